Context: an optimization exercise on an open-source flow, tuned for small area. The choices shown serve that exercise and are no tape-out recipe.
At most, simulation tests tie the RTL to the original design; equivalence was not proved.
Order is by start time. A run may have started before the one above it ended, and the first run may already hold edits.
The series may have gaps, and a smaller design here may also do less where the tests do not look.
Function not checked in run 1: the RTL went through the layout flow alone.
No activity file was given, so power comes from the tool's default toggle rates.

===== run.sh =====
#!/bin/bash
# synth_recipe.tcl (not shown) runs the flow's synth.tcl, then flattens the netlist and writes it again
# the make line also repeats each setting of config.mk as NAME=value (left out here)
make -C /OpenROAD-flow-scripts/flow DESIGN_CONFIG=/design/flow/config.mk WORK_HOME=/design/flow/orfs CLKGATE_MAP_FILE= SYNTH_SCRIPT=/design/flow/synth_recipe.tcl finish

===== config.mk =====
export PLATFORM = sky130hd
export DESIGN_NAME = Brick_Escape
export DESIGN_NICKNAME = Brick_Escape
export VERILOG_FILES = /design/flow/design.v
export SDC_FILE = /design/flow/constraint.sdc
export NUM_CORES = 4
export LEC_CHECK = 0
export CAP_MARGIN = 40
export CORE_MARGIN = 2
export CORE_UTILIZATION = 40
export SLEW_MARGIN = 20

===== constraint.sdc =====
create_clock -name core_clock -period 10.0 [get_ports {CLOCK_50}]
set_input_delay 2.0000 -clock core_clock [delete_from_list [all_inputs] [get_ports {CLOCK_50}]]
set_output_delay 2.0000 -clock core_clock [all_outputs]
set_load 0.01 [all_outputs]

===== design.v =====
module Brick_Escape
	(
		CLOCK_50,						 
		rst,							 
        KEY,
        SW,
		  HEX0,
		  HEX1,
		  HEX2,
		  HEX3,
		  HEX4,
		  HEX5,
		  HEX6,
		  HEX7,
		fb_x,
		fb_y,
		fb_colour
	);
	input			CLOCK_50;				 
	input			rst;
	input   [9:0]   SW;
	input   [3:0]   KEY;
	output  [7:0]   HEX0;
	output  [7:0]   HEX1;
	output  [7:0]   HEX2;
	output  [7:0]   HEX3;
	output  [7:0]   HEX4;
	output  [7:0]   HEX5;
	output  [7:0]   HEX6;
	output  [7:0]   HEX7;
	output  [6:0]   fb_x;
	output  [6:0]   fb_y;
	output  [2:0]   fb_colour;
	wire resetn;
	assign resetn = ~SW[0];
	wire [2:0] colour;
	wire [6:0] x;
	wire [6:0] y;
	assign fb_x = x;
	assign fb_y = y;
	assign fb_colour = colour;
	 wire wonGame;
	 wire go_next, clear_screen, print_path, update_player, update_enemy, wait_screen;	 
	 wire update;		 
	 rateDivider ratedivider(CLOCK_50, rst, update);
	 wire [6:0] playerx;		 
	 wire [6:0] playery;		 
	 wire collided;
	 Player player(CLOCK_50, rst, update, resetn, playerx, playery, KEY, wonGame, collided);
	 wire [6:0] enemyx;
	 wire [6:0] enemyy;
	 wire [6:0] collisionx;
	 wire [6:0] collisiony;
	 wire [6:0] enemyIterator;
	 wire [6:0] collisionIterator;
	 EnemyController enemies(CLOCK_50, rst, update, resetn, enemyx, enemyy, collisionx, collisiony, enemyIterator, collisionIterator);
	 Collision collision(CLOCK_50, rst, clear_screen, playerx, playery, collisionx, collisiony, collided, collisionIterator, wonGame);
	 Controller controller(CLOCK_50, rst, resetn, go_next, print_path, update_player, update_enemy, wait_screen);
	 Datapath datapath(CLOCK_50, rst, resetn, clear_screen, go_next, print_path, update_player, update_enemy, wait_screen, playerx, playery, enemyx, enemyy, enemyIterator, x, y, colour);
	 Score score(CLOCK_50, rst, resetn, playerx, playery, collided, wonGame, HEX0, HEX1, HEX2, HEX3, HEX4, HEX5, HEX6, HEX7);
endmodule
module Collision(clk, rst, clear_screen, playerx, playery, enemyx, enemyy, collided, collisionIterator, wonGame);
	input clk;
	input rst;
	input [6:0] playerx;
	input [6:0] playery;
	input [6:0] enemyx;
	input [6:0] enemyy;
	output reg collided;
	output reg [6:0] collisionIterator;  
	output reg wonGame;
	output reg clear_screen;
		reg [6:0] collisionIterator_nx;
	reg collided_nx;
	reg wonGame_nx;
	reg clear_screen_nx;
	always @(*)
	begin
		collisionIterator_nx = collisionIterator;
		collided_nx = collided;
		wonGame_nx = wonGame;
		clear_screen_nx = clear_screen;
		if(rst)
	begin
		collisionIterator_nx = 7'd0;
		collided_nx = 1'd0;
		wonGame_nx = 1'd0;
		clear_screen_nx = 1'd0;
	end
	else
	begin
		collisionIterator_nx = collisionIterator_nx + 1'd1;
		if(collisionIterator_nx > 7'd66)  
		begin
			collisionIterator_nx = 1'd0;
		end
		else
		begin
			if((playerx == enemyx) && (playery == enemyy))
			begin
				collided_nx = 1'd1;
			end
			else if(((7'd11 <= playerx && playerx <= 7'd21) && (7'd0 <= playery && playery <= 7'd40)) ||
			((7'd11 <= playerx && playerx <= 7'd36) && (7'd40 <= playery && playery <= 7'd42)) ||
			((7'd26 <= playerx && playerx <= 7'd36) && (7'd10 <= playery && playery <= 7'd42)) ||
			((7'd36 <= playerx && playerx <= 7'd43) && (7'd10 <= playery && playery <= 7'd30)) ||
			((7'd43 <= playerx && playerx <= 7'd51) && (7'd10 <= playery && playery <= 7'd60)) ||
			((7'd11 <= playerx && playerx <= 7'd51) && (7'd60 <= playery && playery <= 7'd70)) ||
			((7'd11 <= playerx && playerx <= 7'd21) && (7'd70 <= playery && playery <= 7'd75)) ||
			((7'd11 <= playerx && playerx <= 7'd51) && (7'd75 <= playery && playery <= 7'd83)) ||
			((7'd41 <= playerx && playerx <= 7'd51) && (7'd83 <= playery && playery <= 7'd88)) ||
			((7'd11 <= playerx && playerx <= 7'd51) && (7'd88 <= playery && playery <= 7'd94)) ||
			((7'd11 <= playerx && playerx <= 7'd15) && (7'd95 <= playery && playery <= 7'd99)) ||
			((7'd11 <= playerx && playerx <= 7'd66) && (7'd96 <= playery && playery <= 7'd99)) ||
			((7'd56 <= playerx && playerx <= 7'd66) && (7'd10 <= playery && playery <= 7'd96)) ||
			((7'd66 <= playerx && playerx <= 7'd86) && (7'd10 <= playery && playery <= 7'd40)) ||
			((7'd76 <= playerx && playerx <= 7'd77) && (7'd40 <= playery && playery <= 7'd100)) ||
			((7'd11 <= playerx && playerx <= 7'd77) && (7'd101 <= playery && playery <= 7'd110)) ||
			((7'd11 <= playerx && playerx <= 7'd31) && (7'd110 <= playery && playery <= 7'd115)) ||
			((7'd11 <= playerx && playerx <= 7'd96) && (7'd115 <= playery && playery <= 7'd120)) ||
			((7'd86 <= playerx && playerx <= 7'd96) && (7'd50 <= playery && playery <= 7'd115)) ||
			((7'd96 <= playerx && playerx <= 7'd127) && (7'd50 <= playery && playery <= 7'd54)))
			begin
				collided_nx = 1'd0;
				clear_screen_nx = 1'd0;
			end
			else  
			begin
				clear_screen_nx = 1'd1;
				collided_nx = 1'd1;
			end
		end
		if((playerx > 7'd124 && playerx < 7'd126) && (playery > 7'd50 && playery < 7'd55))
			begin
				wonGame_nx = 1'd1;
			end
		else
			begin
				wonGame_nx = 1'd0;
			end
	end
	end
	always @(posedge clk)
	begin
		collisionIterator <= collisionIterator_nx;
		collided <= collided_nx;
		wonGame <= wonGame_nx;
		clear_screen <= clear_screen_nx;
	end
endmodule
module Datapath(clk, rst, resetn, clear_screen, go_next, print_path, update_player, update_enemy, wait_screen, playerx, playery, enemyx, enemyy, enemyIterator, x, y, colour);
	input clk;
	input rst;
	input resetn;
	input print_path;
	input update_player;
	input update_enemy;
	input wait_screen;
	input [6:0] playerx;
	input [6:0] playery;
	input [6:0] enemyx;
	input [6:0] enemyy;
	reg [6:0] clear_screen_x;
	reg [6:0] clear_screen_y;
	parameter NUMOFENEMIES = 66;
	reg [6:0] pathx;
	reg [6:0] pathy;
	output reg [6:0] enemyIterator;
	output reg go_next;
	output reg [6:0] x;
	output reg [6:0] y;
	output reg [2:0] colour;
	input clear_screen;
	reg cleared;
	reg path1;
	reg path2;
	reg path3;
	reg path4;
	reg path5;
	reg path6;
	reg path7;
	reg path8;
	reg path9;
	reg path10;
	reg path11;
	reg path12;
	reg path13;
	reg path14;
	reg path15;
	reg path16;
	reg path17;
	reg path18;
	reg path19;
	reg path20;
	reg finishLine;
	reg get_new_path;
	reg [6:0] pathx_beg;
	reg [6:0] pathy_beg;
	reg [6:0] pathx_end;
	reg [6:0] pathy_end;
		reg [6:0] clear_screen_x_nx;
	reg [6:0] clear_screen_y_nx;
	reg [6:0] pathx_nx;
	reg [6:0] pathy_nx;
	reg [6:0] enemyIterator_nx;
	reg go_next_nx;
	reg [6:0] x_nx;
	reg [6:0] y_nx;
	reg [2:0] colour_nx;
	reg cleared_nx;
	reg path1_nx;
	reg path2_nx;
	reg path3_nx;
	reg path4_nx;
	reg path5_nx;
	reg path6_nx;
	reg path7_nx;
	reg path8_nx;
	reg path9_nx;
	reg path10_nx;
	reg path11_nx;
	reg path12_nx;
	reg path13_nx;
	reg path14_nx;
	reg path15_nx;
	reg path16_nx;
	reg path17_nx;
	reg path18_nx;
	reg path19_nx;
	reg path20_nx;
	reg finishLine_nx;
	reg get_new_path_nx;
	reg [6:0] pathx_beg_nx;
	reg [6:0] pathy_beg_nx;
	reg [6:0] pathx_end_nx;
	reg [6:0] pathy_end_nx;
	always @(*)
	begin
		clear_screen_x_nx = clear_screen_x;
		clear_screen_y_nx = clear_screen_y;
		pathx_nx = pathx;
		pathy_nx = pathy;
		enemyIterator_nx = enemyIterator;
		go_next_nx = go_next;
		x_nx = x;
		y_nx = y;
		colour_nx = colour;
		cleared_nx = cleared;
		path1_nx = path1;
		path2_nx = path2;
		path3_nx = path3;
		path4_nx = path4;
		path5_nx = path5;
		path6_nx = path6;
		path7_nx = path7;
		path8_nx = path8;
		path9_nx = path9;
		path10_nx = path10;
		path11_nx = path11;
		path12_nx = path12;
		path13_nx = path13;
		path14_nx = path14;
		path15_nx = path15;
		path16_nx = path16;
		path17_nx = path17;
		path18_nx = path18;
		path19_nx = path19;
		path20_nx = path20;
		finishLine_nx = finishLine;
		get_new_path_nx = get_new_path;
		pathx_beg_nx = pathx_beg;
		pathy_beg_nx = pathy_beg;
		pathx_end_nx = pathx_end;
		pathy_end_nx = pathy_end;
			begin
			if(rst)		 
				begin
					get_new_path_nx = 1'd1;
					go_next_nx = 1'd0;
					x_nx = 7'd15;
					y_nx = 7'd2;
					colour_nx = 3'b011;
					clear_screen_x_nx = 7'd0;
					clear_screen_y_nx = 7'd0;
					cleared_nx = 1'b0;
					pathx_nx = 7'd0;
					pathy_nx = 7'd0;
					pathx_beg_nx = 7'd0;
					pathy_beg_nx = 7'd0;
					pathx_end_nx = 7'd0;
					pathy_end_nx = 7'd0;
					enemyIterator_nx = 7'd0;
					finishLine_nx = 1'd0;
					path1_nx = 1'd0;
					path2_nx = 1'd0;
					path3_nx = 1'd0;
					path4_nx = 1'd0;
					path5_nx = 1'd0;
					path6_nx = 1'd0;
					path7_nx = 1'd0;
					path8_nx = 1'd0;
					path9_nx = 1'd0;
					path10_nx = 1'd0;
					path11_nx = 1'd0;
					path12_nx = 1'd0;
					path13_nx = 1'd0;
					path14_nx = 1'd0;
					path15_nx = 1'd0;
					path16_nx = 1'd0;
					path17_nx = 1'd0;
					path18_nx = 1'd0;
					path19_nx = 1'd0;
					path20_nx = 1'd0;
				end
			else if(~resetn)		 
				begin
					go_next_nx = 1'd0;
					x_nx = 7'd15;
					y_nx = 7'd2;
					colour_nx = 3'b011;
				end
			else
				begin
					if(print_path)
					begin
						go_next_nx = 1'd0;
						if(clear_screen)
						begin
							cleared_nx = 1'b0;
						end
						if(!cleared_nx)
						begin
							x_nx = clear_screen_x_nx;
							y_nx = clear_screen_y_nx;
							colour_nx = 3'b000;
							clear_screen_x_nx = clear_screen_x_nx + 1'd1;	 
							if(clear_screen_x_nx > 7'd126)	 
							begin
								clear_screen_x_nx = 1'd0;	 
								clear_screen_y_nx = clear_screen_y_nx + 1'd1;	 
							end
							else if(clear_screen_x_nx == 7'd126 && clear_screen_y_nx == 7'd126)	 
							begin
								clear_screen_x_nx = 1'd0;	 
								clear_screen_y_nx = 1'd0;
								cleared_nx = 1'b1;	 
							end
						end
						else
						begin
							if(!path20_nx)
							begin
								colour_nx = 3'b111;
							end
							else
							begin
								colour_nx = 3'b011;
							end
							if(!path1_nx && get_new_path_nx == 1'd1)
							begin
								pathx_beg_nx = 7'd10;
								pathy_beg_nx = 7'd0;
								pathx_nx = 7'd10;
								pathy_nx = 7'd0;
								pathx_end_nx = 7'd20;
								pathy_end_nx = 7'd40;
								get_new_path_nx = 1'd0;
							end
							if(!path2_nx && get_new_path_nx == 1'd1)
							begin
								pathx_beg_nx = 7'd10;
								pathy_beg_nx = 7'd40;
								pathx_nx = 7'd10;
								pathy_nx = 7'd40;
								pathx_end_nx = 7'd35;
								pathy_end_nx = 7'd42;
								get_new_path_nx = 1'd0;
							end
							if(!path3_nx && get_new_path_nx == 1'd1)
							begin
								pathx_beg_nx = 7'd25;
								pathy_beg_nx = 7'd10;
								pathx_nx = 7'd25;
								pathy_nx = 7'd10;
								pathx_end_nx = 7'd35;
								pathy_end_nx = 7'd42;
								get_new_path_nx = 1'd0;
							end
							if(!path4_nx && get_new_path_nx == 1'd1)
							begin
								pathx_beg_nx = 7'd35;
								pathy_beg_nx = 7'd10;
								pathx_nx = 7'd35;
								pathy_nx = 7'd10;
								pathx_end_nx = 7'd42;
								pathy_end_nx = 7'd30;
								get_new_path_nx = 1'd0;
							end
							if(!path5_nx && get_new_path_nx == 1'd1)
							begin
								pathx_beg_nx = 7'd42;
								pathy_beg_nx = 7'd10;
								pathx_nx = 7'd42;
								pathy_nx = 7'd10;
								pathx_end_nx = 7'd50;
								pathy_end_nx = 7'd60;
								get_new_path_nx = 1'd0;
							end
							if(!path6_nx && get_new_path_nx == 1'd1)
							begin
								pathx_beg_nx = 7'd10;
								pathy_beg_nx = 7'd60;
								pathx_nx = 7'd10;
								pathy_nx = 7'd60;
								pathx_end_nx = 7'd50;
								pathy_end_nx = 7'd70;
								get_new_path_nx = 1'd0;
							end
							if(!path7_nx && get_new_path_nx == 1'd1)
							begin
								pathx_beg_nx = 7'd10;
								pathy_beg_nx = 7'd70;
								pathx_nx = 7'd10;
								pathy_nx = 7'd70;
								pathx_end_nx = 7'd20;
								pathy_end_nx = 7'd75;
								get_new_path_nx = 1'd0;
							end
							if(!path8_nx && get_new_path_nx == 1'd1)
							begin
								pathx_beg_nx = 7'd10;
								pathy_beg_nx = 7'd75;
								pathx_nx = 7'd10;
								pathy_nx = 7'd75;
								pathx_end_nx = 7'd50;
								pathy_end_nx = 7'd83;
								get_new_path_nx = 1'd0;
							end
							if(!path9_nx && get_new_path_nx == 1'd1)
							begin
								pathx_beg_nx = 7'd40;
								pathy_beg_nx = 7'd83;
								pathx_nx = 7'd40;
								pathy_nx = 7'd83;
								pathx_end_nx = 7'd50;
								pathy_end_nx = 7'd88;
								get_new_path_nx = 1'd0;
							end
							if(!path10_nx && get_new_path_nx == 1'd1)
							begin
								pathx_beg_nx = 7'd10;
								pathy_beg_nx = 7'd88;
								pathx_nx = 7'd10;
								pathy_nx = 7'd88;
								pathx_end_nx = 7'd50;
								pathy_end_nx = 7'd94;
								get_new_path_nx = 1'd0;
							end
							if(!path11_nx && get_new_path_nx == 1'd1)
							begin
								pathx_beg_nx = 7'd10;
								pathy_beg_nx = 7'd95;
								pathx_nx = 7'd10;
								pathy_nx = 7'd95;
								pathx_end_nx = 7'd14;
								pathy_end_nx = 7'd99;
								get_new_path_nx = 1'd0;
							end
							if(!path12_nx && get_new_path_nx == 1'd1)
							begin
								pathx_beg_nx = 7'd10;
								pathy_beg_nx = 7'd96;
								pathx_nx = 7'd10;
								pathy_nx = 7'd96;
								pathx_end_nx = 7'd65;
								pathy_end_nx = 7'd99;
								get_new_path_nx = 1'd0;
							end
							if(!path13_nx && get_new_path_nx == 1'd1)
							begin
								pathx_beg_nx = 7'd55;
								pathy_beg_nx = 7'd10;
								pathx_nx = 7'd55;
								pathy_nx = 7'd10;
								pathx_end_nx = 7'd65;
								pathy_end_nx = 7'd96;
								get_new_path_nx = 1'd0;
							end
							if(!path14_nx && get_new_path_nx == 1'd1)
							begin
								pathx_beg_nx = 7'd65;
								pathy_beg_nx = 7'd10;
								pathx_nx = 7'd65;
								pathy_nx = 7'd10;
								pathx_end_nx = 7'd85;
								pathy_end_nx = 7'd40;
								get_new_path_nx = 1'd0;
							end
							if(!path15_nx && get_new_path_nx == 1'd1)
							begin
								pathx_beg_nx = 7'd75;
								pathy_beg_nx = 7'd40;
								pathx_nx = 7'd75;
								pathy_nx = 7'd40;
								pathx_end_nx = 7'd76;
								pathy_end_nx = 7'd100;
								get_new_path_nx = 1'd0;
							end
							if(!path16_nx && get_new_path_nx == 1'd1)
							begin
								pathx_beg_nx = 7'd10;
								pathy_beg_nx = 7'd101;
								pathx_nx = 7'd10;
								pathy_nx = 7'd101;
								pathx_end_nx = 7'd76;
								pathy_end_nx = 7'd110;
								get_new_path_nx = 1'd0;
							end
							if(!path17_nx && get_new_path_nx == 1'd1)
							begin
								pathx_beg_nx = 7'd10;
								pathy_beg_nx = 7'd110;
								pathx_nx = 7'd10;
								pathy_nx = 7'd110;
								pathx_end_nx = 7'd30;
								pathy_end_nx = 7'd115;
								get_new_path_nx = 1'd0;
							end
							if(!path18_nx && get_new_path_nx == 1'd1)
							begin
								pathx_beg_nx = 7'd10;
								pathy_beg_nx = 7'd115;
								pathx_nx = 7'd10;
								pathy_nx = 7'd115;
								pathx_end_nx = 7'd95;
								pathy_end_nx = 7'd120;
								get_new_path_nx = 1'd0;
							end
							if(!path19_nx && get_new_path_nx == 1'd1)
							begin
								pathx_beg_nx = 7'd85;
								pathy_beg_nx = 7'd50;
								pathx_nx = 7'd85;
								pathy_nx = 7'd50;
								pathx_end_nx = 7'd95;
								pathy_end_nx = 7'd115;
								get_new_path_nx = 1'd0;
							end
							if(!path20_nx && get_new_path_nx == 1'd1)
							begin
								pathx_beg_nx = 7'd95;
								pathy_beg_nx = 7'd50;
								pathx_nx = 7'd95;
								pathy_nx = 7'd50;
								pathx_end_nx = 7'd126;
								pathy_end_nx = 7'd54;
								get_new_path_nx = 1'd0;
							end
							if(!finishLine_nx && get_new_path_nx == 1'd1)
							begin
								pathx_beg_nx = 7'd124;
								pathy_beg_nx = 7'd50;
								pathx_nx = 7'd124;
								pathy_nx = 7'd50;
								pathx_end_nx = 7'd126;
								pathy_end_nx = 7'd54;
								get_new_path_nx = 1'd0;
							end
							if(pathx_nx > pathx_end_nx)
							begin
								pathx_nx = pathx_beg_nx;
								pathy_nx = pathy_nx + 1'd1;
							end
							else if(pathx_nx == pathx_end_nx && pathy_nx == pathy_end_nx)
							begin
								get_new_path_nx = 1'd1;
								if(!path1_nx)
									path1_nx = 1'd1;
								else if(!path2_nx)
									path2_nx = 1'd1;
								else if(!path3_nx)
									path3_nx = 1'd1;
								else if(!path4_nx)
									path4_nx = 1'd1;
								else if(!path5_nx)
									path5_nx = 1'd1;
								else if(!path6_nx)
									path6_nx = 1'd1;
								else if(!path7_nx)
									path7_nx = 1'd1;
								else if(!path8_nx)
									path8_nx = 1'd1;
								else if(!path9_nx)
									path9_nx = 1'd1;
								else if(!path10_nx)
									path10_nx = 1'd1;
								else if(!path11_nx)
									path11_nx = 1'd1;
								else if(!path12_nx)
									path12_nx = 1'd1;
								else if(!path13_nx)
									path13_nx = 1'd1;
								else if(!path14_nx)
									path14_nx = 1'd1;
								else if(!path15_nx)
									path15_nx = 1'd1;
								else if(!path16_nx)
									path16_nx = 1'd1;
								else if(!path17_nx)
									path17_nx = 1'd1;
								else if(!path18_nx)
									path18_nx = 1'd1;
								else if(!path19_nx)
									path19_nx = 1'd1;
								else if(!path20_nx)
									path20_nx = 1'd1;
								else
								begin
									go_next_nx = 1'd1;
									path1_nx = 1'd0;
									path2_nx = 1'd0;
									path3_nx = 1'd0;
									path4_nx = 1'd0;
									path5_nx = 1'd0;
									path6_nx = 1'd0;
									path7_nx = 1'd0;
									path8_nx = 1'd0;
									path9_nx = 1'd0;
									path10_nx = 1'd0;
									path11_nx = 1'd0;
									path12_nx = 1'd0;
									path13_nx = 1'd0;
									path14_nx = 1'd0;
									path15_nx = 1'd0;
									path16_nx = 1'd0;
									path17_nx = 1'd0;
									path18_nx = 1'd0;
									path19_nx = 1'd0;
									path20_nx = 1'd0;
								end
							end
							pathx_nx = pathx_nx + 1'd1;
							x_nx = pathx_nx;
							y_nx = pathy_nx;
						end
					end
					if(update_player)
					begin
						go_next_nx = 1'd0;
						x_nx = playerx;
						y_nx = playery;
						colour_nx = 3'b011;
						go_next_nx = 1'd1;
					end
					if(update_enemy)
					begin
						go_next_nx = 1'd0;
						x_nx = enemyx;
						y_nx = enemyy;
						colour_nx = 3'b100;
						enemyIterator_nx = enemyIterator_nx + 1'd1;
						if(enemyIterator_nx >= NUMOFENEMIES)
						begin
							go_next_nx = 1'd1;
							enemyIterator_nx = 1'd0;
						end
					end
					if(wait_screen)
					begin
						go_next_nx = 1'd1;
					end
				end
		end
	end
	always @(posedge clk)
	begin
		clear_screen_x <= clear_screen_x_nx;
		clear_screen_y <= clear_screen_y_nx;
		pathx <= pathx_nx;
		pathy <= pathy_nx;
		enemyIterator <= enemyIterator_nx;
		go_next <= go_next_nx;
		x <= x_nx;
		y <= y_nx;
		colour <= colour_nx;
		cleared <= cleared_nx;
		path1 <= path1_nx;
		path2 <= path2_nx;
		path3 <= path3_nx;
		path4 <= path4_nx;
		path5 <= path5_nx;
		path6 <= path6_nx;
		path7 <= path7_nx;
		path8 <= path8_nx;
		path9 <= path9_nx;
		path10 <= path10_nx;
		path11 <= path11_nx;
		path12 <= path12_nx;
		path13 <= path13_nx;
		path14 <= path14_nx;
		path15 <= path15_nx;
		path16 <= path16_nx;
		path17 <= path17_nx;
		path18 <= path18_nx;
		path19 <= path19_nx;
		path20 <= path20_nx;
		finishLine <= finishLine_nx;
		get_new_path <= get_new_path_nx;
		pathx_beg <= pathx_beg_nx;
		pathy_beg <= pathy_beg_nx;
		pathx_end <= pathx_end_nx;
		pathy_end <= pathy_end_nx;
	end
endmodule
module Controller(clk, rst, resetn, go_next, print_path, update_player, update_enemy, wait_screen);
	input clk;
	input rst;
	input resetn;
	input go_next;
	output reg print_path;
	output reg update_player;
	output reg update_enemy;
	output reg wait_screen;
	reg [1:0] current_state, next_state;
	localparam	S_PRINT_PATH		= 2'd0,
					S_UPDATE_PLAYER	= 2'd1,
					S_UPDATE_ENEMY		= 2'd2,
					S_WAIT_SCREEN		= 2'd3;
	always @(*)
		begin: state_table
			case (current_state)
				S_PRINT_PATH: 		next_state = go_next ? S_UPDATE_PLAYER :	S_PRINT_PATH;
				S_UPDATE_PLAYER: 	next_state = go_next ? S_UPDATE_ENEMY	:	S_UPDATE_PLAYER;
				S_UPDATE_ENEMY:	next_state = go_next ? S_WAIT_SCREEN	:	S_UPDATE_ENEMY;
				S_WAIT_SCREEN:		next_state = S_PRINT_PATH;
			endcase
		end
	always @(*)
		begin: enable_signals
			print_path = 1'd0;
			update_player = 1'd0;
			update_enemy = 1'd0;
			wait_screen = 1'd0;
			case (current_state)
				S_PRINT_PATH:
					begin
						print_path = 1'd1;
					end
				S_UPDATE_PLAYER:
					begin
						update_player = 1'd1;
					end
				S_UPDATE_ENEMY:
					begin
						update_enemy = 1'd1;
					end
				S_WAIT_SCREEN:
					begin
						wait_screen = 1'd1;
					end
			endcase
		end
	always @(posedge clk)
		begin: curr_state_FSM
			if(rst || ~resetn)
				current_state <= S_PRINT_PATH;
			else
				current_state <= next_state;
		end
endmodule
module EnemyController(clk, rst, update, resetn, enemyx, enemyy, collisionx, collisiony, enemyIterator, collisionIterator);
	 input update;
	 input resetn;
	 input clk;
	 input rst;
	 input [6:0] enemyIterator;
	 input [6:0] collisionIterator;
	 parameter NUMOFENEMIES = 66;
	 output reg [6:0] enemyx;			 
	 output reg [6:0] enemyy;			 
	 output reg [6:0] collisionx;
	 output reg [6:0] collisiony;
	 wire [6:0] enemyx_array [0:NUMOFENEMIES-1];	 
	 wire [6:0] enemyy_array [0:NUMOFENEMIES-1];	 
	 Enemy enemy1(clk, rst, update, resetn, enemyx_array[0], enemyy_array[0], 1'b1, 1'b1, 7'd10, 7'd11, 7'd5);
	 Enemy enemy2(clk, rst, update, resetn, enemyx_array[1], enemyy_array[1], 1'b1, 1'b0, 7'd10, 7'd21, 7'd15);
	 Enemy enemy3(clk, rst, update, resetn, enemyx_array[2], enemyy_array[2], 1'b1, 1'b1, 7'd10, 7'd11, 7'd10);
	 Enemy enemy4(clk, rst, update, resetn, enemyx_array[3], enemyy_array[3], 1'b1, 1'b0, 7'd10, 7'd21, 7'd20);
	 Enemy enemy5(clk, rst, update, resetn, enemyx_array[4], enemyy_array[4], 1'b1, 1'b1, 7'd10, 7'd11, 7'd30);
	 Enemy enemy6(clk, rst, update, resetn, enemyx_array[5], enemyy_array[5], 1'b1, 1'b0, 7'd10, 7'd21, 7'd35);
	 Enemy enemy7(clk, rst, update, resetn, enemyx_array[6], enemyy_array[6], 1'b1, 1'b1, 7'd10, 7'd41, 7'd85);
	 Enemy enemy8(clk, rst, update, resetn, enemyx_array[7], enemyy_array[7], 1'b1, 1'b1, 7'd25, 7'd11, 7'd41);
	 Enemy enemy9(clk, rst, update, resetn, enemyx_array[8], enemyy_array[8], 1'b0, 1'b0, 7'd2, 7'd23, 7'd40);
	 Enemy enemy10(clk, rst, update, resetn, enemyx_array[9], enemyy_array[9], 1'b0, 1'b0, 7'd20, 7'd38, 7'd10);
	 Enemy enemy11(clk, rst, update, resetn, enemyx_array[10], enemyy_array[10], 1'b1, 1'b1, 7'd8, 7'd43, 7'd31);
	 Enemy enemy12(clk, rst, update, resetn, enemyx_array[11], enemyy_array[11], 1'b1, 1'b0, 7'd8, 7'd51, 7'd41);
	 Enemy enemy13(clk, rst, update, resetn, enemyx_array[12], enemyy_array[12], 1'b1, 1'b1, 7'd8, 7'd43, 7'd51);
	 Enemy enemy14(clk, rst, update, resetn, enemyx_array[13], enemyy_array[13], 1'b1, 1'b0, 7'd8, 7'd51, 7'd59);
	 Enemy enemy15(clk, rst, update, resetn, enemyx_array[14], enemyy_array[14], 1'b0, 1'b0, 7'd10, 7'd40, 7'd60);
	 Enemy enemy16(clk, rst, update, resetn, enemyx_array[15], enemyy_array[15], 1'b0, 1'b1, 7'd10, 7'd35, 7'd70);
	 Enemy enemy17(clk, rst, update, resetn, enemyx_array[16], enemyy_array[16], 1'b0, 1'b0, 7'd10, 7'd30, 7'd60);
	 Enemy enemy18(clk, rst, update, resetn, enemyx_array[17], enemyy_array[17], 1'b0, 1'b1, 7'd10, 7'd25, 7'd70);	 
	 Enemy enemy19(clk, rst, update, resetn, enemyx_array[18], enemyy_array[18], 1'b0, 1'b0, 7'd10, 7'd15, 7'd60);
	 Enemy enemy20(clk, rst, update, resetn, enemyx_array[19], enemyy_array[19], 1'b1, 1'b1, 7'd10, 7'd11, 7'd72);
	 Enemy enemy21(clk, rst, update, resetn, enemyx_array[20], enemyy_array[20], 1'b0, 1'b0, 7'd8, 7'd30, 7'd75);
	 Enemy enemy22(clk, rst, update, resetn, enemyx_array[21], enemyy_array[21], 1'b0, 1'b1, 7'd8, 7'd38, 7'd83);
	 Enemy enemy23(clk, rst, update, resetn, enemyx_array[22], enemyy_array[22], 1'b0, 1'b0, 7'd6, 7'd35, 7'd88);
	 Enemy enemy24(clk, rst, update, resetn, enemyx_array[23], enemyy_array[23], 1'b0, 1'b0, 7'd6, 7'd19, 7'd88);
	 Enemy enemy25(clk, rst, update, resetn, enemyx_array[24], enemyy_array[24], 1'b0, 1'b1, 7'd3, 7'd20, 7'd99);
	 Enemy enemy26(clk, rst, update, resetn, enemyx_array[25], enemyy_array[25], 1'b0, 1'b0, 7'd3, 7'd23, 7'd96);
	 Enemy enemy27(clk, rst, update, resetn, enemyx_array[26], enemyy_array[26], 1'b0, 1'b1, 7'd3, 7'd26, 7'd99);
	 Enemy enemy28(clk, rst, update, resetn, enemyx_array[27], enemyy_array[27], 1'b0, 1'b0, 7'd3, 7'd29, 7'd96);
	 Enemy enemy29(clk, rst, update, resetn, enemyx_array[28], enemyy_array[28], 1'b0, 1'b1, 7'd3, 7'd32, 7'd99);
	 Enemy enemy30(clk, rst, update, resetn, enemyx_array[29], enemyy_array[29], 1'b0, 1'b0, 7'd3, 7'd35, 7'd96);
	 Enemy enemy31(clk, rst, update, resetn, enemyx_array[30], enemyy_array[30], 1'b0, 1'b1, 7'd3, 7'd38, 7'd99);
	 Enemy enemy32(clk, rst, update, resetn, enemyx_array[31], enemyy_array[31], 1'b0, 1'b0, 7'd3, 7'd41, 7'd96);
	 Enemy enemy33(clk, rst, update, resetn, enemyx_array[32], enemyy_array[32], 1'b0, 1'b1, 7'd3, 7'd44, 7'd99);
	 Enemy enemy34(clk, rst, update, resetn, enemyx_array[33], enemyy_array[33], 1'b0, 1'b0, 7'd3, 7'd47, 7'd96);
	 Enemy enemy35(clk, rst, update, resetn, enemyx_array[34], enemyy_array[34], 1'b1, 1'b1, 7'd10, 7'd56, 7'd88);
	 Enemy enemy36(clk, rst, update, resetn, enemyx_array[35], enemyy_array[35], 1'b1, 1'b0, 7'd10, 7'd66, 7'd80);
	 Enemy enemy37(clk, rst, update, resetn, enemyx_array[36], enemyy_array[36], 1'b1, 1'b1, 7'd10, 7'd56, 7'd70);
	 Enemy enemy38(clk, rst, update, resetn, enemyx_array[37], enemyy_array[37], 1'b1, 1'b0, 7'd10, 7'd66, 7'd65);
	 Enemy enemy39(clk, rst, update, resetn, enemyx_array[38], enemyy_array[38], 1'b1, 1'b1, 7'd10, 7'd56, 7'd55);
	 Enemy enemy40(clk, rst, update, resetn, enemyx_array[39], enemyy_array[39], 1'b1, 1'b0, 7'd10, 7'd66, 7'd50);
	 Enemy enemy41(clk, rst, update, resetn, enemyx_array[40], enemyy_array[40], 1'b0, 1'b1, 7'd4, 7'd76, 7'd40);
	 Enemy enemy42(clk, rst, update, resetn, enemyx_array[41], enemyy_array[41], 1'b1, 1'b1, 7'd6, 7'd73, 7'd40);
	 Enemy enemy43(clk, rst, update, resetn, enemyx_array[42], enemyy_array[42], 1'b0, 1'b0, 7'd9, 7'd76, 7'd101);
	 Enemy enemy44(clk, rst, update, resetn, enemyx_array[43], enemyy_array[43], 1'b0, 1'b1, 7'd9, 7'd65, 7'd110);
	 Enemy enemy45(clk, rst, update, resetn, enemyx_array[44], enemyy_array[44], 1'b0, 1'b1, 7'd9, 7'd60, 7'd110);
	 Enemy enemy46(clk, rst, update, resetn, enemyx_array[45], enemyy_array[45], 1'b0, 1'b1, 7'd9, 7'd55, 7'd110);
	 Enemy enemy47(clk, rst, update, resetn, enemyx_array[46], enemyy_array[46], 1'b0, 1'b1, 7'd9, 7'd50, 7'd110);
	 Enemy enemy48(clk, rst, update, resetn, enemyx_array[47], enemyy_array[47], 1'b0, 1'b0, 7'd9, 7'd45, 7'd101);
	 Enemy enemy49(clk, rst, update, resetn, enemyx_array[48], enemyy_array[48], 1'b0, 1'b0, 7'd9, 7'd40, 7'd101);
	 Enemy enemy50(clk, rst, update, resetn, enemyx_array[49], enemyy_array[49], 1'b0, 1'b0, 7'd9, 7'd35, 7'd101);
	 Enemy enemy51(clk, rst, update, resetn, enemyx_array[50], enemyy_array[50], 1'b0, 1'b0, 7'd9, 7'd30, 7'd101);
	 Enemy enemy52(clk, rst, update, resetn, enemyx_array[51], enemyy_array[51], 1'b0, 1'b1, 7'd9, 7'd25, 7'd110);
	 Enemy enemy53(clk, rst, update, resetn, enemyx_array[52], enemyy_array[52], 1'b0, 1'b0, 7'd9, 7'd20, 7'd101);
	 Enemy enemy54(clk, rst, update, resetn, enemyx_array[53], enemyy_array[53], 1'b0, 1'b1, 7'd9, 7'd15, 7'd110);
	 Enemy enemy55(clk, rst, update, resetn, enemyx_array[54], enemyy_array[54], 1'b0, 1'b0, 7'd9, 7'd11, 7'd101);
	 Enemy enemy56(clk, rst, update, resetn, enemyx_array[55], enemyy_array[55], 1'b1, 1'b1, 7'd20, 7'd11, 7'd112);
	 Enemy enemy57(clk, rst, update, resetn, enemyx_array[56], enemyy_array[56], 1'b0, 1'b0, 7'd5, 7'd35, 7'd115);
	 Enemy enemy58(clk, rst, update, resetn, enemyx_array[57], enemyy_array[57], 1'b0, 1'b0, 7'd5, 7'd40, 7'd115);
	 Enemy enemy59(clk, rst, update, resetn, enemyx_array[58], enemyy_array[58], 1'b0, 1'b1, 7'd5, 7'd45, 7'd120);
	 Enemy enemy60(clk, rst, update, resetn, enemyx_array[59], enemyy_array[59], 1'b0, 1'b1, 7'd5, 7'd50, 7'd120);
	 Enemy enemy61(clk, rst, update, resetn, enemyx_array[60], enemyy_array[60], 1'b0, 1'b0, 7'd5, 7'd55, 7'd115);
	 Enemy enemy62(clk, rst, update, resetn, enemyx_array[61], enemyy_array[61], 1'b0, 1'b0, 7'd5, 7'd60, 7'd115);
	 Enemy enemy63(clk, rst, update, resetn, enemyx_array[62], enemyy_array[62], 1'b0, 1'b1, 7'd5, 7'd65, 7'd120);
	 Enemy enemy64(clk, rst, update, resetn, enemyx_array[63], enemyy_array[63], 1'b0, 1'b1, 7'd5, 7'd70, 7'd120);
	 Enemy enemy65(clk, rst, update, resetn, enemyx_array[64], enemyy_array[64], 1'b0, 1'b0, 7'd5, 7'd75, 7'd115);
	 Enemy enemy66(clk, rst, update, resetn, enemyx_array[65], enemyy_array[65], 1'b0, 1'b0, 7'd5, 7'd80, 7'd115);
	 always @(*)
	 begin
		enemyx = 7'd0;
		enemyy = 7'd0;
		collisionx = 7'd0;
		collisiony = 7'd0;
		if(enemyIterator < NUMOFENEMIES)
		begin
			enemyx = enemyx_array[enemyIterator];
			enemyy = enemyy_array[enemyIterator];
		end
		if(collisionIterator < NUMOFENEMIES)
		begin
			collisionx = enemyx_array[collisionIterator];
			collisiony = enemyy_array[collisionIterator];
		end
	 end
endmodule
module Enemy(clk, rst, update, resetn, enemyx, enemyy, left_and_right, start_right_or_up, max_movement, enemyx_init, enemyy_init);
	input clk;
	input rst;
	input update;
	input resetn;
	input left_and_right;  
	input [6:0] enemyx_init;
	input [6:0] enemyy_init;
	input [6:0] max_movement;
	input start_right_or_up;
	reg [6:0] movement_position;
	reg left_right;	 
	reg up_down;		 
	output reg [6:0] enemyx;
	output reg [6:0] enemyy;
	reg initialize;
		reg [6:0] movement_position_nx;
	reg left_right_nx;
	reg up_down_nx;
	reg [6:0] enemyx_nx;
	reg [6:0] enemyy_nx;
	reg initialize_nx;
	always @(*)
	begin
		movement_position_nx = movement_position;
		left_right_nx = left_right;
		up_down_nx = up_down;
		enemyx_nx = enemyx;
		enemyy_nx = enemyy;
		initialize_nx = initialize;
		if(rst)
	begin
		initialize_nx = 1'd1;
		enemyx_nx = enemyx_init;
		enemyy_nx = enemyy_init;
		left_right_nx = start_right_or_up;
		up_down_nx = start_right_or_up;
		movement_position_nx = 7'd0;
	end
	else if(update)
	begin
		if(initialize_nx || ~resetn)
		begin
			enemyx_nx = enemyx_init;
			enemyy_nx = enemyy_init;
			left_right_nx = start_right_or_up;
			up_down_nx = start_right_or_up;
			movement_position_nx = 7'd0;
			initialize_nx = 1'd0;
		end
		else
		begin
			if(left_and_right)	 
			begin
				if(movement_position_nx == max_movement)	 
				begin
					left_right_nx = ~left_right_nx;
					movement_position_nx = 1'd0;
				end
				if(left_right_nx == 1'b0)
				begin
					enemyx_nx = enemyx_nx - 1'd1;			 
				end
				else
				begin
					enemyx_nx = enemyx_nx + 1'd1;			 
				end
			end
			else		 
			begin
				if(movement_position_nx == max_movement)	 
				begin
					up_down_nx = ~up_down_nx;
					movement_position_nx = 1'd0;
				end
				if(up_down_nx == 1'b0)
				begin
					enemyy_nx = enemyy_nx + 1'd1;			 
				end
				else
				begin
					enemyy_nx = enemyy_nx - 1'd1;			 
				end
			end
			movement_position_nx = movement_position_nx + 1'b1;	 
		end
	end
	end
	always @(posedge clk)
	begin
		movement_position <= movement_position_nx;
		left_right <= left_right_nx;
		up_down <= up_down_nx;
		enemyx <= enemyx_nx;
		enemyy <= enemyy_nx;
		initialize <= initialize_nx;
	end
endmodule
module Player(clk, rst, update, resetn, playerx, playery, KEY, wonGame, collided);
	input rst;
	input update;
	input resetn;
	input wonGame;
	input collided;
	input clk;
	output reg [6:0] playerx;
	output reg [6:0] playery;
	input [3:0] KEY;
		reg [6:0] playerx_nx;
	reg [6:0] playery_nx;
	always @(*)
	begin
		playerx_nx = playerx;
		playery_nx = playery;
		begin
		if(rst || collided || ~resetn || wonGame)
		begin
			playerx_nx = 7'd15; 
			playery_nx = 7'd2; 
		end
		else
		begin
			if(update)
			begin
				if(~KEY[3])  
				begin
					playerx_nx = playerx_nx - 1'b1;
				end
				if(~KEY[2])  
				begin
					playery_nx = playery_nx - 1'b1;
				end
				if(~KEY[1])  
				begin
					playery_nx = playery_nx + 1'b1;
				end
				if(~KEY[0])  
				begin
					playerx_nx = playerx_nx + 1'b1;
				end
			end
		end
	end
	end
	always @(posedge clk)
	begin
		playerx <= playerx_nx;
		playery <= playery_nx;
	end
endmodule
module rateDivider(clk, rst, update);
	input clk;
	input rst;
	output reg update;
	reg [25:0] counter;
		reg [25:0] counter_nx;
	reg update_nx;
	always @(*)
	begin
		counter_nx = counter;
		update_nx = update;
		if(rst)
	begin
		counter_nx = 26'd0;
		update_nx = 1'd0;
	end
	else
	begin
		counter_nx = counter_nx + 1'd1;
		if(counter_nx > 26'd1023)
		begin
			counter_nx = 1'd0;
		end
		update_nx = (counter_nx == 1'd0) ? 1 : 0;
	end
	end
	always @(posedge clk)
	begin
		counter <= counter_nx;
		update <= update_nx;
	end
endmodule
module Score(clk, rst, resetn, playerx, playery, collided, wonGame, HEX0, HEX1, HEX2, HEX3, HEX4, HEX5, HEX6, HEX7);
		input clk;
		input rst;
		input collided;
		input resetn;
		input [6:0] playerx;
		input [6:0] playery;
		input wonGame;
		reg [9:0] currentScore;
		reg [9:0] bestScore;
		reg [3:0] deathCounter1;
		reg [3:0] deathCounter2;
		reg [3:0] deathCounter3;
		reg [3:0] deathCounter4;
		reg [3:0] high_deathCounter1;
		reg [3:0] high_deathCounter2;
		reg [3:0] high_deathCounter3;
		reg [3:0] high_deathCounter4;
		output [7:0] HEX0;
		output [7:0] HEX1;
		output [7:0] HEX2;
		output [7:0] HEX3;
		output [7:0] HEX4;
		output [7:0] HEX5;
		output [7:0] HEX6;
		output [7:0] HEX7;
		reg highScoreExists;
		reg resetScore;
			reg [9:0] currentScore_nx;
	reg [9:0] bestScore_nx;
	reg [3:0] deathCounter1_nx;
	reg [3:0] deathCounter2_nx;
	reg [3:0] deathCounter3_nx;
	reg [3:0] deathCounter4_nx;
	reg [3:0] high_deathCounter1_nx;
	reg [3:0] high_deathCounter2_nx;
	reg [3:0] high_deathCounter3_nx;
	reg [3:0] high_deathCounter4_nx;
	reg highScoreExists_nx;
	reg resetScore_nx;
	always @(*)
	begin
		currentScore_nx = currentScore;
		bestScore_nx = bestScore;
		deathCounter1_nx = deathCounter1;
		deathCounter2_nx = deathCounter2;
		deathCounter3_nx = deathCounter3;
		deathCounter4_nx = deathCounter4;
		high_deathCounter1_nx = high_deathCounter1;
		high_deathCounter2_nx = high_deathCounter2;
		high_deathCounter3_nx = high_deathCounter3;
		high_deathCounter4_nx = high_deathCounter4;
		highScoreExists_nx = highScoreExists;
		resetScore_nx = resetScore;
			if(rst)
		begin
			deathCounter1_nx = 4'd0;
			deathCounter2_nx = 4'd0;
			deathCounter3_nx = 4'd0;
			deathCounter4_nx = 4'd0;
			high_deathCounter1_nx = 4'd0;
			high_deathCounter2_nx = 4'd0;
			high_deathCounter3_nx = 4'd0;
			high_deathCounter4_nx = 4'd0;
			currentScore_nx = 10'd0;
			bestScore_nx = 10'd0;
			highScoreExists_nx = 1'd0;
			resetScore_nx = 1'd0;
		end
		else
		begin
			if(~resetn || resetScore_nx)  
			begin
				deathCounter1_nx = 1'd0;
				deathCounter2_nx = 1'd0;
				deathCounter3_nx = 1'd0;
				deathCounter4_nx = 1'd0;
				currentScore_nx = 1'd0;
				resetScore_nx = 1'd0;
			end
			else if(collided)  
			begin
				currentScore_nx = currentScore_nx + 1'd1;
				deathCounter1_nx = deathCounter1_nx + 1'd1;
				if(deathCounter1_nx == 4'd10)
				begin
					deathCounter1_nx = 1'd0;
					deathCounter2_nx = deathCounter2_nx + 1'd1;
				end
				if(deathCounter2_nx == 4'd10)
				begin
					deathCounter2_nx = 1'd0;
					deathCounter3_nx = deathCounter3_nx + 1'd1;
				end
				if(deathCounter3_nx == 4'd10)
				begin
					deathCounter3_nx = 1'd0;
					deathCounter4_nx = deathCounter4_nx + 1'd1;
				end
			end
			if(wonGame && !resetScore)  
			begin
				if(!highScoreExists_nx || (currentScore_nx < bestScore_nx))
				begin
					high_deathCounter1_nx = deathCounter1_nx;
					high_deathCounter2_nx = deathCounter2_nx;
					high_deathCounter3_nx = deathCounter3_nx;
					high_deathCounter4_nx = deathCounter4_nx;
					bestScore_nx = currentScore_nx;
					highScoreExists_nx = 1'd1;
					resetScore_nx = 1'd1;
				end
			end
		end
	end
	always @(posedge clk)
	begin
		currentScore <= currentScore_nx;
		bestScore <= bestScore_nx;
		deathCounter1 <= deathCounter1_nx;
		deathCounter2 <= deathCounter2_nx;
		deathCounter3 <= deathCounter3_nx;
		deathCounter4 <= deathCounter4_nx;
		high_deathCounter1 <= high_deathCounter1_nx;
		high_deathCounter2 <= high_deathCounter2_nx;
		high_deathCounter3 <= high_deathCounter3_nx;
		high_deathCounter4 <= high_deathCounter4_nx;
		highScoreExists <= highScoreExists_nx;
		resetScore <= resetScore_nx;
	end
		hex_display hex0(deathCounter1, HEX0);
		hex_display hex1(deathCounter2, HEX1);
		hex_display hex2(deathCounter3, HEX2);
		hex_display hex3(deathCounter4, HEX3);
		hex_display hex4(high_deathCounter1, HEX4);
		hex_display hex5(high_deathCounter2, HEX5);
		hex_display hex6(high_deathCounter3, HEX6);
		hex_display hex7(high_deathCounter4, HEX7);
endmodule
module hex_display(IN, OUT);
    input [3:0] IN;
	 output reg [7:0] OUT;
	 always @(*)
	 begin
		case(IN[3:0])
			4'b0000: OUT = 7'b1000000;
			4'b0001: OUT = 7'b1111001;
			4'b0010: OUT = 7'b0100100;
			4'b0011: OUT = 7'b0110000;
			4'b0100: OUT = 7'b0011001;
			4'b0101: OUT = 7'b0010010;
			4'b0110: OUT = 7'b0000010;
			4'b0111: OUT = 7'b1111000;
			4'b1000: OUT = 7'b0000000;
			4'b1001: OUT = 7'b0011000;
			4'b1010: OUT = 7'b0001000;
			4'b1011: OUT = 7'b0000011;
			4'b1100: OUT = 7'b1000110;
			4'b1101: OUT = 7'b0100001;
			4'b1110: OUT = 7'b0000110;
			4'b1111: OUT = 7'b0001110;
			default: OUT = 7'b0111111;
		endcase
	end
endmodule

==> results of run 1 <==
==> cell usage after synthesis (34+ instances only) <==
cell | instances | area share (%)
nor2_1 | 1359 | 6.5
dfxtp_1 | 1314 | 33
nand2_1 | 780 | 3.7
a21oi_1 | 687 | 4.4
o21ai_0 | 516 | 3.3
xnor2_1 | 461 | 5.1
ha_1 | 448 | 7.1
a22oi_1 | 403 | 3.8
nand3_1 | 359 | 2.3
xor2_1 | 351 | 3.9
inv_1 | 329 | 1.6
clkbuf_1 | 320 | 1.5
a21o_1 | 283 | 2.7
and3_1 | 201 | 1.6
nor3_1 | 199 | 1.3
nand4_1 | 134 | 1.1
and2_1 | 88 | 0.70
o21bai_1 | 85 | 0.81
a22o_1 | 66 | 0.73
buf_1 | 66 | 0.31
fa_1 | 66 | 1.7
a221oi_1 | 65 | 0.72
mux2i_1 | 64 | 0.81
nor4_1 | 63 | 0.50
nand2b_1 | 59 | 0.47
nand3b_1 | 58 | 0.55
a31oi_1 | 52 | 0.41
nor4b_1 | 51 | 0.57
nor3b_1 | 50 | 0.48
a211oi_1 | 48 | 0.46
or3_1 | 47 | 0.37
buf_2 | 44 | 0.28
o22ai_1 | 44 | 0.35
nor2b_1 | 43 | 0.34
a32oi_1 | 40 | 0.44
a311oi_1 | 39 | 0.43
or2_2 | 34 | 0.27
==> per-layer routing <==
layer / track usage (%) / routed length [um] / share of wire, %
met4: 13.32 / 15530 / 5.0
met2: 46.20 / 132600 / 43
met1: 40.86 / 138900 / 45
met3: 6.202 / 23730 / 7.6
met5: 0 / 101 / 0.032
==> cell families (layout without fill, tap and decap cells) <==
kind of cell | Yosys count | in the layout | share of synthesized area [%]
AO/OA/AOI/OAI | 2604 | 2604 | 21.70
XOR/XNOR | 812 | 812 | 9.025
adder cells (fa/ha/maj) | 514 | 514 | 8.790
buffers and inverters | 795 | 908 | 4.081
flip-flops | 1314 | 1314 | 33.38
multiplexers | 78 | 78 | 1.013
other | 1 | 28 | 0.004759
AND/OR/NAND/NOR | 3642 | 3642 | 22.01
==> worst register-to-register path, delay by kind of cell, from the launching register on <==
| family | cells | cell delay, ns |
|---|---|---|
| and+or+nand+nor | 8 | 1.88 |
| muxes | 2 | 0.79 |
| adders and majority gates | 2 | 0.62 |
| buffers and inverters | 1 | 0.25 |
| DFF | 1 | 0.61 |
| AOI/OAI and AO/OA | 8 | 2.03 |
==> power by group <==
part           internal, W  switching (W)
Sequential         0.00532       0.000167
Clock              0.00347        0.00244
Combinational     0.000307       0.000630
==> metrics by stage <==
step	total power, W	utilization [%]
2_1_floorplan	0.006149	-
3_3_place_gp	0.006482	42.13
3_5_place_dp	0.006504	42.32
4_1_cts	0.01244	45.05
5_1_grt	0.01277	45.19
6_report	0.01233	45.20
==> path summary, 6_finish.rpt <==
check / end / slack, ns / depth (start not counted)
max: datapath.x[6] / 3.72 / 21
max reg2reg: datapath.x[6] / 3.72 / 21
min: score.bestScore[6] / 0.45 / 2
min reg2reg: score.bestScore[6] / 0.45 / 2
==> final cells by class <==
cell class / instances / area [sq um]
Clock inverter: 58 / 840.8
Antenna cell: 4 / 10.01
Timing Repair Buffer: 290 / 2605
Clock buffer: 226 / 4494
Sequential cell: 1314 / 26310
Fill cell: 19250 / 107100
Inverter: 334 / 1266
Tap cell: 2624 / 3283
Multi-Input combinational cell: 7674 / 49500
==> flow_summary.json, run 1 <==
{
  "synthFlopType": "dfxtp_1",
  "port-buffer-count": 79,
  "yosysUniqueCellTypes": 106,
  "dp_hpwl_um": 231900,
  "rows": 162,
  "max_freq_ghz": 0.1593,
  "skew_ns": 0.04791,
  "path_cells": "and4_1 > nand3_1 > nor3_1 > buf_4 > nand2_1 > o21ai_0 > nor2b_1 > ha_1 > nor2b_1 > o21a_1 > o21a_1 > o21ai_0 > a21oi_1 > o21a_1 > mux2i_1 > ha_1 > nand2_1 > o21ai_0 > nand4b_1 > mux2i_1 > o211ai_1",
  "netlist_area_sq_um": 78800,
  "largest_register": "ratedivider.counter",
  "vias": 74930,
  "clockBufferDepth": 3,
  "ir_worst_vdd_uv": 161.4,
  "grt_pass1_vias": 69800,
  "clock-sinks": 1314,
  "path_clk_slew_ns": 0.06,
  "wire_per_inst_um": 24.82,
  "cp-start-kind": "flop",
  "gr-usage-all-layers_pct": 30.20,
  "p_per_area_nw_per_um2": 139.7,
  "dieArea_sq_um": 200600,
  "grt_pass1_wl_um": 457900,
  "outcome": "complete, no violations",
  "layout-drive-gt1-share_pct": 6.043,
  "layout_setup_ws_ns": 3.724,
  "setup_viol": 0,
  "synth_async_sr_flop_share_pct": 0,
  "ys.warnings.count": 9,
  "num_io_pins": 97,
  "criticalPathCategory": "reg -> reg",
  "synth_cells": 9760,
  "hold_start": "score.bestScore[6]",
  "cp_num_buf_inv": 1,
  "cts_resized": 0,
  "gp_congestion": 1.088,
  "grt-ovfl-total": 0,
  "viasPerCell": 5.983,
  "largest_reg_flops": 26,
  "drtAntennaViolNets": 0,
  "r2r-start": "datapath.path3",
  "synth-seq-cells": 1314,
  "drt_iter0_drc": 7588,
  "layout_common_cells": "nor2_1, dfxtp_1, nand2_1",
  "synth_edf_count": 0,
  "syn_avg_cell_area_sq_um": 8.074,
  "layout.cell_area.non_filler_sq_um": 88310,
  "cp_slowest_cell": "dfxtp_1",
  "critical_path.top_delay_family": "compound AO/OA/AOI/OAI gates",
  "initial_core_util_pct": 40.33,
  "chipWidth_um": 447.8,
  "worstMarginPinSlew_ns": 1.261,
  "drc": 0,
  "slowest_delay_ns": 0.61,
  "arrival_ns": 6.99,
  "cts_tree": "built",
  "cp-end-kind": "flop",
  "period_share_pct": 62.76,
  "syn2layout_area_growth_pct": 12.07,
  "holdWs_ns": 0.4544,
  "hp-class": "reg -> reg",
  "postPlaceCellArea_sq_um": 82690,
  "insertion_delay_ns": 0.85,
  "crit_path_max_fanout": 15,
  "grt_max_degree": 184,
  "drv_cap": 0,
  "final_common_cell": "nor2_1",
  "reg_top3": "ratedivider.counter: 26 flops, score.bestScore: 10 flops, score.currentScore: 10 flops",
  "stdcell_count": 12520,
  "fin_nets": 10300,
  "antenna_found_initial": 17,
  "cp_data_required_time_ns": 10.72,
  "relSlewSlack_pct": 15.96,
  "htreeDepth": 4,
  "ys_seq_area_share_pct": 33.38,
  "root_buffer": "clkbuf_16",
  "die_h_um": 447.8,
  "holdBufCountCts": 0,
  "finalMaxSlewViolations": 0,
  "cp-startpoint": "datapath.path3",
  "leakagePower_nw": 34.67,
  "fin_tns_setup_ns": 0,
  "place_ws_ns": 3.490,
  "dr.pass1.iters": 8,
  "core_area_sq_um": 195400,
  "hold_viol_final": 0,
  "routed_wl_um": 310800,
  "cts_setup_buffers": 0,
  "place_inst": 12210,
  "rsz0062_at_grt": "false",
  "cts_buffers": 154,
  "period_needed_ns": 6.276
}
==> run 2: changes to the inputs <==
==> design.v (replaced) <==
module Brick_Escape
	(
		CLOCK_50,
		rst,
		KEY,
		SW,
		HEX0,
		HEX1,
		HEX2,
		HEX3,
		HEX4,
		HEX5,
		HEX6,
		HEX7,
		fb_x,
		fb_y,
		fb_colour
	);
	input			CLOCK_50;
	input			rst;
	input   [9:0]   SW;
	input   [3:0]   KEY;
	output  [7:0]   HEX0;
	output  [7:0]   HEX1;
	output  [7:0]   HEX2;
	output  [7:0]   HEX3;
	output  [7:0]   HEX4;
	output  [7:0]   HEX5;
	output  [7:0]   HEX6;
	output  [7:0]   HEX7;
	output  [6:0]   fb_x;
	output  [6:0]   fb_y;
	output  [2:0]   fb_colour;
	wire clk = CLOCK_50;
	wire resetn = ~SW[0];
	reg [9:0] rcnt;
	reg update;
	always @(posedge clk)
		if (rst) begin rcnt <= 10'd0; update <= 1'b0; end
		else begin rcnt <= rcnt + 1'b1; update <= (rcnt == 10'd1023); end
	reg [6:0] playerx, playery;
	reg collided, wonGame, clear_screen;
	always @(posedge clk)
		if (rst || collided || ~resetn || wonGame) begin
			playerx <= 7'd15;
			playery <= 7'd2;
		end else if (update) begin
			playerx <= playerx - {6'd0, ~KEY[3]} + {6'd0, ~KEY[0]};
			playery <= playery - {6'd0, ~KEY[2]} + {6'd0, ~KEY[1]};
		end
	wire [49:0] tri_all;
	EnemyPhase phase(clk, rst, update, resetn, tri_all);
	reg [6:0] enemyIterator;
	reg [6:0] collisionIterator;
	wire [6:0] enemyx, enemyy, collisionx, collisiony;
	EnemyRead rd_draw(enemyIterator, tri_all, enemyx, enemyy);
	EnemyRead rd_coll(collisionIterator, tri_all, collisionx, collisiony);
	wire [6:0] px = playerx, py = playery;
	wire on_path =
			((7'd11 <= px && px <= 7'd21) && (py <= 7'd40)) ||
			((7'd11 <= px && px <= 7'd36) && (7'd40 <= py && py <= 7'd42)) ||
			((7'd26 <= px && px <= 7'd36) && (7'd10 <= py && py <= 7'd42)) ||
			((7'd36 <= px && px <= 7'd43) && (7'd10 <= py && py <= 7'd30)) ||
			((7'd43 <= px && px <= 7'd51) && (7'd10 <= py && py <= 7'd60)) ||
			((7'd11 <= px && px <= 7'd51) && (7'd60 <= py && py <= 7'd70)) ||
			((7'd11 <= px && px <= 7'd21) && (7'd70 <= py && py <= 7'd75)) ||
			((7'd11 <= px && px <= 7'd51) && (7'd75 <= py && py <= 7'd83)) ||
			((7'd41 <= px && px <= 7'd51) && (7'd83 <= py && py <= 7'd88)) ||
			((7'd11 <= px && px <= 7'd51) && (7'd88 <= py && py <= 7'd94)) ||
			((7'd11 <= px && px <= 7'd15) && (7'd95 <= py && py <= 7'd99)) ||
			((7'd11 <= px && px <= 7'd66) && (7'd96 <= py && py <= 7'd99)) ||
			((7'd56 <= px && px <= 7'd66) && (7'd10 <= py && py <= 7'd96)) ||
			((7'd66 <= px && px <= 7'd86) && (7'd10 <= py && py <= 7'd40)) ||
			((7'd76 <= px && px <= 7'd77) && (7'd40 <= py && py <= 7'd100)) ||
			((7'd11 <= px && px <= 7'd77) && (7'd101 <= py && py <= 7'd110)) ||
			((7'd11 <= px && px <= 7'd31) && (7'd110 <= py && py <= 7'd115)) ||
			((7'd11 <= px && px <= 7'd96) && (7'd115 <= py && py <= 7'd120)) ||
			((7'd86 <= px && px <= 7'd96) && (7'd50 <= py && py <= 7'd115)) ||
			((7'd96 <= px) && (7'd50 <= py && py <= 7'd54));
	always @(posedge clk)
		if (rst) begin
			collisionIterator <= 7'd0;
			collided <= 1'b0;
			wonGame <= 1'b0;
			clear_screen <= 1'b0;
		end else begin
			if (collisionIterator == 7'd66)
				collisionIterator <= 7'd0;
			else begin
				collisionIterator <= collisionIterator + 1'b1;
				if (px == collisionx && py == collisiony)
					collided <= 1'b1;
				else begin
					collided <= ~on_path;
					clear_screen <= ~on_path;
				end
			end
			wonGame <= (px == 7'd125) && (py > 7'd50) && (py < 7'd55);
		end
	reg [1:0] state;
	reg go_next;
	wire print_path    = (state == 2'd0);
	wire update_player = (state == 2'd1);
	wire update_enemy  = (state == 2'd2);
	wire wait_screen   = (state == 2'd3);
	always @(posedge clk)
		if (rst || ~resetn) state <= 2'd0;
		else if (go_next || wait_screen) state <= state + 1'b1;
	reg [6:0] csx, csy;
	reg cleared;
	reg [6:0] pathx, pathy;
	reg [4:0] pidx;
	reg get_new_path;
	reg [6:0] x, y;
	reg [2:0] colour;
	reg [6:0] begx, begy, endx, endy;
	always @(*) begin
		case (pidx)
			5'd0:  begin begx = 7'd10;  begy = 7'd0;   endx = 7'd20;  endy = 7'd40;  end
			5'd1:  begin begx = 7'd10;  begy = 7'd40;  endx = 7'd35;  endy = 7'd42;  end
			5'd2:  begin begx = 7'd25;  begy = 7'd10;  endx = 7'd35;  endy = 7'd42;  end
			5'd3:  begin begx = 7'd35;  begy = 7'd10;  endx = 7'd42;  endy = 7'd30;  end
			5'd4:  begin begx = 7'd42;  begy = 7'd10;  endx = 7'd50;  endy = 7'd60;  end
			5'd5:  begin begx = 7'd10;  begy = 7'd60;  endx = 7'd50;  endy = 7'd70;  end
			5'd6:  begin begx = 7'd10;  begy = 7'd70;  endx = 7'd20;  endy = 7'd75;  end
			5'd7:  begin begx = 7'd10;  begy = 7'd75;  endx = 7'd50;  endy = 7'd83;  end
			5'd8:  begin begx = 7'd40;  begy = 7'd83;  endx = 7'd50;  endy = 7'd88;  end
			5'd9:  begin begx = 7'd10;  begy = 7'd88;  endx = 7'd50;  endy = 7'd94;  end
			5'd10: begin begx = 7'd10;  begy = 7'd95;  endx = 7'd14;  endy = 7'd99;  end
			5'd11: begin begx = 7'd10;  begy = 7'd96;  endx = 7'd65;  endy = 7'd99;  end
			5'd12: begin begx = 7'd55;  begy = 7'd10;  endx = 7'd65;  endy = 7'd96;  end
			5'd13: begin begx = 7'd65;  begy = 7'd10;  endx = 7'd85;  endy = 7'd40;  end
			5'd14: begin begx = 7'd75;  begy = 7'd40;  endx = 7'd76;  endy = 7'd100; end
			5'd15: begin begx = 7'd10;  begy = 7'd101; endx = 7'd76;  endy = 7'd110; end
			5'd16: begin begx = 7'd10;  begy = 7'd110; endx = 7'd30;  endy = 7'd115; end
			5'd17: begin begx = 7'd10;  begy = 7'd115; endx = 7'd95;  endy = 7'd120; end
			5'd18: begin begx = 7'd85;  begy = 7'd50;  endx = 7'd95;  endy = 7'd115; end
			5'd19: begin begx = 7'd95;  begy = 7'd50;  endx = 7'd126; endy = 7'd54;  end
			default: begin begx = 7'd124; begy = 7'd50; endx = 7'd126; endy = 7'd54;  end
		endcase
	end
	wire clr_now = cleared & ~clear_screen;
	wire [6:0] csx1 = csx + 1'b1;
	wire row_end = (pathx > endx);
	wire path_end = (pathx == endx) && (pathy == endy);
	always @(posedge clk) begin
		if (rst) begin
			get_new_path <= 1'b1;
			go_next <= 1'b0;
			x <= 7'd15;
			y <= 7'd2;
			colour <= 3'b011;
			csx <= 7'd0;
			csy <= 7'd0;
			cleared <= 1'b0;
			pathx <= 7'd0;
			pathy <= 7'd0;
			pidx <= 5'd0;
			enemyIterator <= 7'd0;
		end else if (~resetn) begin
			go_next <= 1'b0;
			x <= 7'd15;
			y <= 7'd2;
			colour <= 3'b011;
		end else begin
			if (print_path) begin
				go_next <= 1'b0;
				cleared <= clr_now;
				if (!clr_now) begin
					x <= csx;
					y <= csy;
					colour <= 3'b000;
					if (csx1 > 7'd126) begin
						csx <= 7'd0;
						csy <= csy + 1'b1;
					end else if (csx1 == 7'd126 && csy == 7'd126) begin
						csx <= 7'd0;
						csy <= 7'd0;
						cleared <= 1'b1;
					end else
						csx <= csx1;
				end else begin
					colour <= (pidx == 5'd20) ? 3'b011 : 3'b111;
					if (get_new_path) begin
						get_new_path <= 1'b0;
						pathx <= begx + 1'b1;
						pathy <= begy;
						x <= begx + 1'b1;
						y <= begy;
					end else if (row_end) begin
						pathx <= begx + 1'b1;
						pathy <= pathy + 1'b1;
						x <= begx + 1'b1;
						y <= pathy + 1'b1;
					end else begin
						if (path_end) begin
							get_new_path <= 1'b1;
							if (pidx == 5'd20) begin
								go_next <= 1'b1;
								pidx <= 5'd0;
							end else
								pidx <= pidx + 1'b1;
						end
						pathx <= pathx + 1'b1;
						x <= pathx + 1'b1;
						y <= pathy;
					end
				end
			end
			if (update_player) begin
				x <= playerx;
				y <= playery;
				colour <= 3'b011;
				go_next <= 1'b1;
			end
			if (update_enemy) begin
				x <= enemyx;
				y <= enemyy;
				colour <= 3'b100;
				if (enemyIterator == 7'd65) begin
					go_next <= 1'b1;
					enemyIterator <= 7'd0;
				end else begin
					go_next <= 1'b0;
					enemyIterator <= enemyIterator + 1'b1;
				end
			end
			if (wait_screen)
				go_next <= 1'b1;
		end
	end
	Score score(clk, rst, resetn, collided, wonGame, HEX0, HEX1, HEX2, HEX3, HEX4, HEX5, HEX6, HEX7);
	assign fb_x = x;
	assign fb_y = y;
	assign fb_colour = colour;
endmodule
module Score(clk, rst, resetn, collided, wonGame, HEX0, HEX1, HEX2, HEX3, HEX4, HEX5, HEX6, HEX7);
	input clk, rst, resetn, collided, wonGame;
	output [7:0] HEX0, HEX1, HEX2, HEX3, HEX4, HEX5, HEX6, HEX7;
	reg [9:0] currentScore, bestScore;
	reg [3:0] d1, d2, d3, d4, h1, h2, h3, h4;
	reg highScoreExists, resetScore;
	reg [9:0] cs_n;
	reg [3:0] d1_n, d2_n, d3_n, d4_n;
	reg rs_n;
	always @(*) begin
		cs_n = currentScore; d1_n = d1; d2_n = d2; d3_n = d3; d4_n = d4; rs_n = resetScore;
		if (~resetn || resetScore) begin
			cs_n = 10'd0; d1_n = 4'd0; d2_n = 4'd0; d3_n = 4'd0; d4_n = 4'd0; rs_n = 1'b0;
		end else if (collided) begin
			cs_n = currentScore + 1'b1;
			d1_n = d1 + 1'b1;
			if (d1_n == 4'd10) begin d1_n = 4'd0; d2_n = d2 + 1'b1; end
			if (d2_n == 4'd10) begin d2_n = 4'd0; d3_n = d3 + 1'b1; end
			if (d3_n == 4'd10) begin d3_n = 4'd0; d4_n = d4 + 1'b1; end
		end
	end
	wire take = wonGame && !resetScore && (!highScoreExists || (cs_n < bestScore));
	always @(posedge clk)
		if (rst) begin
			currentScore <= 10'd0; bestScore <= 10'd0;
			d1 <= 4'd0; d2 <= 4'd0; d3 <= 4'd0; d4 <= 4'd0;
			h1 <= 4'd0; h2 <= 4'd0; h3 <= 4'd0; h4 <= 4'd0;
			highScoreExists <= 1'b0; resetScore <= 1'b0;
		end else begin
			currentScore <= cs_n;
			d1 <= d1_n; d2 <= d2_n; d3 <= d3_n; d4 <= d4_n;
			resetScore <= rs_n | take;
			if (take) begin
				h1 <= d1_n; h2 <= d2_n; h3 <= d3_n; h4 <= d4_n;
				bestScore <= cs_n;
				highScoreExists <= 1'b1;
			end
		end
	hex_display hex0(d1, HEX0);
	hex_display hex1(d2, HEX1);
	hex_display hex2(d3, HEX2);
	hex_display hex3(d4, HEX3);
	hex_display hex4(h1, HEX4);
	hex_display hex5(h2, HEX5);
	hex_display hex6(h3, HEX6);
	hex_display hex7(h4, HEX7);
endmodule
module hex_display(IN, OUT);
	input [3:0] IN;
	output reg [7:0] OUT;
	always @(*)
		case (IN)
			4'h0: OUT = 8'h40;
			4'h1: OUT = 8'h79;
			4'h2: OUT = 8'h24;
			4'h3: OUT = 8'h30;
			4'h4: OUT = 8'h19;
			4'h5: OUT = 8'h12;
			4'h6: OUT = 8'h02;
			4'h7: OUT = 8'h78;
			4'h8: OUT = 8'h00;
			4'h9: OUT = 8'h18;
			4'hA: OUT = 8'h08;
			4'hB: OUT = 8'h03;
			4'hC: OUT = 8'h46;
			4'hD: OUT = 8'h21;
			4'hE: OUT = 8'h06;
			default: OUT = 8'h0E;
		endcase
endmodule
module EnemyPhase(clk, rst, update, resetn, tri_all);
	input clk, rst, update, resetn;
	output [49:0] tri_all;
	reg einit;
	wire restart = update & (einit | ~resetn);
	wire step = update & ~einit & resetn;
	always @(posedge clk)
		if (rst) einit <= 1'b1;
		else if (update) einit <= 1'b0;
	reg [1:0] o2; reg f2;
	always @(posedge clk)
		if (rst | restart) begin o2 <= 0; f2 <= 1'b0; end
		else if (step) begin
			if (!f2) begin if (o2 == 2) begin f2 <= 1'b1; o2 <= 1; end else o2 <= o2 + 1'b1; end
			else begin if (o2 == 0) begin f2 <= 1'b0; o2 <= 1; end else o2 <= o2 - 1'b1; end
		end
	assign tri_all[4:0] = o2;
	reg [1:0] o3; reg f3;
	always @(posedge clk)
		if (rst | restart) begin o3 <= 0; f3 <= 1'b0; end
		else if (step) begin
			if (!f3) begin if (o3 == 3) begin f3 <= 1'b1; o3 <= 2; end else o3 <= o3 + 1'b1; end
			else begin if (o3 == 0) begin f3 <= 1'b0; o3 <= 1; end else o3 <= o3 - 1'b1; end
		end
	assign tri_all[9:5] = o3;
	reg [2:0] o4; reg f4;
	always @(posedge clk)
		if (rst | restart) begin o4 <= 0; f4 <= 1'b0; end
		else if (step) begin
			if (!f4) begin if (o4 == 4) begin f4 <= 1'b1; o4 <= 3; end else o4 <= o4 + 1'b1; end
			else begin if (o4 == 0) begin f4 <= 1'b0; o4 <= 1; end else o4 <= o4 - 1'b1; end
		end
	assign tri_all[14:10] = o4;
	reg [2:0] o5; reg f5;
	always @(posedge clk)
		if (rst | restart) begin o5 <= 0; f5 <= 1'b0; end
		else if (step) begin
			if (!f5) begin if (o5 == 5) begin f5 <= 1'b1; o5 <= 4; end else o5 <= o5 + 1'b1; end
			else begin if (o5 == 0) begin f5 <= 1'b0; o5 <= 1; end else o5 <= o5 - 1'b1; end
		end
	assign tri_all[19:15] = o5;
	reg [2:0] o6; reg f6;
	always @(posedge clk)
		if (rst | restart) begin o6 <= 0; f6 <= 1'b0; end
		else if (step) begin
			if (!f6) begin if (o6 == 6) begin f6 <= 1'b1; o6 <= 5; end else o6 <= o6 + 1'b1; end
			else begin if (o6 == 0) begin f6 <= 1'b0; o6 <= 1; end else o6 <= o6 - 1'b1; end
		end
	assign tri_all[24:20] = o6;
	reg [3:0] o8; reg f8;
	always @(posedge clk)
		if (rst | restart) begin o8 <= 0; f8 <= 1'b0; end
		else if (step) begin
			if (!f8) begin if (o8 == 8) begin f8 <= 1'b1; o8 <= 7; end else o8 <= o8 + 1'b1; end
			else begin if (o8 == 0) begin f8 <= 1'b0; o8 <= 1; end else o8 <= o8 - 1'b1; end
		end
	assign tri_all[29:25] = o8;
	reg [3:0] o9; reg f9;
	always @(posedge clk)
		if (rst | restart) begin o9 <= 0; f9 <= 1'b0; end
		else if (step) begin
			if (!f9) begin if (o9 == 9) begin f9 <= 1'b1; o9 <= 8; end else o9 <= o9 + 1'b1; end
			else begin if (o9 == 0) begin f9 <= 1'b0; o9 <= 1; end else o9 <= o9 - 1'b1; end
		end
	assign tri_all[34:30] = o9;
	reg [3:0] o10; reg f10;
	always @(posedge clk)
		if (rst | restart) begin o10 <= 0; f10 <= 1'b0; end
		else if (step) begin
			if (!f10) begin if (o10 == 10) begin f10 <= 1'b1; o10 <= 9; end else o10 <= o10 + 1'b1; end
			else begin if (o10 == 0) begin f10 <= 1'b0; o10 <= 1; end else o10 <= o10 - 1'b1; end
		end
	assign tri_all[39:35] = o10;
	reg [4:0] o20; reg f20;
	always @(posedge clk)
		if (rst | restart) begin o20 <= 0; f20 <= 1'b0; end
		else if (step) begin
			if (!f20) begin if (o20 == 20) begin f20 <= 1'b1; o20 <= 19; end else o20 <= o20 + 1'b1; end
			else begin if (o20 == 0) begin f20 <= 1'b0; o20 <= 1; end else o20 <= o20 - 1'b1; end
		end
	assign tri_all[44:40] = o20;
	reg [4:0] o25; reg f25;
	always @(posedge clk)
		if (rst | restart) begin o25 <= 0; f25 <= 1'b0; end
		else if (step) begin
			if (!f25) begin if (o25 == 25) begin f25 <= 1'b1; o25 <= 24; end else o25 <= o25 + 1'b1; end
			else begin if (o25 == 0) begin f25 <= 1'b0; o25 <= 1; end else o25 <= o25 - 1'b1; end
		end
	assign tri_all[49:45] = o25;
endmodule
module EnemyRead(idx, tri_all, ex, ey);
	input [6:0] idx;
	input [49:0] tri_all;
	output [6:0] ex, ey;
	reg ax, sg; reg [3:0] g; reg [6:0] base, fix;
	always @(*) begin
		case (idx)
			7'd0: begin ax = 1'b1; sg = 1'b0; g = 4'd7; base = 7'd11; fix = 7'd5; end
			7'd1: begin ax = 1'b1; sg = 1'b1; g = 4'd7; base = 7'd21; fix = 7'd15; end
			7'd2: begin ax = 1'b1; sg = 1'b0; g = 4'd7; base = 7'd11; fix = 7'd10; end
			7'd3: begin ax = 1'b1; sg = 1'b1; g = 4'd7; base = 7'd21; fix = 7'd20; end
			7'd4: begin ax = 1'b1; sg = 1'b0; g = 4'd7; base = 7'd11; fix = 7'd30; end
			7'd5: begin ax = 1'b1; sg = 1'b1; g = 4'd7; base = 7'd21; fix = 7'd35; end
			7'd6: begin ax = 1'b1; sg = 1'b0; g = 4'd7; base = 7'd41; fix = 7'd85; end
			7'd7: begin ax = 1'b1; sg = 1'b0; g = 4'd9; base = 7'd11; fix = 7'd41; end
			7'd8: begin ax = 1'b0; sg = 1'b0; g = 4'd0; base = 7'd40; fix = 7'd23; end
			7'd9: begin ax = 1'b0; sg = 1'b0; g = 4'd8; base = 7'd10; fix = 7'd38; end
			7'd10: begin ax = 1'b1; sg = 1'b0; g = 4'd5; base = 7'd43; fix = 7'd31; end
			7'd11: begin ax = 1'b1; sg = 1'b1; g = 4'd5; base = 7'd51; fix = 7'd41; end
			7'd12: begin ax = 1'b1; sg = 1'b0; g = 4'd5; base = 7'd43; fix = 7'd51; end
			7'd13: begin ax = 1'b1; sg = 1'b1; g = 4'd5; base = 7'd51; fix = 7'd59; end
			7'd14: begin ax = 1'b0; sg = 1'b0; g = 4'd7; base = 7'd60; fix = 7'd40; end
			7'd15: begin ax = 1'b0; sg = 1'b1; g = 4'd7; base = 7'd70; fix = 7'd35; end
			7'd16: begin ax = 1'b0; sg = 1'b0; g = 4'd7; base = 7'd60; fix = 7'd30; end
			7'd17: begin ax = 1'b0; sg = 1'b1; g = 4'd7; base = 7'd70; fix = 7'd25; end
			7'd18: begin ax = 1'b0; sg = 1'b0; g = 4'd7; base = 7'd60; fix = 7'd15; end
			7'd19: begin ax = 1'b1; sg = 1'b0; g = 4'd7; base = 7'd11; fix = 7'd72; end
			7'd20: begin ax = 1'b0; sg = 1'b0; g = 4'd5; base = 7'd75; fix = 7'd30; end
			7'd21: begin ax = 1'b0; sg = 1'b1; g = 4'd5; base = 7'd83; fix = 7'd38; end
			7'd22: begin ax = 1'b0; sg = 1'b0; g = 4'd4; base = 7'd88; fix = 7'd35; end
			7'd23: begin ax = 1'b0; sg = 1'b0; g = 4'd4; base = 7'd88; fix = 7'd19; end
			7'd24: begin ax = 1'b0; sg = 1'b1; g = 4'd1; base = 7'd99; fix = 7'd20; end
			7'd25: begin ax = 1'b0; sg = 1'b0; g = 4'd1; base = 7'd96; fix = 7'd23; end
			7'd26: begin ax = 1'b0; sg = 1'b1; g = 4'd1; base = 7'd99; fix = 7'd26; end
			7'd27: begin ax = 1'b0; sg = 1'b0; g = 4'd1; base = 7'd96; fix = 7'd29; end
			7'd28: begin ax = 1'b0; sg = 1'b1; g = 4'd1; base = 7'd99; fix = 7'd32; end
			7'd29: begin ax = 1'b0; sg = 1'b0; g = 4'd1; base = 7'd96; fix = 7'd35; end
			7'd30: begin ax = 1'b0; sg = 1'b1; g = 4'd1; base = 7'd99; fix = 7'd38; end
			7'd31: begin ax = 1'b0; sg = 1'b0; g = 4'd1; base = 7'd96; fix = 7'd41; end
			7'd32: begin ax = 1'b0; sg = 1'b1; g = 4'd1; base = 7'd99; fix = 7'd44; end
			7'd33: begin ax = 1'b0; sg = 1'b0; g = 4'd1; base = 7'd96; fix = 7'd47; end
			7'd34: begin ax = 1'b1; sg = 1'b0; g = 4'd7; base = 7'd56; fix = 7'd88; end
			7'd35: begin ax = 1'b1; sg = 1'b1; g = 4'd7; base = 7'd66; fix = 7'd80; end
			7'd36: begin ax = 1'b1; sg = 1'b0; g = 4'd7; base = 7'd56; fix = 7'd70; end
			7'd37: begin ax = 1'b1; sg = 1'b1; g = 4'd7; base = 7'd66; fix = 7'd65; end
			7'd38: begin ax = 1'b1; sg = 1'b0; g = 4'd7; base = 7'd56; fix = 7'd55; end
			7'd39: begin ax = 1'b1; sg = 1'b1; g = 4'd7; base = 7'd66; fix = 7'd50; end
			7'd40: begin ax = 1'b0; sg = 1'b1; g = 4'd2; base = 7'd40; fix = 7'd76; end
			7'd41: begin ax = 1'b1; sg = 1'b0; g = 4'd4; base = 7'd73; fix = 7'd40; end
			7'd42: begin ax = 1'b0; sg = 1'b0; g = 4'd6; base = 7'd101; fix = 7'd76; end
			7'd43: begin ax = 1'b0; sg = 1'b1; g = 4'd6; base = 7'd110; fix = 7'd65; end
			7'd44: begin ax = 1'b0; sg = 1'b1; g = 4'd6; base = 7'd110; fix = 7'd60; end
			7'd45: begin ax = 1'b0; sg = 1'b1; g = 4'd6; base = 7'd110; fix = 7'd55; end
			7'd46: begin ax = 1'b0; sg = 1'b1; g = 4'd6; base = 7'd110; fix = 7'd50; end
			7'd47: begin ax = 1'b0; sg = 1'b0; g = 4'd6; base = 7'd101; fix = 7'd45; end
			7'd48: begin ax = 1'b0; sg = 1'b0; g = 4'd6; base = 7'd101; fix = 7'd40; end
			7'd49: begin ax = 1'b0; sg = 1'b0; g = 4'd6; base = 7'd101; fix = 7'd35; end
			7'd50: begin ax = 1'b0; sg = 1'b0; g = 4'd6; base = 7'd101; fix = 7'd30; end
			7'd51: begin ax = 1'b0; sg = 1'b1; g = 4'd6; base = 7'd110; fix = 7'd25; end
			7'd52: begin ax = 1'b0; sg = 1'b0; g = 4'd6; base = 7'd101; fix = 7'd20; end
			7'd53: begin ax = 1'b0; sg = 1'b1; g = 4'd6; base = 7'd110; fix = 7'd15; end
			7'd54: begin ax = 1'b0; sg = 1'b0; g = 4'd6; base = 7'd101; fix = 7'd11; end
			7'd55: begin ax = 1'b1; sg = 1'b0; g = 4'd8; base = 7'd11; fix = 7'd112; end
			7'd56: begin ax = 1'b0; sg = 1'b0; g = 4'd3; base = 7'd115; fix = 7'd35; end
			7'd57: begin ax = 1'b0; sg = 1'b0; g = 4'd3; base = 7'd115; fix = 7'd40; end
			7'd58: begin ax = 1'b0; sg = 1'b1; g = 4'd3; base = 7'd120; fix = 7'd45; end
			7'd59: begin ax = 1'b0; sg = 1'b1; g = 4'd3; base = 7'd120; fix = 7'd50; end
			7'd60: begin ax = 1'b0; sg = 1'b0; g = 4'd3; base = 7'd115; fix = 7'd55; end
			7'd61: begin ax = 1'b0; sg = 1'b0; g = 4'd3; base = 7'd115; fix = 7'd60; end
			7'd62: begin ax = 1'b0; sg = 1'b1; g = 4'd3; base = 7'd120; fix = 7'd65; end
			7'd63: begin ax = 1'b0; sg = 1'b1; g = 4'd3; base = 7'd120; fix = 7'd70; end
			7'd64: begin ax = 1'b0; sg = 1'b0; g = 4'd3; base = 7'd115; fix = 7'd75; end
			7'd65: begin ax = 1'b0; sg = 1'b0; g = 4'd3; base = 7'd115; fix = 7'd80; end
			default: begin ax = 1'b0; sg = 1'b0; g = 4'd3; base = 7'd115; fix = 7'd80; end
		endcase
	end
	wire [4:0] t = tri_all[g*5 +: 5];
	wire [6:0] mv = sg ? base - {2'b00, t} : base + {2'b00, t};
	assign ex = ax ? mv : fix;
	assign ey = ax ? fix : mv;
endmodule
==> run 2 against run 1 <==
- area after synthesis fell by 70%
- combinational power fell by 77%
- register-to-register slack improved by 1.1 ns
- cell area fell by 70%
- count of clock-buffer cells in the layout fell by 171
- first-iteration DRC count fell by 71%
- wire length fell by 76%
- fmax fell by 1.6%
- largest cell class unchanged
==> flow_summary.json, run 2 <==
{
  "synth.top_cells.by_count": "nor2_1, nand2_1, dfxtp_1, a21oi_1, o21ai_0",
  "yosysMostFrequentCell": "nor2_1",
  "die_h_um": 246.7,
  "crit_path_max_fanout": 39,
  "r2r-start": "rd_coll.g[0]",
  "r2r_slack_ns": 4.85,
  "hold_viol_final": 0,
  "cts_buffers": 39,
  "slowest_delay_ns": 0.84,
  "drt_iter0_drc": 2188,
  "htreeDepth": 2,
  "grt_pass1_wl_um": 115400,
  "cp_slowest_cell": "clkdlybuf4s50_1",
  "cp-startpoint": "SW[0]",
  "ys.warnings.count": 5,
  "reg_top3": "rcnt: 10 flops, score.bestScore: 10 flops, score.currentScore: 10 flops",
  "netlist_area_sq_um": 23560,
  "cp_data_required_time_ns": 10.51,
  "synth_edf_count": 0,
  "drtAntennaViolNets": 0,
  "critical_path.top_delay_family": "simple AND/OR/NAND/NOR gates",
  "criticalPathCategory": "in -> reg",
  "num_io_pins": 97,
  "skew_ns": 0.03446,
  "rr_endpoint": "clear_screen",
  "vias": 23160,
  "relSlewSlack_pct": 40.61,
  "cp_num_cells": 16,
  "root_buffer": "clkbuf_16",
  "fin_nets": 3302,
  "drv_cap": 0,
  "wire_per_inst_um": 18.81,
  "cts_tree": "built",
  "cp-end-kind": "flop",
  "grt_pass1_vias": 21220,
  "netlist_top_cells_area": "dfxtp_1, ha_1, nor2_1",
  "path_clk_slew_ns": 0.06,
  "chipWidth_um": 246.7,
  "diodes": 0,
  "synth-seq-cells": 320,
  "syn2layout_area_growth_pct": 10.86,
  "antenna_found_initial": 1,
  "outcome": "complete, no violations",
  "leakagePower_nw": 10.09,
  "layout_common_cells": "nor2_1, nand2_1, dfxtp_1",
  "p_per_area_nw_per_um2": 113.1,
  "cp-start-kind": "input pin",
  "grt-ovfl-total": 0,
  "layout-drive-gt1-share_pct": 6.062,
  "arrival_ns": 6.88,
  "crit_path_end": "HEX4[3]",
  "whs_path_depth": 1,
  "rr_worst_depth": 17,
  "max_freq_ghz": 0.1568,
  "cts_setup_buffers": 0,
  "dr.pass1.iters": 7,
  "clockBufferDepth": 3,
  "yosysUniqueCellTypes": 114,
  "period_needed_ns": 6.377,
  "layout_setup_ws_ns": 3.623,
  "gp_congestion": 0.9757,
  "core_area_sq_um": 57920,
  "synth_async_sr_flop_share_pct": 0,
  "cp_num_buf_inv": 3,
  "routed_wl_um": 73050,
  "place_ws_ns": 3.009,
  "fin_tns_setup_ns": 0,
  "setup_viol": 0,
  "synthFlopType": "dfxtp_1",
  "viasPerCell": 5.964,
  "dieArea_sq_um": 60860,
  "period_share_pct": 63.77,
  "gr-usage-all-layers_pct": 23.19,
  "grt_max_degree": 66,
  "ys_seq_area_share_pct": 27.19,
  "synth_cells": 3120,
  "rsz0062_at_grt": "false",
  "cts_resized": 0,
  "worstMarginPinSlew_ns": 0.8867,
  "finalMaxSlewViolations": 0,
  "drc": 0,
  "insertion_delay_ns": 0.57,
  "synth_top_cell_area_share_pct": 27.19,
  "dp_hpwl_um": 52070,
  "path_cells": "clkdlybuf4s50_1 > or2_2 > nor2_1 > ha_1 > a211oi_1 > a21oi_1 > a31oi_1 > a22o_1 > buf_4 > mux2i_1 > nor2_1 > inv_1 > ha_1 > and3_1 > a2111oi_0 > a21o_1",
  "holdBufCountCts": 0,
  "synth_area_leader_cell": "dfxtp_1",
  "syn_avg_cell_area_sq_um": 7.552,
  "hp-class": "reg -> reg",
  "final_common_cell": "nor2_1",
  "port-buffer-count": 79,
  "rows": 88,
  "clock-sinks": 320,
  "ir_worst_vdd_uv": 96.44,
  "initial_core_util_pct": 40.68
}
==> run 2: changes by cell type after synthesis, sizes merged, moves of 152 or more <==
cell and change:
inv -152, ha -253, a21oi -447, xnor2 -403, clkbuf -167, nand2 -452
a21o -261, nand3 -251, dfxtp -994, o21ai -278, nor2 -1024, and3 -184
a22oi -380, xor2 -298
==> run 2: cells by family after synthesis <==
| kind of cell | count (synthesis) | synth area share (%) |
|---|---|---|
| AO/OA/AOI/OAI | 922 | 25.21 |
| XOR/XNOR | 112 | 4.254 |
| adder cells (fa/ha/maj) | 199 | 10.70 |
| buffers and inverters | 384 | 6.532 |
| flip-flops | 320 | 27.19 |
| multiplexers | 92 | 4.562 |
| other | 1 | 0.01592 |
| AND/OR/NAND/NOR | 1090 | 21.54 |
==> run 2: area by class of cell <==
class	count	area [sq um]
clock inverter	17	180.2
multi-input combinational	2423	15660
fill	5766	31800
tap	765	957.2
sequential	320	6406
inverter	184	698.2
timing repair buffer	119	1105
clock buffer	55	1117
==> run 2: layer usage <==
layer	up-vias	share of wire [%]	routed length [um]	track usage, %
met5	-	0.022	16	0
met4	2	2.9	2151	7.548
met3	154	6.2	4526	2.833
met2	920	47	34170	38.68
met1	10980	44	32190	31.02
li1	11100	-	-	-
==> run 2: metrics by stage <==
stage               std cells  total power, W  util, %  hold slack (ns)  area [sq um]
detailed placement       3806        0.001541    42.77           0.4253         24770
finish                   3883        0.002955    45.10           0.4400         26120
floorplan                3127        0.001480        -           0.4021         23590
global route             3883        0.003067    45.10           0.4570         26120
global placement         3799        0.001538    42.68           0.4153         24720
CTS                      3878        0.002990    45.01           0.4390         26070
==> run 2: worst min-delay path by stage <==
| stage | endpoint | startpoint |
|---|---|---|
| finish | rcnt[0] | rcnt[0] |
| global route | rcnt[0] | rcnt[0] |
| CTS | rcnt[0] | rcnt[0] |
| detailed placement | rcnt[0] | rcnt[0] |
| global placement | rcnt[0] | rcnt[0] |
| floorplan | rcnt[0] | rcnt[0] |
==> run 2: report_power, final <==
part / internal (W) / total [W] / switching, W
logic: 0.0000752 / 0.000214 / 0.000138
clock network: 0.000860 / 0.00144 / 0.000578
registers: 0.00129 / 0.00130 / 0.0000164
==> run 3: changes to the inputs <==
==> design.v (replaced) <==
module Brick_Escape
	(
		CLOCK_50,
		rst,
		KEY,
		SW,
		HEX0,
		HEX1,
		HEX2,
		HEX3,
		HEX4,
		HEX5,
		HEX6,
		HEX7,
		fb_x,
		fb_y,
		fb_colour
	);
	input			CLOCK_50;
	input			rst;
	input   [9:0]   SW;
	input   [3:0]   KEY;
	output  [7:0]   HEX0;
	output  [7:0]   HEX1;
	output  [7:0]   HEX2;
	output  [7:0]   HEX3;
	output  [7:0]   HEX4;
	output  [7:0]   HEX5;
	output  [7:0]   HEX6;
	output  [7:0]   HEX7;
	output  [6:0]   fb_x;
	output  [6:0]   fb_y;
	output  [2:0]   fb_colour;
	wire clk = CLOCK_50;
	wire resetn = ~SW[0];
	reg [9:0] rcnt;
	reg update;
	always @(posedge clk)
		if (rst) begin rcnt <= 10'd0; update <= 1'b0; end
		else begin rcnt <= rcnt + 1'b1; update <= (rcnt == 10'd1023); end
	reg [6:0] playerx, playery;
	reg collided, wonGame, clear_screen;
	always @(posedge clk)
		if (rst || collided || ~resetn || wonGame) begin
			playerx <= 7'd15;
			playery <= 7'd2;
		end else if (update) begin
			playerx <= playerx - {6'd0, ~KEY[3]} + {6'd0, ~KEY[0]};
			playery <= playery - {6'd0, ~KEY[2]} + {6'd0, ~KEY[1]};
		end
	wire [49:0] tri_all;
	EnemyPhase phase(clk, rst, update, resetn, tri_all);
	reg [6:0] enemyIterator;
	reg [6:0] collisionIterator;
	wire [6:0] enemyx, enemyy, collisionx, collisiony;
	EnemyRead rd_draw(enemyIterator, tri_all, enemyx, enemyy);
	EnemyRead rd_coll(collisionIterator, tri_all, collisionx, collisiony);
	wire [6:0] px = playerx, py = playery;
	wire on_path =
			((7'd11 <= px && px <= 7'd21) && (py <= 7'd40)) ||
			((7'd11 <= px && px <= 7'd36) && (7'd40 <= py && py <= 7'd42)) ||
			((7'd26 <= px && px <= 7'd36) && (7'd10 <= py && py <= 7'd42)) ||
			((7'd36 <= px && px <= 7'd43) && (7'd10 <= py && py <= 7'd30)) ||
			((7'd43 <= px && px <= 7'd51) && (7'd10 <= py && py <= 7'd60)) ||
			((7'd11 <= px && px <= 7'd51) && (7'd60 <= py && py <= 7'd70)) ||
			((7'd11 <= px && px <= 7'd21) && (7'd70 <= py && py <= 7'd75)) ||
			((7'd11 <= px && px <= 7'd51) && (7'd75 <= py && py <= 7'd83)) ||
			((7'd41 <= px && px <= 7'd51) && (7'd83 <= py && py <= 7'd88)) ||
			((7'd11 <= px && px <= 7'd51) && (7'd88 <= py && py <= 7'd94)) ||
			((7'd11 <= px && px <= 7'd15) && (7'd95 <= py && py <= 7'd99)) ||
			((7'd11 <= px && px <= 7'd66) && (7'd96 <= py && py <= 7'd99)) ||
			((7'd56 <= px && px <= 7'd66) && (7'd10 <= py && py <= 7'd96)) ||
			((7'd66 <= px && px <= 7'd86) && (7'd10 <= py && py <= 7'd40)) ||
			((7'd76 <= px && px <= 7'd77) && (7'd40 <= py && py <= 7'd100)) ||
			((7'd11 <= px && px <= 7'd77) && (7'd101 <= py && py <= 7'd110)) ||
			((7'd11 <= px && px <= 7'd31) && (7'd110 <= py && py <= 7'd115)) ||
			((7'd11 <= px && px <= 7'd96) && (7'd115 <= py && py <= 7'd120)) ||
			((7'd86 <= px && px <= 7'd96) && (7'd50 <= py && py <= 7'd115)) ||
			((7'd96 <= px) && (7'd50 <= py && py <= 7'd54));
	always @(posedge clk)
		if (rst) begin
			collisionIterator <= 7'd0;
			collided <= 1'b0;
			wonGame <= 1'b0;
			clear_screen <= 1'b0;
		end else begin
			if (collisionIterator == 7'd66)
				collisionIterator <= 7'd0;
			else begin
				collisionIterator <= collisionIterator + 1'b1;
				if (px == collisionx && py == collisiony)
					collided <= 1'b1;
				else begin
					collided <= ~on_path;
					clear_screen <= ~on_path;
				end
			end
			wonGame <= (px == 7'd125) && (py > 7'd50) && (py < 7'd55);
		end
	reg [1:0] state;
	reg go_next;
	wire print_path    = (state == 2'd0);
	wire update_player = (state == 2'd1);
	wire update_enemy  = (state == 2'd2);
	wire wait_screen   = (state == 2'd3);
	always @(posedge clk)
		if (rst || ~resetn) state <= 2'd0;
		else if (go_next || wait_screen) state <= state + 1'b1;
	reg [6:0] csx, csy;
	reg cleared;
	reg [6:0] pathx, pathy;
	reg [4:0] pidx;
	reg get_new_path;
	reg [6:0] x, y;
	reg [2:0] colour;
	wire [6:0] begx, begy, endx, endy;
	assign {begx, begy, endx, endy} =
		(pidx == 5'd0) ? {7'd10, 7'd0, 7'd20, 7'd40} :
		(pidx == 5'd1) ? {7'd10, 7'd40, 7'd35, 7'd42} :
		(pidx == 5'd2) ? {7'd25, 7'd10, 7'd35, 7'd42} :
		(pidx == 5'd3) ? {7'd35, 7'd10, 7'd42, 7'd30} :
		(pidx == 5'd4) ? {7'd42, 7'd10, 7'd50, 7'd60} :
		(pidx == 5'd5) ? {7'd10, 7'd60, 7'd50, 7'd70} :
		(pidx == 5'd6) ? {7'd10, 7'd70, 7'd20, 7'd75} :
		(pidx == 5'd7) ? {7'd10, 7'd75, 7'd50, 7'd83} :
		(pidx == 5'd8) ? {7'd40, 7'd83, 7'd50, 7'd88} :
		(pidx == 5'd9) ? {7'd10, 7'd88, 7'd50, 7'd94} :
		(pidx == 5'd10) ? {7'd10, 7'd95, 7'd14, 7'd99} :
		(pidx == 5'd11) ? {7'd10, 7'd96, 7'd65, 7'd99} :
		(pidx == 5'd12) ? {7'd55, 7'd10, 7'd65, 7'd96} :
		(pidx == 5'd13) ? {7'd65, 7'd10, 7'd85, 7'd40} :
		(pidx == 5'd14) ? {7'd75, 7'd40, 7'd76, 7'd100} :
		(pidx == 5'd15) ? {7'd10, 7'd101, 7'd76, 7'd110} :
		(pidx == 5'd16) ? {7'd10, 7'd110, 7'd30, 7'd115} :
		(pidx == 5'd17) ? {7'd10, 7'd115, 7'd95, 7'd120} :
		(pidx == 5'd18) ? {7'd85, 7'd50, 7'd95, 7'd115} :
		(pidx == 5'd19) ? {7'd95, 7'd50, 7'd126, 7'd54} :
		{7'd124, 7'd50, 7'd126, 7'd54};
	wire clr_now = cleared & ~clear_screen;
	wire [6:0] csx1 = csx + 1'b1;
	wire row_end = (pathx > endx);
	wire path_end = (pathx == endx) && (pathy == endy);
	always @(posedge clk) begin
		if (rst) begin
			get_new_path <= 1'b1;
			go_next <= 1'b0;
			x <= 7'd15;
			y <= 7'd2;
			colour <= 3'b011;
			csx <= 7'd0;
			csy <= 7'd0;
			cleared <= 1'b0;
			pathx <= 7'd0;
			pathy <= 7'd0;
			pidx <= 5'd0;
			enemyIterator <= 7'd0;
		end else if (~resetn) begin
			go_next <= 1'b0;
			x <= 7'd15;
			y <= 7'd2;
			colour <= 3'b011;
		end else begin
			if (print_path) begin
				go_next <= 1'b0;
				cleared <= clr_now;
				if (!clr_now) begin
					x <= csx;
					y <= csy;
					colour <= 3'b000;
					if (csx1 > 7'd126) begin
						csx <= 7'd0;
						csy <= csy + 1'b1;
					end else if (csx1 == 7'd126 && csy == 7'd126) begin
						csx <= 7'd0;
						csy <= 7'd0;
						cleared <= 1'b1;
					end else
						csx <= csx1;
				end else begin
					colour <= (pidx == 5'd20) ? 3'b011 : 3'b111;
					if (get_new_path) begin
						get_new_path <= 1'b0;
						pathx <= begx + 1'b1;
						pathy <= begy;
						x <= begx + 1'b1;
						y <= begy;
					end else if (row_end) begin
						pathx <= begx + 1'b1;
						pathy <= pathy + 1'b1;
						x <= begx + 1'b1;
						y <= pathy + 1'b1;
					end else begin
						if (path_end) begin
							get_new_path <= 1'b1;
							if (pidx == 5'd20) begin
								go_next <= 1'b1;
								pidx <= 5'd0;
							end else
								pidx <= pidx + 1'b1;
						end
						pathx <= pathx + 1'b1;
						x <= pathx + 1'b1;
						y <= pathy;
					end
				end
			end
			if (update_player) begin
				x <= playerx;
				y <= playery;
				colour <= 3'b011;
				go_next <= 1'b1;
			end
			if (update_enemy) begin
				x <= enemyx;
				y <= enemyy;
				colour <= 3'b100;
				if (enemyIterator == 7'd65) begin
					go_next <= 1'b1;
					enemyIterator <= 7'd0;
				end else begin
					go_next <= 1'b0;
					enemyIterator <= enemyIterator + 1'b1;
				end
			end
			if (wait_screen)
				go_next <= 1'b1;
		end
	end
	Score score(clk, rst, resetn, collided, wonGame, HEX0, HEX1, HEX2, HEX3, HEX4, HEX5, HEX6, HEX7);
	assign fb_x = x;
	assign fb_y = y;
	assign fb_colour = colour;
endmodule
module Score(clk, rst, resetn, collided, wonGame, HEX0, HEX1, HEX2, HEX3, HEX4, HEX5, HEX6, HEX7);
	input clk, rst, resetn, collided, wonGame;
	output [7:0] HEX0, HEX1, HEX2, HEX3, HEX4, HEX5, HEX6, HEX7;
	reg [9:0] currentScore, bestScore;
	reg [3:0] d1, d2, d3, d4, h1, h2, h3, h4;
	reg highScoreExists, resetScore;
	reg [9:0] cs_n;
	reg [3:0] d1_n, d2_n, d3_n, d4_n;
	reg rs_n;
	always @(*) begin
		cs_n = currentScore; d1_n = d1; d2_n = d2; d3_n = d3; d4_n = d4; rs_n = resetScore;
		if (~resetn || resetScore) begin
			cs_n = 10'd0; d1_n = 4'd0; d2_n = 4'd0; d3_n = 4'd0; d4_n = 4'd0; rs_n = 1'b0;
		end else if (collided) begin
			cs_n = currentScore + 1'b1;
			d1_n = d1 + 1'b1;
			if (d1_n == 4'd10) begin d1_n = 4'd0; d2_n = d2 + 1'b1; end
			if (d2_n == 4'd10) begin d2_n = 4'd0; d3_n = d3 + 1'b1; end
			if (d3_n == 4'd10) begin d3_n = 4'd0; d4_n = d4 + 1'b1; end
		end
	end
	wire take = wonGame && !resetScore && (!highScoreExists || (cs_n < bestScore));
	always @(posedge clk)
		if (rst) begin
			currentScore <= 10'd0; bestScore <= 10'd0;
			d1 <= 4'd0; d2 <= 4'd0; d3 <= 4'd0; d4 <= 4'd0;
			h1 <= 4'd0; h2 <= 4'd0; h3 <= 4'd0; h4 <= 4'd0;
			highScoreExists <= 1'b0; resetScore <= 1'b0;
		end else begin
			currentScore <= cs_n;
			d1 <= d1_n; d2 <= d2_n; d3 <= d3_n; d4 <= d4_n;
			resetScore <= rs_n | take;
			if (take) begin
				h1 <= d1_n; h2 <= d2_n; h3 <= d3_n; h4 <= d4_n;
				bestScore <= cs_n;
				highScoreExists <= 1'b1;
			end
		end
	hex_display hex0(d1, HEX0);
	hex_display hex1(d2, HEX1);
	hex_display hex2(d3, HEX2);
	hex_display hex3(d4, HEX3);
	hex_display hex4(h1, HEX4);
	hex_display hex5(h2, HEX5);
	hex_display hex6(h3, HEX6);
	hex_display hex7(h4, HEX7);
endmodule
module hex_display(IN, OUT);
	input [3:0] IN;
	output [7:0] OUT;
	assign OUT =
		(IN == 4'h0) ? 8'h40 :
		(IN == 4'h1) ? 8'h79 :
		(IN == 4'h2) ? 8'h24 :
		(IN == 4'h3) ? 8'h30 :
		(IN == 4'h4) ? 8'h19 :
		(IN == 4'h5) ? 8'h12 :
		(IN == 4'h6) ? 8'h02 :
		(IN == 4'h7) ? 8'h78 :
		(IN == 4'h8) ? 8'h00 :
		(IN == 4'h9) ? 8'h18 :
		(IN == 4'hA) ? 8'h08 :
		(IN == 4'hB) ? 8'h03 :
		(IN == 4'hC) ? 8'h46 :
		(IN == 4'hD) ? 8'h21 :
		(IN == 4'hE) ? 8'h06 :
		8'h0E;
endmodule
module EnemyPhase(clk, rst, update, resetn, tri_all);
	input clk, rst, update, resetn;
	output [49:0] tri_all;
	reg einit;
	reg [3:0] p16;		 
	reg [3:0] a;		 
	reg [1:0] b;		 
	reg [2:0] e;		 
	reg [2:0] c;		 
	reg d2;				 
	reg [1:0] d3;		 
	wire restart = update & (einit | ~resetn);
	wire step = update & ~einit & resetn;
	wire a9 = (a == 4'd9);
	wire c5 = (c == 3'd5);
	always @(posedge clk) begin
		if (rst) einit <= 1'b1;
		else if (update) einit <= 1'b0;
		if (rst | restart) begin
			p16 <= 4'd0; a <= 4'd0; b <= 2'd0; e <= 3'd0; c <= 3'd0; d2 <= 1'b0; d3 <= 2'd0;
		end else if (step) begin
			p16 <= p16 + 1'b1;
			a <= a9 ? 4'd0 : a + 1'b1;
			if (a9) begin
				b <= b + 1'b1;
				e <= (e == 3'd4) ? 3'd0 : e + 1'b1;
			end
			c <= c5 ? 3'd0 : c + 1'b1;
			if (c5) begin
				d2 <= ~d2;
				d3 <= (d3 == 2'd2) ? 2'd0 : d3 + 1'b1;
			end
		end
	end
	wire [4:0] a5 = {1'b0, a};
	wire [4:0] c5b = {2'b00, c};
	wire [4:0] t2  = {3'b000, p16[1] & ~p16[0], p16[0]};
	wire [4:0] t4  = p16[2] ? 5'd8 - {2'b00, p16[2:0]} : {2'b00, p16[2:0]};
	wire [4:0] t8  = p16[3] ? 5'd16 - {1'b0, p16} : {1'b0, p16};
	wire [4:0] t3  = (c > 3'd3) ? 5'd6 - c5b : c5b;
	wire [4:0] t6  = d2 ? 5'd6 - c5b : c5b;
	wire [4:0] t9  = (d3 == 2'd0) ? c5b : (d3 == 2'd1) ? ((c > 3'd3) ? 5'd12 - c5b : 5'd6 + c5b) : 5'd6 - c5b;
	wire [4:0] t5  = (a > 4'd5) ? 5'd10 - a5 : a5;
	wire [4:0] t10 = b[0] ? 5'd10 - a5 : a5;
	wire [4:0] t20 = (b == 2'd0) ? a5 : (b == 2'd1) ? 5'd10 + a5 : (b == 2'd2) ? 5'd20 - a5 : 5'd10 - a5;
	wire [4:0] t25 = (e == 3'd0) ? a5 : (e == 3'd1) ? 5'd10 + a5 : (e == 3'd2) ? ((a > 4'd5) ? 5'd30 - a5 : 5'd20 + a5) :
	                 (e == 3'd3) ? 5'd20 - a5 : 5'd10 - a5;
	assign tri_all = {t25, t20, t10, t9, t8, t6, t5, t4, t3, t2};
endmodule
module EnemyRead(idx, tri_all, ex, ey);
	input [6:0] idx;
	input [49:0] tri_all;
	output [6:0] ex, ey;
	wire ax, sg; wire [3:0] g; wire [6:0] base, fix;
	assign {ax, sg, g, base, fix} =
		(idx == 7'd0) ? {1'b1, 1'b0, 4'd7, 7'd11, 7'd5} :
		(idx == 7'd1) ? {1'b1, 1'b1, 4'd7, 7'd106, 7'd15} :
		(idx == 7'd2) ? {1'b1, 1'b0, 4'd7, 7'd11, 7'd10} :
		(idx == 7'd3) ? {1'b1, 1'b1, 4'd7, 7'd106, 7'd20} :
		(idx == 7'd4) ? {1'b1, 1'b0, 4'd7, 7'd11, 7'd30} :
		(idx == 7'd5) ? {1'b1, 1'b1, 4'd7, 7'd106, 7'd35} :
		(idx == 7'd6) ? {1'b1, 1'b0, 4'd7, 7'd41, 7'd85} :
		(idx == 7'd7) ? {1'b1, 1'b0, 4'd9, 7'd11, 7'd41} :
		(idx == 7'd8) ? {1'b0, 1'b0, 4'd0, 7'd40, 7'd23} :
		(idx == 7'd9) ? {1'b0, 1'b0, 4'd8, 7'd10, 7'd38} :
		(idx == 7'd10) ? {1'b1, 1'b0, 4'd5, 7'd43, 7'd31} :
		(idx == 7'd11) ? {1'b1, 1'b1, 4'd5, 7'd76, 7'd41} :
		(idx == 7'd12) ? {1'b1, 1'b0, 4'd5, 7'd43, 7'd51} :
		(idx == 7'd13) ? {1'b1, 1'b1, 4'd5, 7'd76, 7'd59} :
		(idx == 7'd14) ? {1'b0, 1'b0, 4'd7, 7'd60, 7'd40} :
		(idx == 7'd15) ? {1'b0, 1'b1, 4'd7, 7'd57, 7'd35} :
		(idx == 7'd16) ? {1'b0, 1'b0, 4'd7, 7'd60, 7'd30} :
		(idx == 7'd17) ? {1'b0, 1'b1, 4'd7, 7'd57, 7'd25} :
		(idx == 7'd18) ? {1'b0, 1'b0, 4'd7, 7'd60, 7'd15} :
		(idx == 7'd19) ? {1'b1, 1'b0, 4'd7, 7'd11, 7'd72} :
		(idx == 7'd20) ? {1'b0, 1'b0, 4'd5, 7'd75, 7'd30} :
		(idx == 7'd21) ? {1'b0, 1'b1, 4'd5, 7'd44, 7'd38} :
		(idx == 7'd22) ? {1'b0, 1'b0, 4'd4, 7'd88, 7'd35} :
		(idx == 7'd23) ? {1'b0, 1'b0, 4'd4, 7'd88, 7'd19} :
		(idx == 7'd24) ? {1'b0, 1'b1, 4'd1, 7'd28, 7'd20} :
		(idx == 7'd25) ? {1'b0, 1'b0, 4'd1, 7'd96, 7'd23} :
		(idx == 7'd26) ? {1'b0, 1'b1, 4'd1, 7'd28, 7'd26} :
		(idx == 7'd27) ? {1'b0, 1'b0, 4'd1, 7'd96, 7'd29} :
		(idx == 7'd28) ? {1'b0, 1'b1, 4'd1, 7'd28, 7'd32} :
		(idx == 7'd29) ? {1'b0, 1'b0, 4'd1, 7'd96, 7'd35} :
		(idx == 7'd30) ? {1'b0, 1'b1, 4'd1, 7'd28, 7'd38} :
		(idx == 7'd31) ? {1'b0, 1'b0, 4'd1, 7'd96, 7'd41} :
		(idx == 7'd32) ? {1'b0, 1'b1, 4'd1, 7'd28, 7'd44} :
		(idx == 7'd33) ? {1'b0, 1'b0, 4'd1, 7'd96, 7'd47} :
		(idx == 7'd34) ? {1'b1, 1'b0, 4'd7, 7'd56, 7'd88} :
		(idx == 7'd35) ? {1'b1, 1'b1, 4'd7, 7'd61, 7'd80} :
		(idx == 7'd36) ? {1'b1, 1'b0, 4'd7, 7'd56, 7'd70} :
		(idx == 7'd37) ? {1'b1, 1'b1, 4'd7, 7'd61, 7'd65} :
		(idx == 7'd38) ? {1'b1, 1'b0, 4'd7, 7'd56, 7'd55} :
		(idx == 7'd39) ? {1'b1, 1'b1, 4'd7, 7'd61, 7'd50} :
		(idx == 7'd40) ? {1'b0, 1'b1, 4'd2, 7'd87, 7'd76} :
		(idx == 7'd41) ? {1'b1, 1'b0, 4'd4, 7'd73, 7'd40} :
		(idx == 7'd42) ? {1'b0, 1'b0, 4'd6, 7'd101, 7'd76} :
		(idx == 7'd43) ? {1'b0, 1'b1, 4'd6, 7'd17, 7'd65} :
		(idx == 7'd44) ? {1'b0, 1'b1, 4'd6, 7'd17, 7'd60} :
		(idx == 7'd45) ? {1'b0, 1'b1, 4'd6, 7'd17, 7'd55} :
		(idx == 7'd46) ? {1'b0, 1'b1, 4'd6, 7'd17, 7'd50} :
		(idx == 7'd47) ? {1'b0, 1'b0, 4'd6, 7'd101, 7'd45} :
		(idx == 7'd48) ? {1'b0, 1'b0, 4'd6, 7'd101, 7'd40} :
		(idx == 7'd49) ? {1'b0, 1'b0, 4'd6, 7'd101, 7'd35} :
		(idx == 7'd50) ? {1'b0, 1'b0, 4'd6, 7'd101, 7'd30} :
		(idx == 7'd51) ? {1'b0, 1'b1, 4'd6, 7'd17, 7'd25} :
		(idx == 7'd52) ? {1'b0, 1'b0, 4'd6, 7'd101, 7'd20} :
		(idx == 7'd53) ? {1'b0, 1'b1, 4'd6, 7'd17, 7'd15} :
		(idx == 7'd54) ? {1'b0, 1'b0, 4'd6, 7'd101, 7'd11} :
		(idx == 7'd55) ? {1'b1, 1'b0, 4'd8, 7'd11, 7'd112} :
		(idx == 7'd56) ? {1'b0, 1'b0, 4'd3, 7'd115, 7'd35} :
		(idx == 7'd57) ? {1'b0, 1'b0, 4'd3, 7'd115, 7'd40} :
		(idx == 7'd58) ? {1'b0, 1'b1, 4'd3, 7'd7, 7'd45} :
		(idx == 7'd59) ? {1'b0, 1'b1, 4'd3, 7'd7, 7'd50} :
		(idx == 7'd60) ? {1'b0, 1'b0, 4'd3, 7'd115, 7'd55} :
		(idx == 7'd61) ? {1'b0, 1'b0, 4'd3, 7'd115, 7'd60} :
		(idx == 7'd62) ? {1'b0, 1'b1, 4'd3, 7'd7, 7'd65} :
		(idx == 7'd63) ? {1'b0, 1'b1, 4'd3, 7'd7, 7'd70} :
		(idx == 7'd64) ? {1'b0, 1'b0, 4'd3, 7'd115, 7'd75} :
		{1'b0, 1'b0, 4'd3, 7'd115, 7'd80};
	wire [4:0] t = tri_all[g*5 +: 5];
	wire [6:0] mv = (base + {2'b00, t}) ^ {7{sg}};    
	assign ex = ax ? mv : fix;
	assign ey = ax ? fix : mv;
endmodule
==> flow/run.sh (new file) <==
#!/bin/bash
bash standard.sh > standard.log 2>&1
==> standard.sh (new file) <==
#!/bin/bash
# synth_recipe.tcl (not shown) runs the flow's synth.tcl, then flattens the netlist and writes it again
# the make line also repeats each setting of config.mk as NAME=value (left out here)
make -C /OpenROAD-flow-scripts/flow DESIGN_CONFIG=/design/flow/config.mk WORK_HOME=/design/flow/orfs CLKGATE_MAP_FILE= SYNTH_SCRIPT=/design/flow/synth_recipe.tcl "${@:-finish}"
--- a/config.mk
+++ b/config.mk
@@ -7,2 +7,3 @@
 export LEC_CHECK = 0
+export ABC_AREA = 1
 export CAP_MARGIN = 40
removed: run.sh
==> run 3 against run 2 <==
- cell count grew 11%
- global-route usage up 0.60 points
- still clean on timing, DRC and antenna
- area after synthesis down 13%
- fmax rose by 1.5%
- wire length shrank 12%
- critical path depth grew 19
==> flow_summary.json, run 3 <==
{
  "outcome": "complete, no violations",
  "path_clk_slew_ns": 0.08,
  "seqCellArea_sq_um": 3403,
  "yosysMostFrequentCell": "nand2_1",
  "fin_tns_setup_ns": 0,
  "seqPwrFrac_pct": 43.8,
  "rr_endpoint": "clear_screen",
  "p_int_w": 0.001084,
  "gr-usage-all-layers_pct": 23.80,
  "p_per_area_nw_per_um2": 70.86,
  "cp-start-kind": "flop",
  "synth_cells": 3592,
  "hold_viol_final": 0,
  "dp_hpwl_um": 50500,
  "p_comb_share_pct": 13.6,
  "arrival_ns": 6.71,
  "port-buffer-count": 79,
  "r2r-start": "collisionIterator[4]",
  "antenna_found_initial": 0,
  "pwr-share-clk_pct": 42.7,
  "rr_worst_depth": 35,
  "grt-ovfl-total": 0,
  "clockBufferDepth": 2,
  "layout-drive-gt1-share_pct": 2.533,
  "cp-startpoint": "collisionIterator[4]",
  "synthFlopType": "dfxtp_1",
  "reg_top3": "rcnt: 10 flops, score.bestScore: 10 flops, score.currentScore: 10 flops",
  "hp-class": "reg -> reg",
  "vias": 23420,
  "rows": 82,
  "grt_pass1_vias": 20940,
  "routed_wl_um": 64310,
  "synth_top_cell_area_share_pct": 16.69,
  "swShare_pct": 31.50,
  "worstMarginPinSlew_ns": 0.7988,
  "slowest_delay_ns": 0.50,
  "cts_tree": "built",
  "netlist_area_sq_um": 20390,
  "cp_slowest_cell": "inv_1",
  "drt_iter0_drc": 2445,
  "skew_ns": 0.01444,
  "gp_congestion": 0.9743,
  "drc": 0,
  "cp_data_required_time_ns": 10.43,
  "crit_path_max_fanout": 20,
  "grt_max_degree": 57,
  "leakagePower_nw": 10.41,
  "cts_buffers": 17,
  "num_io_pins": 97,
  "syn2layout_area_growth_pct": 9.510,
  "cts_resized": 0,
  "fin_nets": 3792,
  "synth_async_sr_flop_share_pct": 0,
  "yosysUniqueCellTypes": 66,
  "chipWidth_um": 229.8,
  "crit_path_end": "clear_screen",
  "cp_common_cell": "nand2_1",
  "hold_start": "phase.einit",
  "insertion_delay_ns": 0.50,
  "drv_cap": 0,
  "final_common_cell": "nand2_1",
  "finalMaxSlewViolations": 0,
  "max_freq_ghz": 0.1592,
  "layout_common_cells": "nand2_1, inv_1, nor2_1",
  "synth_area_leader_cell": "dfxtp_1",
  "cp-end-kind": "flop",
  "syn_avg_cell_area_sq_um": 5.677,
  "htreeDepth": 4,
  "initial_core_util_pct": 40.56,
  "ys_seq_area_share_pct": 16.69,
  "setup_viol": 0,
  "p_switching_w": 0.0004984,
  "dieArea_sq_um": 52800,
  "cts_setup_buffers": 0,
  "die_h_um": 229.8,
  "grt_pass1_wl_um": 104100,
  "netlist_top_cells_area": "dfxtp_1, nand2_1, inv_1",
  "clock-sinks": 170,
  "core_area_sq_um": 50270,
  "holdWs_ns": 0.4490,
  "rsz0062_at_grt": "false",
  "fillers": 5500,
  "root_buffer": "clkbuf_16",
  "multi_input_area_sq_um": 14390,
  "diodes": 0,
  "relSlewSlack_pct": 46.25,
  "ys.warnings.count": 3,
  "criticalPathCategory": "reg -> reg",
  "wire_per_inst_um": 14.94,
  "holdBufCountCts": 0,
  "drtAntennaViolNets": 0,
  "synth-seq-cells": 170,
  "ir_worst_vdd_uv": 132.7,
  "period_share_pct": 62.80,
  "synth.top_cells.by_count": "nand2_1, inv_1, nor2_1, a21oi_1, o21ai_0",
  "r2r_slack_ns": 3.72,
  "period_needed_ns": 6.280,
  "synth_edf_count": 0,
  "viasPerCell": 5.440,
  "dr.pass1.iters": 8
}
run 3: cell count changes in the layout (fill, tap and decap cells not counted), moves of 39 or more:
| cell | delta |
|---|---|
| mux2i_1 | -70 |
| nor2_1 | +231 |
| nand2_1 | +374 |
| xnor2_1 | -44 |
| ha_1 | -42 |
| o21ai_0 | +56 |
| nand3_1 | +122 |
| inv_1 | +391 |
| a21oi_1 | +49 |
| nand2b_1 | -39 |
| dfxtp_1 | -150 |
run 3: kinds of logic (layout without fill, tap and decap cells):
group	Yosys count	after routing	share of synthesized area, %
buffers and inverters	688	721	12.88
adder cells (fa/ha/maj)	157	157	9.780
XOR/XNOR	52	52	2.233
flip-flops	170	170	16.69
multiplexers	1	1	0.04909
AND/OR/NAND/NOR	1694	1694	34.67
AO/OA/AOI/OAI	829	829	23.67
other	1	8	0.01839
run 3: worst max-delay path, delay by kind of cell, from the launching register on:
| kind | cells | cell delay [ns] |
|---|---|---|
| AND/OR/NAND/NOR | 23 | 3.05 |
| AO/OA/AOI/OAI | 7 | 1.13 |
| buffers and inverters | 4 | 1.10 |
| flip-flops | 1 | 0.48 |
| adder cells (fa/ha/maj) | 1 | 0.47 |
run 3: layout make-up:
type | count | area share (%)
Sequential cell | 170 | 15.24
Multi-Input combinational cell | 2741 | 64.43
Clock buffer | 17 | 1.905
Clock inverter | 15 | 0.7060
Tap cell | 672 | 3.765
Inverter | 600 | 10.09
Timing Repair Buffer | 89 | 3.872
run 3: layer usage:
layer / GRT usage, % / up-vias / routed length, um / share of wire, %
met5: 0 / - / 0 / 0
met4: 8.327 / 0 / 1734 / 2.7
met3: 4.154 / 109 / 4721 / 7.3
met2: 37.06 / 883 / 27610 / 43
met1: 32.92 / 10470 / 30250 / 47
li1: - / 11950 / - / -
run 3: worst min-delay path by stage:
stage	endpoint	slack [ns]	cells after the start
after floorplan	rcnt[0]	0.42	1
after global placement	rcnt[0]	0.43	1
after detailed placement	phase.einit	0.43	2
after CTS	phase.einit	0.45	2
after global routing	phase.einit	0.46	2
final	phase.einit	0.45	2
run 3: per-stage QoR:
step | std cells | utilization (%) | power (W) | setup WS [ns] | instance area [sq um]
2_1_floorplan | 3599 | - | 0.0008650 | 5.148 | 20420
3_3_place_gp | 4271 | 43.24 | 0.0009186 | 3.853 | 21740
3_5_place_dp | 4272 | 43.26 | 0.0009194 | 3.888 | 21750
4_1_cts | 4304 | 44.42 | 0.001602 | 3.854 | 22330
5_1_grt | 4304 | 44.42 | 0.001654 | 3.133 | 22330
6_report | 4304 | 44.42 | 0.001582 | 3.720 | 22330
run 3: power by group through the flow:
stage | combinational, W | sequential (W) | clock (W)
2_1_floorplan | 0.000159 | 0.000706 | 0
3_3_place_gp | 0.000210 | 0.000708 | 0
3_5_place_dp | 0.000211 | 0.000708 | 0
4_1_cts | 0.000212 | 0.000692 | 0.000697
5_1_grt | 0.000242 | 0.000693 | 0.000719
6_report | 0.000215 | 0.000692 | 0.000675
==> run 4: changes to the inputs <==
==> flow/run.sh (replaced) <==
#!/bin/bash
# Own flow: the standard ORFS flow (standard.sh), with two changes to synthesis only:
#  - ABC maps the combinational logic with flow/abc_area.script (deep AIG synthesis, then
#    area-oriented mapping) instead of ORFS's abc_area.script;
#  - no full/half-adder extraction (ADDER_MAP_FILE empty), so ABC sees the adders as logic.
# Registers are untouched: Yosys creates and names them before ABC runs.
set -euo pipefail
rm -rf scripts_local
cp -r "$FLOW_HOME/scripts" scripts_local
cp flow/abc_area.script scripts_local/abc_area.script
export SCRIPTS_DIR="$PWD/scripts_local"
bash standard.sh ADDER_MAP_FILE= finish > flow_make.log 2>&1
==> flow/abc_area.script (new file) <==
strash
&get -n
&fraig -x
&put
scorr
dc2
strash
&get -n
&deepsyn -T 180
&put
&get -n
&dch -f
&nf
&put
--- a/config.mk
+++ b/config.mk
@@ -10,3 +10,3 @@
 export CORE_MARGIN = 2
-export CORE_UTILIZATION = 40
+export CORE_UTILIZATION = 60
 export SLEW_MARGIN = 20
==> run 4 against run 3 <==
- wire length fell by 38%
- register-to-register slack lost 1.4 ns
- worst setup slack worse by 1.4 ns
- highest routed layer unchanged
- global-route usage increased by 11 points
- cell area fell by 34%
- hold slack worse by 0.0013 ns
- clock skew grew 0.0019 ns
- sequential power is 0.6% higher
- fmax is 18% lower
- critical path type unchanged
- sequential share of layout area increased by 8.0 points
==> flow_summary.json, run 4 <==
{
  "outcome": "complete, no violations",
  "fin_tns_setup_ns": 0,
  "setup_viol": 0,
  "rows": 53,
  "r2r-start": "collisionIterator[4]",
  "leakagePower_nw": 5.191,
  "r2r_slack_ns": 2.30,
  "m1WireLength_um": 16890,
  "drv_cap": 0,
  "p_per_area_nw_per_um2": 102.4,
  "arrival_ns": 8.05,
  "reg_top3": "rcnt: 10 flops, score.bestScore: 10 flops, score.currentScore: 10 flops",
  "grt_pass1_wl_um": 64710,
  "worstMarginPinSlew_ns": 0.8752,
  "fin_nets": 1978,
  "synthSimpleGateAreaFrac_pct": 32.61,
  "yosysMostFrequentCell": "nor2_1",
  "vias": 14990,
  "cts_buffers": 17,
  "cts_tree": "built",
  "syn2layout_area_growth_pct": 13.82,
  "port-buffer-count": 79,
  "clockBufferDepth": 2,
  "synth_async_sr_flop_share_pct": 0,
  "insertion_delay_ns": 0.45,
  "final_common_cell": "nor2_1",
  "synth-seq-cells": 170,
  "hp-class": "reg -> reg",
  "period_share_pct": 77.04,
  "die_h_um": 150.5,
  "cp_data_required_time_ns": 10.35,
  "cts_resized": 0,
  "cp-end-kind": "flop",
  "wire_per_inst_um": 17.82,
  "layout_setup_ws_ns": 2.296,
  "diodes": 0,
  "rr_endpoint": "clear_screen",
  "cp_slowest_cell": "dfxtp_1",
  "synth_top_family_by_area": "simple AND/OR/NAND/NOR gates",
  "total_power_w": 0.001500,
  "rsz0062_at_grt": "false",
  "num_io_pins": 97,
  "chipWidth_um": 150.5,
  "muxShareOfSynthArea_pct": 1.954,
  "dr.pass1.iters": 8,
  "hold_start": "rcnt[9]",
  "place_ws_ns": 2.647,
  "core_area_sq_um": 21020,
  "period_needed_ns": 7.704,
  "layout-drive-gt1-share_pct": 2.430,
  "drc": 0,
  "syn_avg_cell_area_sq_um": 6.949,
  "ir_worst_vdd_uv": 92.22,
  "antenna_found_initial": 1,
  "ys_seq_area_share_pct": 26.44,
  "yosysUniqueCellTypes": 68,
  "grt_pass1_vias": 13200,
  "path_clk_slew_ns": 0.07,
  "dp_hpwl_um": 29170,
  "synth_top_cell_area_share_pct": 26.44,
  "clock-sinks": 170,
  "root_buffer": "clkbuf_16",
  "max_freq_ghz": 0.1298,
  "gr-usage-all-layers_pct": 34.73,
  "path_cells": "nor2_1 > nor3_1 > a2bb2oi_1 > o211ai_1 > a31oi_1 > nor3_1 > xnor2_1 > o21ai_0 > o22ai_1 > or2_0 > xnor2_1 > nor2_1 > or3b_1 > a21oi_1 > o21ai_0 > a31oi_1 > nor3b_1 > o21a_1 > o31a_1 > a2111oi_0 > a211oi_1 > a211oi_1",
  "drt_iter0_drc": 1575,
  "netlist_top_cells_area": "dfxtp_1, nor2_1, nand2_1",
  "criticalPathCategory": "reg -> reg",
  "ys.warnings.count": 3,
  "crit_path_max_fanout": 21,
  "holdPathEnd": "update",
  "dieArea_sq_um": 22640,
  "cp-startpoint": "collisionIterator[4]",
  "fillers": 1844,
  "drtAntennaViolNets": 0,
  "skew_ns": 0.01636,
  "routed_wl_um": 40100,
  "htreeDepth": 4,
  "whs_path_depth": 2,
  "synth_cells": 1852,
  "synth-compound-area-share_pct": 31.36,
  "routed-wl-met3_um": 3848,
  "seqCellArea_sq_um": 3403,
  "synth.top_cells.by_count": "nor2_1, nand2_1, a21oi_1, dfxtp_1, o21ai_0",
  "synth_edf_count": 0,
  "cts_setup_buffers": 0,
  "slowest_delay_ns": 0.82,
  "viasPerCell": 6.660,
  "top_layer": "met4",
  "synthAdderAreaFrac_pct": 0.1556,
  "grt_max_degree": 53,
  "rr_worst_depth": 22,
  "wl_met2_um": 17920,
  "multi_input_area_sq_um": 9251,
  "cp-start-kind": "flop",
  "holdBufCountCts": 0,
  "relSlewSlack_pct": 41.21,
  "initial_core_util_pct": 61.22,
  "finalMaxSlewViolations": 0,
  "synthFlopType": "dfxtp_1",
  "grt-ovfl-total": 0,
  "gp_congestion": 1.062,
  "layout_common_cells": "nor2_1, nand2_1, a21oi_1",
  "netlist_area_sq_um": 12870,
  "hold_viol_final": 0,
  "synth_area_leader_cell": "dfxtp_1",
  "synth_xor_area_share_pct": 5.551
}
-- run 4: cell count changes after synthesis, moves of 47 or more --
cell / before / now
clkbuf_1: 70 / 0
a21oi_1: 289 / 172
nand3_1: 232 / 69
nand2_1: 703 / 237
inv_1: 565 / 0
nand2b_1: 0 / 52
o21ai_0: 286 / 158
nor2b_1: 0 / 47
nor2_1: 563 / 251
ha_1: 153 / 0
-- run 4: power by group --
group / switching (W) / internal, W
logic: 0.0000770 / 0.0000485
registers: 0.0000125 / 0.000683
clock network: 0.000324 / 0.000354
-- run 4: area by class of cell --
class | count | share of cell area, %
clock inverters | 15 | 1.093
flip-flops and latches | 170 | 23.23
inverters | 47 | 1.204
well taps | 275 | 2.349
repair buffers | 93 | 6.064
multi-input cells | 1633 | 63.15
clock buffers | 17 | 2.904
-- run 4: metal layers --
layer / track usage, % / up-vias
li1: - / 7119
met1: 46.41 / 6773
met2: 55.57 / 937
met3: 5.667 / 156
met4: 14.62 / 0
met5: 0 / -
-- run 4: kinds of logic after synthesis --
group,count (synthesis)
AO/OA/AOI/OAI,632
XOR/XNOR,80
adder cells (fa/ha/maj),2
buffers and inverters,56
flip-flops,170
multiplexers,24
other,1
AND/OR/NAND/NOR,887
-- run 4: worst max-delay path, delay by kind of cell, from the launching register on --
kind	cells	cell delay [ns]
and+or+nand+nor	7	2.34
AOI/OAI and AO/OA	13	4.00
DFF	1	0.82
xor gates and xnor gates	2	0.42
-- run 4: worst max path at each step --
stage                               to  slack, ns  cells past startpoint
final                     clear_screen       2.30                     22
after global placement    clear_screen       2.71                     22
after global routing      clear_screen       1.70                     22
after floorplan           clear_screen       3.78                     22
after CTS                 clear_screen       2.52                     22
after detailed placement  clear_screen       2.65                     22
-- run 4: per-stage QoR --
step                utilization [%]  area, sq um  hold slack, ns  std cells
finish                        69.69        14650          0.4476       2250
global route                  69.69        14650          0.4757       2250
CTS                           69.66        14640          0.4495       2249
detailed placement            66.88        14060          0.4388       2217
global placement              66.84        14050          0.4332       2216
floorplan                         -        12900          0.4146       1859
==> run 5: changes to the inputs <==
--- a/config.mk
+++ b/config.mk
@@ -10,3 +10,3 @@
 export CORE_MARGIN = 2
-export CORE_UTILIZATION = 60
+export CORE_UTILIZATION = 75
 export SLEW_MARGIN = 20
==> run 5 against run 4 <==
- worst setup slack better by 0.13 ns
- wire length up 2.6%
- highest routed layer unchanged
- still clean
- area after synthesis unchanged
==> flow_summary.json, run 5 <==
{
  "clock-sinks": 170,
  "max_freq_ghz": 0.1320,
  "layout_setup_ws_ns": 2.424,
  "finalMaxSlewViolations": 0,
  "cp-start-kind": "flop",
  "netlist_top_cells_area": "dfxtp_1, nor2_1, nand2_1",
  "chipWidth_um": 135.0,
  "r2r-start": "collisionIterator[4]",
  "layout-drive-gt1-share_pct": 2.230,
  "grt_pass1_vias": 14250,
  "final_common_cell": "nor2_1",
  "synth-seq-cells": 170,
  "clockBufferDepth": 2,
  "outcome": "complete, no violations",
  "stdcell_count": 2193,
  "fin_tns_setup_ns": 0,
  "ys_seq_area_share_pct": 26.44,
  "total_power_w": 0.001493,
  "syn2layout_area_growth_pct": 13.19,
  "place_ws_ns": 2.756,
  "path_clk_slew_ns": 0.07,
  "drt_iter0_drc": 2625,
  "ys.warnings.count": 3,
  "grt_pass1_wl_um": 66810,
  "synth_cells": 1852,
  "rows": 47,
  "diodes": 0,
  "die_h_um": 135.0,
  "holdBufCountCts": 0,
  "drc": 0,
  "synth_area_leader_cell": "dfxtp_1",
  "core_area_sq_um": 16700,
  "rr_worst_depth": 22,
  "layout_common_cells": "nor2_1, nand2_1, a21oi_1",
  "relSlewSlack_pct": 41.54,
  "hold_viol_final": 0,
  "hp-class": "reg -> reg",
  "postPlaceCellArea_sq_um": 13970,
  "synthFlopType": "dfxtp_1",
  "setup_viol": 0,
  "yosysMostFrequentCell": "nor2_1",
  "period_needed_ns": 7.576,
  "synth.top_cells.by_count": "nor2_1, nand2_1, a21oi_1, dfxtp_1, o21ai_0",
  "dp_hpwl_um": 28490,
  "ir_worst_vdd_uv": 132.8,
  "cts_setup_buffers": 0,
  "htreeDepth": 4,
  "layout.cell_area.non_filler_sq_um": 14570,
  "r2r_slack_ns": 2.42,
  "place_inst": 2159,
  "cts_resized": 0,
  "synth_edf_count": 0,
  "criticalPathCategory": "reg -> reg",
  "initial_core_util_pct": 77.06,
  "netlist_area_sq_um": 12870,
  "cp_data_required_time_ns": 10.36,
  "period_share_pct": 75.76,
  "dr.pass1.iters": 17,
  "rsz0062_at_grt": "false",
  "reg_top3": "rcnt: 10 flops, score.bestScore: 10 flops, score.currentScore: 10 flops",
  "yosysUniqueCellTypes": 68,
  "worstMarginPinSlew_ns": 0.8548,
  "fin_nets": 1976,
  "grt_max_degree": 53,
  "routed_wl_um": 41170,
  "gr-usage-all-layers_pct": 43.90,
  "antenna_found_initial": 0,
  "syn_avg_cell_area_sq_um": 6.949,
  "crit_path_max_fanout": 21,
  "dieArea_sq_um": 18220,
  "whs_path_depth": 2,
  "skew_ns": 0.009805,
  "gp_congestion": 1.196,
  "arrival_ns": 7.93,
  "wire_per_inst_um": 18.77,
  "leakagePower_nw": 5.173,
  "rr_endpoint": "clear_screen",
  "synth_async_sr_flop_share_pct": 0,
  "vias": 15790,
  "port-buffer-count": 79,
  "cts_buffers": 17,
  "cts_tree": "built",
  "drv_cap": 0,
  "root_buffer": "clkbuf_16",
  "insertion_delay_ns": 0.44,
  "holdPathEnd": "update",
  "synth_top_cell_area_share_pct": 26.44,
  "drtAntennaViolNets": 0,
  "viasPerCell": 7.202,
  "p_per_area_nw_per_um2": 102.5,
  "cp-end-kind": "flop",
  "grt-ovfl-total": 0,
  "fillers": 1004,
  "hold_start": "rcnt[9]",
  "num_io_pins": 97
}
-- run 5: worst max path at each step --
stage / startpoint / end / cells after the start
detailed placement: collisionIterator[4] / clear_screen / 22
finish: collisionIterator[4] / clear_screen / 22
global placement: collisionIterator[4] / clear_screen / 22
floorplan: collisionIterator[3] / clear_screen / 22
global route: collisionIterator[4] / clear_screen / 22
CTS: collisionIterator[4] / clear_screen / 22
-- run 5: kinds of logic (layout without fill, tap and decap cells) --
group                    count (synthesis)  in the layout  share of synthesized area, %
AO/OA/AOI/OAI                          632            632                         31.36
other                                    1              8                       0.02914
XOR/XNOR                                80             80                         5.551
adder cells (fa/ha/maj)                  2              2                        0.1556
flip-flops                             170            170                         26.44
multiplexers                            24             24                         1.954
AND/OR/NAND/NOR                        887            887                         32.61
buffers and inverters                   56            170                         1.896
-- run 5: through the flow --
step / hold slack, ns / utilization, %
2_1_floorplan: 0.4146 / -
3_3_place_gp: 0.4282 / 83.54
3_5_place_dp: 0.4433 / 83.65
4_1_cts: 0.4554 / 87.15
5_1_grt: 0.4844 / 87.23
6_report: 0.4540 / 87.23
-- run 5: cell type report --
type | instances | area [sq um] | area share (%)
inverters | 47 | 176.4 | 1.211
well taps | 220 | 275.3 | 1.890
clock inverters | 12 | 137.6 | 0.9448
repair buffers | 91 | 877.1 | 6.021
flip-flops and latches | 170 | 3403 | 23.36
clock buffers | 20 | 446.7 | 3.066
multi-input cells | 1633 | 9251 | 63.51
-- run 5: worst max-delay path: stages (launching register included) --
cell and delay [ns]:
dfxtp_1 0.82, nor2_1 0.29, nor3_1 0.67, a2bb2oi_1 0.28, o211ai_1 0.36, a31oi_1 0.23, nor3_1 0.37, xnor2_1 0.15
o21ai_0 0.41, o22ai_1 0.25, or2_0 0.33, xnor2_1 0.26, nor2_1 0.08, or3b_1 0.40, a21oi_1 0.25, o21ai_0 0.22
a31oi_1 0.36, nor3b_1 0.13, o21a_1 0.26, o31a_1 0.31, a2111oi_0 0.60, a211oi_1 0.22, a211oi_1 0.23
-- run 5: power by group --
| group | leakage [nW] | total (W) | internal [W] | switching (W) |
|---|---|---|---|---|
| Combinational | 3.52 | 0.000122 | 0.0000479 | 0.0000746 |
| Sequential | 1.37 | 0.000699 | 0.000684 | 0.0000154 |
| Clock | 0.275 | 0.000671 | 0.000378 | 0.000293 |
| Total | 5.17 | 0.00149 | 0.00111 | 0.000383 |
-- run 5: layer usage --
layer	share of wire [%]	global-route usage [%]
met1	37	55.24
met2	45	70.78
met3	12	10.21
met4	5.5	21.88
met5	0	0
==> run 6: changes to the inputs <==
==> design.v (replaced) <==
module Brick_Escape
	(
		CLOCK_50,
		rst,
		KEY,
		SW,
		HEX0,
		HEX1,
		HEX2,
		HEX3,
		HEX4,
		HEX5,
		HEX6,
		HEX7,
		fb_x,
		fb_y,
		fb_colour
	);
	input			CLOCK_50;
	input			rst;
	input   [9:0]   SW;
	input   [3:0]   KEY;
	output  [7:0]   HEX0;
	output  [7:0]   HEX1;
	output  [7:0]   HEX2;
	output  [7:0]   HEX3;
	output  [7:0]   HEX4;
	output  [7:0]   HEX5;
	output  [7:0]   HEX6;
	output  [7:0]   HEX7;
	output  [6:0]   fb_x;
	output  [6:0]   fb_y;
	output  [2:0]   fb_colour;
	wire clk = CLOCK_50;
	wire resetn = ~SW[0];
	reg [9:0] rcnt;
	reg update;
	always @(posedge clk)
		if (rst) begin rcnt <= 10'd0; update <= 1'b0; end
		else begin rcnt <= rcnt + 1'b1; update <= (rcnt == 10'd1023); end
	reg [6:0] playerx, playery;
	reg collided, wonGame, clear_screen;
	always @(posedge clk)
		if (rst || collided || ~resetn || wonGame) begin
			playerx <= 7'd15;
			playery <= 7'd2;
		end else if (update) begin
			playerx <= playerx + {{6{~KEY[3] & KEY[0]}}, KEY[3] ^ KEY[0]};	 
			playery <= playery + {{6{~KEY[2] & KEY[1]}}, KEY[2] ^ KEY[1]};
		end
	wire [49:0] tri_all;
	EnemyPhase phase(clk, rst, update, resetn, tri_all);
	reg [6:0] enemyIterator;
	reg [6:0] collisionIterator;
	wire [6:0] enemyx, enemyy, collisionx, collisiony;
	EnemyRead rd_draw(enemyIterator, tri_all, enemyx, enemyy);
	EnemyRead rd_coll(collisionIterator, tri_all, collisionx, collisiony);
	wire [6:0] px = playerx, py = playery;
	wire on_path =
			((7'd11 <= px && px <= 7'd21) && (py <= 7'd40)) ||
			((7'd11 <= px && px <= 7'd36) && (7'd40 <= py && py <= 7'd42)) ||
			((7'd26 <= px && px <= 7'd36) && (7'd10 <= py && py <= 7'd42)) ||
			((7'd36 <= px && px <= 7'd43) && (7'd10 <= py && py <= 7'd30)) ||
			((7'd43 <= px && px <= 7'd51) && (7'd10 <= py && py <= 7'd60)) ||
			((7'd11 <= px && px <= 7'd51) && (7'd60 <= py && py <= 7'd70)) ||
			((7'd11 <= px && px <= 7'd21) && (7'd70 <= py && py <= 7'd75)) ||
			((7'd11 <= px && px <= 7'd51) && (7'd75 <= py && py <= 7'd83)) ||
			((7'd41 <= px && px <= 7'd51) && (7'd83 <= py && py <= 7'd88)) ||
			((7'd11 <= px && px <= 7'd51) && (7'd88 <= py && py <= 7'd94)) ||
			((7'd11 <= px && px <= 7'd15) && (7'd95 <= py && py <= 7'd99)) ||
			((7'd11 <= px && px <= 7'd66) && (7'd96 <= py && py <= 7'd99)) ||
			((7'd56 <= px && px <= 7'd66) && (7'd10 <= py && py <= 7'd96)) ||
			((7'd66 <= px && px <= 7'd86) && (7'd10 <= py && py <= 7'd40)) ||
			((7'd76 <= px && px <= 7'd77) && (7'd40 <= py && py <= 7'd100)) ||
			((7'd11 <= px && px <= 7'd77) && (7'd101 <= py && py <= 7'd110)) ||
			((7'd11 <= px && px <= 7'd31) && (7'd110 <= py && py <= 7'd115)) ||
			((7'd11 <= px && px <= 7'd96) && (7'd115 <= py && py <= 7'd120)) ||
			((7'd86 <= px && px <= 7'd96) && (7'd50 <= py && py <= 7'd115)) ||
			((7'd96 <= px) && (7'd50 <= py && py <= 7'd54));
	always @(posedge clk)
		if (rst) begin
			collisionIterator <= 7'd0;
			collided <= 1'b0;
			wonGame <= 1'b0;
			clear_screen <= 1'b0;
		end else begin
			if (collisionIterator[6] & collisionIterator[1])	 
				collisionIterator <= 7'd0;
			else begin
				collisionIterator <= collisionIterator + 1'b1;
				if (px == collisionx && py == collisiony)
					collided <= 1'b1;
				else begin
					collided <= ~on_path;
					clear_screen <= ~on_path;
				end
			end
			wonGame <= (px == 7'd125) && (py > 7'd50) && (py < 7'd55);
		end
	reg [1:0] state;
	reg go_next;
	wire print_path    = (state == 2'd0);
	wire update_player = (state == 2'd1);
	wire update_enemy  = (state == 2'd2);
	wire wait_screen   = (state == 2'd3);
	always @(posedge clk)
		if (rst || ~resetn) state <= 2'd0;
		else if (go_next || wait_screen) state <= state + 1'b1;
	reg [6:0] csx, csy;
	reg cleared;
	reg [6:0] pathx, pathy;
	reg [4:0] pidx;
	reg get_new_path;
	reg [6:0] x, y;
	reg [2:0] colour;
	wire [6:0] begx1, begy, endx, endx1, endy;
	wire [34:0] prom_lo =
		(pidx[3:0] == 4'd0) ? {7'd11, 7'd0, 7'd20, 7'd21, 7'd40} :
		(pidx[3:0] == 4'd1) ? {7'd11, 7'd40, 7'd35, 7'd36, 7'd42} :
		(pidx[3:0] == 4'd2) ? {7'd26, 7'd10, 7'd35, 7'd36, 7'd42} :
		(pidx[3:0] == 4'd3) ? {7'd36, 7'd10, 7'd42, 7'd43, 7'd30} :
		(pidx[3:0] == 4'd4) ? {7'd43, 7'd10, 7'd50, 7'd51, 7'd60} :
		(pidx[3:0] == 4'd5) ? {7'd11, 7'd60, 7'd50, 7'd51, 7'd70} :
		(pidx[3:0] == 4'd6) ? {7'd11, 7'd70, 7'd20, 7'd21, 7'd75} :
		(pidx[3:0] == 4'd7) ? {7'd11, 7'd75, 7'd50, 7'd51, 7'd83} :
		(pidx[3:0] == 4'd8) ? {7'd41, 7'd83, 7'd50, 7'd51, 7'd88} :
		(pidx[3:0] == 4'd9) ? {7'd11, 7'd88, 7'd50, 7'd51, 7'd94} :
		(pidx[3:0] == 4'd10) ? {7'd11, 7'd95, 7'd14, 7'd15, 7'd99} :
		(pidx[3:0] == 4'd11) ? {7'd11, 7'd96, 7'd65, 7'd66, 7'd99} :
		(pidx[3:0] == 4'd12) ? {7'd56, 7'd10, 7'd65, 7'd66, 7'd96} :
		(pidx[3:0] == 4'd13) ? {7'd66, 7'd10, 7'd85, 7'd86, 7'd40} :
		(pidx[3:0] == 4'd14) ? {7'd76, 7'd40, 7'd76, 7'd77, 7'd100} :
		{7'd11, 7'd101, 7'd76, 7'd77, 7'd110};
	wire [34:0] prom_hi =
		(pidx[2:0] == 3'd0) ? {7'd11, 7'd110, 7'd30, 7'd31, 7'd115} :
		(pidx[2:0] == 3'd1) ? {7'd11, 7'd115, 7'd95, 7'd96, 7'd120} :
		(pidx[2:0] == 3'd2) ? {7'd86, 7'd50, 7'd95, 7'd96, 7'd115} :
		(pidx[2:0] == 3'd3) ? {7'd96, 7'd50, 7'd126, 7'd127, 7'd54} :
		{7'd125, 7'd50, 7'd126, 7'd127, 7'd54};
	assign {begx1, begy, endx, endx1, endy} = pidx[4] ? prom_hi : prom_lo;
	wire clr_now = cleared & ~clear_screen;
	wire [6:0] csx1 = csx + 1'b1;
	wire row_end = (pathx == endx1);
	wire path_end = (pathx == endx) && (pathy == endy);
	wire [6:0] pathx1 = pathx + 1'b1;
	wire [6:0] pathy1 = pathy + 1'b1;
	wire [6:0] pathx_n = (get_new_path | row_end) ? begx1 : pathx1;
	wire [6:0] pathy_n = get_new_path ? begy : row_end ? pathy1 : pathy;
	wire draw_step = print_path & clr_now;
	wire clear_step = print_path & ~clr_now;
	wire path_done = draw_step & ~get_new_path & ~row_end & path_end;
	wire last_path = pidx[4] & pidx[2];		 
	wire last_enemy = enemyIterator[6] & enemyIterator[0];	 
	always @(posedge clk) begin
		if (rst) begin
			get_new_path <= 1'b1;
			go_next <= 1'b0;
			x <= 7'd15;
			y <= 7'd2;
			colour <= 3'b011;
			csx <= 7'd0;
			csy <= 7'd0;
			cleared <= 1'b0;
			pidx <= 5'd0;
			enemyIterator <= 7'd0;
		end else if (~resetn) begin
			go_next <= 1'b0;
			x <= 7'd15;
			y <= 7'd2;
			colour <= 3'b011;
		end else begin
			go_next <= update_player | wait_screen | (update_enemy & last_enemy) | (path_done & last_path);
			if (print_path)
				cleared <= clr_now;
			if (clear_step) begin
				x <= csx;
				y <= csy;
				colour <= 3'b000;
				if (&csx[6:1]) begin		 
					csx <= 7'd0;
					csy <= csy + 1'b1;
				end else if (csx == 7'd125 && csy == 7'd126) begin
					csx <= 7'd0;
					csy <= 7'd0;
					cleared <= 1'b1;
				end else
					csx <= csx1;
			end
			if (draw_step) begin
				colour <= last_path ? 3'b011 : 3'b111;
				pathx <= pathx_n;
				pathy <= pathy_n;
				x <= pathx_n;
				y <= pathy_n;
				get_new_path <= path_done;
				if (path_done)
					pidx <= last_path ? 5'd0 : pidx + 1'b1;
			end
			if (update_player) begin
				x <= playerx;
				y <= playery;
				colour <= 3'b011;
			end
			if (update_enemy) begin
				x <= enemyx;
				y <= enemyy;
				colour <= 3'b100;
				enemyIterator <= last_enemy ? 7'd0 : enemyIterator + 1'b1;
			end
		end
	end
	Score score(clk, rst, resetn, collided, wonGame, HEX0, HEX1, HEX2, HEX3, HEX4, HEX5, HEX6, HEX7);
	assign fb_x = x;
	assign fb_y = y;
	assign fb_colour = colour;
endmodule
module Score(clk, rst, resetn, collided, wonGame, HEX0, HEX1, HEX2, HEX3, HEX4, HEX5, HEX6, HEX7);
	input clk, rst, resetn, collided, wonGame;
	output [7:0] HEX0, HEX1, HEX2, HEX3, HEX4, HEX5, HEX6, HEX7;
	reg [9:0] currentScore, bestScore;
	reg [3:0] d1, d2, d3, d4, h1, h2, h3, h4;	 
	reg highScoreExists, resetScore;
	wire clr = ~resetn | resetScore;
	wire c1 = collided & d1[3] & d1[0];		 
	wire c2 = c1 & d2[3] & d2[0];
	wire c3 = c2 & d3[3] & d3[0];
	wire [9:0] cs_n = clr ? 10'd0 : currentScore + {9'd0, collided};
	wire [3:0] d1_n = (clr | c1) ? 4'd0 : d1 + {3'd0, collided};
	wire [3:0] d2_n = (clr | c2) ? 4'd0 : d2 + {3'd0, c1};
	wire [3:0] d3_n = (clr | c3) ? 4'd0 : d3 + {3'd0, c2};
	wire [3:0] d4_n = clr ? 4'd0 : d4 + {3'd0, c3};
	wire take = wonGame && !resetScore && (!highScoreExists || (cs_n < bestScore));
	always @(posedge clk)
		if (rst) begin
			currentScore <= 10'd0;	 
			d1 <= 4'd0; d2 <= 4'd0; d3 <= 4'd0; d4 <= 4'd0;
			h1 <= 4'd0; h2 <= 4'd0; h3 <= 4'd0; h4 <= 4'd0;
			highScoreExists <= 1'b0; resetScore <= 1'b0;
		end else begin
			currentScore <= cs_n;
			d1 <= d1_n; d2 <= d2_n; d3 <= d3_n; d4 <= d4_n;
			resetScore <= take;
			if (take) begin
				h1 <= d1_n; h2 <= d2_n; h3 <= d3_n; h4 <= d4_n;
				bestScore <= cs_n;
				highScoreExists <= 1'b1;
			end
		end
	digit_display hex0(d1, HEX0);
	digit_display hex1(d2, HEX1);
	digit_display hex2(d3, HEX2);
	hex_display hex3(d4, HEX3);
	digit_display hex4(h1, HEX4);
	digit_display hex5(h2, HEX5);
	digit_display hex6(h3, HEX6);
	hex_display hex7(h4, HEX7);
endmodule
module hex_display(IN, OUT);
	input [3:0] IN;
	output [7:0] OUT;
	assign OUT =
		(IN == 4'h0) ? 8'h40 :
		(IN == 4'h1) ? 8'h79 :
		(IN == 4'h2) ? 8'h24 :
		(IN == 4'h3) ? 8'h30 :
		(IN == 4'h4) ? 8'h19 :
		(IN == 4'h5) ? 8'h12 :
		(IN == 4'h6) ? 8'h02 :
		(IN == 4'h7) ? 8'h78 :
		(IN == 4'h8) ? 8'h00 :
		(IN == 4'h9) ? 8'h18 :
		(IN == 4'hA) ? 8'h08 :
		(IN == 4'hB) ? 8'h03 :
		(IN == 4'hC) ? 8'h46 :
		(IN == 4'hD) ? 8'h21 :
		(IN == 4'hE) ? 8'h06 :
		8'h0E;
endmodule
module digit_display(IN, OUT);
	input [3:0] IN;
	output [7:0] OUT;
	wire A = IN[3], B = IN[2], C = IN[1], D = IN[0];
	wire sa = A | C | (B & D) | (~B & ~D);
	wire sb = ~B | (~C & ~D) | (C & D);
	wire sc = B | ~C | D;
	wire sd = (~B & ~D) | (~B & C) | (C & ~D) | (B & ~C & D);	 
	wire se = (~B & ~D) | (C & ~D);
	wire sf = A | (~C & ~D) | (B & ~C) | (B & ~D);
	wire sg = A | (~B & C) | (B & ~C) | (C & ~D);
	assign OUT = {1'b0, ~sg, ~sf, ~se, ~sd, ~sc, ~sb, ~sa};
endmodule
module EnemyPhase(clk, rst, update, resetn, tri_all);
	input clk, rst, update, resetn;
	output [49:0] tri_all;
	reg einit;
	reg [3:0] p16;		 
	reg [3:0] a;		 
	reg [1:0] b;		 
	reg [2:0] e;		 
	reg [2:0] c;		 
	reg d2;				 
	reg [1:0] d3;		 
	wire restart = update & (einit | ~resetn);
	wire step = update & ~einit & resetn;
	wire a9 = a[3] & a[0];		 
	wire c5 = c[2] & c[0];		 
	always @(posedge clk) begin
		if (rst) einit <= 1'b1;
		else if (update) einit <= 1'b0;
		if (rst | restart) begin
			p16 <= 4'd0; a <= 4'd0; b <= 2'd0; e <= 3'd0; c <= 3'd0; d2 <= 1'b0; d3 <= 2'd0;
		end else if (step) begin
			p16 <= p16 + 1'b1;
			a <= a9 ? 4'd0 : a + 1'b1;
			if (a9) begin
				b <= b + 1'b1;
				e <= e[2] ? 3'd0 : e + 1'b1;		 
			end
			c <= c5 ? 3'd0 : c + 1'b1;
			if (c5) begin
				d2 <= ~d2;
				d3 <= d3[1] ? 2'd0 : d3 + 1'b1;		 
			end
		end
	end
	wire [4:0] a5 = {1'b0, a};
	wire [4:0] c5b = {2'b00, c};
	wire a_hi = a[3] | (a[2] & a[1]);		 
	wire c_hi = c[2];						 
	wire [4:0] t2  = {3'b000, p16[1] & ~p16[0], p16[0]};
	wire [4:0] t4  = p16[2] ? 5'd8 - {2'b00, p16[2:0]} : {2'b00, p16[2:0]};
	wire [4:0] t8  = p16[3] ? 5'd16 - {1'b0, p16} : {1'b0, p16};
	wire [4:0] t3  = c_hi ? 5'd6 - c5b : c5b;
	wire [4:0] t6  = d2 ? 5'd6 - c5b : c5b;
	wire [4:0] t9  = d3[1] ? 5'd6 - c5b : ~d3[0] ? c5b : c_hi ? 5'd12 - c5b : 5'd6 + c5b;
	wire [4:0] t5  = a_hi ? 5'd10 - a5 : a5;
	wire [4:0] t10 = b[0] ? 5'd10 - a5 : a5;
	wire [4:0] t20 = b[1] ? (b[0] ? 5'd10 - a5 : 5'd20 - a5) : (b[0] ? 5'd10 + a5 : a5);
	wire [4:0] t25 = e[2] ? 5'd10 - a5 : e[1] ? (e[0] ? 5'd20 - a5 : (a_hi ? 5'd30 - a5 : 5'd20 + a5)) :
	                 (e[0] ? 5'd10 + a5 : a5);
	assign tri_all = {t25, t20, t10, t9, t8, t6, t5, t4, t3, t2};
endmodule
module EnemyRead(idx, tri_all, ex, ey);
	input [6:0] idx;
	input [49:0] tri_all;
	output [6:0] ex, ey;
	wire ax, sg; wire [3:0] g; wire [6:0] base, fix;
	wire [19:0] rom_lo =
		(idx[5:0] == 6'd0) ? {1'b1, 1'b0, 4'd7, 7'd11, 7'd5} :
		(idx[5:0] == 6'd1) ? {1'b1, 1'b1, 4'd7, 7'd106, 7'd15} :
		(idx[5:0] == 6'd2) ? {1'b1, 1'b0, 4'd7, 7'd11, 7'd10} :
		(idx[5:0] == 6'd3) ? {1'b1, 1'b1, 4'd7, 7'd106, 7'd20} :
		(idx[5:0] == 6'd4) ? {1'b1, 1'b0, 4'd7, 7'd11, 7'd30} :
		(idx[5:0] == 6'd5) ? {1'b1, 1'b1, 4'd7, 7'd106, 7'd35} :
		(idx[5:0] == 6'd6) ? {1'b1, 1'b0, 4'd7, 7'd41, 7'd85} :
		(idx[5:0] == 6'd7) ? {1'b1, 1'b0, 4'd9, 7'd11, 7'd41} :
		(idx[5:0] == 6'd8) ? {1'b0, 1'b0, 4'd0, 7'd40, 7'd23} :
		(idx[5:0] == 6'd9) ? {1'b0, 1'b0, 4'd8, 7'd10, 7'd38} :
		(idx[5:0] == 6'd10) ? {1'b1, 1'b0, 4'd5, 7'd43, 7'd31} :
		(idx[5:0] == 6'd11) ? {1'b1, 1'b1, 4'd5, 7'd76, 7'd41} :
		(idx[5:0] == 6'd12) ? {1'b1, 1'b0, 4'd5, 7'd43, 7'd51} :
		(idx[5:0] == 6'd13) ? {1'b1, 1'b1, 4'd5, 7'd76, 7'd59} :
		(idx[5:0] == 6'd14) ? {1'b0, 1'b0, 4'd7, 7'd60, 7'd40} :
		(idx[5:0] == 6'd15) ? {1'b0, 1'b1, 4'd7, 7'd57, 7'd35} :
		(idx[5:0] == 6'd16) ? {1'b0, 1'b0, 4'd7, 7'd60, 7'd30} :
		(idx[5:0] == 6'd17) ? {1'b0, 1'b1, 4'd7, 7'd57, 7'd25} :
		(idx[5:0] == 6'd18) ? {1'b0, 1'b0, 4'd7, 7'd60, 7'd15} :
		(idx[5:0] == 6'd19) ? {1'b1, 1'b0, 4'd7, 7'd11, 7'd72} :
		(idx[5:0] == 6'd20) ? {1'b0, 1'b0, 4'd5, 7'd75, 7'd30} :
		(idx[5:0] == 6'd21) ? {1'b0, 1'b1, 4'd5, 7'd44, 7'd38} :
		(idx[5:0] == 6'd22) ? {1'b0, 1'b0, 4'd4, 7'd88, 7'd35} :
		(idx[5:0] == 6'd23) ? {1'b0, 1'b0, 4'd4, 7'd88, 7'd19} :
		(idx[5:0] == 6'd24) ? {1'b0, 1'b1, 4'd1, 7'd28, 7'd20} :
		(idx[5:0] == 6'd25) ? {1'b0, 1'b0, 4'd1, 7'd96, 7'd23} :
		(idx[5:0] == 6'd26) ? {1'b0, 1'b1, 4'd1, 7'd28, 7'd26} :
		(idx[5:0] == 6'd27) ? {1'b0, 1'b0, 4'd1, 7'd96, 7'd29} :
		(idx[5:0] == 6'd28) ? {1'b0, 1'b1, 4'd1, 7'd28, 7'd32} :
		(idx[5:0] == 6'd29) ? {1'b0, 1'b0, 4'd1, 7'd96, 7'd35} :
		(idx[5:0] == 6'd30) ? {1'b0, 1'b1, 4'd1, 7'd28, 7'd38} :
		(idx[5:0] == 6'd31) ? {1'b0, 1'b0, 4'd1, 7'd96, 7'd41} :
		(idx[5:0] == 6'd32) ? {1'b0, 1'b1, 4'd1, 7'd28, 7'd44} :
		(idx[5:0] == 6'd33) ? {1'b0, 1'b0, 4'd1, 7'd96, 7'd47} :
		(idx[5:0] == 6'd34) ? {1'b1, 1'b0, 4'd7, 7'd56, 7'd88} :
		(idx[5:0] == 6'd35) ? {1'b1, 1'b1, 4'd7, 7'd61, 7'd80} :
		(idx[5:0] == 6'd36) ? {1'b1, 1'b0, 4'd7, 7'd56, 7'd70} :
		(idx[5:0] == 6'd37) ? {1'b1, 1'b1, 4'd7, 7'd61, 7'd65} :
		(idx[5:0] == 6'd38) ? {1'b1, 1'b0, 4'd7, 7'd56, 7'd55} :
		(idx[5:0] == 6'd39) ? {1'b1, 1'b1, 4'd7, 7'd61, 7'd50} :
		(idx[5:0] == 6'd40) ? {1'b0, 1'b1, 4'd2, 7'd87, 7'd76} :
		(idx[5:0] == 6'd41) ? {1'b1, 1'b0, 4'd4, 7'd73, 7'd40} :
		(idx[5:0] == 6'd42) ? {1'b0, 1'b0, 4'd6, 7'd101, 7'd76} :
		(idx[5:0] == 6'd43) ? {1'b0, 1'b1, 4'd6, 7'd17, 7'd65} :
		(idx[5:0] == 6'd44) ? {1'b0, 1'b1, 4'd6, 7'd17, 7'd60} :
		(idx[5:0] == 6'd45) ? {1'b0, 1'b1, 4'd6, 7'd17, 7'd55} :
		(idx[5:0] == 6'd46) ? {1'b0, 1'b1, 4'd6, 7'd17, 7'd50} :
		(idx[5:0] == 6'd47) ? {1'b0, 1'b0, 4'd6, 7'd101, 7'd45} :
		(idx[5:0] == 6'd48) ? {1'b0, 1'b0, 4'd6, 7'd101, 7'd40} :
		(idx[5:0] == 6'd49) ? {1'b0, 1'b0, 4'd6, 7'd101, 7'd35} :
		(idx[5:0] == 6'd50) ? {1'b0, 1'b0, 4'd6, 7'd101, 7'd30} :
		(idx[5:0] == 6'd51) ? {1'b0, 1'b1, 4'd6, 7'd17, 7'd25} :
		(idx[5:0] == 6'd52) ? {1'b0, 1'b0, 4'd6, 7'd101, 7'd20} :
		(idx[5:0] == 6'd53) ? {1'b0, 1'b1, 4'd6, 7'd17, 7'd15} :
		(idx[5:0] == 6'd54) ? {1'b0, 1'b0, 4'd6, 7'd101, 7'd11} :
		(idx[5:0] == 6'd55) ? {1'b1, 1'b0, 4'd8, 7'd11, 7'd112} :
		(idx[5:0] == 6'd56) ? {1'b0, 1'b0, 4'd3, 7'd115, 7'd35} :
		(idx[5:0] == 6'd57) ? {1'b0, 1'b0, 4'd3, 7'd115, 7'd40} :
		(idx[5:0] == 6'd58) ? {1'b0, 1'b1, 4'd3, 7'd7, 7'd45} :
		(idx[5:0] == 6'd59) ? {1'b0, 1'b1, 4'd3, 7'd7, 7'd50} :
		(idx[5:0] == 6'd60) ? {1'b0, 1'b0, 4'd3, 7'd115, 7'd55} :
		(idx[5:0] == 6'd61) ? {1'b0, 1'b0, 4'd3, 7'd115, 7'd60} :
		(idx[5:0] == 6'd62) ? {1'b0, 1'b1, 4'd3, 7'd7, 7'd65} :
		{1'b0, 1'b1, 4'd3, 7'd7, 7'd70};
	wire [19:0] rom_hi = idx[0] ? {1'b0, 1'b0, 4'd3, 7'd115, 7'd80} : {1'b0, 1'b0, 4'd3, 7'd115, 7'd75};
	assign {ax, sg, g, base, fix} = idx[6] ? rom_hi : rom_lo;
	wire [4:0] t = tri_all[g*5 +: 5];
	wire [6:0] mv = (base + {2'b00, t}) ^ {7{sg}};    
	assign ex = ax ? mv : fix;
	assign ey = ax ? fix : mv;
endmodule
==> flow/run.sh (replaced) <==
#!/bin/bash
# Own flow: the standard ORFS flow (standard.sh), with these changes:
#  - synthesis: ABC maps the combinational logic with flow/abc_area.script (deep AIG
#    synthesis, then area-oriented mapping) instead of ORFS's abc_area.script, and without
#    the full/half-adder extraction (ADDER_MAP_FILE empty), so ABC sees adders as logic.
#    The deep synthesis is randomised: it runs with three seeds at once (the main run in
#    standard.sh's folder, two more in side folders) and the smallest netlist is kept.
#    Registers are untouched: Yosys creates and names them before ABC runs.
#  - every port still gets its buffer, but the smallest one (buf_1);
#  - clock tree from clkbuf_8 cells, without dummy loads.
set -euo pipefail
here=$PWD
mk_scripts() {  # mk_scripts DIR SEED
  rm -rf "$1"; cp -r "$FLOW_HOME/scripts" "$1"
  sed "s/@SEED@/$2/" flow/abc_area.script > "$1/abc_area.script"
}
mk_scripts scripts_s1 1
mk_scripts scripts_s2 2
mk_scripts scripts_s3 3
# side synthesis runs: standard.sh's make command with another WORK_HOME
for s in 2 3; do
  mkdir -p side_s$s
  grep '^make ' standard.sh | sed -e "s#WORK_HOME=[^ ]*#WORK_HOME=$here/side_s$s/orfs#" \
    -e 's#"${@:-finish}"#ADDER_MAP_FILE= synth#' > side_s$s/synth.sh
  ( export SCRIPTS_DIR="$here/scripts_s$s"; bash side_s$s/synth.sh > side_s$s/synth_make.log 2>&1 ) &
done
SCRIPTS_DIR="$here/scripts_s1" bash standard.sh ADDER_MAP_FILE= synth > synth_make_s1.log 2>&1
wait
res=orfs/results/sky130hd/Brick_Escape/base
rep=orfs/reports/sky130hd/Brick_Escape/base
area() { grep "Chip area" "$1" | awk '{print $NF}'; }
best=1; best_a=$(area $rep/synth_stat.txt)
for s in 2 3; do
  f=side_s$s/$rep/synth_stat.txt
  if [[ -f side_s$s/$res/1_2_yosys.v && -f $f ]]; then
    a=$(area $f)
    if awk -v a="$a" -v b="$best_a" 'BEGIN{exit !(a < b)}'; then best=$s; best_a=$a; fi
  fi
done
echo "synthesis areas: s1 $(area $rep/synth_stat.txt) s2 $(area side_s2/$rep/synth_stat.txt 2>/dev/null) s3 $(area side_s3/$rep/synth_stat.txt 2>/dev/null); kept s$best" > synth_choice.log
if [[ $best != 1 ]]; then
  cp side_s$best/$res/1_2_yosys.v $res/1_2_yosys.v
  cp side_s$best/$rep/synth_stat.txt $rep/synth_stat.txt
  rm -f $res/1_synth.odb $res/1_synth.v
fi
SCRIPTS_DIR="$here/scripts_s1" bash standard.sh ADDER_MAP_FILE= \
  "BUFFER_PORTS_ARGS=-buffer_cell sky130_fd_sc_hd__buf_1" \
  "CTS_ARGS=-sink_clustering_enable -repair_clock_nets -dont_use_dummy_load -buf_list sky130_fd_sc_hd__clkbuf_8" \
  finish > flow_make.log 2>&1
==> flow/abc_area.script (replaced) <==
strash
&get -n
&fraig -x
&put
scorr
dc2
strash
&get -n
&deepsyn -T 240 -S @SEED@
&put
&get -n
&dch -f
&nf
&put
--- a/config.mk
+++ b/config.mk
@@ -10,3 +10,3 @@
 export CORE_MARGIN = 2
-export CORE_UTILIZATION = 75
+export CORE_UTILIZATION = 60
 export SLEW_MARGIN = 20
==> run 6 against run 5 <==
- clock power shrank 46%
- sequential cell count unchanged
- via count down 9.9%
- largest cell class unchanged
- non-clock buffer count is 18 higher
- hold slack got worse by 0.0080 ns
- largest power group unchanged
- count of clock-buffer cells in the layout fell by 3
- power down 21%
- critical path depth is 4 lower
- cell count down 2.7%
- utilization down 21 points
==> flow_summary.json, run 6 <==
{
  "outcome": "complete, no violations",
  "arrival_ns": 6.19,
  "synthFlopType": "dfxtp_1",
  "ys.warnings.count": 3,
  "rsz0062_at_grt": "false",
  "synth.top_cells.by_count": "nor2_1, nand2_1, a21oi_1, dfxtp_1, o21ai_0",
  "ir_worst_vdd_uv": 90.98,
  "synth_area_leader_cell": "dfxtp_1",
  "period_needed_ns": 5.810,
  "gp_congestion": 1.011,
  "synth_async_sr_flop_share_pct": 0,
  "die_h_um": 148.6,
  "p_per_area_nw_per_um2": 87.04,
  "r2r-start": "collisionIterator[3]",
  "core_area_sq_um": 20360,
  "rows": 52,
  "grt-ovfl-total": 0,
  "cts_resized": 0,
  "synth_cells": 1739,
  "htreeDepth": 4,
  "drv_cap": 0,
  "drt_iter0_drc": 1675,
  "dp_hpwl_um": 29050,
  "yosysMostFrequentCell": "nor2_1",
  "layout_common_cells": "nor2_1, nand2_1, a21oi_1",
  "syn_avg_cell_area_sq_um": 7.213,
  "grt_max_degree": 34,
  "grt_pass1_wl_um": 63420,
  "hold_viol_final": 0,
  "vias": 14240,
  "crit_path_max_fanout": 29,
  "fin_tns_setup_ns": 0,
  "initial_core_util_pct": 61.59,
  "layout.cell_area.non_filler_sq_um": 13590,
  "synth_edf_count": 24,
  "reg_top3": "rcnt: 10 flops, score.bestScore: 10 flops, score.currentScore: 10 flops",
  "relSlewSlack_pct": 44.22,
  "antenna_found_initial": 0,
  "synth_top_cell_area_share_pct": 23.30,
  "setup_viol": 0,
  "cp-start-kind": "flop",
  "holdBufCountCts": 0,
  "max_freq_ghz": 0.1721,
  "finalMaxSlewViolations": 0,
  "grtUsageMet2_pct": 56.48,
  "postPlaceCellArea_sq_um": 13300,
  "holdWs_ns": 0.4460,
  "netlist_area_sq_um": 12540,
  "ys_seq_area_share_pct": 29.05,
  "criticalPathCategory": "reg -> reg",
  "r2r_slack_ns": 4.19,
  "grt_use_met3_pct": 5.521,
  "clockBufferDepth": 2,
  "wire_per_inst_um": 18.40,
  "period_share_pct": 58.10,
  "diodes": 0,
  "netlist_top_cells_area": "dfxtp_1, nor2_1, a21oi_1",
  "hp-class": "reg -> reg",
  "cp-startpoint": "collisionIterator[3]",
  "synth-seq-cells": 170,
  "routed_wl_um": 39250,
  "rr_endpoint": "collided",
  "num_io_pins": 97,
  "port-buffer-count": 79,
  "skew_ns": 0.03306,
  "root_buffer": "clkbuf_8",
  "gr-usage-all-layers_pct": 34.76,
  "drtAntennaViolNets": 0,
  "final_common_cell": "nor2_1",
  "yosysUniqueCellTypes": 70,
  "chipWidth_um": 148.6,
  "rr_worst_depth": 18,
  "cts_tree": "built",
  "cp_data_required_time_ns": 10.38,
  "viasPerCell": 6.674,
  "layout-drive-gt1-share_pct": 2.523,
  "dr.pass1.iters": 6,
  "leakagePower_nw": 4.821,
  "cts_setup_buffers": 0,
  "fin_nets": 1881,
  "crit_path_end": "collided",
  "grt_pass1_vias": 12760,
  "dieArea_sq_um": 22080,
  "use_met1_pct": 46.89,
  "drc": 0,
  "total_power_w": 0.001183,
  "cp-end-kind": "flop",
  "cts_buffers": 17,
  "grt_busiest_layer": "met2",
  "insertion_delay_ns": 0.47,
  "path_clk_slew_ns": 0.09,
  "fillers": 1831,
  "clock-sinks": 170,
  "syn2layout_area_growth_pct": 8.329,
  "worstMarginPinSlew_ns": 0.8337
}
[run 6: worst min path at each step]
stage,start,to,cells past startpoint
2_1_floorplan,rcnt[9],rcnt[9],1
3_3_place_gp,rcnt[9],rcnt[9],1
3_5_place_dp,rcnt[9],rcnt[9],1
4_1_cts,rcnt[9],rcnt[9],1
5_1_grt,rcnt[9],rcnt[9],1
6_report,rcnt[9],rcnt[9],1
[run 6: layout make-up]
type	instances	area, sq um	area share [%]
timing repair buffer	109	514.2	3.785
inverter	70	262.8	1.934
tap	270	337.8	2.486
clock buffer	17	234.0	1.722
multi-input combinational	1497	8596	63.26
sequential	170	3643	26.81
[run 6: layer usage]
layer / share of wire [%] / wire [um]
met2: 46 / 17960
met4: 3.2 / 1265
met3: 10 / 4003
met1: 41 / 16020
met5: 0 / 0
[run 6: cell families (layout without fill, tap and decap cells)]
logic type / after synthesis / count (layout) / share of synthesized area, %
AND/OR/NAND/NOR: 793 / 793 / 30.16
AO/OA/AOI/OAI: 583 / 583 / 29.83
flip-flops: 170 / 170 / 29.05
XOR/XNOR: 84 / 84 / 5.865
buffers and inverters: 79 / 196 / 2.633
multiplexers: 22 / 22 / 1.875
adder cells (fa/ha/maj): 7 / 7 / 0.5586
other: 1 / 8 / 0.02990
[run 6: per-stage QoR]
step / util [%] / instances / worst slack [ns]
2_1_floorplan: - / 1746 / 4.814
6_report: 66.72 / 2133 / 4.190
3_5_place_dp: 65.32 / 2109 / 3.799
3_3_place_gp: 65.21 / 2105 / 3.912
4_1_cts: 66.47 / 2126 / 4.125
5_1_grt: 66.72 / 2133 / 3.720
[run 6: worst max-delay path: stages (launching register included)]
cell and delay (ns):
dfxtp_1 0.32, buf_4 0.29, and4b_1 0.31, nor2b_1 0.18
nor3_1 0.65, buf_2 0.28, nand4_1 0.11, a221oi_1 0.37
o211ai_1 0.21, nor2b_1 0.20, maj3_1 0.40, maj3_1 0.39
maj3_1 0.41, o21ai_0 0.39, a2bb2oi_1 0.32, xnor2_1 0.10
a2111oi_0 0.46, o31ai_1 0.17, a21oi_1 0.14
[run 6: report_power, final]
part / leakage (nW) / switching (W) / internal [W]
logic: 3.30 / 0.0000763 / 0.0000379
clock network: 0.122 / 0.000215 / 0.000150
registers: 1.40 / 0.00000641 / 0.000697
total: 4.82 / 0.000298 / 0.000885
==> run 7: changes to the inputs <==
--- a/flow/run.sh
+++ b/flow/run.sh
@@ -9,3 +9,3 @@
 #  - every port still gets its buffer, but the smallest one (buf_1);
-#  - clock tree from clkbuf_8 cells, without dummy loads.
+#  - clock tree from clkbuf_16 cells, without dummy loads.
 set -euo pipefail
@@ -47,3 +47,3 @@
   "BUFFER_PORTS_ARGS=-buffer_cell sky130_fd_sc_hd__buf_1" \
-  "CTS_ARGS=-sink_clustering_enable -repair_clock_nets -dont_use_dummy_load -buf_list sky130_fd_sc_hd__clkbuf_8" \
+  "CTS_ARGS=-sink_clustering_enable -repair_clock_nets -dont_use_dummy_load -buf_list sky130_fd_sc_hd__clkbuf_16" \
   finish > flow_make.log 2>&1
==> run 7 against run 6 <==
- sequential power increased by 1%
- synthesized cell count increased by 0.23%
- power increased by 23%
- clock power increased by 46%
- wire length decreased by 0.38%
- critical path depth decreased by 3
- sequential share of layout area decreased by 0.63 points
- cell area increased by 2.4%
- worst setup slack improved by 0.19 ns
- register-to-register slack improved by 0.24 ns
- cell count about the same
- count of clock-buffer cells in the layout unchanged
==> flow_summary.json, run 7 <==
{
  "setup_viol": 0,
  "synth_area_leader_cell": "dfxtp_1",
  "arrival_ns": 5.93,
  "netlist_area_sq_um": 12730,
  "synth_edf_count": 24,
  "max_freq_ghz": 0.1780,
  "slowest_delay_ns": 0.46,
  "seqPwrFrac_pct": 48.8,
  "root_buffer": "clkbuf_16",
  "grt_use_met3_pct": 5.366,
  "yosysUniqueCellTypes": 74,
  "reg_top3": "rcnt: 10 flops, score.bestScore: 10 flops, score.currentScore: 10 flops",
  "use_met1_pct": 44.02,
  "gp_congestion": 1.008,
  "cts_resized": 0,
  "die_h_um": 149.6,
  "dr.pass1.iters": 8,
  "drv_cap": 0,
  "p_switching_w": 0.0003813,
  "p_comb_share_pct": 14.7,
  "cts_setup_buffers": 0,
  "diodes": 0,
  "worstMarginPinSlew_ns": 0.8752,
  "critical_path.top_delay_family": "simple AND/OR/NAND/NOR gates",
  "r2r-start": "collisionIterator[5]",
  "chipWidth_um": 149.6,
  "cp_data_required_time_ns": 10.31,
  "pwr-share-clk_pct": 36.5,
  "netlist_top_cells_area": "dfxtp_1, a21oi_1, nor2_1",
  "path_cells": "buf_1 > or2_0 > or3_1 > maj3_1 > maj3_1 > maj3_1 > a21oi_1 > nor2_1 > a221oi_1 > o21ai_0 > o221ai_1 > a21oi_1 > nor2_1 > buf_4 > mux2_1",
  "grt_max_degree": 44,
  "cp_num_buf_inv": 2,
  "grt_pass1_wl_um": 62340,
  "core_area_sq_um": 20890,
  "outcome": "complete, no violations",
  "synth_async_sr_flop_share_pct": 0,
  "skew_ns": 0.02410,
  "final_common_cell": "nor2_1",
  "ys.warnings.count": 3,
  "vias": 14180,
  "clock-sinks": 170,
  "initial_core_util_pct": 60.92,
  "p_int_w": 0.001075,
  "cp-end-kind": "flop",
  "layout-drive-gt1-share_pct": 2.204,
  "grt_pass1_vias": 12510,
  "drtAntennaViolNets": 0,
  "yosysMostFrequentCell": "nor2_1",
  "num_io_pins": 97,
  "synth.top_cells.by_count": "nor2_1, nand2_1, a21oi_1, dfxtp_1, o21ai_0",
  "cp-startpoint": "SW[0]",
  "synthFlopType": "dfxtp_1",
  "dieArea_sq_um": 22390,
  "routed_wl_um": 39100,
  "leakagePower_nw": 4.827,
  "synth-seq-cells": 170,
  "criticalPathCategory": "in -> reg",
  "cp-start-kind": "input pin",
  "stdcell_count": 2135,
  "crit_path_end": "score.h2[3]",
  "rsz0062_at_grt": "false",
  "grtUsageMet2_pct": 56.97,
  "rows": 53,
  "period_share_pct": 56.19,
  "port-buffer-count": 79,
  "insertion_delay_ns": 0.43,
  "rr_worst_depth": 18,
  "fillers": 1851,
  "layout_common_cells": "nor2_1, nand2_1, a21oi_1",
  "period_needed_ns": 5.619,
  "wire_per_inst_um": 18.31,
  "grt_busiest_layer": "met2",
  "drt_iter0_drc": 1662,
  "crit_path_max_fanout": 21,
  "syn_avg_cell_area_sq_um": 7.301,
  "cts_tree": "built",
  "holdWs_ns": 0.4502,
  "fin_nets": 1878,
  "r2r_slack_ns": 4.43,
  "antenna_found_initial": 0,
  "grt-ovfl-total": 0,
  "ys_seq_area_share_pct": 28.63,
  "p_per_area_nw_per_um2": 104.6,
  "total_power_w": 0.001456,
  "synth_cells": 1743,
  "holdBufCountCts": 0,
  "syn2layout_area_growth_pct": 9.360,
  "gr-usage-all-layers_pct": 34.03,
  "drc": 0,
  "relSlewSlack_pct": 40.83,
  "swShare_pct": 26.19,
  "fin_tns_setup_ns": 0,
  "dp_hpwl_um": 28510,
  "cp_num_cells": 15,
  "rr_endpoint": "collided",
  "hold_viol_final": 0,
  "clockBufferDepth": 2,
  "cp_slowest_cell": "or2_0",
  "viasPerCell": 6.642,
  "synth_top_cell_area_share_pct": 22.97,
  "cts_buffers": 17,
  "ir_worst_vdd_uv": 113.5,
  "hp-class": "reg -> reg",
  "path_clk_slew_ns": 0.06,
  "htreeDepth": 4,
  "place_inst": 2117,
  "cp_common_cell": "maj3_1",
  "finalMaxSlewViolations": 0
}
-- run 7: power groups by stage --
stage          clock [W]  sequential, W  combinational (W)
3_3_place_gp           0       0.000725           0.000207
3_5_place_dp           0       0.000725           0.000209
5_1_grt         0.000564       0.000711           0.000235
6_report        0.000532       0.000711           0.000214
4_1_cts         0.000541       0.000710           0.000210
2_1_floorplan          0       0.000730           0.000148
-- run 7: cell type report --
class	count	area [sq um]	area share, %
Multi-Input combinational cell	1525	8875	63.77
Sequential cell	170	3643	26.18
Timing Repair Buffer	102	456.7	3.281
Clock buffer	17	425.4	3.057
Tap cell	275	344.1	2.472
Inverter	46	172.7	1.241
-- run 7: metrics by stage --
step                      util, %  area, sq um  worst slack (ns)
after global routing        66.62        13920             4.065
after floorplan                 -        12750             4.101
final                       66.62        13920             4.381
after CTS                   66.60        13910             4.395
after detailed placement    64.56        13490             3.953
after global placement      64.40        13450             3.850
-- run 7: worst register-to-register path: stages, from the launching register on --
cell and delay (ns):
dfxtp_1 0.32, buf_4 0.29, clkinv_1 0.36, a31oi_1 0.55
nor4_1 0.16, nor4_2 0.56, a211oi_1 0.15, o21ai_0 0.46
nor4bb_1 0.44, a211o_1 0.18, a31oi_1 0.14, xor2_1 0.30
xnor3_1 0.38, o211a_1 0.14, a22o_1 0.20, o2111a_1 0.25
a31oi_1 0.29, a21oi_1 0.14, a21boi_0 0.15
-- run 7: worst min path at each step --
stage | from | to | slack (ns) | depth (start not counted)
2_1_floorplan | score.highScoreExists | score.highScoreExists | 0.41 | 2
3_3_place_gp | rcnt[9] | rcnt[9] | 0.43 | 1
3_5_place_dp | score.highScoreExists | score.highScoreExists | 0.44 | 2
4_1_cts | score.highScoreExists | score.highScoreExists | 0.45 | 2
5_1_grt | rcnt[9] | rcnt[9] | 0.47 | 1
6_report | score.highScoreExists | score.highScoreExists | 0.45 | 2
-- run 7: cells by family (layout without fill, tap and decap cells) --
group	after synthesis	in the layout	synth area share, %
AO/OA/AOI/OAI	569	569	28.96
buffers and inverters	55	165	1.888
adder cells (fa/ha/maj)	6	6	0.4719
flip-flops	170	170	28.63
XOR/XNOR	95	95	6.646
other	1	8	0.02947
multiplexers	19	19	1.573
AND/OR/NAND/NOR	828	828	31.81
-- run 7: layer usage --
layer	wire length, um	up-vias
li1	-	6752
met1	16210	6513
met2	18190	790
met3	3343	125
met4	1354	0
met5	0	-
==> run 8: changes to the inputs <==
--- a/design.v
+++ b/design.v
@@ -347,69 +347,69 @@
 	wire ax, sg; wire [3:0] g; wire [6:0] base, fix;
-	wire [19:0] rom_lo =
-		(idx[5:0] == 6'd0) ? {1'b1, 1'b0, 4'd7, 7'd11, 7'd5} :
-		(idx[5:0] == 6'd1) ? {1'b1, 1'b1, 4'd7, 7'd106, 7'd15} :
-		(idx[5:0] == 6'd2) ? {1'b1, 1'b0, 4'd7, 7'd11, 7'd10} :
-		(idx[5:0] == 6'd3) ? {1'b1, 1'b1, 4'd7, 7'd106, 7'd20} :
-		(idx[5:0] == 6'd4) ? {1'b1, 1'b0, 4'd7, 7'd11, 7'd30} :
-		(idx[5:0] == 6'd5) ? {1'b1, 1'b1, 4'd7, 7'd106, 7'd35} :
-		(idx[5:0] == 6'd6) ? {1'b1, 1'b0, 4'd7, 7'd41, 7'd85} :
-		(idx[5:0] == 6'd7) ? {1'b1, 1'b0, 4'd9, 7'd11, 7'd41} :
-		(idx[5:0] == 6'd8) ? {1'b0, 1'b0, 4'd0, 7'd40, 7'd23} :
-		(idx[5:0] == 6'd9) ? {1'b0, 1'b0, 4'd8, 7'd10, 7'd38} :
-		(idx[5:0] == 6'd10) ? {1'b1, 1'b0, 4'd5, 7'd43, 7'd31} :
-		(idx[5:0] == 6'd11) ? {1'b1, 1'b1, 4'd5, 7'd76, 7'd41} :
-		(idx[5:0] == 6'd12) ? {1'b1, 1'b0, 4'd5, 7'd43, 7'd51} :
-		(idx[5:0] == 6'd13) ? {1'b1, 1'b1, 4'd5, 7'd76, 7'd59} :
-		(idx[5:0] == 6'd14) ? {1'b0, 1'b0, 4'd7, 7'd60, 7'd40} :
-		(idx[5:0] == 6'd15) ? {1'b0, 1'b1, 4'd7, 7'd57, 7'd35} :
-		(idx[5:0] == 6'd16) ? {1'b0, 1'b0, 4'd7, 7'd60, 7'd30} :
-		(idx[5:0] == 6'd17) ? {1'b0, 1'b1, 4'd7, 7'd57, 7'd25} :
-		(idx[5:0] == 6'd18) ? {1'b0, 1'b0, 4'd7, 7'd60, 7'd15} :
-		(idx[5:0] == 6'd19) ? {1'b1, 1'b0, 4'd7, 7'd11, 7'd72} :
-		(idx[5:0] == 6'd20) ? {1'b0, 1'b0, 4'd5, 7'd75, 7'd30} :
-		(idx[5:0] == 6'd21) ? {1'b0, 1'b1, 4'd5, 7'd44, 7'd38} :
-		(idx[5:0] == 6'd22) ? {1'b0, 1'b0, 4'd4, 7'd88, 7'd35} :
-		(idx[5:0] == 6'd23) ? {1'b0, 1'b0, 4'd4, 7'd88, 7'd19} :
-		(idx[5:0] == 6'd24) ? {1'b0, 1'b1, 4'd1, 7'd28, 7'd20} :
-		(idx[5:0] == 6'd25) ? {1'b0, 1'b0, 4'd1, 7'd96, 7'd23} :
-		(idx[5:0] == 6'd26) ? {1'b0, 1'b1, 4'd1, 7'd28, 7'd26} :
-		(idx[5:0] == 6'd27) ? {1'b0, 1'b0, 4'd1, 7'd96, 7'd29} :
-		(idx[5:0] == 6'd28) ? {1'b0, 1'b1, 4'd1, 7'd28, 7'd32} :
-		(idx[5:0] == 6'd29) ? {1'b0, 1'b0, 4'd1, 7'd96, 7'd35} :
-		(idx[5:0] == 6'd30) ? {1'b0, 1'b1, 4'd1, 7'd28, 7'd38} :
-		(idx[5:0] == 6'd31) ? {1'b0, 1'b0, 4'd1, 7'd96, 7'd41} :
-		(idx[5:0] == 6'd32) ? {1'b0, 1'b1, 4'd1, 7'd28, 7'd44} :
-		(idx[5:0] == 6'd33) ? {1'b0, 1'b0, 4'd1, 7'd96, 7'd47} :
-		(idx[5:0] == 6'd34) ? {1'b1, 1'b0, 4'd7, 7'd56, 7'd88} :
-		(idx[5:0] == 6'd35) ? {1'b1, 1'b1, 4'd7, 7'd61, 7'd80} :
-		(idx[5:0] == 6'd36) ? {1'b1, 1'b0, 4'd7, 7'd56, 7'd70} :
-		(idx[5:0] == 6'd37) ? {1'b1, 1'b1, 4'd7, 7'd61, 7'd65} :
-		(idx[5:0] == 6'd38) ? {1'b1, 1'b0, 4'd7, 7'd56, 7'd55} :
-		(idx[5:0] == 6'd39) ? {1'b1, 1'b1, 4'd7, 7'd61, 7'd50} :
-		(idx[5:0] == 6'd40) ? {1'b0, 1'b1, 4'd2, 7'd87, 7'd76} :
-		(idx[5:0] == 6'd41) ? {1'b1, 1'b0, 4'd4, 7'd73, 7'd40} :
-		(idx[5:0] == 6'd42) ? {1'b0, 1'b0, 4'd6, 7'd101, 7'd76} :
-		(idx[5:0] == 6'd43) ? {1'b0, 1'b1, 4'd6, 7'd17, 7'd65} :
-		(idx[5:0] == 6'd44) ? {1'b0, 1'b1, 4'd6, 7'd17, 7'd60} :
-		(idx[5:0] == 6'd45) ? {1'b0, 1'b1, 4'd6, 7'd17, 7'd55} :
-		(idx[5:0] == 6'd46) ? {1'b0, 1'b1, 4'd6, 7'd17, 7'd50} :
-		(idx[5:0] == 6'd47) ? {1'b0, 1'b0, 4'd6, 7'd101, 7'd45} :
-		(idx[5:0] == 6'd48) ? {1'b0, 1'b0, 4'd6, 7'd101, 7'd40} :
-		(idx[5:0] == 6'd49) ? {1'b0, 1'b0, 4'd6, 7'd101, 7'd35} :
-		(idx[5:0] == 6'd50) ? {1'b0, 1'b0, 4'd6, 7'd101, 7'd30} :
-		(idx[5:0] == 6'd51) ? {1'b0, 1'b1, 4'd6, 7'd17, 7'd25} :
-		(idx[5:0] == 6'd52) ? {1'b0, 1'b0, 4'd6, 7'd101, 7'd20} :
-		(idx[5:0] == 6'd53) ? {1'b0, 1'b1, 4'd6, 7'd17, 7'd15} :
-		(idx[5:0] == 6'd54) ? {1'b0, 1'b0, 4'd6, 7'd101, 7'd11} :
-		(idx[5:0] == 6'd55) ? {1'b1, 1'b0, 4'd8, 7'd11, 7'd112} :
-		(idx[5:0] == 6'd56) ? {1'b0, 1'b0, 4'd3, 7'd115, 7'd35} :
-		(idx[5:0] == 6'd57) ? {1'b0, 1'b0, 4'd3, 7'd115, 7'd40} :
-		(idx[5:0] == 6'd58) ? {1'b0, 1'b1, 4'd3, 7'd7, 7'd45} :
-		(idx[5:0] == 6'd59) ? {1'b0, 1'b1, 4'd3, 7'd7, 7'd50} :
-		(idx[5:0] == 6'd60) ? {1'b0, 1'b0, 4'd3, 7'd115, 7'd55} :
-		(idx[5:0] == 6'd61) ? {1'b0, 1'b0, 4'd3, 7'd115, 7'd60} :
-		(idx[5:0] == 6'd62) ? {1'b0, 1'b1, 4'd3, 7'd7, 7'd65} :
-		{1'b0, 1'b1, 4'd3, 7'd7, 7'd70};
-	wire [19:0] rom_hi = idx[0] ? {1'b0, 1'b0, 4'd3, 7'd115, 7'd80} : {1'b0, 1'b0, 4'd3, 7'd115, 7'd75};
-	assign {ax, sg, g, base, fix} = idx[6] ? rom_hi : rom_lo;
+	assign {ax, sg, g, base, fix} =
+		(idx == 7'd0) ? {1'b1, 1'b0, 4'd7, 7'd11, 7'd5} :
+		(idx == 7'd1) ? {1'b1, 1'b1, 4'd7, 7'd106, 7'd15} :
+		(idx == 7'd2) ? {1'b1, 1'b0, 4'd7, 7'd11, 7'd10} :
+		(idx == 7'd3) ? {1'b1, 1'b1, 4'd7, 7'd106, 7'd20} :
+		(idx == 7'd4) ? {1'b1, 1'b0, 4'd7, 7'd11, 7'd30} :
+		(idx == 7'd5) ? {1'b1, 1'b1, 4'd7, 7'd106, 7'd35} :
+		(idx == 7'd6) ? {1'b1, 1'b0, 4'd7, 7'd41, 7'd85} :
+		(idx == 7'd7) ? {1'b1, 1'b0, 4'd9, 7'd11, 7'd41} :
+		(idx == 7'd8) ? {1'b0, 1'b0, 4'd0, 7'd40, 7'd23} :
+		(idx == 7'd9) ? {1'b0, 1'b0, 4'd8, 7'd10, 7'd38} :
+		(idx == 7'd10) ? {1'b1, 1'b0, 4'd5, 7'd43, 7'd31} :
+		(idx == 7'd11) ? {1'b1, 1'b1, 4'd5, 7'd76, 7'd41} :
+		(idx == 7'd12) ? {1'b1, 1'b0, 4'd5, 7'd43, 7'd51} :
+		(idx == 7'd13) ? {1'b1, 1'b1, 4'd5, 7'd76, 7'd59} :
+		(idx == 7'd14) ? {1'b0, 1'b0, 4'd7, 7'd60, 7'd40} :
+		(idx == 7'd15) ? {1'b0, 1'b1, 4'd7, 7'd57, 7'd35} :
+		(idx == 7'd16) ? {1'b0, 1'b0, 4'd7, 7'd60, 7'd30} :
+		(idx == 7'd17) ? {1'b0, 1'b1, 4'd7, 7'd57, 7'd25} :
+		(idx == 7'd18) ? {1'b0, 1'b0, 4'd7, 7'd60, 7'd15} :
+		(idx == 7'd19) ? {1'b1, 1'b0, 4'd7, 7'd11, 7'd72} :
+		(idx == 7'd20) ? {1'b0, 1'b0, 4'd5, 7'd75, 7'd30} :
+		(idx == 7'd21) ? {1'b0, 1'b1, 4'd5, 7'd44, 7'd38} :
+		(idx == 7'd22) ? {1'b0, 1'b0, 4'd4, 7'd88, 7'd35} :
+		(idx == 7'd23) ? {1'b0, 1'b0, 4'd4, 7'd88, 7'd19} :
+		(idx == 7'd24) ? {1'b0, 1'b1, 4'd1, 7'd28, 7'd20} :
+		(idx == 7'd25) ? {1'b0, 1'b0, 4'd1, 7'd96, 7'd23} :
+		(idx == 7'd26) ? {1'b0, 1'b1, 4'd1, 7'd28, 7'd26} :
+		(idx == 7'd27) ? {1'b0, 1'b0, 4'd1, 7'd96, 7'd29} :
+		(idx == 7'd28) ? {1'b0, 1'b1, 4'd1, 7'd28, 7'd32} :
+		(idx == 7'd29) ? {1'b0, 1'b0, 4'd1, 7'd96, 7'd35} :
+		(idx == 7'd30) ? {1'b0, 1'b1, 4'd1, 7'd28, 7'd38} :
+		(idx == 7'd31) ? {1'b0, 1'b0, 4'd1, 7'd96, 7'd41} :
+		(idx == 7'd32) ? {1'b0, 1'b1, 4'd1, 7'd28, 7'd44} :
+		(idx == 7'd33) ? {1'b0, 1'b0, 4'd1, 7'd96, 7'd47} :
+		(idx == 7'd34) ? {1'b1, 1'b0, 4'd7, 7'd56, 7'd88} :
+		(idx == 7'd35) ? {1'b1, 1'b1, 4'd7, 7'd61, 7'd80} :
+		(idx == 7'd36) ? {1'b1, 1'b0, 4'd7, 7'd56, 7'd70} :
+		(idx == 7'd37) ? {1'b1, 1'b1, 4'd7, 7'd61, 7'd65} :
+		(idx == 7'd38) ? {1'b1, 1'b0, 4'd7, 7'd56, 7'd55} :
+		(idx == 7'd39) ? {1'b1, 1'b1, 4'd7, 7'd61, 7'd50} :
+		(idx == 7'd40) ? {1'b0, 1'b1, 4'd2, 7'd87, 7'd76} :
+		(idx == 7'd41) ? {1'b1, 1'b0, 4'd4, 7'd73, 7'd40} :
+		(idx == 7'd42) ? {1'b0, 1'b0, 4'd6, 7'd101, 7'd76} :
+		(idx == 7'd43) ? {1'b0, 1'b1, 4'd6, 7'd17, 7'd65} :
+		(idx == 7'd44) ? {1'b0, 1'b1, 4'd6, 7'd17, 7'd60} :
+		(idx == 7'd45) ? {1'b0, 1'b1, 4'd6, 7'd17, 7'd55} :
+		(idx == 7'd46) ? {1'b0, 1'b1, 4'd6, 7'd17, 7'd50} :
+		(idx == 7'd47) ? {1'b0, 1'b0, 4'd6, 7'd101, 7'd45} :
+		(idx == 7'd48) ? {1'b0, 1'b0, 4'd6, 7'd101, 7'd40} :
+		(idx == 7'd49) ? {1'b0, 1'b0, 4'd6, 7'd101, 7'd35} :
+		(idx == 7'd50) ? {1'b0, 1'b0, 4'd6, 7'd101, 7'd30} :
+		(idx == 7'd51) ? {1'b0, 1'b1, 4'd6, 7'd17, 7'd25} :
+		(idx == 7'd52) ? {1'b0, 1'b0, 4'd6, 7'd101, 7'd20} :
+		(idx == 7'd53) ? {1'b0, 1'b1, 4'd6, 7'd17, 7'd15} :
+		(idx == 7'd54) ? {1'b0, 1'b0, 4'd6, 7'd101, 7'd11} :
+		(idx == 7'd55) ? {1'b1, 1'b0, 4'd8, 7'd11, 7'd112} :
+		(idx == 7'd56) ? {1'b0, 1'b0, 4'd3, 7'd115, 7'd35} :
+		(idx == 7'd57) ? {1'b0, 1'b0, 4'd3, 7'd115, 7'd40} :
+		(idx == 7'd58) ? {1'b0, 1'b1, 4'd3, 7'd7, 7'd45} :
+		(idx == 7'd59) ? {1'b0, 1'b1, 4'd3, 7'd7, 7'd50} :
+		(idx == 7'd60) ? {1'b0, 1'b0, 4'd3, 7'd115, 7'd55} :
+		(idx == 7'd61) ? {1'b0, 1'b0, 4'd3, 7'd115, 7'd60} :
+		(idx == 7'd62) ? {1'b0, 1'b1, 4'd3, 7'd7, 7'd65} :
+		(idx == 7'd63) ? {1'b0, 1'b1, 4'd3, 7'd7, 7'd70} :
+		(idx == 7'd64) ? {1'b0, 1'b0, 4'd3, 7'd115, 7'd75} :
+		{1'b0, 1'b0, 4'd3, 7'd115, 7'd80};
 	wire [4:0] t = tri_all[g*5 +: 5];
--- a/flow/run.sh
+++ b/flow/run.sh
@@ -3,3 +3,3 @@
 #  - synthesis: ABC maps the combinational logic with flow/abc_area.script (deep AIG
-#    synthesis, then area-oriented mapping) instead of ORFS's abc_area.script, and without
+#    synthesis, then mapping with the delay target relaxed, for area) instead of ORFS's abc_area.script, and without
 #    the full/half-adder extraction (ADDER_MAP_FILE empty), so ABC sees adders as logic.
@@ -9,3 +9,3 @@
 #  - every port still gets its buffer, but the smallest one (buf_1);
-#  - clock tree from clkbuf_16 cells, without dummy loads.
+#  - clock tree from clkbuf_8 cells, without dummy loads.
 set -euo pipefail
@@ -47,3 +47,3 @@
   "BUFFER_PORTS_ARGS=-buffer_cell sky130_fd_sc_hd__buf_1" \
-  "CTS_ARGS=-sink_clustering_enable -repair_clock_nets -dont_use_dummy_load -buf_list sky130_fd_sc_hd__clkbuf_16" \
+  "CTS_ARGS=-sink_clustering_enable -repair_clock_nets -dont_use_dummy_load -buf_list sky130_fd_sc_hd__clkbuf_8" \
   finish > flow_make.log 2>&1
==> flow/abc_area.script (replaced) <==
strash
&get -n
&fraig -x
&put
scorr
dc2
strash
&get -n
&deepsyn -T 240 -S @SEED@
&put
&get -n
&dch
&nf -R 1000
&put
==> run 8 against run 7 <==
- sequential cell count stayed put
- worst setup slack worse by 2.1 ns
- die area decreased by 4.1%
- global-route usage fell by 0.99 points
- still clean
- via count is 4.5% lower
==> flow_summary.json, run 8 <==
{
  "outcome": "complete, no violations",
  "yosysMostFrequentCell": "nor2_1",
  "critical_path.top_delay_family": "compound AO/OA/AOI/OAI gates",
  "synth_area_leader_cell": "dfxtp_1",
  "layout_common_cells": "nor2_1, nand2_1, a21oi_1",
  "num_io_pins": 97,
  "ys.warnings.count": 3,
  "synth_top_cell_area_share_pct": 23.97,
  "grt_pass1_wl_um": 58970,
  "cp_num_cells": 31,
  "total_power_w": 0.001207,
  "gp_congestion": 0.9914,
  "relSlewSlack_pct": 39.43,
  "crit_path_max_fanout": 20,
  "r2r_slack_ns": 2.25,
  "leakagePower_nw": 4.634,
  "fin_tns_setup_ns": 0,
  "rr_endpoint": "x[6]",
  "rsz0062_at_grt": "false",
  "reg_top3": "rcnt: 10 flops, score.bestScore: 10 flops, score.currentScore: 10 flops",
  "layout-drive-gt1-share_pct": 2.201,
  "synth_edf_count": 24,
  "hp-class": "reg -> reg",
  "fillers": 1818,
  "clock-sinks": 170,
  "arrival_ns": 8.08,
  "die_h_um": 146.6,
  "syn_avg_cell_area_sq_um": 7.170,
  "dp_hpwl_um": 26790,
  "skew_ns": 0.03556,
  "wire_per_inst_um": 17.39,
  "max_freq_ghz": 0.1291,
  "drc": 0,
  "worstMarginPinSlew_ns": 0.9016,
  "synthFlopType": "dfxtp_1",
  "initial_core_util_pct": 60.66,
  "netlist_top_cells_area": "dfxtp_1, nor2_1, a21oi_1",
  "holdBufCountCts": 0,
  "antenna_found_initial": 0,
  "drt_iter0_drc": 1507,
  "cp_data_required_time_ns": 10.33,
  "period_needed_ns": 7.749,
  "holdWs_ns": 0.4441,
  "core_area_sq_um": 20100,
  "period_share_pct": 77.49,
  "insertion_delay_ns": 0.47,
  "holdPathEnd": "score.highScoreExists",
  "grt-ovfl-total": 0,
  "cp_slowest_cell": "dfxtp_1",
  "layout_setup_ws_ns": 2.251,
  "diodes": 0,
  "multi_input_area_sq_um": 8327,
  "synth_async_sr_flop_share_pct": 0,
  "rows": 52,
  "cp_num_buf_inv": 0,
  "synth.top_cells.by_count": "nor2_1, nand2_1, a21oi_1, dfxtp_1, o21ai_0",
  "synth-seq-cells": 170,
  "drv_cap": 0,
  "cts_setup_buffers": 0,
  "r2r-start": "enemyIterator[5]",
  "fin_nets": 1835,
  "viasPerCell": 6.491,
  "place_ws_ns": 2.466,
  "htreeDepth": 4,
  "seqCellArea_sq_um": 3643,
  "cp-end-kind": "flop",
  "grt_pass1_vias": 11920,
  "syn2layout_area_growth_pct": 8.135,
  "slowest_delay_ns": 0.77,
  "cts_tree": "built",
  "post-route-util_pct": 65.60,
  "dr.pass1.iters": 10,
  "vias": 13550,
  "finalMaxSlewViolations": 0,
  "cts_resized": 0,
  "setup_viol": 0,
  "routed_wl_um": 36300,
  "chipWidth_um": 146.6,
  "p_per_area_nw_per_um2": 91.50,
  "port-buffer-count": 79,
  "cts_buffers": 17,
  "netlist_area_sq_um": 12200,
  "yosysUniqueCellTypes": 66,
  "ir_worst_vdd_uv": 69.77,
  "rr_worst_depth": 31,
  "ys_seq_area_share_pct": 29.88,
  "cp_common_cell": "nor2_1",
  "cp-start-kind": "flop",
  "hold_viol_final": 0,
  "whs_path_depth": 2,
  "final_common_cell": "nor2_1",
  "root_buffer": "clkbuf_8",
  "synth_cells": 1701,
  "grt_max_degree": 43,
  "dieArea_sq_um": 21480,
  "clockBufferDepth": 2,
  "criticalPathCategory": "reg -> reg",
  "drtAntennaViolNets": 0,
  "gr-usage-all-layers_pct": 33.05,
  "path_clk_slew_ns": 0.07,
  "hold_start": "score.highScoreExists"
}
-- run 8: worst max-delay path by stage --
stage,start,end,slack (ns)
floorplan,enemyIterator[3],x[6],3.55
global placement,enemyIterator[5],x[6],2.38
detailed placement,enemyIterator[5],x[6],2.47
CTS,enemyIterator[5],x[6],2.42
global route,enemyIterator[5],x[6],1.60
finish,enemyIterator[5],x[6],2.25
-- run 8: through the flow --
| stage | cell area [sq um] | instances |
|---|---|---|
| floorplan | 12220 | 1708 |
| global placement | 12920 | 2065 |
| detailed placement | 12940 | 2068 |
| CTS | 13180 | 2085 |
| global route | 13190 | 2087 |
| finish | 13190 | 2087 |
-- run 8: tightest hold or removal path, cell delays in order, from the launching register on --
cell and delay (ns):
dfxtp_1 0.30, clkinv_1 0.05, a21oi_1 0.05
-- run 8: area by class of cell --
cell class,count,share of cell area (%)
sequential,170,27.63
timing repair buffer,101,3.501
tap,270,2.562
multi-input combinational,1480,63.14
inverter,49,1.395
clock buffer,17,1.774
-- run 8: cell families (layout without fill, tap and decap cells) --
group	Yosys count	count (layout)	share of synthesized area, %
buf+inv	58	167	2.062
fa+ha+maj	6	6	0.4925
xor+xnor	76	76	5.458
flops	170	170	29.88
simple gates	809	809	31.07
mux	27	27	2.319
compound gates	554	554	28.70
other cells	1	8	0.03075
-- run 8: power breakdown --
part	leakage [nW]	total [W]	internal (W)	switching (W)
Sequential	1.39	0.000699	0.000695	0.00000384
Clock	0.122	0.000369	0.000150	0.000219
Combinational	3.12	0.000138	0.0000464	0.0000920
-- run 8: layer usage --
layer,GRT usage (%),routed length [um]
met1,45.19,15640
met2,52.74,16200
met3,6.531,3483
met4,10.63,976
met5,0,0
==> run 9: changes to the inputs <==
--- a/flow/run.sh
+++ b/flow/run.sh
@@ -5,4 +5,4 @@
 #    the full/half-adder extraction (ADDER_MAP_FILE empty), so ABC sees adders as logic.
-#    The deep synthesis is randomised: it runs with three seeds at once (the main run in
-#    standard.sh's folder, two more in side folders) and the smallest netlist is kept.
+#    The deep synthesis is randomised: it runs with four seeds at once (the main run in
+#    standard.sh's folder, three more in side folders) and the smallest netlist is kept.
 #    Registers are untouched: Yosys creates and names them before ABC runs.
@@ -19,4 +19,5 @@
 mk_scripts scripts_s3 3
+mk_scripts scripts_s4 4
 # side synthesis runs: standard.sh's make command with another WORK_HOME
-for s in 2 3; do
+for s in 2 3 4; do
   mkdir -p side_s$s
@@ -32,3 +33,3 @@
 best=1; best_a=$(area $rep/synth_stat.txt)
-for s in 2 3; do
+for s in 2 3 4; do
   f=side_s$s/$rep/synth_stat.txt
@@ -39,3 +40,3 @@
 done
-echo "synthesis areas: s1 $(area $rep/synth_stat.txt) s2 $(area side_s2/$rep/synth_stat.txt 2>/dev/null) s3 $(area side_s3/$rep/synth_stat.txt 2>/dev/null); kept s$best" > synth_choice.log
+echo "synthesis areas: s1 $(area $rep/synth_stat.txt) s2 $(area side_s2/$rep/synth_stat.txt 2>/dev/null) s3 $(area side_s3/$rep/synth_stat.txt 2>/dev/null) s4 $(area side_s4/$rep/synth_stat.txt 2>/dev/null); kept s$best" > synth_choice.log
 if [[ $best != 1 ]]; then
==> flow/abc_area.script (replaced) <==
strash
&get -n
&fraig -x
&put
scorr
dc2
strash
&get -n
&deepsyn -T 300 -S @SEED@
&put
&get -n
&dch
&nf -R 1000
&put
--- a/config.mk
+++ b/config.mk
@@ -11,2 +11,3 @@
 export CORE_UTILIZATION = 60
+export GPL_TIMING_DRIVEN = 0
 export SLEW_MARGIN = 20
==> run 9 against run 8 <==
- utilization up 0.64 points
- combinational power up 3%
- wire length grew 0.17%
- critical endpoint is now y[6]
- fmax fell by 8.1%
- count of clock-buffer cells in the layout is the same
- sequential power about the same
- register-to-register slack got worse by 0.69 ns
- cell area up 0.98%
- power up 0.15%
- sequential cell count is the same
- global-route usage down 0.17 points
==> flow_summary.json, run 9 <==
{
  "holdWs_ns": 0.4496,
  "core_area_sq_um": 20100,
  "max_freq_ghz": 0.1185,
  "reg_top3": "rcnt: 10 flops, score.bestScore: 10 flops, score.currentScore: 10 flops",
  "cp_data_required_time_ns": 10.39,
  "synth_area_leader_cell": "dfxtp_1",
  "critical_path.top_delay_family": "compound AO/OA/AOI/OAI gates",
  "ir_worst_vdd_uv": 77.96,
  "cp-start-kind": "flop",
  "setup_viol": 0,
  "routed_wl_um": 36360,
  "layout-drive-gt1-share_pct": 2.632,
  "netlist_area_sq_um": 12200,
  "period_needed_ns": 8.436,
  "synth_cells": 1701,
  "post-route-util_pct": 66.24,
  "yosysUniqueCellTypes": 66,
  "total_power_w": 0.001208,
  "place_ws_ns": 1.906,
  "fin_nets": 1842,
  "synth_top_cell_area_share_pct": 23.97,
  "holdBufCountCts": 0,
  "initial_core_util_pct": 60.66,
  "leakagePower_nw": 4.688,
  "path_clk_slew_ns": 0.07,
  "viasPerCell": 6.475,
  "cp-end-kind": "flop",
  "arrival_ns": 8.82,
  "dr.pass1.iters": 7,
  "grt-ovfl-total": 0,
  "cp_slowest_cell": "dfxtp_1",
  "worstMarginPinSlew_ns": 0.8812,
  "ys.warnings.count": 3,
  "dieArea_sq_um": 21480,
  "synth.top_cells.by_count": "nor2_1, nand2_1, a21oi_1, dfxtp_1, o21ai_0",
  "multi_input_area_sq_um": 8329,
  "synth_async_sr_flop_share_pct": 0,
  "num_io_pins": 97,
  "cts_tree": "built",
  "rsz0062_at_grt": "false",
  "chipWidth_um": 146.6,
  "cp_num_buf_inv": 0,
  "skew_ns": 0.03529,
  "die_h_um": 146.6,
  "wire_per_inst_um": 17.36,
  "clockBufferDepth": 2,
  "grt_max_degree": 35,
  "criticalPathCategory": "reg -> reg",
  "synthFlopType": "dfxtp_1",
  "drv_cap": 0,
  "hp-class": "reg -> reg",
  "slowest_delay_ns": 0.90,
  "synth-seq-cells": 170,
  "r2r_slack_ns": 1.56,
  "cts_buffers": 17,
  "diodes": 0,
  "period_share_pct": 84.36,
  "grt_pass1_vias": 12040,
  "cts_resized": 0,
  "htreeDepth": 4,
  "synth_edf_count": 24,
  "p_per_area_nw_per_um2": 90.75,
  "rows": 52,
  "layout_setup_ws_ns": 1.564,
  "clock-sinks": 170,
  "gr-usage-all-layers_pct": 32.87,
  "seqCellArea_sq_um": 3643,
  "grt_pass1_wl_um": 58970,
  "ys_seq_area_share_pct": 29.88,
  "gp_congestion": 1.019,
  "port-buffer-count": 79,
  "finalMaxSlewViolations": 0,
  "cp_common_cell": "nor2_1",
  "syn2layout_area_growth_pct": 9.192,
  "relSlewSlack_pct": 40.80,
  "syn_avg_cell_area_sq_um": 7.170,
  "cts_setup_buffers": 0,
  "yosysMostFrequentCell": "nor2_1",
  "hold_viol_final": 0,
  "final_common_cell": "nor2_1",
  "root_buffer": "clkbuf_8",
  "dp_hpwl_um": 26990,
  "fillers": 1821,
  "crit_path_max_fanout": 24,
  "drtAntennaViolNets": 0,
  "outcome": "complete, no violations",
  "fin_tns_setup_ns": 0,
  "layout_common_cells": "nor2_1, nand2_1, a21oi_1",
  "antenna_found_initial": 0,
  "vias": 13560,
  "drc": 0,
  "insertion_delay_ns": 0.48,
  "netlist_top_cells_area": "dfxtp_1, nor2_1, a21oi_1",
  "drt_iter0_drc": 1283
}
[run 9: cell counts after synthesis]
No cell type changed its count.
[run 9: path summary, 6_finish.rpt]
check                        startpoint                     to  cells past startpoint
hold / removal    score.highScoreExists  score.highScoreExists                      2
setup / recovery       enemyIterator[2]                   y[6]                     32
hold reg to reg   score.highScoreExists  score.highScoreExists                      2
setup reg to reg       enemyIterator[2]                   y[6]                     32
[run 9: metal layers]
layer | track usage (%) | wire length (um) | vias to the layer above
met2 | 53.73 | 16800 | 662
met3 | 6.063 | 3116 | 95
met4 | 9.806 | 809 | 0
li1 | - | - | 6536
met1 | 44.49 | 15630 | 6265
met5 | 0 | 0 | -
[run 9: power breakdown]
| group | internal [W] | leakage [nW] | switching [W] | total, W |
|---|---|---|---|---|
| sequential | 0.000695 | 1.39 | 0.00000561 | 0.000701 |
| combinational | 0.0000506 | 3.17 | 0.0000910 | 0.000142 |
| clock | 0.000150 | 0.122 | 0.000216 | 0.000366 |
[run 9: area by class of cell]
class,instances,share of cell area [%]
Clock buffer,17,1.757
Buffer,9,0.5074
Sequential cell,170,27.36
Tap cell,270,2.537
Timing Repair Buffer,99,3.909
Inverter,49,1.381
Multi-Input combinational cell,1480,62.55
[run 9: metrics by stage]
step | instances | area, sq um
finish | 2094 | 13320
CTS | 2084 | 13210
global placement | 2057 | 12860
global route | 2094 | 13320
detailed placement | 2067 | 12970
floorplan | 1708 | 12220
[run 9: cell families (layout without fill, tap and decap cells)]
kind of cell             Yosys count  count (layout)  share of synthesized area, %
buffers and inverters             58             174                         2.062
other                              1               8                       0.03075
XOR/XNOR                          76              76                         5.458
adder cells (fa/ha/maj)            6               6                        0.4925
AND/OR/NAND/NOR                  809             809                         31.07
multiplexers                      27              27                         2.319
AO/OA/AOI/OAI                    554             554                         28.70
flip-flops                       170             170                         29.88
[run 9: tightest hold or removal path: stages (launching register included)]
cell and delay [ns]:
dfxtp_1 0.31, clkinv_1 0.05, a21oi_1 0.05
==> run 10: changes to the inputs <==
--- a/flow/run.sh
+++ b/flow/run.sh
@@ -5,4 +5,4 @@
 #    the full/half-adder extraction (ADDER_MAP_FILE empty), so ABC sees adders as logic.
-#    The deep synthesis is randomised: it runs with four seeds at once (the main run in
-#    standard.sh's folder, three more in side folders) and the smallest netlist is kept.
+#    The deep synthesis is randomised: it runs with seven seeds at once (the main run in
+#    standard.sh's folder, six more in side folders) and the smallest netlist is kept.
 #    Registers are untouched: Yosys creates and names them before ABC runs.
@@ -20,4 +20,7 @@
 mk_scripts scripts_s4 4
+mk_scripts scripts_s5 5
+mk_scripts scripts_s6 6
+mk_scripts scripts_s7 7
 # side synthesis runs: standard.sh's make command with another WORK_HOME
-for s in 2 3 4; do
+for s in 2 3 4 5 6 7; do
   mkdir -p side_s$s
@@ -33,3 +36,3 @@
 best=1; best_a=$(area $rep/synth_stat.txt)
-for s in 2 3 4; do
+for s in 2 3 4 5 6 7; do
   f=side_s$s/$rep/synth_stat.txt
@@ -40,3 +43,5 @@
 done
-echo "synthesis areas: s1 $(area $rep/synth_stat.txt) s2 $(area side_s2/$rep/synth_stat.txt 2>/dev/null) s3 $(area side_s3/$rep/synth_stat.txt 2>/dev/null) s4 $(area side_s4/$rep/synth_stat.txt 2>/dev/null); kept s$best" > synth_choice.log
+{ echo "synthesis areas (kept s$best):"; for s in 1 2 3 4 5 6 7; do
+    if [[ $s == 1 ]]; then f=$rep/synth_stat.txt; else f=side_s$s/$rep/synth_stat.txt; fi
+    echo "  s$s $(area $f 2>/dev/null)"; done; } > synth_choice.log
 if [[ $best != 1 ]]; then
--- a/config.mk
+++ b/config.mk
@@ -11,3 +11,2 @@
 export CORE_UTILIZATION = 60
-export GPL_TIMING_DRIVEN = 0
 export SLEW_MARGIN = 20
==> run 10 against run 9 <==
- global-route usage rose by 0.47 points
- largest power group unchanged
- clock power rose by 4%
- worst setup slack improved by 0.58 ns
- sequential cell count did not move
- hold slack improved by 0.0020 ns
- cell area fell by 1.7%
- sequential share of layout area rose by 0.48 points
- combinational power fell by 25%
- clock skew fell by 0.0060 ns
==> flow_summary.json, run 10 <==
{
  "ys.warnings.count": 3,
  "grt_max_degree": 40,
  "cp_data_required_time_ns": 10.39,
  "outcome": "complete, no violations",
  "wire_per_inst_um": 17.47,
  "p_int_w": 0.0008826,
  "fin_nets": 1833,
  "synth_top_cell_area_share_pct": 24.08,
  "grt_pass1_vias": 12010,
  "rr_worst_depth": 31,
  "fin_tns_setup_ns": 0,
  "core_area_sq_um": 20040,
  "crit_path_max_fanout": 20,
  "gp_congestion": 1.011,
  "drt_iter0_drc": 1254,
  "p_per_area_nw_per_um2": 90.91,
  "criticalPathCategory": "reg -> reg",
  "layout_setup_ws_ns": 2.145,
  "yosysUniqueCellTypes": 68,
  "critical_path.top_delay_family": "compound AO/OA/AOI/OAI gates",
  "reg_top3": "rcnt: 10 flops, score.bestScore: 10 flops, score.currentScore: 10 flops",
  "whs_path_depth": 2,
  "dieArea_sq_um": 21390,
  "drv_cap": 0,
  "p_comb_share_pct": 8.9,
  "cts_resized": 0,
  "num_io_pins": 97,
  "seqPwrFrac_pct": 59.2,
  "drc": 0,
  "hold_start": "rcnt[9]",
  "holdPathEnd": "update",
  "cp-end-kind": "flop",
  "gr-usage-all-layers_pct": 33.34,
  "cp_num_buf_inv": 0,
  "drtAntennaViolNets": 0,
  "dr.pass1.iters": 8,
  "final_common_cell": "nor2_1",
  "dp_hpwl_um": 26750,
  "synthFlopType": "dfxtp_1",
  "rows": 52,
  "cts_buffers": 17,
  "synth-seq-cells": 170,
  "relSlewSlack_pct": 38.61,
  "synth.top_cells.by_count": "nor2_1, nand2_1, a21oi_1, o21ai_0, dfxtp_1",
  "htreeDepth": 4,
  "total_power_w": 0.001190,
  "port-buffer-count": 79,
  "grt-ovfl-total": 0,
  "routed_wl_um": 36430,
  "layout_common_cells": "nor2_1, nand2_1, o21ai_0, a21oi_1, dfxtp_1",
  "diodes": 0,
  "die_h_um": 146.2,
  "clockBufferDepth": 2,
  "netlist_area_sq_um": 12140,
  "vias": 13540,
  "cp_slowest_cell": "dfxtp_1",
  "holdBufCountCts": 0,
  "path_clk_slew_ns": 0.09,
  "p_switching_w": 0.0003072,
  "clock-sinks": 170,
  "hold_viol_final": 0,
  "r2r_slack_ns": 2.15,
  "cts_setup_buffers": 0,
  "antenna_found_initial": 0,
  "ys_seq_area_share_pct": 30.01,
  "hp-class": "reg -> reg",
  "synth_area_leader_cell": "dfxtp_1",
  "layout-drive-gt1-share_pct": 1.983,
  "skew_ns": 0.02926,
  "max_freq_ghz": 0.1273,
  "fillers": 1866,
  "period_needed_ns": 7.855,
  "root_buffer": "clkbuf_8",
  "place_ws_ns": 2.476,
  "worstMarginPinSlew_ns": 0.8977,
  "viasPerCell": 6.493,
  "leakagePower_nw": 4.622,
  "yosysMostFrequentCell": "nor2_1",
  "rr_endpoint": "collided",
  "pwr-share-clk_pct": 31.8,
  "rsz0062_at_grt": "false",
  "synth_cells": 1706,
  "cts_tree": "built",
  "syn2layout_area_growth_pct": 7.813,
  "initial_core_util_pct": 60.58,
  "setup_viol": 0,
  "synth_async_sr_flop_share_pct": 0,
  "slowest_delay_ns": 0.74,
  "swShare_pct": 25.82,
  "period_share_pct": 78.55,
  "finalMaxSlewViolations": 0,
  "grt_pass1_wl_um": 59670,
  "netlist_top_cells_area": "dfxtp_1, nor2_1, nand2_1",
  "insertion_delay_ns": 0.46,
  "syn_avg_cell_area_sq_um": 7.116,
  "ir_worst_vdd_uv": 71.77,
  "r2r-start": "collisionIterator[1]",
  "cp-start-kind": "flop",
  "synth_edf_count": 24,
  "arrival_ns": 8.24,
  "chipWidth_um": 146.2
}
-- run 10: kinds of logic (layout without fill, tap and decap cells) --
group / after synthesis / in the layout / share of synthesized area, %
other: 1 / 8 / 0.03089
multiplexers: 12 / 12 / 1.144
AO/OA/AOI/OAI: 561 / 561 / 29.06
buffers and inverters: 75 / 177 / 2.597
XOR/XNOR: 85 / 85 / 6.133
adder cells (fa/ha/maj): 3 / 3 / 0.2474
AND/OR/NAND/NOR: 799 / 799 / 30.78
flip-flops: 170 / 170 / 30.01
-- run 10: cell type report --
cell class	count	area (sq um)	share of cell area, %
multi-input combinational	1468	8219	62.80
sequential	170	3643	27.84
timing repair buffer	94	405.4	3.098
tap	270	337.8	2.581
inverter	66	247.7	1.893
clock buffer	17	234.0	1.788
-- run 10: worst min-delay path, cell delays in order, from the launching register on --
cell     delay [ns]
dfxtp_1        0.33
nand2_1        0.06
nor2_1         0.03
-- run 10: worst max path at each step --
stage,start,depth (start not counted),endpoint
after floorplan,collisionIterator[0],30,collided
after global placement,collisionIterator[1],31,collided
after detailed placement,collisionIterator[1],31,clear_screen
after CTS,collisionIterator[1],31,clear_screen
after global routing,collisionIterator[1],30,clear_screen
final,collisionIterator[1],31,collided
-- run 10: metal layers --
layer	vias to the layer above	GRT usage [%]	wire length (um)
li1	6530	-	-
met1	6190	45.22	15500
met2	696	53.73	16490
met3	122	5.594	3190
met4	0	12.28	1250
met5	-	0	0
-- run 10: power by group through the flow --
| stage | Sequential (W) | Clock [W] | Combinational [W] |
|---|---|---|---|
| after detailed placement | 0.000720 | 0 | 0.000104 |
| after global routing | 0.000706 | 0.000408 | 0.000117 |
| after global placement | 0.000720 | 0 | 0.000102 |
| after CTS | 0.000704 | 0.000386 | 0.000104 |
| after floorplan | 0.000720 | 0 | 0.0000741 |
| final | 0.000705 | 0.000379 | 0.000106 |
-- run 10: through the flow --
step | utilization [%] | std cells | hold slack (ns) | cell area (sq um)
floorplan | - | 1713 | 0.4146 | 12170
global placement | 64.02 | 2064 | 0.4292 | 12830
detailed placement | 64.14 | 2068 | 0.4413 | 12850
CTS | 65.31 | 2085 | 0.4539 | 13090
global route | 65.31 | 2085 | 0.4784 | 13090
finish | 65.31 | 2085 | 0.4516 | 13090

==> port drivers added, routing unchanged <==
Ports are ideal in the flow. The routed layouts listed here were re-timed in OpenROAD. Step 1: set_driving_cell puts a clkbuf_16 on CLOCK_50 and a buf_2 on each other input, an assumption about the parent block. Step 2 adds t to the input delays and takes it off the output delays; t is the mean of the earliest and latest rising clock arrival at the registers after step 1. Input paths then give back, and output paths get back, about the clock's delay inside the block. a / b / c = no drivers / after step 1 / after step 2; a / b = the first two.
run | shift t [ns] | setup slack, ns | hold WS [ns] | pins driven straight from the clock port
run 1 | 0.911 | 3.724 / 3.724 / 3.724 | 0.454 / 0.454 / 0.454 | 1
run 2 | 0.611 | 3.623 / 3.659 / 3.049 | 0.440 / 0.440 / 0.440 | 1
run 3 | 0.548 | 3.720 / 3.720 / 3.720 | 0.449 / 0.449 / 0.449 | 1
run 4 | 0.488 | 2.296 / 2.296 / 2.296 | 0.448 / 0.448 / 0.448 | 1
run 5 | 0.483 | 2.424 / 2.424 / 2.424 | 0.454 / 0.454 / 0.454 | 1
run 6 | 0.499 | 4.190 / 4.190 / 3.901 | 0.446 / 0.446 / 0.446 | 1
run 7 | 0.469 | 4.381 / 4.410 / 3.941 | 0.450 / 0.450 / 0.450 | 1
run 8 | 0.496 | 2.251 / 2.251 / 2.251 | 0.444 / 0.444 / 0.444 | 1
run 9 | 0.502 | 1.564 / 1.564 / 1.564 | 0.450 / 0.450 / 0.450 | 1
run 10 | 0.493 | 2.145 / 2.145 / 2.145 | 0.452 / 0.452 / 0.452 | 1
After both steps every run listed still meets setup and hold. For run 2, which loses most, drivers alone change the setup slack by +0.036 ns; drivers and shift together by -0.574 ns.
